From an optimization exercise on the open Yosys and OpenROAD flow, aimed at a short achievable clock period and few clock cycles; shortcuts taken in it are not production practice. RTL that was checked went through simulation tests only; none was proved equivalent to the original. The runs stand in the order in which they began. Some may have run side by side, so a run need not build on the results above it, and the first need not be the original design. The series may have gaps, and a smaller design here may also do less where the tests do not look. The RTL of run 3 was laid out without a check of its function.

$ cat design/flow/run.sh
#!/bin/bash
# synth_recipe.tcl (not shown) runs the flow's synth.tcl, then flattens the netlist and writes it again
# the make line also repeats each setting of config.mk as NAME=value (left out here)
make -C /OpenROAD-flow-scripts/flow DESIGN_CONFIG=/design/flow/config.mk WORK_HOME=/design/flow/orfs CLKGATE_MAP_FILE= SYNTH_SCRIPT=/design/flow/synth_recipe.tcl finish
$ cat design/flow/config.mk
export PLATFORM = sky130hd
export DESIGN_NAME = CHIP
export DESIGN_NICKNAME = CHIP
export VERILOG_FILES = /design/flow/design.v
export SDC_FILE = /design/flow/constraint.sdc
export NUM_CORES = 4
export LEC_CHECK = 0
export CAP_MARGIN = 20
export CORE_MARGIN = 2
export CORE_UTILIZATION = 30
export PLACE_DENSITY = 0.5
export SETUP_SLACK_MARGIN = 0.6
export SLEW_MARGIN = 20
$ cat design/flow/constraint.sdc
create_clock -name core_clock -period 10.0 [get_ports {clk}]
set_input_delay 2.0000 -clock core_clock [delete_from_list [all_inputs] [get_ports {clk}]]
set_output_delay 2.0000 -clock core_clock [all_outputs]
set_load 0.01 [all_outputs]
$ cat design/flow/design.v
module ALU(rst_n, alu_in_1, alu_in_2, alu_ctrl, alu_out, zero);
    input rst_n;
    input[31:0] alu_in_1;
    input[31:0] alu_in_2;
    output [31:0] alu_out;
    reg [31:0] alu_out_r;
    input[3:0] alu_ctrl;
    output reg zero;
    wire value_zero;
    assign alu_out = alu_out_r;
    assign value_zero = (alu_out_r == 32'b0);
    always @(*) begin
        if (!rst_n) begin
            zero = 0;
            alu_out_r = 0;
        end
        else begin 
            zero = alu_ctrl[2] & value_zero;   
            case(alu_ctrl)
                4'b0000: alu_out_r = alu_in_1 & alu_in_2;
                4'b0001: alu_out_r = alu_in_1 | alu_in_2;
                4'b0010: alu_out_r = alu_in_1 + alu_in_2;
                4'b0110: alu_out_r = alu_in_1 - alu_in_2;
                4'b1000: begin 
                    if ($signed(alu_in_1) < $signed(alu_in_2)) begin 
                        alu_out_r = 1;
                    end
                    else begin 
                        alu_out_r = 0;
                    end
                end
                4'b1001: alu_out_r = alu_in_1 << alu_in_2[4:0];
                4'b1010: alu_out_r = $signed(alu_in_1) >>> alu_in_2[4:0];
                default: alu_out_r = 0;
            endcase
        end
    end    
endmodule
module ALU_Control(rst_n, I_in, ALUOp, alu_ctrl_out);
    input rst_n;
    input [31:0] I_in;
    input [1:0] ALUOp;
    output reg [3:0] alu_ctrl_out;
    always @(*) begin
        if (!rst_n) begin
            alu_ctrl_out = 0;
        end
        else begin 
            case(ALUOp)
                2'b00: alu_ctrl_out = 4'b0010;
                2'b01: alu_ctrl_out = 4'b0110;
                2'b10: begin 
                    case(I_in[14:12])
                        3'b000: alu_ctrl_out = (I_in[30] & I_in[5]) ? 4'b0110 : 4'b0010;
                        3'b111: alu_ctrl_out = 4'b0000;
                        3'b110: alu_ctrl_out = 4'b0001;
                        3'b010: alu_ctrl_out = 4'b1000;  
                        3'b001: alu_ctrl_out = 4'b1001;  
                        3'b101: alu_ctrl_out = 4'b1010;  
                        default: alu_ctrl_out = 0;
                    endcase
                end                   
                2'b11: alu_ctrl_out = 4'b0010;
                default: alu_ctrl_out = 0;
            endcase
        end
    end
endmodule
module Control(rst_n, Con_in, Branch, MemRead, ALUOp, MemWrite, ALUSrc, RegWrite, RegWrite_src, Jal, Jalr, Auipc, Mul);
	input rst_n;
	input [7:0] Con_in;
	output reg Branch;
	output reg MemRead;
	output reg MemWrite;
	output reg ALUSrc;
	output reg RegWrite;
	output reg Jal;
	output reg Jalr;
	output reg [1:0] ALUOp;
	output reg [1:0] RegWrite_src;
	output reg Auipc;
	output reg Mul;
	always @(*) begin
		if (!rst_n) begin
            Branch = 0;
			MemRead = 0;
			RegWrite_src = 0;
			MemWrite = 0;
			ALUSrc = 0;
			RegWrite = 0;
			ALUOp = 0;
			Jal = 0;
			Jalr = 0;
			Auipc = 0;
			Mul = 0;
        end
        else begin 
	    	ALUSrc = (~Con_in[6] & (~Con_in[4] | ~Con_in[5])) | Con_in[2];
			RegWrite_src[0] = ~Con_in[5] & ~Con_in[4] ;   
			RegWrite_src[1] = Con_in[2] & Con_in[5];     
			RegWrite = Con_in[4] | ~Con_in[5] | Con_in[2];
			MemRead = ~Con_in[5] ;
			MemWrite = Con_in[5] & ~Con_in[4] & ~Con_in[6];
			Branch = Con_in[6] & ~Con_in[2];
			ALUOp[1] =  (Con_in[4] & ~Con_in[2]) | (Con_in[2] & Con_in[5]);
			ALUOp[0] = Con_in[6];
			Jal = Con_in[2] & Con_in[3];
			Jalr = ~Con_in[4] & ~Con_in[3] & Con_in[2];
			Auipc = Con_in[2] & ~Con_in[5];
			Mul = ~Con_in[6] & Con_in[5] & Con_in[4] & ~Con_in[3] & ~Con_in[2] & Con_in[1] & Con_in[0] & Con_in[7];
		end 
    end
endmodule
module Imm_Gen(rst_n, I_in, imm_out);
	input rst_n;
	input [31:0] I_in;
	output reg [31:0] imm_out;
	always @(*) begin
		if (!rst_n) begin
            imm_out = 0;
        end
		else begin 
			case (I_in[6:5])
				2'b00: begin
					imm_out = I_in[2] ? (I_in & {{20{1'b1}}, 12'b0}) : { {20{I_in[31]}}, I_in[31:20]};   
				end
				2'b01: imm_out = { {20{I_in[31]}}, I_in[31:25], I_in[11:7]};
				2'b10: imm_out = { {20{I_in[31]}}, I_in[31], I_in[7], I_in[30:25], I_in[11:8]};
				2'b11: begin
					case (I_in[3:2]) 
						2'b00: imm_out = { {20{I_in[31]}}, I_in[31], I_in[7], I_in[30:25], I_in[11:8]};  	 
						2'b01: imm_out = { {20{I_in[31]}}, I_in[31:20]};  									 
						2'b11: imm_out = { {12{I_in[31]}}, I_in[31], I_in[19:12], I_in[20], I_in[30:21]};	 
						default: imm_out = 0;
					endcase
				end 
				default : imm_out = 0;
			endcase
		end
	end
endmodule
module PC_CAL(rst_n, pc_in, pc_out, mul, mul_ready, jump_signal, jump_addr, read_data);
	input rst_n;
    input mul;
    input mul_ready;
    input  [1:0]  jump_signal;
    input  [31:0] jump_addr;
    input  [31:0] pc_in;
    input  [31:0] read_data;
    output reg [31:0] pc_out;
    always @(*) begin
    	if (!rst_n) begin
            pc_out = 0;
        end
        else begin
            if (mul) begin 
                if (mul_ready) begin 
                    pc_out = pc_in+4;
                end
                else begin 
                    pc_out = pc_in;
                end
            end
            else begin 
                case (jump_signal) 
                    2'b00: pc_out = pc_in+4;
                    2'b01: pc_out = pc_in+jump_addr;
                    2'b10: pc_out = read_data;
                    default: pc_out = 0;
                endcase  
            end
        end 
    end
endmodule
module RegWrite_Mux(rst_n, ctrl, pc, read_data, alu_result, regW_data, mul_ready, mul_out);
	input rst_n;
    input  [1:0]  ctrl;
    input  [31:0] pc;
    input  [31:0] read_data;
    input  [31:0] alu_result;
    input mul_ready;
    input [31:0] mul_out;
    output reg [31:0] regW_data;
    always @(*) begin
    	if (!rst_n) begin
            regW_data = 0;
        end
        else begin
            if (mul_ready) begin 
                regW_data = mul_out;
            end
            else begin 
                case (ctrl) 
                    2'b00: regW_data = alu_result;
                    2'b01: regW_data = read_data;
                    2'b10: regW_data = pc +4;
                    default: regW_data = 0;
                endcase  
            end
        end 
    end
endmodule
module multDiv(
    clk,
    rst_n,
    valid,
    ready,
    mode,
    in_A,
    in_B,
    out
);
    input         clk, rst_n;
    input         valid, mode;  
    input  [31:0] in_A, in_B;
    output [63:0] out;
    output ready;
    parameter IDLE = 2'b00;
    parameter MULT = 2'b01;
    parameter DIV  = 2'b10;
    parameter OUT  = 2'b11;
    reg  [ 1:0] state, state_nxt;
    reg  [ 4:0] counter, counter_nxt;
    reg  [63:0] shreg, shreg_nxt;
    reg  [31:0] alu_in, alu_in_nxt;
    reg  [32:0] alu_out;
    reg ready_c, ready_nxt;
    assign out = shreg;
    assign ready = ready_c;
    always @(*) begin
        case(state)
            IDLE: begin
                if (valid == 0)
                    state_nxt = IDLE;
                else 
                    if (mode == 0)
                        state_nxt = MULT;
                    else
                        state_nxt = DIV;
            end
            MULT: begin 
                if (counter == 5'd31)
                    state_nxt = OUT;
                else 
                    state_nxt = MULT;
            end
            DIV : begin 
                if (counter == 5'd31)
                    state_nxt = OUT;
                else 
                    state_nxt = DIV;
            end
            OUT : state_nxt = IDLE;
        endcase
    end
    always @(*) begin
        case(state)
            MULT: begin 
                if (counter == 5'd31)
                    ready_nxt = 1;
                else 
                    ready_nxt = 0;
            end
            DIV : begin 
                if (counter == 5'd31)
                    ready_nxt = 1;
                else 
                    ready_nxt = 0;
            end
            default : ready_nxt = 0;
        endcase
    end
    always @(*) begin
        if (state == MULT || state == DIV)
            counter_nxt = counter + 1;
        else
            counter_nxt = 0;
    end
    always @(*) begin
        case(state)
            IDLE: begin
                if (valid) alu_in_nxt = in_B;
                else       alu_in_nxt = 0;
            end
            OUT : alu_in_nxt = 0;
            default: alu_in_nxt = alu_in;
        endcase
    end
    always @(*) begin
        case(state)
            MULT: begin
                if (shreg[0] == 1)
                    alu_out = alu_in + shreg[63:32];
                else 
                    alu_out = shreg[63:32];
            end
            DIV: begin
                if (shreg[62:31] < alu_in)  
                    alu_out = {shreg[62:31], 1'b0};
                else
                    alu_out = {shreg[62:31] - alu_in, 1'b1};
            end
            default: alu_out = 33'b0;
        endcase
    end
    always @(*) begin
        case(state)
            IDLE: begin
                if (valid) shreg_nxt = {33'b0, in_A};
                else       shreg_nxt = 0;
            end
            MULT: begin
                shreg_nxt[63:31] = alu_out;
                shreg_nxt[30:0] = shreg[31:1];
            end
            DIV: begin
                shreg_nxt[63:32] = alu_out[32:1];
                shreg_nxt[31:1] = shreg[30:0];
                shreg_nxt[0] = alu_out[0];
            end
            default: shreg_nxt = shreg;
        endcase
    end
    always @(posedge clk or negedge rst_n) begin
        if (!rst_n) begin
            state   <= IDLE;
            counter <= 0;
            shreg   <= 0;
            alu_in  <= 0;
            ready_c <= 0;
        end
        else begin
            state   <= state_nxt;
            counter <= counter_nxt;
            shreg   <= shreg_nxt;
            alu_in  <= alu_in_nxt;
            ready_c <= ready_nxt;
        end
    end
endmodule
module CHIP(clk,
            rst_n,
            mem_wen_D,
            mem_addr_D,
            mem_wdata_D,
            mem_rdata_D,
            mem_addr_I,
            mem_rdata_I);
    input         clk, rst_n ;
    output        mem_wen_D  ;
    output [31:0] mem_addr_D ;
    output [31:0] mem_wdata_D;
    input  [31:0] mem_rdata_D;
    output [31:0] mem_addr_I ;
    input  [31:0] mem_rdata_I;
    reg    [31:0] PC          ;              
    wire   [31:0] PC_nxt      ;              
    wire          regWrite    ;              
    wire   [ 4:0] rs1, rs2, rd;              
    wire   [31:0] rs1_data    ;              
    wire   [31:0] rs2_data    ;              
    wire   [31:0] rd_data     ;              
    wire branch, memRead, memWrite, aluSrc2_imm;   
    wire [1:0] aluOp;  
    wire [1:0] regWrite_src;
    wire jal;   
    wire jalr;   
    wire jump;   
    wire auipc;
    wire [31:0] jump_addr;
    wire [31:0] imm_addr;  
    wire alu_equal;   
    wire [31:0] alu_in_1; 
    wire [31:0] alu_in_2;  
    wire [31:0] alu_out;
    wire [3:0] alu_ctrl_out;  
    wire mul;
    wire mul_ready;
    wire [31:0] mul_out;
    reg_file reg0(                           
        .clk(clk),                           
        .rst_n(rst_n),                       
        .wen(regWrite),                      
        .a1(rs1),                            
        .a2(rs2),                            
        .aw(rd),                             
        .d(rd_data),                         
        .q1(rs1_data),                       
        .q2(rs2_data));                      
    assign rs1 = mem_rdata_I[19:15];
    assign rs2 = mem_rdata_I[24:20];
    assign rd = mem_rdata_I[11:7];
    assign jump = (alu_equal & branch) | jal;
    assign jump_addr = imm_addr << 1;
    assign alu_in_1 = auipc ? PC : rs1_data;   
    assign alu_in_2 = aluSrc2_imm ? imm_addr : rs2_data;
    assign mem_wen_D = memWrite;
    assign mem_addr_I = PC;
    assign mem_addr_D = alu_out;
    assign mem_wdata_D = rs2_data;
    PC_CAL pc_cal(
        .rst_n(rst_n),
        .pc_in(PC), 
        .pc_out(PC_nxt), 
        .mul(mul),
        .mul_ready(mul_ready),
        .jump_signal({jalr, jump}), 
        .jump_addr(jump_addr),
        .read_data(alu_out)
    );
    Control control(
        .rst_n(rst_n),
        .Con_in({mem_rdata_I[25] ,mem_rdata_I[6:0]}), 
        .Branch(branch), 
        .MemRead(memRead), 
        .RegWrite_src(regWrite_src), 
        .ALUOp(aluOp), 
        .MemWrite(memWrite), 
        .ALUSrc(aluSrc2_imm), 
        .RegWrite(regWrite),
        .Jal(jal),
        .Jalr(jalr),
        .Auipc(auipc),
        .Mul(mul)
    );
    Imm_Gen imm_gen(
        .rst_n(rst_n),
        .I_in(mem_rdata_I), 
        .imm_out(imm_addr)
    );
    ALU_Control alu_ctrl(
        .rst_n(rst_n),
        .I_in(mem_rdata_I), 
        .ALUOp(aluOp), 
        .alu_ctrl_out(alu_ctrl_out)
    );
    ALU alu(
        .rst_n(rst_n),
        .alu_in_1(alu_in_1), 
        .alu_in_2(alu_in_2),
        .alu_ctrl(alu_ctrl_out),
        .alu_out(alu_out), 
        .zero(alu_equal)
    );
    RegWrite_Mux reg_mux(
        .rst_n(rst_n), 
        .ctrl(regWrite_src), 
        .pc(PC),
        .read_data(mem_rdata_D), 
        .alu_result(alu_out), 
        .regW_data(rd_data),
        .mul_ready(mul_ready),
        .mul_out(mul_out)
    );
    multDiv multdiv(
        .clk(clk),
        .rst_n(rst_n),
        .valid(mul),
        .ready(mul_ready),
        .mode(1'b0),
        .in_A(rs1_data),
        .in_B(rs2_data),
        .out(mul_out)
    );
    always @(posedge clk or negedge rst_n) begin
        if (!rst_n) begin
            PC <= 32'h00010000;  
        end
        else begin
            PC <= PC_nxt;
        end
    end
endmodule
module reg_file(clk, rst_n, wen, a1, a2, aw, d, q1, q2);
    parameter BITS = 32;
    parameter word_depth = 32;
    parameter addr_width = 5;  
    input clk, rst_n, wen;  
    input [BITS-1:0] d;
    input [addr_width-1:0] a1, a2, aw;
    output [BITS-1:0] q1, q2;
    reg [BITS-1:0] mem [0:word_depth-1];
    reg [BITS-1:0] mem_nxt [0:word_depth-1];
    integer i;
    assign q1 = mem[a1];
    assign q2 = mem[a2];
    always @(*) begin
        for (i=0; i<word_depth; i=i+1)
            mem_nxt[i] = (wen && (aw == i)) ? d : mem[i];
    end
    always @(posedge clk or negedge rst_n) begin
        if (!rst_n) begin
            mem[0] <= 0;
            for (i=1; i<word_depth; i=i+1) begin
                case(i)
                    32'd2: mem[i] <= 32'hbffffff0;
                    32'd3: mem[i] <= 32'h10008000;
                    default: mem[i] <= 32'h0;
                endcase
            end
        end
        else begin
            mem[0] <= 0;
            for (i=1; i<word_depth; i=i+1)
                mem[i] <= mem_nxt[i];
        end       
    end
endmodule
==> reports/metrics.cfg, run 1 <==
[logic_synthesis]
synth_top_family_by_area = compound AO/OA/AOI/OAI gates
synthTopCellsByCount = nand2_1 (1862), dfrtp_1 (1098), o21ai_0 (719), clkbuf_1 (644), and3_1 (632)
synth_area_per_cell_um2 = 8.363
post-synth-top-count-cell = nand2_1
synth_edf_count = 0
yosys.area.top_type = dfrtp_1
yosysTopAreaCellShare = 0.3735
synth-main-ff-cell = dfrtp_1
ys_seq_area_frac = 0.3843
synth_area_leaders = dfrtp_1 (37%), nand2_1 (9.5%), and3_1 (5.4%)
synth_mux_area_frac = 0.05183
ys_ff_latch = 1128
synth_cell_types = 104
synth_xor_area_frac = 0.01560
synth_cells = 8795
synth-compound-area-share = 0.2335
synth_area_um2 = 73560
yosys.area_share.adder = 0.03538
synthSimpleGateAreaFrac = 0.2293
async_flop_share = 1.000
yosysWarnings = 12

[timing]
rsz0062_at_grt = true
period_share = 0.9695
fin_setup_tns_ns = 0
worst_pin_slew_ns = 1.244
hold_viol = 0
maxSlewHeadroom = 0.1706
fin_worst_skew_ns = 0.07147
slew_violations = 0
hold_slack_ns = 0.4700
setup_ws_ns = 0.3045
finalSetupViolCount = 0
fmax_mhz = 103.1
fin_crit_ns = 9.695

[floorplanning]
io_pins = 163
die-area_um2 = 249200
num_rows = 181
die_width_um = 499.2
start_util = 0.3021
die_h_um = 499.2
fp.coreArea_um2 = 243500

[routing]
wl_um = 504500
ant_nets = 0
drtPass1Iterations = 9
vias = 84635
drt-initial-drc-count = 13715
drc_errors = 0
via_per_inst = 6.385
routedWlPerCell_um = 38.06

[finish]
n_fill_cell = 24366
fin_nets = 10190
drive_gt1_frac = 0.2607
final_cells = 13256
area_delta_synth_final_pct = 34.04

[clock_network]
numCtsBuffers = 141
ctsLongestPathBuffers = 3
clk_latency_ns = 0.84
cts.sinks = 1128
cts_root_buffer = clkbuf_16
cts_htree_levels = 4
cts_tree = done
path_clk_slew_ns = 0.05
ctsHoldBuffers = 0

[grt]
overflow = 0
antenna_found_initial = 37
grt_pass1_wl_um = 681200
grt_max_degree = 130
first_global_vias = 79239
track_usage = 0.3902

[outcome]
status = timing/DRC/antenna clean

[placed_design]
placed_cells = 12807
dp_slack_ns = -1.666
gp_congestion = 1.037
hpwlAfterDp_um = 357900
io_buffers = 162

[worst_setup_path]
cp.arrival_ns = 7.70
cp-start-kind = input port
crit_family = buffers and inverters
worstSetupPathType = input port to output port
path_max_fanout = 8
path_common_cell = buf_4
ff2ff_setup_slack_ns = 2.76
cpPeakStageDelay_ns = 0.52
slowest_stage = or4_4
path_buf_inv = 11
cp.required_ns = 8.00
crit_path_end_kind = output port

[run]
drv_cap = 0

[min_path]
hp-class = flip-flop to flip-flop

## layout by cell type (no fill, tap or decap), drive strengths merged, types with 28 or more instances in the layout
cell type	netlist	layout
xor2	56	56
o31ai	75	75
nand3	139	139
nor2	434	434
mux2i	136	136
a21o	45	45
or3	64	64
dfrtp	1098	1098
a21oi	258	258
a22o	158	158
nand2b	36	36
and2	31	32
a222oi	29	29
o21bai	28	28
and3	633	633
clkinv	7	46
nor2b	28	28
a2111oi	157	157
a22oi	329	329
buf	104	1585
nand2	1862	1862
o21ai	726	726
a2111o	35	35
dfstp	30	30
a211oi	38	38
o211ai	65	65
xnor2	75	75
mux2	213	213
clkbuf	646	206
nor4	32	32
clkdlybuf4s50	0	120
ha	200	200
nand4	126	126
nand3b	34	34
a221oi	196	196
a31oi	37	37
inv	173	181
nor3	97	97
## state kept, by name (all words and copies together), names as in the netlist, named ones only
register	flops
reg0.mem	992
multdiv.shreg	64
multdiv.ready_c	1
multdiv.alu_in	32
multdiv.counter	5
multdiv.state	1
PC	32
## final timing paths
| check | startpoint | to | cells after the start |
|---|---|---|---|
| worst min register to register | multdiv.counter[0] | multdiv.counter[0] | 1 |
| min in group asynchronous | rst_n | multdiv.shreg[7] | 2 |
| worst max-delay path | mem_rdata_I[20] | mem_addr_D[10] | 29 |
| max in group asynchronous | rst_n | reg0.mem[27][14] | 5 |
| worst min-delay path | multdiv.counter[0] | multdiv.counter[0] | 1 |
| worst max register to register | reg0.mem[11][7] | PC[27] | 31 |
## timing repair
action | CTS | global route
pin swaps | 154 | 134
gates cloned | 8 | 2
setup endpoints to repair | 112 | 31
setup buffers | 124 | 35
resized for setup | 526 | 240
## final cells by class
type,instances,area (um^2),area share
Clock buffer,193,4066,0.04124
Sequential cell,1128,28270,0.2867
Timing Repair Buffer,1728,15870,0.1609
Inverter,180,686.9,0.006967
Clock inverter,66,900.9,0.009137
Antenna cell,19,47.55,0.0004822
Multi-Input combinational cell,6740,44750,0.4539
Tap cell,3202,4006,0.04063
## cells by family (layout without fill, tap and decap cells)
family,after synthesis,after routing
flip-flops,1128,1128
AO/OA/AOI/OAI,2433,2433
XOR/XNOR,131,131
adder cells (fa/ha/maj),205,205
other,0,19
buffers and inverters,930,2167
multiplexers,351,351
AND/OR/NAND/NOR,3617,3620
## worst register-to-register path: cells and delay by family (launching register included)
family / cells / cell delay, ns
adder cells (fa/ha/maj): 1 / 0.29
flip-flops: 1 / 0.42
AO/OA/AOI/OAI: 10 / 2.36
buffers and inverters: 8 / 1.57
AND/OR/NAND/NOR: 11 / 2.18
multiplexers: 1 / 0.26
## metal layers
| metal | vias to the layer above | global-route usage | wire length [um] |
|---|---|---|---|
| met3 | 1663 | 0.1280 | 62020 |
| met5 | - | 0 | 107 |
| met4 | 18 | 0.2183 | 35700 |
| met1 | 42092 | 0.5130 | 201100 |
| li1 | 34448 | - | - |
| met2 | 6414 | 0.5597 | 205600 |
## through the flow
stage	cell area [um^2]	utilization
floorplan	73570	-
global placement	89240	0.3666
detailed placement	89250	0.3666
finish	98590	0.4050
CTS	97260	0.3995
global route	98560	0.4048
Testbench counts, summed over its fixed seeds: cycles 38,625.
Power of run 1 is not shown: the default activity estimate is doubtful for this run.
## Run 2: large edit since run 1, in outline
design/flow/design.v: 508 -> 1804 lines; modules unchanged: 0
  mul_stA: new, 1409 lines, shown in part
  mul_stB: new, 233 lines
  CHIP: edited, 133 -> 162 lines
  removed: ALU, ALU_Control, Control, Imm_Gen, PC_CAL, RegWrite_Mux, multDiv, reg_file
==> module mul_stA as of run 2, first 60 of 1409 lines <==
module mul_stA(input [31:0] a, input [31:0] b, output [176:0] q);
  wire pp0_0 = a[0] & b[0];
  wire pp0_1 = a[1] & b[0];
  wire pp0_2 = a[2] & b[0];
  wire pp0_3 = a[3] & b[0];
  wire pp0_4 = a[4] & b[0];
  wire pp0_5 = a[5] & b[0];
  wire pp0_6 = a[6] & b[0];
  wire pp0_7 = a[7] & b[0];
  wire pp0_8 = a[8] & b[0];
  wire pp0_9 = a[9] & b[0];
  wire pp0_10 = a[10] & b[0];
  wire pp0_11 = a[11] & b[0];
  wire pp0_12 = a[12] & b[0];
  wire pp0_13 = a[13] & b[0];
  wire pp0_14 = a[14] & b[0];
  wire pp0_15 = a[15] & b[0];
  wire pp0_16 = a[16] & b[0];
  wire pp0_17 = a[17] & b[0];
  wire pp0_18 = a[18] & b[0];
  wire pp0_19 = a[19] & b[0];
  wire pp0_20 = a[20] & b[0];
  wire pp0_21 = a[21] & b[0];
  wire pp0_22 = a[22] & b[0];
  wire pp0_23 = a[23] & b[0];
  wire pp0_24 = a[24] & b[0];
  wire pp0_25 = a[25] & b[0];
  wire pp0_26 = a[26] & b[0];
  wire pp0_27 = a[27] & b[0];
  wire pp0_28 = a[28] & b[0];
  wire pp0_29 = a[29] & b[0];
  wire pp0_30 = a[30] & b[0];
  wire pp0_31 = a[31] & b[0];
  wire pp1_1 = a[0] & b[1];
  wire pp1_2 = a[1] & b[1];
  wire pp1_3 = a[2] & b[1];
  wire pp1_4 = a[3] & b[1];
  wire pp1_5 = a[4] & b[1];
  wire pp1_6 = a[5] & b[1];
  wire pp1_7 = a[6] & b[1];
  wire pp1_8 = a[7] & b[1];
  wire pp1_9 = a[8] & b[1];
  wire pp1_10 = a[9] & b[1];
  wire pp1_11 = a[10] & b[1];
  wire pp1_12 = a[11] & b[1];
  wire pp1_13 = a[12] & b[1];
  wire pp1_14 = a[13] & b[1];
  wire pp1_15 = a[14] & b[1];
  wire pp1_16 = a[15] & b[1];
  wire pp1_17 = a[16] & b[1];
  wire pp1_18 = a[17] & b[1];
  wire pp1_19 = a[18] & b[1];
  wire pp1_20 = a[19] & b[1];
  wire pp1_21 = a[20] & b[1];
  wire pp1_22 = a[21] & b[1];
  wire pp1_23 = a[22] & b[1];
  wire pp1_24 = a[23] & b[1];
  wire pp1_25 = a[24] & b[1];
  wire pp1_26 = a[25] & b[1];
  wire pp1_27 = a[26] & b[1];
==> module mul_stB as of run 2 <==
module mul_stB(input [176:0] q, output [31:0] p);
  wire bs703 = q[10] ^ q[11];
  wire bc704 = q[10] & q[11];
  wire bs705 = q[15] ^ q[16] ^ q[17];
  wire bc706 = (q[15] & q[16]) | (q[15] & q[17]) | (q[16] & q[17]);
  wire bs707 = q[18] ^ q[19];
  wire bc708 = q[18] & q[19];
  wire bs709 = q[21] ^ q[22] ^ q[23];
  wire bc710 = (q[21] & q[22]) | (q[21] & q[23]) | (q[22] & q[23]);
  wire bs711 = q[24] ^ q[25] ^ q[26];
  wire bc712 = (q[24] & q[25]) | (q[24] & q[26]) | (q[25] & q[26]);
  wire bs713 = q[27] ^ q[28] ^ q[29];
  wire bc714 = (q[27] & q[28]) | (q[27] & q[29]) | (q[28] & q[29]);
  wire bs715 = q[30] ^ q[31] ^ q[32];
  wire bc716 = (q[30] & q[31]) | (q[30] & q[32]) | (q[31] & q[32]);
  wire bs717 = q[33] ^ q[34] ^ q[35];
  wire bc718 = (q[33] & q[34]) | (q[33] & q[35]) | (q[34] & q[35]);
  wire bs719 = q[36] ^ q[37] ^ q[38];
  wire bc720 = (q[36] & q[37]) | (q[36] & q[38]) | (q[37] & q[38]);
  wire bs721 = q[39] ^ q[40] ^ q[41];
  wire bc722 = (q[39] & q[40]) | (q[39] & q[41]) | (q[40] & q[41]);
  wire bs723 = q[42] ^ q[43] ^ q[44];
  wire bc724 = (q[42] & q[43]) | (q[42] & q[44]) | (q[43] & q[44]);
  wire bs725 = q[45] ^ q[46] ^ q[47];
  wire bc726 = (q[45] & q[46]) | (q[45] & q[47]) | (q[46] & q[47]);
  wire bs727 = q[48] ^ q[49] ^ q[50];
  wire bc728 = (q[48] & q[49]) | (q[48] & q[50]) | (q[49] & q[50]);
  wire bs729 = q[51] ^ q[52] ^ q[53];
  wire bc730 = (q[51] & q[52]) | (q[51] & q[53]) | (q[52] & q[53]);
  wire bs731 = q[54] ^ q[55] ^ q[56];
  wire bc732 = (q[54] & q[55]) | (q[54] & q[56]) | (q[55] & q[56]);
  wire bs733 = q[57] ^ q[58] ^ q[59];
  wire bc734 = (q[57] & q[58]) | (q[57] & q[59]) | (q[58] & q[59]);
  wire bs735 = q[60] ^ q[61] ^ q[62];
  wire bc736 = (q[60] & q[61]) | (q[60] & q[62]) | (q[61] & q[62]);
  wire bs737 = q[63] ^ q[64] ^ q[65];
  wire bc738 = (q[63] & q[64]) | (q[63] & q[65]) | (q[64] & q[65]);
  wire bs739 = q[66] ^ q[67] ^ q[68];
  wire bc740 = (q[66] & q[67]) | (q[66] & q[68]) | (q[67] & q[68]);
  wire bs741 = q[69] ^ q[70] ^ q[71];
  wire bc742 = (q[69] & q[70]) | (q[69] & q[71]) | (q[70] & q[71]);
  wire bs743 = q[72] ^ q[73] ^ q[74];
  wire bc744 = (q[72] & q[73]) | (q[72] & q[74]) | (q[73] & q[74]);
  wire bs745 = q[75] ^ q[76] ^ q[77];
  wire bc746 = (q[75] & q[76]) | (q[75] & q[77]) | (q[76] & q[77]);
  wire bs747 = q[78] ^ q[79] ^ q[80];
  wire bc748 = (q[78] & q[79]) | (q[78] & q[80]) | (q[79] & q[80]);
  wire bs749 = q[81] ^ q[82] ^ q[83];
  wire bc750 = (q[81] & q[82]) | (q[81] & q[83]) | (q[82] & q[83]);
  wire bs751 = q[84] ^ q[85] ^ q[86];
  wire bc752 = (q[84] & q[85]) | (q[84] & q[86]) | (q[85] & q[86]);
  wire bs753 = q[87] ^ q[88] ^ q[89];
  wire bc754 = (q[87] & q[88]) | (q[87] & q[89]) | (q[88] & q[89]);
  wire bs755 = q[90] ^ q[91] ^ q[92];
  wire bc756 = (q[90] & q[91]) | (q[90] & q[92]) | (q[91] & q[92]);
  wire bs757 = q[93] ^ q[94] ^ q[95];
  wire bc758 = (q[93] & q[94]) | (q[93] & q[95]) | (q[94] & q[95]);
  wire bs759 = q[96] ^ q[97] ^ q[98];
  wire bc760 = (q[96] & q[97]) | (q[96] & q[98]) | (q[97] & q[98]);
  wire bs761 = q[99] ^ q[100] ^ q[101];
  wire bc762 = (q[99] & q[100]) | (q[99] & q[101]) | (q[100] & q[101]);
  wire bs763 = q[102] ^ q[103] ^ q[104];
  wire bc764 = (q[102] & q[103]) | (q[102] & q[104]) | (q[103] & q[104]);
  wire bs765 = q[105] ^ q[106] ^ q[107];
  wire bc766 = (q[105] & q[106]) | (q[105] & q[107]) | (q[106] & q[107]);
  wire bs767 = q[108] ^ q[109] ^ q[110];
  wire bc768 = (q[108] & q[109]) | (q[108] & q[110]) | (q[109] & q[110]);
  wire bs769 = q[111] ^ q[112] ^ q[113];
  wire bc770 = (q[111] & q[112]) | (q[111] & q[113]) | (q[112] & q[113]);
  wire bs771 = q[114] ^ q[115] ^ q[116];
  wire bc772 = (q[114] & q[115]) | (q[114] & q[116]) | (q[115] & q[116]);
  wire bs773 = q[117] ^ q[118] ^ q[119];
  wire bc774 = (q[117] & q[118]) | (q[117] & q[119]) | (q[118] & q[119]);
  wire bs775 = q[120] ^ q[121] ^ q[122];
  wire bc776 = (q[120] & q[121]) | (q[120] & q[122]) | (q[121] & q[122]);
  wire bs777 = q[123] ^ q[124] ^ q[125];
  wire bc778 = (q[123] & q[124]) | (q[123] & q[125]) | (q[124] & q[125]);
  wire bs779 = q[126] ^ q[127] ^ q[128];
  wire bc780 = (q[126] & q[127]) | (q[126] & q[128]) | (q[127] & q[128]);
  wire bs781 = q[129] ^ q[130] ^ q[131];
  wire bc782 = (q[129] & q[130]) | (q[129] & q[131]) | (q[130] & q[131]);
  wire bs783 = q[132] ^ q[133] ^ q[134];
  wire bc784 = (q[132] & q[133]) | (q[132] & q[134]) | (q[133] & q[134]);
  wire bs785 = q[135] ^ q[136] ^ q[137];
  wire bc786 = (q[135] & q[136]) | (q[135] & q[137]) | (q[136] & q[137]);
  wire bs787 = q[138] ^ q[139] ^ q[140];
  wire bc788 = (q[138] & q[139]) | (q[138] & q[140]) | (q[139] & q[140]);
  wire bs789 = q[141] ^ q[142] ^ q[143];
  wire bc790 = (q[141] & q[142]) | (q[141] & q[143]) | (q[142] & q[143]);
  wire bs791 = q[144] ^ q[145] ^ q[146];
  wire bc792 = (q[144] & q[145]) | (q[144] & q[146]) | (q[145] & q[146]);
  wire bs793 = q[147] ^ q[148] ^ q[149];
  wire bc794 = (q[147] & q[148]) | (q[147] & q[149]) | (q[148] & q[149]);
  wire bs795 = q[150] ^ q[151] ^ q[152];
  wire bc796 = (q[150] & q[151]) | (q[150] & q[152]) | (q[151] & q[152]);
  wire bs797 = q[153] ^ q[154] ^ q[155];
  wire bc798 = (q[153] & q[154]) | (q[153] & q[155]) | (q[154] & q[155]);
  wire bs799 = q[156] ^ q[157] ^ q[158];
  wire bc800 = (q[156] & q[157]) | (q[156] & q[158]) | (q[157] & q[158]);
  wire bs801 = q[159] ^ q[160] ^ q[161];
  wire bc802 = (q[159] & q[160]) | (q[159] & q[161]) | (q[160] & q[161]);
  wire bs803 = q[162] ^ q[163] ^ q[164];
  wire bc804 = (q[162] & q[163]) | (q[162] & q[164]) | (q[163] & q[164]);
  wire bs805 = q[165] ^ q[166] ^ q[167];
  wire bc806 = (q[165] & q[166]) | (q[165] & q[167]) | (q[166] & q[167]);
  wire bs807 = q[168] ^ q[169] ^ q[170];
  wire bc808 = (q[168] & q[169]) | (q[168] & q[170]) | (q[169] & q[170]);
  wire bs809 = q[171] ^ q[172] ^ q[173];
  wire bc810 = (q[171] & q[172]) | (q[171] & q[173]) | (q[172] & q[173]);
  wire bs811 = q[174] ^ q[175] ^ q[176];
  wire bc812 = (q[174] & q[175]) | (q[174] & q[176]) | (q[175] & q[176]);
  wire bs813 = q[6] ^ q[7];
  wire bc814 = q[6] & q[7];
  wire bs815 = q[12] ^ q[13] ^ q[14];
  wire bc816 = (q[12] & q[13]) | (q[12] & q[14]) | (q[13] & q[14]);
  wire bs817 = q[20] ^ bs705 ^ bs707;
  wire bc818 = (q[20] & bs705) | (q[20] & bs707) | (bs705 & bs707);
  wire bs819 = bs709 ^ bs711 ^ bc706;
  wire bc820 = (bs709 & bs711) | (bs709 & bc706) | (bs711 & bc706);
  wire bs821 = bs713 ^ bs715 ^ bc710;
  wire bc822 = (bs713 & bs715) | (bs713 & bc710) | (bs715 & bc710);
  wire bs823 = bs717 ^ bs719 ^ bc714;
  wire bc824 = (bs717 & bs719) | (bs717 & bc714) | (bs719 & bc714);
  wire bs825 = bs721 ^ bs723 ^ bc718;
  wire bc826 = (bs721 & bs723) | (bs721 & bc718) | (bs723 & bc718);
  wire bs827 = bs725 ^ bs727 ^ bc722;
  wire bc828 = (bs725 & bs727) | (bs725 & bc722) | (bs727 & bc722);
  wire bs829 = bs729 ^ bs731 ^ bc726;
  wire bc830 = (bs729 & bs731) | (bs729 & bc726) | (bs731 & bc726);
  wire bs831 = bs733 ^ bs735 ^ bc730;
  wire bc832 = (bs733 & bs735) | (bs733 & bc730) | (bs735 & bc730);
  wire bs833 = bs737 ^ bs739 ^ bc734;
  wire bc834 = (bs737 & bs739) | (bs737 & bc734) | (bs739 & bc734);
  wire bs835 = bs741 ^ bs743 ^ bc738;
  wire bc836 = (bs741 & bs743) | (bs741 & bc738) | (bs743 & bc738);
  wire bs837 = bs745 ^ bs747 ^ bc742;
  wire bc838 = (bs745 & bs747) | (bs745 & bc742) | (bs747 & bc742);
  wire bs839 = bs749 ^ bs751 ^ bc746;
  wire bc840 = (bs749 & bs751) | (bs749 & bc746) | (bs751 & bc746);
  wire bs841 = bs753 ^ bs755 ^ bc750;
  wire bc842 = (bs753 & bs755) | (bs753 & bc750) | (bs755 & bc750);
  wire bs843 = bs757 ^ bs759 ^ bc754;
  wire bc844 = (bs757 & bs759) | (bs757 & bc754) | (bs759 & bc754);
  wire bs845 = bs761 ^ bs763 ^ bc758;
  wire bc846 = (bs761 & bs763) | (bs761 & bc758) | (bs763 & bc758);
  wire bs847 = bs765 ^ bs767 ^ bc762;
  wire bc848 = (bs765 & bs767) | (bs765 & bc762) | (bs767 & bc762);
  wire bs849 = bs769 ^ bs771 ^ bc766;
  wire bc850 = (bs769 & bs771) | (bs769 & bc766) | (bs771 & bc766);
  wire bs851 = bs773 ^ bs775 ^ bc770;
  wire bc852 = (bs773 & bs775) | (bs773 & bc770) | (bs775 & bc770);
  wire bs853 = bs777 ^ bs779 ^ bc774;
  wire bc854 = (bs777 & bs779) | (bs777 & bc774) | (bs779 & bc774);
  wire bs855 = bs781 ^ bs783 ^ bc778;
  wire bc856 = (bs781 & bs783) | (bs781 & bc778) | (bs783 & bc778);
  wire bs857 = bs785 ^ bs787 ^ bc782;
  wire bc858 = (bs785 & bs787) | (bs785 & bc782) | (bs787 & bc782);
  wire bs859 = bs789 ^ bs791 ^ bc786;
  wire bc860 = (bs789 & bs791) | (bs789 & bc786) | (bs791 & bc786);
  wire bs861 = bs793 ^ bs795 ^ bc790;
  wire bc862 = (bs793 & bs795) | (bs793 & bc790) | (bs795 & bc790);
  wire bs863 = bs797 ^ bs799 ^ bc794;
  wire bc864 = (bs797 & bs799) | (bs797 & bc794) | (bs799 & bc794);
  wire bs865 = bs801 ^ bs803 ^ bc798;
  wire bc866 = (bs801 & bs803) | (bs801 & bc798) | (bs803 & bc798);
  wire bs867 = bs805 ^ bs807 ^ bc802;
  wire bc868 = (bs805 & bs807) | (bs805 & bc802) | (bs807 & bc802);
  wire bs869 = bs809 ^ bs811 ^ bc806;
  wire bc870 = (bs809 & bs811) | (bs809 & bc806) | (bs811 & bc806);
  wire bs871 = q[3] ^ q[4];
  wire bc872 = q[3] & q[4];
  wire bs873 = q[8] ^ q[9] ^ bs813;
  wire bc874 = (q[8] & q[9]) | (q[8] & bs813) | (q[9] & bs813);
  wire bs875 = bs703 ^ bs815 ^ bc814;
  wire bc876 = (bs703 & bs815) | (bs703 & bc814) | (bs815 & bc814);
  wire bs877 = bc704 ^ bs817 ^ bc816;
  wire bc878 = (bc704 & bs817) | (bc704 & bc816) | (bs817 & bc816);
  wire bs879 = bc708 ^ bs819 ^ bc818;
  wire bc880 = (bc708 & bs819) | (bc708 & bc818) | (bs819 & bc818);
  wire bs881 = bc712 ^ bs821 ^ bc820;
  wire bc882 = (bc712 & bs821) | (bc712 & bc820) | (bs821 & bc820);
  wire bs883 = bc716 ^ bs823 ^ bc822;
  wire bc884 = (bc716 & bs823) | (bc716 & bc822) | (bs823 & bc822);
  wire bs885 = bc720 ^ bs825 ^ bc824;
  wire bc886 = (bc720 & bs825) | (bc720 & bc824) | (bs825 & bc824);
  wire bs887 = bc724 ^ bs827 ^ bc826;
  wire bc888 = (bc724 & bs827) | (bc724 & bc826) | (bs827 & bc826);
  wire bs889 = bc728 ^ bs829 ^ bc828;
  wire bc890 = (bc728 & bs829) | (bc728 & bc828) | (bs829 & bc828);
  wire bs891 = bc732 ^ bs831 ^ bc830;
  wire bc892 = (bc732 & bs831) | (bc732 & bc830) | (bs831 & bc830);
  wire bs893 = bc736 ^ bs833 ^ bc832;
  wire bc894 = (bc736 & bs833) | (bc736 & bc832) | (bs833 & bc832);
  wire bs895 = bc740 ^ bs835 ^ bc834;
  wire bc896 = (bc740 & bs835) | (bc740 & bc834) | (bs835 & bc834);
  wire bs897 = bc744 ^ bs837 ^ bc836;
  wire bc898 = (bc744 & bs837) | (bc744 & bc836) | (bs837 & bc836);
  wire bs899 = bc748 ^ bs839 ^ bc838;
  wire bc900 = (bc748 & bs839) | (bc748 & bc838) | (bs839 & bc838);
  wire bs901 = bc752 ^ bs841 ^ bc840;
  wire bc902 = (bc752 & bs841) | (bc752 & bc840) | (bs841 & bc840);
  wire bs903 = bc756 ^ bs843 ^ bc842;
  wire bc904 = (bc756 & bs843) | (bc756 & bc842) | (bs843 & bc842);
  wire bs905 = bc760 ^ bs845 ^ bc844;
  wire bc906 = (bc760 & bs845) | (bc760 & bc844) | (bs845 & bc844);
  wire bs907 = bc764 ^ bs847 ^ bc846;
  wire bc908 = (bc764 & bs847) | (bc764 & bc846) | (bs847 & bc846);
  wire bs909 = bc768 ^ bs849 ^ bc848;
  wire bc910 = (bc768 & bs849) | (bc768 & bc848) | (bs849 & bc848);
  wire bs911 = bc772 ^ bs851 ^ bc850;
  wire bc912 = (bc772 & bs851) | (bc772 & bc850) | (bs851 & bc850);
  wire bs913 = bc776 ^ bs853 ^ bc852;
  wire bc914 = (bc776 & bs853) | (bc776 & bc852) | (bs853 & bc852);
  wire bs915 = bc780 ^ bs855 ^ bc854;
  wire bc916 = (bc780 & bs855) | (bc780 & bc854) | (bs855 & bc854);
  wire bs917 = bc784 ^ bs857 ^ bc856;
  wire bc918 = (bc784 & bs857) | (bc784 & bc856) | (bs857 & bc856);
  wire bs919 = bc788 ^ bs859 ^ bc858;
  wire bc920 = (bc788 & bs859) | (bc788 & bc858) | (bs859 & bc858);
  wire bs921 = bc792 ^ bs861 ^ bc860;
  wire bc922 = (bc792 & bs861) | (bc792 & bc860) | (bs861 & bc860);
  wire bs923 = bc796 ^ bs863 ^ bc862;
  wire bc924 = (bc796 & bs863) | (bc796 & bc862) | (bs863 & bc862);
  wire bs925 = bc800 ^ bs865 ^ bc864;
  wire bc926 = (bc800 & bs865) | (bc800 & bc864) | (bs865 & bc864);
  wire bs927 = bc804 ^ bs867 ^ bc866;
  wire bc928 = (bc804 & bs867) | (bc804 & bc866) | (bs867 & bc866);
  wire bs929 = bc808 ^ bs869 ^ bc868;
  wire bc930 = (bc808 & bs869) | (bc808 & bc868) | (bs869 & bc868);
  wire [31:0] r0 = {bs929, bs927, bs925, bs923, bs921, bs919, bs917, bs915, bs913, bs911, bs909, bs907, bs905, bs903, bs901, bs899, bs897, bs895, bs893, bs891, bs889, bs887, bs885, bs883, bs881, bs879, bs877, bs875, bs873, q[5], q[1], q[0]};
  wire [31:0] r1 = {bc928, bc926, bc924, bc922, bc920, bc918, bc916, bc914, bc912, bc910, bc908, bc906, bc904, bc902, bc900, bc898, bc896, bc894, bc892, bc890, bc888, bc886, bc884, bc882, bc880, bc878, bc876, bc874, bc872, bs871, q[2], 1'b0};
  assign p = r0 + r1;
endmodule
==> module CHIP as of run 2 <==
module CHIP(clk,
            rst_n,
            mem_wen_D,
            mem_addr_D,
            mem_wdata_D,
            mem_rdata_D,
            mem_addr_I,
            mem_rdata_I);
    input         clk, rst_n ;
    output        mem_wen_D  ;
    output [31:0] mem_addr_D ;
    output [31:0] mem_wdata_D;
    input  [31:0] mem_rdata_D;
    output [31:0] mem_addr_I ;
    input  [31:0] mem_rdata_I;
    reg  [31:0] PC;
    reg         e_valid;
    reg  [31:0] e_a, e_b, e_r2, e_imm, e_pc, e_link;
    reg  [1:0]  e_selA, e_selB, e_selS;     
    reg  [4:0]  e_rd;
    reg         e_wr, e_load, e_store, e_beq, e_jal, e_jalr, e_mul;
    reg         e_add, e_sub, e_and, e_or, e_slt, e_sll, e_sra;
    reg  [1:0]  mul_ph;
    reg  [31:0] mA, mB;
    reg  [176:0] mQ;
    reg         m_wr, m_load;
    reg  [4:0]  m_rd;
    reg  [31:0] m_res;
    reg         m_wen;
    reg  [31:0] m_addr, m_wdata;
    reg  [31:0] l_val;
    reg  [31:0] rf [1:31];
    wire [31:0] ins = mem_rdata_I;
    wire [4:0]  opc = ins[6:2];
    wire [2:0]  f3  = ins[14:12];
    wire [4:0]  rs1 = ins[19:15];
    wire [4:0]  rs2 = ins[24:20];
    wire [4:0]  rd  = ins[11:7];
    wire d_R     = (opc == 5'b01100);
    wire d_I     = (opc == 5'b00100);
    wire d_load  = (opc == 5'b00000);
    wire d_store = (opc == 5'b01000);
    wire d_beq   = (opc == 5'b11000);
    wire d_jal   = (opc == 5'b11011);
    wire d_jalr  = (opc == 5'b11001);
    wire d_auipc = (opc == 5'b00101);
    wire d_mul   = d_R & ins[25];
    wire d_use1  = ~(d_jal | d_auipc);
    wire d_use2  = d_R | d_store | d_beq;
    wire d_wr    = (d_R | d_I | d_load | d_jal | d_jalr | d_auipc) & (rd != 5'd0);
    wire d_useimm = ~(d_R | d_beq);
    reg [31:0] d_imm;
    always @(*) begin
        if (d_store)      d_imm = {{20{ins[31]}}, ins[31:25], ins[11:7]};
        else if (d_beq)   d_imm = {{20{ins[31]}}, ins[7], ins[30:25], ins[11:8], 1'b0};
        else if (d_jal)   d_imm = {{12{ins[31]}}, ins[19:12], ins[20], ins[30:21], 1'b0};
        else if (d_auipc) d_imm = {ins[31:12], 12'b0};
        else              d_imm = {{20{ins[31]}}, ins[31:20]};
    end
    wire [31:0] rv1 = (rs1 == 5'd0) ? 32'd0 : rf[rs1];
    wire [31:0] rv2 = (rs2 == 5'd0) ? 32'd0 : rf[rs2];
    wire hE1 = e_valid & e_wr & (e_rd == rs1);
    wire hE2 = e_valid & e_wr & (e_rd == rs2);
    wire hM1 = m_wr & (m_rd == rs1);
    wire hM2 = m_wr & (m_rd == rs2);
    wire load_use = e_valid & e_load & ((hE1 & d_use1) | (hE2 & d_use2));
    wire [31:0] a  = e_selA[1] ? m_res : e_selA[0] ? l_val : e_a;
    wire [31:0] b  = e_selB[1] ? m_res : e_selB[0] ? l_val : e_b;
    wire [31:0] r2 = e_selS[1] ? m_res : e_selS[0] ? l_val : e_r2;
    wire [31:0] sum  = e_sub ? (a - b) : (a + b);
    wire        lt   = $signed(a) < $signed(b);
    wire [31:0] shl  = a << b[4:0];
    wire [31:0] shr  = $signed(a) >>> b[4:0];
    wire [31:0] alu  = ({32{e_add | e_sub}} & sum) |
                       ({32{e_and}} & (a & b)) |
                       ({32{e_or}}  & (a | b)) |
                       ({32{e_slt}} & {31'd0, lt}) |
                       ({32{e_sll}} & shl) |
                       ({32{e_sra}} & shr) |
                       ({32{e_jal | e_jalr}} & e_link);
    wire        eq   = (a == b);
    wire [31:0] btgt = e_pc + e_imm;
    wire        taken = e_valid & (e_jal | e_jalr | (e_beq & eq));
    wire [31:0] tgt  = e_jalr ? sum : btgt;
    wire [31:0] mul_p;
    wire [176:0] mul_q;
    mul_stA mulA(.a(mA), .b(mB), .q(mul_q));
    mul_stB mulB(.q(mQ), .p(mul_p));
    wire e_busy = e_valid & e_mul & (mul_ph != 2'd2);
    wire stall = load_use | e_busy;
    wire [31:0] wb = m_load ? mem_rdata_D : m_res;
    assign mem_addr_I  = PC;
    assign mem_wen_D   = m_wen;
    assign mem_addr_D  = m_addr;
    assign mem_wdata_D = m_wdata;
    always @(posedge clk or negedge rst_n) begin
        if (!rst_n) begin
            PC      <= 32'h00010000;
            e_valid <= 1'b0;
            mul_ph  <= 2'd0;
            m_wr    <= 1'b0;
            m_wen   <= 1'b0;
        end else begin
            if (taken)       PC <= tgt;
            else if (!stall) PC <= PC + 32'd4;
            if (!e_busy) e_valid <= ~taken & ~load_use;
            if (e_valid & e_mul) mul_ph <= e_busy ? mul_ph + 2'd1 : 2'd0;
            m_wr  <= e_valid & e_wr & ~e_busy;
            m_wen <= e_valid & e_store;
        end
    end
    always @(posedge clk) begin
        if (!e_busy) begin
            e_a    <= d_auipc ? PC : rv1;
            e_b    <= d_useimm ? d_imm : rv2;
            e_r2   <= rv2;
            e_imm  <= d_imm;
            e_pc   <= PC;
            e_link <= PC + 32'd4;
            e_selA <= d_auipc ? 2'b00 : {hE1, ~hE1 & hM1};
            e_selB <= d_useimm ? 2'b00 : {hE2, ~hE2 & hM2};
            e_selS <= {hE2, ~hE2 & hM2};
            e_rd   <= rd;
            e_wr   <= d_wr;
            e_load <= d_load;
            e_store <= d_store;
            e_beq  <= d_beq;
            e_jal  <= d_jal;
            e_jalr <= d_jalr;
            e_mul  <= d_mul;
            e_add  <= ~d_mul & ((d_R & f3 == 3'b000 & ~ins[30]) | (d_I & f3 == 3'b000) | d_auipc);
            e_sub  <= ~d_mul & d_R & f3 == 3'b000 & ins[30];
            e_and  <= ~d_mul & (d_R | d_I) & f3 == 3'b111;
            e_or   <= ~d_mul & (d_R | d_I) & f3 == 3'b110;
            e_slt  <= ~d_mul & (d_R | d_I) & f3 == 3'b010;
            e_sll  <= ~d_mul & (d_R | d_I) & f3 == 3'b001;
            e_sra  <= ~d_mul & (d_R | d_I) & f3 == 3'b101;
        end
        if (e_valid & e_mul & mul_ph == 2'd0) begin
            mA <= a;
            mB <= b;
        end
        mQ <= mul_q;
        m_rd    <= e_rd;
        m_load  <= e_load;
        m_res   <= (e_mul) ? mul_p : alu;
        m_addr  <= sum;
        m_wdata <= r2;
        l_val   <= wb;
    end
    genvar gi;
    generate
        for (gi = 1; gi < 32; gi = gi + 1) begin : g_rf
            always @(posedge clk or negedge rst_n) begin
                if (!rst_n)
                    rf[gi] <= (gi == 2) ? 32'hbffffff0 : (gi == 3) ? 32'h10008000 : 32'h0;
                else if (m_wr && m_rd == gi)
                    rf[gi] <= wb;
            end
        end
    endgenerate
endmodule
--- a/design/flow/config.mk
+++ b/design/flow/config.mk
@@ -6,8 +6,9 @@
 export NUM_CORES = 4
 export LEC_CHECK = 0
+export ABC_CLOCK_PERIOD_IN_PS = 2500
 export CAP_MARGIN = 20
 export CORE_MARGIN = 2
 export CORE_UTILIZATION = 30
 export PLACE_DENSITY = 0.5
-export SETUP_SLACK_MARGIN = 0.6
+export SETUP_SLACK_MARGIN = 5
 export SLEW_MARGIN = 20
==> run 2 against run 1 <==
Net effect:
- synthesized cell count is 12% higher
- setup slack better by 4.6 ns
- worst hold slack worse by 0.036 ns
- die area is 25% higher
- register-to-register slack better by 2.2 ns
- synthesized area is 26% higher
- flip-flop and latch count is 491 higher
- first-iteration DRC count is 0.11% higher
- still clean
- global-route usage is 10 points lower
==> reports/metrics.cfg, run 2 <==
[finish]
fin_nets = 10472
n_fill_cell = 31272
largestRegisters = rf: 992 flops, mQ: 177 flops
regMostFlops = rf
area_delta_synth_final_pct = 16.10
final_cell_mix = dfrtp_1 (999), nand2_1 (990), a21oi_1 (943), nor2_1 (845), inv_1 (661)
mostFrequentLayoutCell = dfrtp_1
drive_gt1_frac = 0.09679
largest_reg_flops = 992

[timing]
slew_violations = 0
hold_viol = 0
fin_setup_tns_ns = 0
finalSetupViolCount = 0
fin_crit_ns = 5.125
fmax_mhz = 195.1
period_share = 0.5125
worst_pin_slew_ns = 1.255
fin_worst_skew_ns = 0.1082
rsz0062_at_grt = false
maxSlewHeadroom = 0.1631

[logic_synthesis]
ys_ff_latch = 1619
yosys.area.top_type = dfrtp_1
async_flop_share = 0.6356
synth_area_um2 = 92450
synth_area_per_cell_um2 = 9.361
yosysWarnings = 34
synth-main-ff-cell = dfrtp_1
synthTopCellsByCount = nand2_1 (1002), dfrtp_1 (999), a21oi_1 (948), nor2_1 (919), clkbuf_1 (679)
synth_area_leaders = dfrtp_1 (27%), edfxtp_1 (9.1%), fa_1 (8.9%)
synth_cells = 9877
synth_cell_types = 95
ys_seq_area_frac = 0.4369
synth_edf_count = 279
post-synth-top-count-cell = nand2_1
yosysTopAreaCellShare = 0.2704

[outcome]
status = timing/DRC/antenna clean

[worst_setup_path]
worstSetupPathType = input port to flip-flop
cpPeakStageDelay_ns = 0.83
ff2ff_setup_slack_ns = 4.98
crit_start = mem_rdata_I[19]
path_max_fanout = 25
cp.required_ns = 10.59
r2r_end = m_res[27]
crit_path_end_kind = flip-flop
cp-start-kind = input port
ff2ff_path_depth = 14
slowest_stage = nor3_1
reg2reg_from = e_selA[1]
critical_path.cell_chain = clkdlybuf4s50_1, nand2_1, nor2_4, buf_4, a222oi_1, nand4_1, nor3_1, o31ai_1
cp.arrival_ns = 5.72
cp-endpoint = e_a[3]

[routing]
drt-initial-drc-count = 13730
via_per_inst = 5.949
drtPass1Iterations = 13
vias = 83813
drc_errors = 0
ant_nets = 0
routedWlPerCell_um = 33.17
wl_um = 467300

[floorplanning]
die-area_um2 = 312600
io_pins = 163
fp.coreArea_um2 = 306300
die_width_um = 559.1
die_h_um = 559.1
start_util = 0.3018
num_rows = 203

[grt]
grt_pass1_wl_um = 644100
track_usage = 0.2887
overflow = 0
first_global_vias = 80393
antenna_found_initial = 36
grt_max_degree = 173

[clock_network]
cts_tree = done
ctsHoldBuffers = 0
cts_root_buffer = clkbuf_16
cts.sinks = 1619
numCtsBuffers = 193
cts_htree_levels = 4
ctsLongestPathBuffers = 4
path_clk_slew_ns = 0.06
clk_latency_ns = 0.94

[run]
drv_cap = 0

[placed_design]
io_buffers = 160
hpwlAfterDp_um = 302200
gp_congestion = 0.9893

[min_path]
min_path_cells = 0
hp-class = flip-flop to flip-flop

==> run 2: through the flow <==
step	hold slack, ns	area [um^2]	worst slack, ns	instances	utilization
after global placement	0.4144	99440	3.542	13647	0.3246
after floorplan	0.3715	92460	5.317	9877	-
final	0.4344	107300	4.875	14089	0.3504
after CTS	0.4364	106500	5.002	14026	0.3478
after global routing	0.4515	107300	4.956	14072	0.3503
after detailed placement	0.4218	99550	3.460	13651	0.3250
==> run 2: area by class of cell <==
type | instances | area (um^2) | share of cell area
Inverter | 672 | 2534 | 0.02360
Multi-Input combinational cell | 6819 | 48090 | 0.4480
Clock buffer | 274 | 5590 | 0.05208
Antenna cell | 19 | 47.55 | 0.0004429
Sequential cell | 1619 | 40400 | 0.3763
Timing Repair Buffer | 501 | 4572 | 0.04259
Clock inverter | 85 | 978.4 | 0.009115
Tap cell | 4100 | 5130 | 0.04779
==> run 2: critical path, delay by kind of cell <==
family | cells | cell delay (ns)
AOI/OAI and AO/OA | 2 | 0.50
buffers and inverters | 2 | 1.15
and+or+nand+nor | 4 | 2.00
==> run 2: worst min path at each step <==
stage               startpoint       to  slack (ns)
finish                 e_rd[3]  m_rd[3]        0.43
global route           e_rd[3]  m_rd[3]        0.45
CTS                    e_rd[3]  m_rd[3]        0.44
detailed placement     e_rd[3]  m_rd[3]        0.42
global placement        e_load   m_load        0.41
floorplan               e_load   m_load        0.37
==> run 2: cell families after synthesis <==
kind of cell,Yosys count,synth area share
fa+ha+maj,600,0.1145
simple gates,2897,0.1419
flops,1619,0.4369
buf+inv,1439,0.05909
mux,230,0.02523
xor+xnor,216,0.02046
compound gates,2876,0.2019
==> run 2: routing by layer <==
layer | wire [um] | up-vias | global-route usage
met4 | 31410 | 24 | 0.1566
met3 | 53560 | 1645 | 0.08233
li1 | - | 34371 | -
met5 | 448 | - | 0.003049
met1 | 181100 | 41781 | 0.3722
met2 | 200800 | 5992 | 0.4352
==> run 2: repair_timing <==
item,4_1_cts,5_1_grt
pin swaps,14,16
cloned,0,1
endpoints found under the setup margin,137,87
gates resized for setup,65,51
setup buffers,16,33
Testbench counts for the RTL of run 2, summed over its fixed seeds: cycles 25,491.
Power of run 2 is not shown: the default activity estimate is doubtful for this run.
==> inputs of run 3 (changes only) <==
--- a/design/flow/design.v
+++ b/design/flow/design.v
@@ -1,3 +1,3 @@
-module mul_stA(input [31:0] a, input [31:0] b, output [176:0] q);
+module mul_stA(input [31:0] a, input [31:0] b, output [251:0] q);
   wire pp0_0 = a[0] & b[0];
   wire pp0_1 = a[1] & b[0];
@@ -1080,154 +1080,4 @@
   wire as551 = ac362 ^ ac364 ^ ac366;
   wire ac552 = (ac362 & ac364) | (ac362 & ac366) | (ac364 & ac366);
-  wire as553 = pp0_6 ^ pp1_6;
-  wire ac554 = pp0_6 & pp1_6;
-  wire as555 = pp0_7 ^ pp1_7 ^ pp2_7;
-  wire ac556 = (pp0_7 & pp1_7) | (pp0_7 & pp2_7) | (pp1_7 & pp2_7);
-  wire as557 = pp3_7 ^ pp4_7;
-  wire ac558 = pp3_7 & pp4_7;
-  wire as559 = pp0_8 ^ pp1_8 ^ pp2_8;
-  wire ac560 = (pp0_8 & pp1_8) | (pp0_8 & pp2_8) | (pp1_8 & pp2_8);
-  wire as561 = pp3_8 ^ pp4_8 ^ pp5_8;
-  wire ac562 = (pp3_8 & pp4_8) | (pp3_8 & pp5_8) | (pp4_8 & pp5_8);
-  wire as563 = pp6_8 ^ pp7_8;
-  wire ac564 = pp6_8 & pp7_8;
-  wire as565 = pp2_9 ^ pp3_9 ^ pp4_9;
-  wire ac566 = (pp2_9 & pp3_9) | (pp2_9 & pp4_9) | (pp3_9 & pp4_9);
-  wire as567 = pp5_9 ^ pp6_9 ^ pp7_9;
-  wire ac568 = (pp5_9 & pp6_9) | (pp5_9 & pp7_9) | (pp6_9 & pp7_9);
-  wire as569 = pp8_9 ^ pp9_9 ^ as381;
-  wire ac570 = (pp8_9 & pp9_9) | (pp8_9 & as381) | (pp9_9 & as381);
-  wire as571 = pp5_10 ^ pp6_10 ^ pp7_10;
-  wire ac572 = (pp5_10 & pp6_10) | (pp5_10 & pp7_10) | (pp6_10 & pp7_10);
-  wire as573 = pp8_10 ^ pp9_10 ^ pp10_10;
-  wire ac574 = (pp8_10 & pp9_10) | (pp8_10 & pp10_10) | (pp9_10 & pp10_10);
-  wire as575 = as383 ^ as385 ^ ac382;
-  wire ac576 = (as383 & as385) | (as383 & ac382) | (as385 & ac382);
-  wire as577 = pp8_11 ^ pp9_11 ^ pp10_11;
-  wire ac578 = (pp8_11 & pp9_11) | (pp8_11 & pp10_11) | (pp9_11 & pp10_11);
-  wire as579 = pp11_11 ^ as387 ^ as389;
-  wire ac580 = (pp11_11 & as387) | (pp11_11 & as389) | (as387 & as389);
-  wire as581 = as391 ^ ac384 ^ ac386;
-  wire ac582 = (as391 & ac384) | (as391 & ac386) | (ac384 & ac386);
-  wire as583 = pp11_12 ^ pp12_12 ^ as393;
-  wire ac584 = (pp11_12 & pp12_12) | (pp11_12 & as393) | (pp12_12 & as393);
-  wire as585 = as395 ^ as397 ^ as399;
-  wire ac586 = (as395 & as397) | (as395 & as399) | (as397 & as399);
-  wire as587 = ac388 ^ ac390 ^ ac392;
-  wire ac588 = (ac388 & ac390) | (ac388 & ac392) | (ac390 & ac392);
-  wire as589 = as183 ^ as401 ^ as403;
-  wire ac590 = (as183 & as401) | (as183 & as403) | (as401 & as403);
-  wire as591 = as405 ^ as407 ^ ac394;
-  wire ac592 = (as405 & as407) | (as405 & ac394) | (as407 & ac394);
-  wire as593 = ac396 ^ ac398 ^ ac400;
-  wire ac594 = (ac396 & ac398) | (ac396 & ac400) | (ac398 & ac400);
-  wire as595 = ac184 ^ as409 ^ as411;
-  wire ac596 = (ac184 & as409) | (ac184 & as411) | (as409 & as411);
-  wire as597 = as413 ^ as415 ^ ac402;
-  wire ac598 = (as413 & as415) | (as413 & ac402) | (as415 & ac402);
-  wire as599 = ac404 ^ ac406 ^ ac408;
-  wire ac600 = (ac404 & ac406) | (ac404 & ac408) | (ac406 & ac408);
-  wire as601 = ac188 ^ as417 ^ as419;
-  wire ac602 = (ac188 & as417) | (ac188 & as419) | (as417 & as419);
-  wire as603 = as421 ^ as423 ^ ac410;
-  wire ac604 = (as421 & as423) | (as421 & ac410) | (as423 & ac410);
-  wire as605 = ac412 ^ ac414 ^ ac416;
-  wire ac606 = (ac412 & ac414) | (ac412 & ac416) | (ac414 & ac416);
-  wire as607 = ac194 ^ as425 ^ as427;
-  wire ac608 = (ac194 & as425) | (ac194 & as427) | (as425 & as427);
-  wire as609 = as429 ^ as431 ^ ac418;
-  wire ac610 = (as429 & as431) | (as429 & ac418) | (as431 & ac418);
-  wire as611 = ac420 ^ ac422 ^ ac424;
-  wire ac612 = (ac420 & ac422) | (ac420 & ac424) | (ac422 & ac424);
-  wire as613 = ac202 ^ as433 ^ as435;
-  wire ac614 = (ac202 & as433) | (ac202 & as435) | (as433 & as435);
-  wire as615 = as437 ^ as439 ^ ac426;
-  wire ac616 = (as437 & as439) | (as437 & ac426) | (as439 & ac426);
-  wire as617 = ac428 ^ ac430 ^ ac432;
-  wire ac618 = (ac428 & ac430) | (ac428 & ac432) | (ac430 & ac432);
-  wire as619 = ac212 ^ as441 ^ as443;
-  wire ac620 = (ac212 & as441) | (ac212 & as443) | (as441 & as443);
-  wire as621 = as445 ^ as447 ^ ac434;
-  wire ac622 = (as445 & as447) | (as445 & ac434) | (as447 & ac434);
-  wire as623 = ac436 ^ ac438 ^ ac440;
-  wire ac624 = (ac436 & ac438) | (ac436 & ac440) | (ac438 & ac440);
-  wire as625 = ac224 ^ as449 ^ as451;
-  wire ac626 = (ac224 & as449) | (ac224 & as451) | (as449 & as451);
-  wire as627 = as453 ^ as455 ^ ac442;
-  wire ac628 = (as453 & as455) | (as453 & ac442) | (as455 & ac442);
-  wire as629 = ac444 ^ ac446 ^ ac448;
-  wire ac630 = (ac444 & ac446) | (ac444 & ac448) | (ac446 & ac448);
-  wire as631 = ac236 ^ as457 ^ as459;
-  wire ac632 = (ac236 & as457) | (ac236 & as459) | (as457 & as459);
-  wire as633 = as461 ^ as463 ^ ac450;
-  wire ac634 = (as461 & as463) | (as461 & ac450) | (as463 & ac450);
-  wire as635 = ac452 ^ ac454 ^ ac456;
-  wire ac636 = (ac452 & ac454) | (ac452 & ac456) | (ac454 & ac456);
-  wire as637 = ac248 ^ as465 ^ as467;
-  wire ac638 = (ac248 & as465) | (ac248 & as467) | (as465 & as467);
-  wire as639 = as469 ^ as471 ^ ac458;
-  wire ac640 = (as469 & as471) | (as469 & ac458) | (as471 & ac458);
-  wire as641 = ac460 ^ ac462 ^ ac464;
-  wire ac642 = (ac460 & ac462) | (ac460 & ac464) | (ac462 & ac464);
-  wire as643 = ac260 ^ as473 ^ as475;
-  wire ac644 = (ac260 & as473) | (ac260 & as475) | (as473 & as475);
-  wire as645 = as477 ^ as479 ^ ac466;
-  wire ac646 = (as477 & as479) | (as477 & ac466) | (as479 & ac466);
-  wire as647 = ac468 ^ ac470 ^ ac472;
-  wire ac648 = (ac468 & ac470) | (ac468 & ac472) | (ac470 & ac472);
-  wire as649 = ac272 ^ as481 ^ as483;
-  wire ac650 = (ac272 & as481) | (ac272 & as483) | (as481 & as483);
-  wire as651 = as485 ^ as487 ^ ac474;
-  wire ac652 = (as485 & as487) | (as485 & ac474) | (as487 & ac474);
-  wire as653 = ac476 ^ ac478 ^ ac480;
-  wire ac654 = (ac476 & ac478) | (ac476 & ac480) | (ac478 & ac480);
-  wire as655 = ac284 ^ as489 ^ as491;
-  wire ac656 = (ac284 & as489) | (ac284 & as491) | (as489 & as491);
-  wire as657 = as493 ^ as495 ^ ac482;
-  wire ac658 = (as493 & as495) | (as493 & ac482) | (as495 & ac482);
-  wire as659 = ac484 ^ ac486 ^ ac488;
-  wire ac660 = (ac484 & ac486) | (ac484 & ac488) | (ac486 & ac488);
-  wire as661 = ac296 ^ as497 ^ as499;
-  wire ac662 = (ac296 & as497) | (ac296 & as499) | (as497 & as499);
-  wire as663 = as501 ^ as503 ^ ac490;
-  wire ac664 = (as501 & as503) | (as501 & ac490) | (as503 & ac490);
-  wire as665 = ac492 ^ ac494 ^ ac496;
-  wire ac666 = (ac492 & ac494) | (ac492 & ac496) | (ac494 & ac496);
-  wire as667 = ac308 ^ as505 ^ as507;
-  wire ac668 = (ac308 & as505) | (ac308 & as507) | (as505 & as507);
-  wire as669 = as509 ^ as511 ^ ac498;
-  wire ac670 = (as509 & as511) | (as509 & ac498) | (as511 & ac498);
-  wire as671 = ac500 ^ ac502 ^ ac504;
-  wire ac672 = (ac500 & ac502) | (ac500 & ac504) | (ac502 & ac504);
-  wire as673 = ac320 ^ as513 ^ as515;
-  wire ac674 = (ac320 & as513) | (ac320 & as515) | (as513 & as515);
-  wire as675 = as517 ^ as519 ^ ac506;
-  wire ac676 = (as517 & as519) | (as517 & ac506) | (as519 & ac506);
-  wire as677 = ac508 ^ ac510 ^ ac512;
-  wire ac678 = (ac508 & ac510) | (ac508 & ac512) | (ac510 & ac512);
-  wire as679 = ac332 ^ as521 ^ as523;
-  wire ac680 = (ac332 & as521) | (ac332 & as523) | (as521 & as523);
-  wire as681 = as525 ^ as527 ^ ac514;
-  wire ac682 = (as525 & as527) | (as525 & ac514) | (as527 & ac514);
-  wire as683 = ac516 ^ ac518 ^ ac520;
-  wire ac684 = (ac516 & ac518) | (ac516 & ac520) | (ac518 & ac520);
-  wire as685 = ac344 ^ as529 ^ as531;
-  wire ac686 = (ac344 & as529) | (ac344 & as531) | (as529 & as531);
-  wire as687 = as533 ^ as535 ^ ac522;
-  wire ac688 = (as533 & as535) | (as533 & ac522) | (as535 & ac522);
-  wire as689 = ac524 ^ ac526 ^ ac528;
-  wire ac690 = (ac524 & ac526) | (ac524 & ac528) | (ac526 & ac528);
-  wire as691 = ac356 ^ as537 ^ as539;
-  wire ac692 = (ac356 & as537) | (ac356 & as539) | (as537 & as539);
-  wire as693 = as541 ^ as543 ^ ac530;
-  wire ac694 = (as541 & as543) | (as541 & ac530) | (as543 & ac530);
-  wire as695 = ac532 ^ ac534 ^ ac536;
-  wire ac696 = (ac532 & ac534) | (ac532 & ac536) | (ac534 & ac536);
-  wire as697 = ac368 ^ as545 ^ as547;
-  wire ac698 = (ac368 & as545) | (ac368 & as547) | (as545 & as547);
-  wire as699 = as549 ^ as551 ^ ac538;
-  wire ac700 = (as549 & as551) | (as549 & ac538) | (as551 & ac538);
-  wire as701 = ac540 ^ ac542 ^ ac544;
-  wire ac702 = (ac540 & ac542) | (ac540 & ac544) | (ac542 & ac544);
   assign q[0] = pp0_0;
   assign q[1] = pp0_1;
@@ -1251,162 +1101,387 @@
   assign q[19] = pp4_5;
   assign q[20] = pp5_5;
-  assign q[21] = pp2_6;
-  assign q[22] = pp3_6;
-  assign q[23] = pp4_6;
-  assign q[24] = pp5_6;
-  assign q[25] = pp6_6;
-  assign q[26] = as553;
-  assign q[27] = pp5_7;
-  assign q[28] = pp6_7;
-  assign q[29] = pp7_7;
-  assign q[30] = as555;
-  assign q[31] = as557;
-  assign q[32] = ac554;
-  assign q[33] = pp8_8;
-  assign q[34] = as559;
-  assign q[35] = as561;
-  assign q[36] = as563;
-  assign q[37] = ac556;
-  assign q[38] = ac558;
-  assign q[39] = as565;
-  assign q[40] = as567;
-  assign q[41] = as569;
-  assign q[42] = ac560;
-  assign q[43] = ac562;
-  assign q[44] = ac564;
-  assign q[45] = as571;
-  assign q[46] = as573;
-  assign q[47] = as575;
-  assign q[48] = ac566;
-  assign q[49] = ac568;
-  assign q[50] = ac570;
-  assign q[51] = as577;
-  assign q[52] = as579;
-  assign q[53] = as581;
-  assign q[54] = ac572;
-  assign q[55] = ac574;
-  assign q[56] = ac576;
-  assign q[57] = as583;
-  assign q[58] = as585;
-  assign q[59] = as587;
-  assign q[60] = ac578;
-  assign q[61] = ac580;
-  assign q[62] = ac582;
-  assign q[63] = as589;
-  assign q[64] = as591;
-  assign q[65] = as593;
-  assign q[66] = ac584;
-  assign q[67] = ac586;
-  assign q[68] = ac588;
-  assign q[69] = as595;
-  assign q[70] = as597;
-  assign q[71] = as599;
-  assign q[72] = ac590;
-  assign q[73] = ac592;
-  assign q[74] = ac594;
-  assign q[75] = as601;
-  assign q[76] = as603;
-  assign q[77] = as605;
-  assign q[78] = ac596;
-  assign q[79] = ac598;
-  assign q[80] = ac600;
-  assign q[81] = as607;
-  assign q[82] = as609;
-  assign q[83] = as611;
-  assign q[84] = ac602;
-  assign q[85] = ac604;
-  assign q[86] = ac606;
-  assign q[87] = as613;
-  assign q[88] = as615;
-  assign q[89] = as617;
-  assign q[90] = ac608;
-  assign q[91] = ac610;
-  assign q[92] = ac612;
-  assign q[93] = as619;
-  assign q[94] = as621;
-  assign q[95] = as623;
-  assign q[96] = ac614;
-  assign q[97] = ac616;
-  assign q[98] = ac618;
-  assign q[99] = as625;
-  assign q[100] = as627;
-  assign q[101] = as629;
-  assign q[102] = ac620;
-  assign q[103] = ac622;
-  assign q[104] = ac624;
-  assign q[105] = as631;
-  assign q[106] = as633;
-  assign q[107] = as635;
-  assign q[108] = ac626;
-  assign q[109] = ac628;
-  assign q[110] = ac630;
-  assign q[111] = as637;
-  assign q[112] = as639;
-  assign q[113] = as641;
-  assign q[114] = ac632;
-  assign q[115] = ac634;
-  assign q[116] = ac636;
-  assign q[117] = as643;
-  assign q[118] = as645;
-  assign q[119] = as647;
-  assign q[120] = ac638;
-  assign q[121] = ac640;
-  assign q[122] = ac642;
-  assign q[123] = as649;
-  assign q[124] = as651;
-  assign q[125] = as653;
-  assign q[126] = ac644;
-  assign q[127] = ac646;
-  assign q[128] = ac648;
-  assign q[129] = as655;
-  assign q[130] = as657;
-  assign q[131] = as659;
-  assign q[132] = ac650;
-  assign q[133] = ac652;
-  assign q[134] = ac654;
-  assign q[135] = as661;
-  assign q[136] = as663;
-  assign q[137] = as665;
-  assign q[138] = ac656;
-  assign q[139] = ac658;
-  assign q[140] = ac660;
-  assign q[141] = as667;
-  assign q[142] = as669;
-  assign q[143] = as671;
-  assign q[144] = ac662;
-  assign q[145] = ac664;
-  assign q[146] = ac666;
-  assign q[147] = as673;
-  assign q[148] = as675;
-  assign q[149] = as677;
-  assign q[150] = ac668;
-  assign q[151] = ac670;
-  assign q[152] = ac672;
-  assign q[153] = as679;
-  assign q[154] = as681;
-  assign q[155] = as683;
-  assign q[156] = ac674;
-  assign q[157] = ac676;
-  assign q[158] = ac678;
-  assign q[159] = as685;
-  assign q[160] = as687;
-  assign q[161] = as689;
-  assign q[162] = ac680;
-  assign q[163] = ac682;
-  assign q[164] = ac684;
-  assign q[165] = as691;
-  assign q[166] = as693;
-  assign q[167] = as695;
-  assign q[168] = ac686;
-  assign q[169] = ac688;
-  assign q[170] = ac690;
-  assign q[171] = as697;
-  assign q[172] = as699;
-  assign q[173] = as701;
-  assign q[174] = ac692;
-  assign q[175] = ac694;
-  assign q[176] = ac696;
+  assign q[21] = pp0_6;
+  assign q[22] = pp1_6;
+  assign q[23] = pp2_6;
+  assign q[24] = pp3_6;
+  assign q[25] = pp4_6;
+  assign q[26] = pp5_6;
+  assign q[27] = pp6_6;
+  assign q[28] = pp0_7;
+  assign q[29] = pp1_7;
+  assign q[30] = pp2_7;
+  assign q[31] = pp3_7;
+  assign q[32] = pp4_7;
+  assign q[33] = pp5_7;
+  assign q[34] = pp6_7;
+  assign q[35] = pp7_7;
+  assign q[36] = pp0_8;
+  assign q[37] = pp1_8;
+  assign q[38] = pp2_8;
+  assign q[39] = pp3_8;
+  assign q[40] = pp4_8;
+  assign q[41] = pp5_8;
+  assign q[42] = pp6_8;
+  assign q[43] = pp7_8;
+  assign q[44] = pp8_8;
+  assign q[45] = pp2_9;
+  assign q[46] = pp3_9;
+  assign q[47] = pp4_9;
+  assign q[48] = pp5_9;
+  assign q[49] = pp6_9;
+  assign q[50] = pp7_9;
+  assign q[51] = pp8_9;
+  assign q[52] = pp9_9;
+  assign q[53] = as381;
+  assign q[54] = pp5_10;
+  assign q[55] = pp6_10;
+  assign q[56] = pp7_10;
+  assign q[57] = pp8_10;
+  assign q[58] = pp9_10;
+  assign q[59] = pp10_10;
+  assign q[60] = as383;
+  assign q[61] = as385;
+  assign q[62] = ac382;
+  assign q[63] = pp8_11;
+  assign q[64] = pp9_11;
+  assign q[65] = pp10_11;
+  assign q[66] = pp11_11;
+  assign q[67] = as387;
+  assign q[68] = as389;
+  assign q[69] = as391;
+  assign q[70] = ac384;
+  assign q[71] = ac386;
+  assign q[72] = pp11_12;
+  assign q[73] = pp12_12;
+  assign q[74] = as393;
+  assign q[75] = as395;
+  assign q[76] = as397;
+  assign q[77] = as399;
+  assign q[78] = ac388;
+  assign q[79] = ac390;
+  assign q[80] = ac392;
+  assign q[81] = as183;
+  assign q[82] = as401;
+  assign q[83] = as403;
+  assign q[84] = as405;
+  assign q[85] = as407;
+  assign q[86] = ac394;
+  assign q[87] = ac396;
+  assign q[88] = ac398;
+  assign q[89] = ac400;
+  assign q[90] = ac184;
+  assign q[91] = as409;
+  assign q[92] = as411;
+  assign q[93] = as413;
+  assign q[94] = as415;
+  assign q[95] = ac402;
+  assign q[96] = ac404;
+  assign q[97] = ac406;
+  assign q[98] = ac408;
+  assign q[99] = ac188;
+  assign q[100] = as417;
+  assign q[101] = as419;
+  assign q[102] = as421;
+  assign q[103] = as423;
+  assign q[104] = ac410;
+  assign q[105] = ac412;
+  assign q[106] = ac414;
+  assign q[107] = ac416;
+  assign q[108] = ac194;
+  assign q[109] = as425;
+  assign q[110] = as427;
+  assign q[111] = as429;
+  assign q[112] = as431;
+  assign q[113] = ac418;
+  assign q[114] = ac420;
+  assign q[115] = ac422;
+  assign q[116] = ac424;
+  assign q[117] = ac202;
+  assign q[118] = as433;
+  assign q[119] = as435;
+  assign q[120] = as437;
+  assign q[121] = as439;
+  assign q[122] = ac426;
+  assign q[123] = ac428;
+  assign q[124] = ac430;
+  assign q[125] = ac432;
+  assign q[126] = ac212;
+  assign q[127] = as441;
+  assign q[128] = as443;
+  assign q[129] = as445;
+  assign q[130] = as447;
+  assign q[131] = ac434;
+  assign q[132] = ac436;
+  assign q[133] = ac438;
+  assign q[134] = ac440;
+  assign q[135] = ac224;
+  assign q[136] = as449;
+  assign q[137] = as451;
+  assign q[138] = as453;
+  assign q[139] = as455;
+  assign q[140] = ac442;
+  assign q[141] = ac444;
+  assign q[142] = ac446;
+  assign q[143] = ac448;
+  assign q[144] = ac236;
+  assign q[145] = as457;
+  assign q[146] = as459;
+  assign q[147] = as461;
+  assign q[148] = as463;
+  assign q[149] = ac450;
+  assign q[150] = ac452;
+  assign q[151] = ac454;
+  assign q[152] = ac456;
+  assign q[153] = ac248;
+  assign q[154] = as465;
+  assign q[155] = as467;
+  assign q[156] = as469;
+  assign q[157] = as471;
+  assign q[158] = ac458;
+  assign q[159] = ac460;
+  assign q[160] = ac462;
+  assign q[161] = ac464;
+  assign q[162] = ac260;
+  assign q[163] = as473;
+  assign q[164] = as475;
+  assign q[165] = as477;
+  assign q[166] = as479;
+  assign q[167] = ac466;
+  assign q[168] = ac468;
+  assign q[169] = ac470;
+  assign q[170] = ac472;
+  assign q[171] = ac272;
+  assign q[172] = as481;
+  assign q[173] = as483;
+  assign q[174] = as485;
+  assign q[175] = as487;
+  assign q[176] = ac474;
+  assign q[177] = ac476;
+  assign q[178] = ac478;
+  assign q[179] = ac480;
+  assign q[180] = ac284;
+  assign q[181] = as489;
+  assign q[182] = as491;
+  assign q[183] = as493;
+  assign q[184] = as495;
+  assign q[185] = ac482;
+  assign q[186] = ac484;
+  assign q[187] = ac486;
+  assign q[188] = ac488;
+  assign q[189] = ac296;
+  assign q[190] = as497;
+  assign q[191] = as499;
+  assign q[192] = as501;
+  assign q[193] = as503;
+  assign q[194] = ac490;
+  assign q[195] = ac492;
+  assign q[196] = ac494;
+  assign q[197] = ac496;
+  assign q[198] = ac308;
+  assign q[199] = as505;
+  assign q[200] = as507;
+  assign q[201] = as509;
+  assign q[202] = as511;
+  assign q[203] = ac498;
+  assign q[204] = ac500;
+  assign q[205] = ac502;
+  assign q[206] = ac504;
+  assign q[207] = ac320;
+  assign q[208] = as513;
+  assign q[209] = as515;
+  assign q[210] = as517;
+  assign q[211] = as519;
+  assign q[212] = ac506;
+  assign q[213] = ac508;
+  assign q[214] = ac510;
+  assign q[215] = ac512;
+  assign q[216] = ac332;
+  assign q[217] = as521;
+  assign q[218] = as523;
+  assign q[219] = as525;
+  assign q[220] = as527;
+  assign q[221] = ac514;
+  assign q[222] = ac516;
+  assign q[223] = ac518;
+  assign q[224] = ac520;
+  assign q[225] = ac344;
+  assign q[226] = as529;
+  assign q[227] = as531;
+  assign q[228] = as533;
+  assign q[229] = as535;
+  assign q[230] = ac522;
+  assign q[231] = ac524;
+  assign q[232] = ac526;
+  assign q[233] = ac528;
+  assign q[234] = ac356;
+  assign q[235] = as537;
+  assign q[236] = as539;
+  assign q[237] = as541;
+  assign q[238] = as543;
+  assign q[239] = ac530;
+  assign q[240] = ac532;
+  assign q[241] = ac534;
+  assign q[242] = ac536;
+  assign q[243] = ac368;
+  assign q[244] = as545;
+  assign q[245] = as547;
+  assign q[246] = as549;
+  assign q[247] = as551;
+  assign q[248] = ac538;
+  assign q[249] = ac540;
+  assign q[250] = ac542;
+  assign q[251] = ac544;
 endmodule
-module mul_stB(input [176:0] q, output [31:0] p);
+module mul_stB(input [251:0] q, output [63:0] p);
+  wire bs553 = q[21] ^ q[22];
+  wire bc554 = q[21] & q[22];
+  wire bs555 = q[28] ^ q[29] ^ q[30];
+  wire bc556 = (q[28] & q[29]) | (q[28] & q[30]) | (q[29] & q[30]);
+  wire bs557 = q[31] ^ q[32];
+  wire bc558 = q[31] & q[32];
+  wire bs559 = q[36] ^ q[37] ^ q[38];
+  wire bc560 = (q[36] & q[37]) | (q[36] & q[38]) | (q[37] & q[38]);
+  wire bs561 = q[39] ^ q[40] ^ q[41];
+  wire bc562 = (q[39] & q[40]) | (q[39] & q[41]) | (q[40] & q[41]);
+  wire bs563 = q[42] ^ q[43];
+  wire bc564 = q[42] & q[43];
+  wire bs565 = q[45] ^ q[46] ^ q[47];
+  wire bc566 = (q[45] & q[46]) | (q[45] & q[47]) | (q[46] & q[47]);
+  wire bs567 = q[48] ^ q[49] ^ q[50];
+  wire bc568 = (q[48] & q[49]) | (q[48] & q[50]) | (q[49] & q[50]);
+  wire bs569 = q[51] ^ q[52] ^ q[53];
+  wire bc570 = (q[51] & q[52]) | (q[51] & q[53]) | (q[52] & q[53]);
+  wire bs571 = q[54] ^ q[55] ^ q[56];
+  wire bc572 = (q[54] & q[55]) | (q[54] & q[56]) | (q[55] & q[56]);
+  wire bs573 = q[57] ^ q[58] ^ q[59];
+  wire bc574 = (q[57] & q[58]) | (q[57] & q[59]) | (q[58] & q[59]);
+  wire bs575 = q[60] ^ q[61] ^ q[62];
+  wire bc576 = (q[60] & q[61]) | (q[60] & q[62]) | (q[61] & q[62]);
+  wire bs577 = q[63] ^ q[64] ^ q[65];
+  wire bc578 = (q[63] & q[64]) | (q[63] & q[65]) | (q[64] & q[65]);
+  wire bs579 = q[66] ^ q[67] ^ q[68];
+  wire bc580 = (q[66] & q[67]) | (q[66] & q[68]) | (q[67] & q[68]);
+  wire bs581 = q[69] ^ q[70] ^ q[71];
+  wire bc582 = (q[69] & q[70]) | (q[69] & q[71]) | (q[70] & q[71]);
+  wire bs583 = q[72] ^ q[73] ^ q[74];
+  wire bc584 = (q[72] & q[73]) | (q[72] & q[74]) | (q[73] & q[74]);
+  wire bs585 = q[75] ^ q[76] ^ q[77];
+  wire bc586 = (q[75] & q[76]) | (q[75] & q[77]) | (q[76] & q[77]);
+  wire bs587 = q[78] ^ q[79] ^ q[80];
+  wire bc588 = (q[78] & q[79]) | (q[78] & q[80]) | (q[79] & q[80]);
+  wire bs589 = q[81] ^ q[82] ^ q[83];
+  wire bc590 = (q[81] & q[82]) | (q[81] & q[83]) | (q[82] & q[83]);
+  wire bs591 = q[84] ^ q[85] ^ q[86];
+  wire bc592 = (q[84] & q[85]) | (q[84] & q[86]) | (q[85] & q[86]);
+  wire bs593 = q[87] ^ q[88] ^ q[89];
+  wire bc594 = (q[87] & q[88]) | (q[87] & q[89]) | (q[88] & q[89]);
+  wire bs595 = q[90] ^ q[91] ^ q[92];
+  wire bc596 = (q[90] & q[91]) | (q[90] & q[92]) | (q[91] & q[92]);
+  wire bs597 = q[93] ^ q[94] ^ q[95];
+  wire bc598 = (q[93] & q[94]) | (q[93] & q[95]) | (q[94] & q[95]);
+  wire bs599 = q[96] ^ q[97] ^ q[98];
+  wire bc600 = (q[96] & q[97]) | (q[96] & q[98]) | (q[97] & q[98]);
+  wire bs601 = q[99] ^ q[100] ^ q[101];
+  wire bc602 = (q[99] & q[100]) | (q[99] & q[101]) | (q[100] & q[101]);
+  wire bs603 = q[102] ^ q[103] ^ q[104];
+  wire bc604 = (q[102] & q[103]) | (q[102] & q[104]) | (q[103] & q[104]);
+  wire bs605 = q[105] ^ q[106] ^ q[107];
+  wire bc606 = (q[105] & q[106]) | (q[105] & q[107]) | (q[106] & q[107]);
+  wire bs607 = q[108] ^ q[109] ^ q[110];
+  wire bc608 = (q[108] & q[109]) | (q[108] & q[110]) | (q[109] & q[110]);
+  wire bs609 = q[111] ^ q[112] ^ q[113];
+  wire bc610 = (q[111] & q[112]) | (q[111] & q[113]) | (q[112] & q[113]);
+  wire bs611 = q[114] ^ q[115] ^ q[116];
+  wire bc612 = (q[114] & q[115]) | (q[114] & q[116]) | (q[115] & q[116]);
+  wire bs613 = q[117] ^ q[118] ^ q[119];
+  wire bc614 = (q[117] & q[118]) | (q[117] & q[119]) | (q[118] & q[119]);
+  wire bs615 = q[120] ^ q[121] ^ q[122];
+  wire bc616 = (q[120] & q[121]) | (q[120] & q[122]) | (q[121] & q[122]);
+  wire bs617 = q[123] ^ q[124] ^ q[125];
+  wire bc618 = (q[123] & q[124]) | (q[123] & q[125]) | (q[124] & q[125]);
+  wire bs619 = q[126] ^ q[127] ^ q[128];
+  wire bc620 = (q[126] & q[127]) | (q[126] & q[128]) | (q[127] & q[128]);
+  wire bs621 = q[129] ^ q[130] ^ q[131];
+  wire bc622 = (q[129] & q[130]) | (q[129] & q[131]) | (q[130] & q[131]);
+  wire bs623 = q[132] ^ q[133] ^ q[134];
+  wire bc624 = (q[132] & q[133]) | (q[132] & q[134]) | (q[133] & q[134]);
+  wire bs625 = q[135] ^ q[136] ^ q[137];
+  wire bc626 = (q[135] & q[136]) | (q[135] & q[137]) | (q[136] & q[137]);
+  wire bs627 = q[138] ^ q[139] ^ q[140];
+  wire bc628 = (q[138] & q[139]) | (q[138] & q[140]) | (q[139] & q[140]);
+  wire bs629 = q[141] ^ q[142] ^ q[143];
+  wire bc630 = (q[141] & q[142]) | (q[141] & q[143]) | (q[142] & q[143]);
+  wire bs631 = q[144] ^ q[145] ^ q[146];
+  wire bc632 = (q[144] & q[145]) | (q[144] & q[146]) | (q[145] & q[146]);
+  wire bs633 = q[147] ^ q[148] ^ q[149];
+  wire bc634 = (q[147] & q[148]) | (q[147] & q[149]) | (q[148] & q[149]);
+  wire bs635 = q[150] ^ q[151] ^ q[152];
+  wire bc636 = (q[150] & q[151]) | (q[150] & q[152]) | (q[151] & q[152]);
+  wire bs637 = q[153] ^ q[154] ^ q[155];
+  wire bc638 = (q[153] & q[154]) | (q[153] & q[155]) | (q[154] & q[155]);
+  wire bs639 = q[156] ^ q[157] ^ q[158];
+  wire bc640 = (q[156] & q[157]) | (q[156] & q[158]) | (q[157] & q[158]);
+  wire bs641 = q[159] ^ q[160] ^ q[161];
+  wire bc642 = (q[159] & q[160]) | (q[159] & q[161]) | (q[160] & q[161]);
+  wire bs643 = q[162] ^ q[163] ^ q[164];
+  wire bc644 = (q[162] & q[163]) | (q[162] & q[164]) | (q[163] & q[164]);
+  wire bs645 = q[165] ^ q[166] ^ q[167];
+  wire bc646 = (q[165] & q[166]) | (q[165] & q[167]) | (q[166] & q[167]);
+  wire bs647 = q[168] ^ q[169] ^ q[170];
+  wire bc648 = (q[168] & q[169]) | (q[168] & q[170]) | (q[169] & q[170]);
+  wire bs649 = q[171] ^ q[172] ^ q[173];
+  wire bc650 = (q[171] & q[172]) | (q[171] & q[173]) | (q[172] & q[173]);
+  wire bs651 = q[174] ^ q[175] ^ q[176];
+  wire bc652 = (q[174] & q[175]) | (q[174] & q[176]) | (q[175] & q[176]);
+  wire bs653 = q[177] ^ q[178] ^ q[179];
+  wire bc654 = (q[177] & q[178]) | (q[177] & q[179]) | (q[178] & q[179]);
+  wire bs655 = q[180] ^ q[181] ^ q[182];
+  wire bc656 = (q[180] & q[181]) | (q[180] & q[182]) | (q[181] & q[182]);
+  wire bs657 = q[183] ^ q[184] ^ q[185];
+  wire bc658 = (q[183] & q[184]) | (q[183] & q[185]) | (q[184] & q[185]);
+  wire bs659 = q[186] ^ q[187] ^ q[188];
+  wire bc660 = (q[186] & q[187]) | (q[186] & q[188]) | (q[187] & q[188]);
+  wire bs661 = q[189] ^ q[190] ^ q[191];
+  wire bc662 = (q[189] & q[190]) | (q[189] & q[191]) | (q[190] & q[191]);
+  wire bs663 = q[192] ^ q[193] ^ q[194];
+  wire bc664 = (q[192] & q[193]) | (q[192] & q[194]) | (q[193] & q[194]);
+  wire bs665 = q[195] ^ q[196] ^ q[197];
+  wire bc666 = (q[195] & q[196]) | (q[195] & q[197]) | (q[196] & q[197]);
+  wire bs667 = q[198] ^ q[199] ^ q[200];
+  wire bc668 = (q[198] & q[199]) | (q[198] & q[200]) | (q[199] & q[200]);
+  wire bs669 = q[201] ^ q[202] ^ q[203];
+  wire bc670 = (q[201] & q[202]) | (q[201] & q[203]) | (q[202] & q[203]);
+  wire bs671 = q[204] ^ q[205] ^ q[206];
+  wire bc672 = (q[204] & q[205]) | (q[204] & q[206]) | (q[205] & q[206]);
+  wire bs673 = q[207] ^ q[208] ^ q[209];
+  wire bc674 = (q[207] & q[208]) | (q[207] & q[209]) | (q[208] & q[209]);
+  wire bs675 = q[210] ^ q[211] ^ q[212];
+  wire bc676 = (q[210] & q[211]) | (q[210] & q[212]) | (q[211] & q[212]);
+  wire bs677 = q[213] ^ q[214] ^ q[215];
+  wire bc678 = (q[213] & q[214]) | (q[213] & q[215]) | (q[214] & q[215]);
+  wire bs679 = q[216] ^ q[217] ^ q[218];
+  wire bc680 = (q[216] & q[217]) | (q[216] & q[218]) | (q[217] & q[218]);
+  wire bs681 = q[219] ^ q[220] ^ q[221];
+  wire bc682 = (q[219] & q[220]) | (q[219] & q[221]) | (q[220] & q[221]);
+  wire bs683 = q[222] ^ q[223] ^ q[224];
+  wire bc684 = (q[222] & q[223]) | (q[222] & q[224]) | (q[223] & q[224]);
+  wire bs685 = q[225] ^ q[226] ^ q[227];
+  wire bc686 = (q[225] & q[226]) | (q[225] & q[227]) | (q[226] & q[227]);
+  wire bs687 = q[228] ^ q[229] ^ q[230];
+  wire bc688 = (q[228] & q[229]) | (q[228] & q[230]) | (q[229] & q[230]);
+  wire bs689 = q[231] ^ q[232] ^ q[233];
+  wire bc690 = (q[231] & q[232]) | (q[231] & q[233]) | (q[232] & q[233]);
+  wire bs691 = q[234] ^ q[235] ^ q[236];
+  wire bc692 = (q[234] & q[235]) | (q[234] & q[236]) | (q[235] & q[236]);
+  wire bs693 = q[237] ^ q[238] ^ q[239];
+  wire bc694 = (q[237] & q[238]) | (q[237] & q[239]) | (q[238] & q[239]);
+  wire bs695 = q[240] ^ q[241] ^ q[242];
+  wire bc696 = (q[240] & q[241]) | (q[240] & q[242]) | (q[241] & q[242]);
+  wire bs697 = q[243] ^ q[244] ^ q[245];
+  wire bc698 = (q[243] & q[244]) | (q[243] & q[245]) | (q[244] & q[245]);
+  wire bs699 = q[246] ^ q[247] ^ q[248];
+  wire bc700 = (q[246] & q[247]) | (q[246] & q[248]) | (q[247] & q[248]);
+  wire bs701 = q[249] ^ q[250] ^ q[251];
+  wire bc702 = (q[249] & q[250]) | (q[249] & q[251]) | (q[250] & q[251]);
   wire bs703 = q[10] ^ q[11];
   wire bc704 = q[10] & q[11];
@@ -1415,108 +1490,108 @@
   wire bs707 = q[18] ^ q[19];
   wire bc708 = q[18] & q[19];
-  wire bs709 = q[21] ^ q[22] ^ q[23];
-  wire bc710 = (q[21] & q[22]) | (q[21] & q[23]) | (q[22] & q[23]);
-  wire bs711 = q[24] ^ q[25] ^ q[26];
-  wire bc712 = (q[24] & q[25]) | (q[24] & q[26]) | (q[25] & q[26]);
-  wire bs713 = q[27] ^ q[28] ^ q[29];
-  wire bc714 = (q[27] & q[28]) | (q[27] & q[29]) | (q[28] & q[29]);
-  wire bs715 = q[30] ^ q[31] ^ q[32];
-  wire bc716 = (q[30] & q[31]) | (q[30] & q[32]) | (q[31] & q[32]);
-  wire bs717 = q[33] ^ q[34] ^ q[35];
-  wire bc718 = (q[33] & q[34]) | (q[33] & q[35]) | (q[34] & q[35]);
-  wire bs719 = q[36] ^ q[37] ^ q[38];
-  wire bc720 = (q[36] & q[37]) | (q[36] & q[38]) | (q[37] & q[38]);
-  wire bs721 = q[39] ^ q[40] ^ q[41];
-  wire bc722 = (q[39] & q[40]) | (q[39] & q[41]) | (q[40] & q[41]);
-  wire bs723 = q[42] ^ q[43] ^ q[44];
-  wire bc724 = (q[42] & q[43]) | (q[42] & q[44]) | (q[43] & q[44]);
-  wire bs725 = q[45] ^ q[46] ^ q[47];
-  wire bc726 = (q[45] & q[46]) | (q[45] & q[47]) | (q[46] & q[47]);
-  wire bs727 = q[48] ^ q[49] ^ q[50];
-  wire bc728 = (q[48] & q[49]) | (q[48] & q[50]) | (q[49] & q[50]);
-  wire bs729 = q[51] ^ q[52] ^ q[53];
-  wire bc730 = (q[51] & q[52]) | (q[51] & q[53]) | (q[52] & q[53]);
-  wire bs731 = q[54] ^ q[55] ^ q[56];
-  wire bc732 = (q[54] & q[55]) | (q[54] & q[56]) | (q[55] & q[56]);
-  wire bs733 = q[57] ^ q[58] ^ q[59];
-  wire bc734 = (q[57] & q[58]) | (q[57] & q[59]) | (q[58] & q[59]);
-  wire bs735 = q[60] ^ q[61] ^ q[62];
-  wire bc736 = (q[60] & q[61]) | (q[60] & q[62]) | (q[61] & q[62]);
-  wire bs737 = q[63] ^ q[64] ^ q[65];
-  wire bc738 = (q[63] & q[64]) | (q[63] & q[65]) | (q[64] & q[65]);
-  wire bs739 = q[66] ^ q[67] ^ q[68];
-  wire bc740 = (q[66] & q[67]) | (q[66] & q[68]) | (q[67] & q[68]);
-  wire bs741 = q[69] ^ q[70] ^ q[71];
-  wire bc742 = (q[69] & q[70]) | (q[69] & q[71]) | (q[70] & q[71]);
-  wire bs743 = q[72] ^ q[73] ^ q[74];
-  wire bc744 = (q[72] & q[73]) | (q[72] & q[74]) | (q[73] & q[74]);
-  wire bs745 = q[75] ^ q[76] ^ q[77];
-  wire bc746 = (q[75] & q[76]) | (q[75] & q[77]) | (q[76] & q[77]);
-  wire bs747 = q[78] ^ q[79] ^ q[80];
-  wire bc748 = (q[78] & q[79]) | (q[78] & q[80]) | (q[79] & q[80]);
-  wire bs749 = q[81] ^ q[82] ^ q[83];
-  wire bc750 = (q[81] & q[82]) | (q[81] & q[83]) | (q[82] & q[83]);
-  wire bs751 = q[84] ^ q[85] ^ q[86];
-  wire bc752 = (q[84] & q[85]) | (q[84] & q[86]) | (q[85] & q[86]);
-  wire bs753 = q[87] ^ q[88] ^ q[89];
-  wire bc754 = (q[87] & q[88]) | (q[87] & q[89]) | (q[88] & q[89]);
-  wire bs755 = q[90] ^ q[91] ^ q[92];
-  wire bc756 = (q[90] & q[91]) | (q[90] & q[92]) | (q[91] & q[92]);
-  wire bs757 = q[93] ^ q[94] ^ q[95];
-  wire bc758 = (q[93] & q[94]) | (q[93] & q[95]) | (q[94] & q[95]);
-  wire bs759 = q[96] ^ q[97] ^ q[98];
-  wire bc760 = (q[96] & q[97]) | (q[96] & q[98]) | (q[97] & q[98]);
-  wire bs761 = q[99] ^ q[100] ^ q[101];
-  wire bc762 = (q[99] & q[100]) | (q[99] & q[101]) | (q[100] & q[101]);
-  wire bs763 = q[102] ^ q[103] ^ q[104];
-  wire bc764 = (q[102] & q[103]) | (q[102] & q[104]) | (q[103] & q[104]);
-  wire bs765 = q[105] ^ q[106] ^ q[107];
-  wire bc766 = (q[105] & q[106]) | (q[105] & q[107]) | (q[106] & q[107]);
-  wire bs767 = q[108] ^ q[109] ^ q[110];
-  wire bc768 = (q[108] & q[109]) | (q[108] & q[110]) | (q[109] & q[110]);
-  wire bs769 = q[111] ^ q[112] ^ q[113];
-  wire bc770 = (q[111] & q[112]) | (q[111] & q[113]) | (q[112] & q[113]);
-  wire bs771 = q[114] ^ q[115] ^ q[116];
-  wire bc772 = (q[114] & q[115]) | (q[114] & q[116]) | (q[115] & q[116]);
-  wire bs773 = q[117] ^ q[118] ^ q[119];
-  wire bc774 = (q[117] & q[118]) | (q[117] & q[119]) | (q[118] & q[119]);
-  wire bs775 = q[120] ^ q[121] ^ q[122];
-  wire bc776 = (q[120] & q[121]) | (q[120] & q[122]) | (q[121] & q[122]);
-  wire bs777 = q[123] ^ q[124] ^ q[125];
-  wire bc778 = (q[123] & q[124]) | (q[123] & q[125]) | (q[124] & q[125]);
-  wire bs779 = q[126] ^ q[127] ^ q[128];
-  wire bc780 = (q[126] & q[127]) | (q[126] & q[128]) | (q[127] & q[128]);
-  wire bs781 = q[129] ^ q[130] ^ q[131];
-  wire bc782 = (q[129] & q[130]) | (q[129] & q[131]) | (q[130] & q[131]);
-  wire bs783 = q[132] ^ q[133] ^ q[134];
-  wire bc784 = (q[132] & q[133]) | (q[132] & q[134]) | (q[133] & q[134]);
-  wire bs785 = q[135] ^ q[136] ^ q[137];
-  wire bc786 = (q[135] & q[136]) | (q[135] & q[137]) | (q[136] & q[137]);
-  wire bs787 = q[138] ^ q[139] ^ q[140];
-  wire bc788 = (q[138] & q[139]) | (q[138] & q[140]) | (q[139] & q[140]);
-  wire bs789 = q[141] ^ q[142] ^ q[143];
-  wire bc790 = (q[141] & q[142]) | (q[141] & q[143]) | (q[142] & q[143]);
-  wire bs791 = q[144] ^ q[145] ^ q[146];
-  wire bc792 = (q[144] & q[145]) | (q[144] & q[146]) | (q[145] & q[146]);
-  wire bs793 = q[147] ^ q[148] ^ q[149];
-  wire bc794 = (q[147] & q[148]) | (q[147] & q[149]) | (q[148] & q[149]);
-  wire bs795 = q[150] ^ q[151] ^ q[152];
-  wire bc796 = (q[150] & q[151]) | (q[150] & q[152]) | (q[151] & q[152]);
-  wire bs797 = q[153] ^ q[154] ^ q[155];
-  wire bc798 = (q[153] & q[154]) | (q[153] & q[155]) | (q[154] & q[155]);
-  wire bs799 = q[156] ^ q[157] ^ q[158];
-  wire bc800 = (q[156] & q[157]) | (q[156] & q[158]) | (q[157] & q[158]);
-  wire bs801 = q[159] ^ q[160] ^ q[161];
-  wire bc802 = (q[159] & q[160]) | (q[159] & q[161]) | (q[160] & q[161]);
-  wire bs803 = q[162] ^ q[163] ^ q[164];
-  wire bc804 = (q[162] & q[163]) | (q[162] & q[164]) | (q[163] & q[164]);
-  wire bs805 = q[165] ^ q[166] ^ q[167];
-  wire bc806 = (q[165] & q[166]) | (q[165] & q[167]) | (q[166] & q[167]);
-  wire bs807 = q[168] ^ q[169] ^ q[170];
-  wire bc808 = (q[168] & q[169]) | (q[168] & q[170]) | (q[169] & q[170]);
-  wire bs809 = q[171] ^ q[172] ^ q[173];
-  wire bc810 = (q[171] & q[172]) | (q[171] & q[173]) | (q[172] & q[173]);
-  wire bs811 = q[174] ^ q[175] ^ q[176];
-  wire bc812 = (q[174] & q[175]) | (q[174] & q[176]) | (q[175] & q[176]);
+  wire bs709 = q[23] ^ q[24] ^ q[25];
+  wire bc710 = (q[23] & q[24]) | (q[23] & q[25]) | (q[24] & q[25]);
+  wire bs711 = q[26] ^ q[27] ^ bs553;
+  wire bc712 = (q[26] & q[27]) | (q[26] & bs553) | (q[27] & bs553);
+  wire bs713 = q[33] ^ q[34] ^ q[35];
+  wire bc714 = (q[33] & q[34]) | (q[33] & q[35]) | (q[34] & q[35]);
+  wire bs715 = bs555 ^ bs557 ^ bc554;
+  wire bc716 = (bs555 & bs557) | (bs555 & bc554) | (bs557 & bc554);
+  wire bs717 = q[44] ^ bs559 ^ bs561;
+  wire bc718 = (q[44] & bs559) | (q[44] & bs561) | (bs559 & bs561);
+  wire bs719 = bs563 ^ bc556 ^ bc558;
+  wire bc720 = (bs563 & bc556) | (bs563 & bc558) | (bc556 & bc558);
+  wire bs721 = bs565 ^ bs567 ^ bs569;
+  wire bc722 = (bs565 & bs567) | (bs565 & bs569) | (bs567 & bs569);
+  wire bs723 = bc560 ^ bc562 ^ bc564;
+  wire bc724 = (bc560 & bc562) | (bc560 & bc564) | (bc562 & bc564);
+  wire bs725 = bs571 ^ bs573 ^ bs575;
+  wire bc726 = (bs571 & bs573) | (bs571 & bs575) | (bs573 & bs575);
+  wire bs727 = bc566 ^ bc568 ^ bc570;
+  wire bc728 = (bc566 & bc568) | (bc566 & bc570) | (bc568 & bc570);
+  wire bs729 = bs577 ^ bs579 ^ bs581;
+  wire bc730 = (bs577 & bs579) | (bs577 & bs581) | (bs579 & bs581);
+  wire bs731 = bc572 ^ bc574 ^ bc576;
+  wire bc732 = (bc572 & bc574) | (bc572 & bc576) | (bc574 & bc576);
+  wire bs733 = bs583 ^ bs585 ^ bs587;
+  wire bc734 = (bs583 & bs585) | (bs583 & bs587) | (bs585 & bs587);
+  wire bs735 = bc578 ^ bc580 ^ bc582;
+  wire bc736 = (bc578 & bc580) | (bc578 & bc582) | (bc580 & bc582);
+  wire bs737 = bs589 ^ bs591 ^ bs593;
+  wire bc738 = (bs589 & bs591) | (bs589 & bs593) | (bs591 & bs593);
+  wire bs739 = bc584 ^ bc586 ^ bc588;
+  wire bc740 = (bc584 & bc586) | (bc584 & bc588) | (bc586 & bc588);
+  wire bs741 = bs595 ^ bs597 ^ bs599;
+  wire bc742 = (bs595 & bs597) | (bs595 & bs599) | (bs597 & bs599);
+  wire bs743 = bc590 ^ bc592 ^ bc594;
+  wire bc744 = (bc590 & bc592) | (bc590 & bc594) | (bc592 & bc594);
+  wire bs745 = bs601 ^ bs603 ^ bs605;
+  wire bc746 = (bs601 & bs603) | (bs601 & bs605) | (bs603 & bs605);
+  wire bs747 = bc596 ^ bc598 ^ bc600;
+  wire bc748 = (bc596 & bc598) | (bc596 & bc600) | (bc598 & bc600);
+  wire bs749 = bs607 ^ bs609 ^ bs611;
+  wire bc750 = (bs607 & bs609) | (bs607 & bs611) | (bs609 & bs611);
+  wire bs751 = bc602 ^ bc604 ^ bc606;
+  wire bc752 = (bc602 & bc604) | (bc602 & bc606) | (bc604 & bc606);
+  wire bs753 = bs613 ^ bs615 ^ bs617;
+  wire bc754 = (bs613 & bs615) | (bs613 & bs617) | (bs615 & bs617);
+  wire bs755 = bc608 ^ bc610 ^ bc612;
+  wire bc756 = (bc608 & bc610) | (bc608 & bc612) | (bc610 & bc612);
+  wire bs757 = bs619 ^ bs621 ^ bs623;
+  wire bc758 = (bs619 & bs621) | (bs619 & bs623) | (bs621 & bs623);
+  wire bs759 = bc614 ^ bc616 ^ bc618;
+  wire bc760 = (bc614 & bc616) | (bc614 & bc618) | (bc616 & bc618);
+  wire bs761 = bs625 ^ bs627 ^ bs629;
+  wire bc762 = (bs625 & bs627) | (bs625 & bs629) | (bs627 & bs629);
+  wire bs763 = bc620 ^ bc622 ^ bc624;
+  wire bc764 = (bc620 & bc622) | (bc620 & bc624) | (bc622 & bc624);
+  wire bs765 = bs631 ^ bs633 ^ bs635;
+  wire bc766 = (bs631 & bs633) | (bs631 & bs635) | (bs633 & bs635);
+  wire bs767 = bc626 ^ bc628 ^ bc630;
+  wire bc768 = (bc626 & bc628) | (bc626 & bc630) | (bc628 & bc630);
+  wire bs769 = bs637 ^ bs639 ^ bs641;
+  wire bc770 = (bs637 & bs639) | (bs637 & bs641) | (bs639 & bs641);
+  wire bs771 = bc632 ^ bc634 ^ bc636;
+  wire bc772 = (bc632 & bc634) | (bc632 & bc636) | (bc634 & bc636);
+  wire bs773 = bs643 ^ bs645 ^ bs647;
+  wire bc774 = (bs643 & bs645) | (bs643 & bs647) | (bs645 & bs647);
+  wire bs775 = bc638 ^ bc640 ^ bc642;
+  wire bc776 = (bc638 & bc640) | (bc638 & bc642) | (bc640 & bc642);
+  wire bs777 = bs649 ^ bs651 ^ bs653;
+  wire bc778 = (bs649 & bs651) | (bs649 & bs653) | (bs651 & bs653);
+  wire bs779 = bc644 ^ bc646 ^ bc648;
+  wire bc780 = (bc644 & bc646) | (bc644 & bc648) | (bc646 & bc648);
+  wire bs781 = bs655 ^ bs657 ^ bs659;
+  wire bc782 = (bs655 & bs657) | (bs655 & bs659) | (bs657 & bs659);
+  wire bs783 = bc650 ^ bc652 ^ bc654;
+  wire bc784 = (bc650 & bc652) | (bc650 & bc654) | (bc652 & bc654);
+  wire bs785 = bs661 ^ bs663 ^ bs665;
+  wire bc786 = (bs661 & bs663) | (bs661 & bs665) | (bs663 & bs665);
+  wire bs787 = bc656 ^ bc658 ^ bc660;
+  wire bc788 = (bc656 & bc658) | (bc656 & bc660) | (bc658 & bc660);
+  wire bs789 = bs667 ^ bs669 ^ bs671;
+  wire bc790 = (bs667 & bs669) | (bs667 & bs671) | (bs669 & bs671);
+  wire bs791 = bc662 ^ bc664 ^ bc666;
+  wire bc792 = (bc662 & bc664) | (bc662 & bc666) | (bc664 & bc666);
+  wire bs793 = bs673 ^ bs675 ^ bs677;
+  wire bc794 = (bs673 & bs675) | (bs673 & bs677) | (bs675 & bs677);
+  wire bs795 = bc668 ^ bc670 ^ bc672;
+  wire bc796 = (bc668 & bc670) | (bc668 & bc672) | (bc670 & bc672);
+  wire bs797 = bs679 ^ bs681 ^ bs683;
+  wire bc798 = (bs679 & bs681) | (bs679 & bs683) | (bs681 & bs683);
+  wire bs799 = bc674 ^ bc676 ^ bc678;
+  wire bc800 = (bc674 & bc676) | (bc674 & bc678) | (bc676 & bc678);
+  wire bs801 = bs685 ^ bs687 ^ bs689;
+  wire bc802 = (bs685 & bs687) | (bs685 & bs689) | (bs687 & bs689);
+  wire bs803 = bc680 ^ bc682 ^ bc684;
+  wire bc804 = (bc680 & bc682) | (bc680 & bc684) | (bc682 & bc684);
+  wire bs805 = bs691 ^ bs693 ^ bs695;
+  wire bc806 = (bs691 & bs693) | (bs691 & bs695) | (bs693 & bs695);
+  wire bs807 = bc686 ^ bc688 ^ bc690;
+  wire bc808 = (bc686 & bc688) | (bc686 & bc690) | (bc688 & bc690);
+  wire bs809 = bs697 ^ bs699 ^ bs701;
+  wire bc810 = (bs697 & bs699) | (bs697 & bs701) | (bs699 & bs701);
+  wire bs811 = bc692 ^ bc694 ^ bc696;
+  wire bc812 = (bc692 & bc694) | (bc692 & bc696) | (bc694 & bc696);
   wire bs813 = q[6] ^ q[7];
   wire bc814 = q[6] & q[7];
@@ -1639,5 +1714,5 @@
   wire [31:0] r0 = {bs929, bs927, bs925, bs923, bs921, bs919, bs917, bs915, bs913, bs911, bs909, bs907, bs905, bs903, bs901, bs899, bs897, bs895, bs893, bs891, bs889, bs887, bs885, bs883, bs881, bs879, bs877, bs875, bs873, q[5], q[1], q[0]};
   wire [31:0] r1 = {bc928, bc926, bc924, bc922, bc920, bc918, bc916, bc914, bc912, bc910, bc908, bc906, bc904, bc902, bc900, bc898, bc896, bc894, bc892, bc890, bc888, bc886, bc884, bc882, bc880, bc878, bc876, bc874, bc872, bs871, q[2], 1'b0};
-  assign p = r0 + r1;
+  assign p = {r1, r0};
 endmodule
 module CHIP(clk,
@@ -1657,14 +1732,17 @@
     input  [31:0] mem_rdata_I;
     reg  [31:0] PC;
+    reg  [31:0] PC_o;                       
     reg         e_valid;
-    reg  [31:0] e_a, e_b, e_r2, e_imm, e_pc, e_link;
-    reg  [1:0]  e_selA, e_selB, e_selS;     
+    reg  [31:0] e_a, e_b, e_imm, e_pc, e_link;
+    reg  [3:0]  e_selA;                     
+    reg  [3:0]  e_selB;                     
+    reg  [1:0]  e_selS;                     
     reg  [4:0]  e_rd;
     reg         e_wr, e_load, e_store, e_beq, e_jal, e_jalr, e_mul;
     reg         e_add, e_sub, e_and, e_or, e_slt, e_sll, e_sra;
-    reg  [1:0]  mul_ph;
-    reg  [31:0] mA, mB;
-    reg  [176:0] mQ;
-    reg         m_wr, m_load;
+    localparam MQW = 252;                   
+    reg  [MQW-1:0] mQ;
+    reg  [63:0] mQ2;
+    reg         m_wr, m_load, m_mul, m_ph;
     reg  [4:0]  m_rd;
     reg  [31:0] m_res;
@@ -1696,41 +1774,53 @@
         if (d_store)      d_imm = {{20{ins[31]}}, ins[31:25], ins[11:7]};
         else if (d_beq)   d_imm = {{20{ins[31]}}, ins[7], ins[30:25], ins[11:8], 1'b0};
-        else if (d_jal)   d_imm = {{12{ins[31]}}, ins[19:12], ins[20], ins[30:21], 1'b0};
         else if (d_auipc) d_imm = {ins[31:12], 12'b0};
         else              d_imm = {{20{ins[31]}}, ins[31:20]};
     end
-    wire [31:0] rv1 = (rs1 == 5'd0) ? 32'd0 : rf[rs1];
-    wire [31:0] rv2 = (rs2 == 5'd0) ? 32'd0 : rf[rs2];
+    wire [991:0] rf_flat;
+    genvar gi;
+    generate
+        for (gi = 1; gi < 32; gi = gi + 1) begin : g_flat
+            assign rf_flat[32*gi-1 -: 32] = rf[gi];
+        end
+    endgenerate
+    wire [31:0] rv1, rv2;
+    rf_read rd1(.regs(rf_flat), .sel(rs1), .q(rv1));
+    rf_read rd2(.regs(rf_flat), .sel(rs2), .q(rv2));
     wire hE1 = e_valid & e_wr & (e_rd == rs1);
     wire hE2 = e_valid & e_wr & (e_rd == rs2);
     wire hM1 = m_wr & (m_rd == rs1);
     wire hM2 = m_wr & (m_rd == rs2);
-    wire load_use = e_valid & e_load & ((hE1 & d_use1) | (hE2 & d_use2));
-    wire [31:0] a  = e_selA[1] ? m_res : e_selA[0] ? l_val : e_a;
-    wire [31:0] b  = e_selB[1] ? m_res : e_selB[0] ? l_val : e_b;
-    wire [31:0] r2 = e_selS[1] ? m_res : e_selS[0] ? l_val : e_r2;
-    wire [31:0] sum  = e_sub ? (a - b) : (a + b);
-    wire        lt   = $signed(a) < $signed(b);
-    wire [31:0] shl  = a << b[4:0];
-    wire [31:0] shr  = $signed(a) >>> b[4:0];
-    wire [31:0] alu  = ({32{e_add | e_sub}} & sum) |
-                       ({32{e_and}} & (a & b)) |
-                       ({32{e_or}}  & (a | b)) |
-                       ({32{e_slt}} & {31'd0, lt}) |
-                       ({32{e_sll}} & shl) |
-                       ({32{e_sra}} & shr) |
-                       ({32{e_jal | e_jalr}} & e_link);
-    wire        eq   = (a == b);
-    wire [31:0] btgt = e_pc + e_imm;
-    wire        taken = e_valid & (e_jal | e_jalr | (e_beq & eq));
-    wire [31:0] tgt  = e_jalr ? sum : btgt;
+    wire load_use = e_valid & (e_load | e_mul) & ((hE1 & d_use1) | (hE2 & d_use2));
+    wire [31:0] jal_tgt;
+    jal_add jadd(.pc(PC), .ins(ins), .tgt(jal_tgt));
+    wire [31:0] a, b, r2, alu, sum, tgt;
+    wire        eq;
+    ex_stage ex(
+        .e_a(e_a), .e_b(e_b), .e_imm(e_imm), .e_pc(e_pc), .e_link(e_link),
+        .m_res(m_res), .l_val(l_val),
+        .selA(e_selA), .selB(e_selB), .selS(e_selS),
+        .op_add(e_add), .op_sub(e_sub), .op_and(e_and), .op_or(e_or), .op_slt(e_slt),
+        .op_sll(e_sll), .op_sra(e_sra), .op_link(e_jal | e_jalr), .jalr(e_jalr),
+        .a(a), .b(b), .r2(r2), .alu(alu), .sum(sum), .eq(eq), .tgt(tgt));
+    wire        m_busy = m_mul & ~m_ph;      
+    wire        taken = e_valid & ~m_busy & (e_jalr | (e_beq & eq));
     wire [31:0] mul_p;
-    wire [176:0] mul_q;
-    mul_stA mulA(.a(mA), .b(mB), .q(mul_q));
-    mul_stB mulB(.q(mQ), .p(mul_p));
-    wire e_busy = e_valid & e_mul & (mul_ph != 2'd2);
-    wire stall = load_use | e_busy;
-    wire [31:0] wb = m_load ? mem_rdata_D : m_res;
-    assign mem_addr_I  = PC;
+    wire [63:0] mul_r;
+    wire [MQW-1:0] mul_q;
+    mul_stA mulA(.a(a), .b(b), .q(mul_q));
+    mul_stB mulB(.q(mQ), .p(mul_r));
+    mul_add mulC(.r(mQ2), .p(mul_p));
+    wire stall = load_use | m_busy;
+    wire [31:0] pc_inc = PC + 32'd4;
+    wire        s_t = taken;
+    wire        s_h = ~taken & stall;
+    wire        s_j = ~taken & ~stall & d_jal;
+    wire        s_i = ~taken & ~stall & ~d_jal;
+    wire [31:0] pc_nxt = ({32{s_t}} & tgt) | ({32{s_h}} & PC) |
+                         ({32{s_j}} & jal_tgt) | ({32{s_i}} & pc_inc);
+    wire [31:0] pco_nxt = ({32{s_t}} & tgt) | ({32{s_h}} & PC_o) |
+                          ({32{s_j}} & jal_tgt) | ({32{s_i}} & (PC_o + 32'd4));
+    wire [31:0] wb = m_load ? mem_rdata_D : m_mul ? mul_p : m_res;
+    assign mem_addr_I  = PC_o;
     assign mem_wen_D   = m_wen;
     assign mem_addr_D  = m_addr;
@@ -1739,57 +1829,57 @@
         if (!rst_n) begin
             PC      <= 32'h00010000;
+            PC_o    <= 32'h00010000;
             e_valid <= 1'b0;
-            mul_ph  <= 2'd0;
             m_wr    <= 1'b0;
             m_wen   <= 1'b0;
+            m_mul   <= 1'b0;
+            m_ph    <= 1'b0;
         end else begin
-            if (taken)       PC <= tgt;
-            else if (!stall) PC <= PC + 32'd4;
-            if (!e_busy) e_valid <= ~taken & ~load_use;
-            if (e_valid & e_mul) mul_ph <= e_busy ? mul_ph + 2'd1 : 2'd0;
-            m_wr  <= e_valid & e_wr & ~e_busy;
-            m_wen <= e_valid & e_store;
+            PC      <= pc_nxt;
+            PC_o    <= pco_nxt;
+            m_ph    <= m_busy;
+            if (!m_busy) begin
+                e_valid <= ~taken & ~load_use;
+                m_wr    <= e_valid & e_wr;
+                m_wen   <= e_valid & e_store;
+                m_mul   <= e_valid & e_wr & e_mul;
+            end
         end
     end
     always @(posedge clk) begin
-        if (!e_busy) begin
-            e_a    <= d_auipc ? PC : rv1;
-            e_b    <= d_useimm ? d_imm : rv2;
-            e_r2   <= rv2;
-            e_imm  <= d_imm;
-            e_pc   <= PC;
-            e_link <= PC + 32'd4;
-            e_selA <= d_auipc ? 2'b00 : {hE1, ~hE1 & hM1};
-            e_selB <= d_useimm ? 2'b00 : {hE2, ~hE2 & hM2};
-            e_selS <= {hE2, ~hE2 & hM2};
-            e_rd   <= rd;
-            e_wr   <= d_wr;
-            e_load <= d_load;
-            e_store <= d_store;
-            e_beq  <= d_beq;
-            e_jal  <= d_jal;
-            e_jalr <= d_jalr;
-            e_mul  <= d_mul;
-            e_add  <= ~d_mul & ((d_R & f3 == 3'b000 & ~ins[30]) | (d_I & f3 == 3'b000) | d_auipc);
-            e_sub  <= ~d_mul & d_R & f3 == 3'b000 & ins[30];
-            e_and  <= ~d_mul & (d_R | d_I) & f3 == 3'b111;
-            e_or   <= ~d_mul & (d_R | d_I) & f3 == 3'b110;
-            e_slt  <= ~d_mul & (d_R | d_I) & f3 == 3'b010;
-            e_sll  <= ~d_mul & (d_R | d_I) & f3 == 3'b001;
-            e_sra  <= ~d_mul & (d_R | d_I) & f3 == 3'b101;
-        end
-        if (e_valid & e_mul & mul_ph == 2'd0) begin
-            mA <= a;
-            mB <= b;
-        end
-        mQ <= mul_q;
+        if (!m_busy) begin
+        e_a    <= rv1;
+        e_b    <= rv2;
+        e_imm  <= d_imm;
+        e_pc   <= PC;
+        e_link <= pc_inc;
+        e_selA <= d_auipc  ? 4'b0001 : {hE1, ~hE1 & hM1, ~hE1 & ~hM1, 1'b0};
+        e_selB <= d_useimm ? 4'b0001 : {hE2, ~hE2 & hM2, ~hE2 & ~hM2, 1'b0};
+        e_selS <= {hE2, ~hE2 & hM2};
+        e_rd   <= rd;
+        e_wr   <= d_wr;
+        e_load <= d_load;
+        e_store <= d_store;
+        e_beq  <= d_beq;
+        e_jal  <= d_jal;
+        e_jalr <= d_jalr;
+        e_mul  <= d_mul;
+        e_add  <= ~d_mul & ((d_R & f3 == 3'b000 & ~ins[30]) | (d_I & f3 == 3'b000) | d_auipc);
+        e_sub  <= ~d_mul & d_R & f3 == 3'b000 & ins[30];
+        e_and  <= ~d_mul & (d_R | d_I) & f3 == 3'b111;
+        e_or   <= ~d_mul & (d_R | d_I) & f3 == 3'b110;
+        e_slt  <= ~d_mul & (d_R | d_I) & f3 == 3'b010;
+        e_sll  <= ~d_mul & (d_R | d_I) & f3 == 3'b001;
+        e_sra  <= ~d_mul & (d_R | d_I) & f3 == 3'b101;
         m_rd    <= e_rd;
         m_load  <= e_load;
-        m_res   <= (e_mul) ? mul_p : alu;
+        l_val   <= wb;
+        end
+        m_res   <= alu;
         m_addr  <= sum;
         m_wdata <= r2;
-        l_val   <= wb;
+        mQ  <= mul_q;
+        mQ2 <= mul_r;
     end
-    genvar gi;
     generate
         for (gi = 1; gi < 32; gi = gi + 1) begin : g_rf
@@ -1797,5 +1887,5 @@
                 if (!rst_n)
                     rf[gi] <= (gi == 2) ? 32'hbffffff0 : (gi == 3) ? 32'h10008000 : 32'h0;
-                else if (m_wr && m_rd == gi)
+                else if (m_wr && !m_busy && m_rd == gi)
                     rf[gi] <= wb;
             end
@@ -1803,2 +1893,49 @@
     endgenerate
 endmodule
+module rf_read(regs, sel, q);
+    input  [991:0] regs;
+    input  [4:0]   sel;
+    output [31:0]  q;
+    wire   [1023:0] all = {regs, 32'd0};
+    assign q = all[32*sel +: 32];
+endmodule
+module jal_add(pc, ins, tgt);
+    input  [31:0] pc, ins;
+    output [31:0] tgt;
+    assign tgt = pc + {{12{ins[31]}}, ins[19:12], ins[20], ins[30:21], 1'b0};
+endmodule
+module mul_add(r, p);
+    input  [63:0] r;
+    output [31:0] p;
+    assign p = r[31:0] + r[63:32];
+endmodule
+module ex_stage(e_a, e_b, e_imm, e_pc, e_link, m_res, l_val, selA, selB, selS,
+                op_add, op_sub, op_and, op_or, op_slt, op_sll, op_sra, op_link, jalr,
+                a, b, r2, alu, sum, eq, tgt);
+    input  [31:0] e_a, e_b, e_imm, e_pc, e_link, m_res, l_val;
+    input  [3:0]  selA, selB;
+    input  [1:0]  selS;
+    input         op_add, op_sub, op_and, op_or, op_slt, op_sll, op_sra, op_link, jalr;
+    output [31:0] a, b, r2, alu, sum, tgt;
+    output        eq;
+    assign a  = ({32{selA[3]}} & m_res) | ({32{selA[2]}} & l_val) |
+                ({32{selA[1]}} & e_a)   | ({32{selA[0]}} & e_pc);
+    assign b  = ({32{selB[3]}} & m_res) | ({32{selB[2]}} & l_val) |
+                ({32{selB[1]}} & e_b)   | ({32{selB[0]}} & e_imm);
+    assign r2 = ({32{selS[1]}} & m_res) | ({32{selS[0]}} & l_val) |
+                ({32{~(selS[1] | selS[0])}} & e_b);
+    assign sum = op_sub ? (a - b) : (a + b);
+    wire        lt  = $signed(a) < $signed(b);
+    wire [31:0] shl = a << b[4:0];
+    wire [31:0] shr = $signed(a) >>> b[4:0];
+    assign alu = ({32{op_add | op_sub}} & sum) |
+                 ({32{op_and}} & (a & b)) |
+                 ({32{op_or}}  & (a | b)) |
+                 ({32{op_slt}} & {31'd0, lt}) |
+                 ({32{op_sll}} & shl) |
+                 ({32{op_sra}} & shr) |
+                 ({32{op_link}} & e_link);
+    assign eq  = (a == b);
+    wire [31:0] btgt = e_pc + e_imm;
+    assign tgt = ({32{jalr}} & sum) | ({32{~jalr}} & btgt);
+endmodule
==> design/flow/flow/run.sh (new file) <==
#!/bin/bash
set -euo pipefail
MARGIN=7
sed -E "s/\"\\\$\\{@:-finish\\}\"/SETUP_SLACK_MARGIN=$MARGIN \"\${@:-finish}\"/" standard.sh > my_standard.sh
grep -q "SETUP_SLACK_MARGIN=$MARGIN" my_standard.sh
sed -E "s/\"\\\$\\{@:-finish\\}\"/ADDER_MAP_FILE= \"\${@:-finish}\"/" standard.sh > synth_standard.sh
grep -q "ADDER_MAP_FILE= " synth_standard.sh
bash synth_standard.sh synth > log_synth.txt 2>&1
for t in floorplan place cts route finish; do
  bash my_standard.sh $t > log_$t.txt 2>&1
done
==> design/flow/standard.sh (new file) <==
#!/bin/bash
# synth_recipe.tcl (not shown) runs the flow's synth.tcl, then flattens the netlist and writes it again
# the make line also repeats each setting of config.mk as NAME=value (left out here)
make -C /OpenROAD-flow-scripts/flow DESIGN_CONFIG=/design/flow/config.mk WORK_HOME=/design/flow/orfs CLKGATE_MAP_FILE= SYNTH_SCRIPT=/design/flow/synth_recipe.tcl "${@:-finish}"
==> design/flow/config.mk (replaced) <==
export PLATFORM = sky130hd
export DESIGN_NAME = CHIP
export DESIGN_NICKNAME = CHIP
export VERILOG_FILES = /design/flow/design.v
export SDC_FILE = /design/flow/constraint.sdc
export NUM_CORES = 4
export LEC_CHECK = 0
export CAP_MARGIN = 20
export CORE_MARGIN = 2
export CORE_UTILIZATION = 30
export PLACE_DENSITY = 0.45
export SLEW_MARGIN = 20
export SYNTH_HIERARCHICAL = 1
export TNS_END_PERCENT = 10
removed: design/flow/run.sh
==> run 3 against run 2 <==
Net effect:
- now fails the layout checks on max-capacitance violations
- critical path type is now flip-flop to flip-flop
- routed wire length is 4.3% higher
- synthesized cell count increased by 12%
- final area is 21% higher
- synthesized area increased by 15%
- via count rose by 7.3%
- highest routed layer unchanged
- flip-flop and latch count is 79 higher
- register-to-register slack better by 0.08 ns
- global-route usage decreased by 3.1 points
==> reports/metrics.cfg, run 3 <==
[logic_synthesis]
async_flop_share = 0.6249
synth_area_per_cell_um2 = 9.610
yosysTopAreaCellShare = 0.2423
synth_edf_count = 225
yosys.area.top_type = dfrtp_1
synth_cells = 11068
synthTopCellsByCount = nand2_1 (1922), o21ai_0 (1230), dfrtp_1 (1030), xnor2_1 (665), clkbuf_1 (578)
synth_area_leaders = dfrtp_1 (24%), mux4_2 (8.1%), dfxtp_1 (7.8%)
synth_area_um2 = 106400
synth_cell_types = 116
ys_ff_latch = 1698
yosysWarnings = 8
post-synth-top-count-cell = nand2_1
ys_seq_area_frac = 0.3910
synth-main-ff-cell = dfrtp_1

[worst_setup_path]
worstSetupPathType = flip-flop to flip-flop
crit_path_end_kind = flip-flop
slowest_stage = nor3_4
cp_num_cells = 24
cp.required_ns = 10.75
crit_family = simple AND/OR/NAND/NOR gates
cpPeakStageDelay_ns = 0.50
cp.arrival_ns = 5.69
cp-start-kind = flip-flop
ff2ff_path_depth = 24
path_common_cell = buf_6
critical_path.cell_chain = buf_6, buf_12, a22o_4, a221oi_4, inv_4, buf_6, buf_6, buf_6, buf_6, xnor2_4, or3_4, nor3_4, nand3_2, nor3_4, a21o_1, buf_6, and3_4, buf_12, a41o_4, nor3_4, buf_6, buf_12, a222oi_1, o21ai_1
path_buf_inv = 11
path_max_fanout = 6

[finish]
mostFrequentLayoutCell = nand2_1
area_delta_synth_final_pct = 22.09
final_cell_mix = nand2_1 (1869), o21ai_0 (1085), dfrtp_1 (1024), xnor2_1 (627), dfxtp_1 (405)
drive_gt1_frac = 0.2156
n_fill_cell = 34868
regMostFlops = rf
largestRegisters = rf: 992 flops, mQ: 252 flops, mQ2: 64 flops
fin_nets = 11053
largest_reg_flops = 992

[grt]
met2_usage = 0.4132
met1_usage = 0.3290
track_usage = 0.2579
antenna_found_initial = 41
first_global_vias = 86730
grt_max_degree = 187
overflow = 0
grt_pass1_wl_um = 664500
busiest_layer = met2
grt_use_met3 = 0.03984

[clock_network]
cts_root_buffer = clkbuf_16
cts_tree = done
numCtsBuffers = 210
clk_latency_ns = 0.95
ctsHoldBuffers = 0
cts.sinks = 1698
path_clk_slew_ns = 0.06
cts_htree_levels = 4
ctsLongestPathBuffers = 4

[floorplanning]
die-area_um2 = 359300
start_util = 0.3016
die_width_um = 599.4
num_rows = 218
fp.coreArea_um2 = 352700
io_pins = 163
die_h_um = 599.4

[routing]
via_per_inst = 5.649
drc_errors = 0
wl_um = 487500
drtPass1Iterations = 6
drt-initial-drc-count = 9216
routedWlPerCell_um = 30.64
ant_nets = 0
vias = 89892

[run]
drv_cap = 1

[timing]
finalSetupViolCount = 0
period_share = 0.4944
fmax_mhz = 202.3
fin_crit_ns = 4.944
maxSlewHeadroom = 0.04215
fin_worst_skew_ns = 0.1042
hold_viol = 0
worst_pin_slew_ns = 1.437
fin_setup_tns_ns = 0
rsz0062_at_grt = true
slew_violations = 0

[min_path]
hp-class = flip-flop to flip-flop
min_path_cells = 0

[placed_design]
io_buffers = 160
hpwlAfterDp_um = 285800
gp_congestion = 0.9425

[outcome]
so.violations = max-capacitance violations
status = complete, but fails checks

[run 3: cell types whose count changed in the layout (fill, tap and decap cells not counted), moves of 515 or more]
cell     change
xnor2_1    +515
o21ai_0    +517
nor2_1     -561
inv_1      -532
a21oi_1    -732
nand2_1    +879
[run 3: per-layer routing]
metal  vias up  routed length [um]
met2      3882              220900
met3      1110               35700
met5         -                 146
li1      39298                   -
met4        22               34160
met1     45580              196600
[run 3: cell type report]
type / instances / area (um^2) / share of cell area
Inverter: 176 / 797.0 / 0.006137
Timing Repair inverter: 1 / 8.758 / 0.00006744
Clock buffer: 319 / 6376 / 0.04910
Clock inverter: 70 / 805.8 / 0.006205
Sequential cell: 1698 / 41620 / 0.3205
Multi-Input combinational cell: 8026 / 62830 / 0.4839
Tap cell: 4730 / 5918 / 0.04557
Timing Repair Buffer: 874 / 11450 / 0.08816
Antenna cell: 20 / 50.05 / 0.0003854
[run 3: worst register-to-register path, delay by kind of cell, from the launching register on]
kind	cells	cell delay, ns
simple gates	6	1.51
compound gates	6	1.35
buf+inv	11	1.28
flops	1	0.44
xor+xnor	1	0.14
[run 3: through the flow]
step	cell area, um^2	std cells	util	hold slack [ns]	setup slack, ns
after detailed placement	110500	14984	0.3132	0.3150	3.343
after global placement	110400	14981	0.3130	0.3099	2.989
after global routing	129800	15900	0.3681	0.3297	4.928
after floorplan	107300	11068	-	0.3997	5.725
after CTS	126900	15747	0.3597	0.3289	5.079
final	129900	15914	0.3682	0.3272	5.056
[run 3: path summary, 6_finish.rpt]
path | from | end | slack (ns)
max in group asynchronous | rst_n | rf[11][29] | 6.63
hold / removal | mQ[0] | mQ2[0] | 0.33
setup reg to reg | e_selB[0] | PC[10] | 5.06
min in group asynchronous | rst_n | rf[20][3] | 1.07
hold reg to reg | mQ[0] | mQ2[0] | 0.33
setup / recovery | e_selB[0] | PC[10] | 5.06
[run 3: Yosys stat by module, one instance, submodules excluded]
| module | cell area [um^2] | cells |
|---|---|---|
| CHIP | 55770 | 4735 |
| ex_stage | 10920 | 1805 |
| mul_add | 1755 | 269 |
| rf_read | 8127 | 688 |
| jal_add | 1572 | 239 |
| mul_stA | 12230 | 1802 |
| mul_stB | 7865 | 842 |
[run 3: kinds of logic after synthesis]
| family | share of synthesized area |
|---|---|
| flops | 0.3910 |
| xor+xnor | 0.1030 |
| fa+ha+maj | 0.03683 |
| simple gates | 0.1217 |
| buf+inv | 0.06538 |
| other cells | 0.00003526 |
| compound gates | 0.1634 |
| mux | 0.1186 |
[run 3: what timing repair did]
action	4_1_cts	5_1_grt
resized for setup	989	413
gates cloned	96	27
endpoints found under the setup margin	2007	1929
buffers inserted	278	115
pin swaps	202	215
Power of run 3 is not shown: the default activity estimate is doubtful for this run.
==> inputs of run 4 (changes only) <==
--- a/design/flow/design.v
+++ b/design/flow/design.v
@@ -1734,8 +1734,6 @@
     reg  [31:0] PC_o;                       
     reg         e_valid;
-    reg  [31:0] e_a, e_b, e_imm, e_pc, e_link;
-    reg  [3:0]  e_selA;                     
-    reg  [3:0]  e_selB;                     
-    reg  [1:0]  e_selS;                     
+    reg  [31:0] e_a, e_b, e_r2, e_imm, e_pc, e_link;
+    reg         e_selA, e_selB, e_selS;     
     reg  [4:0]  e_rd;
     reg         e_wr, e_load, e_store, e_beq, e_jal, e_jalr, e_mul;
@@ -1749,6 +1747,7 @@
     reg         m_wen;
     reg  [31:0] m_addr, m_wdata;
-    reg  [31:0] l_val;
     reg  [31:0] rf [1:31];
+    wire [31:0] mul_p;
+    wire [31:0] wb = m_load ? mem_rdata_D : m_mul ? mul_p : m_res;
     wire [31:0] ins = mem_rdata_I;
     wire [4:0]  opc = ins[6:2];
@@ -1792,4 +1791,6 @@
     wire hM2 = m_wr & (m_rd == rs2);
     wire load_use = e_valid & (e_load | e_mul) & ((hE1 & d_use1) | (hE2 & d_use2));
+    wire [31:0] op1 = hM1 ? wb : rv1;
+    wire [31:0] op2 = hM2 ? wb : rv2;
     wire [31:0] jal_tgt;
     jal_add jadd(.pc(PC), .ins(ins), .tgt(jal_tgt));
@@ -1798,5 +1799,5 @@
     ex_stage ex(
         .e_a(e_a), .e_b(e_b), .e_imm(e_imm), .e_pc(e_pc), .e_link(e_link),
-        .m_res(m_res), .l_val(l_val),
+        .e_r2(e_r2), .m_res(m_res),
         .selA(e_selA), .selB(e_selB), .selS(e_selS),
         .op_add(e_add), .op_sub(e_sub), .op_and(e_and), .op_or(e_or), .op_slt(e_slt),
@@ -1805,5 +1806,4 @@
     wire        m_busy = m_mul & ~m_ph;      
     wire        taken = e_valid & ~m_busy & (e_jalr | (e_beq & eq));
-    wire [31:0] mul_p;
     wire [63:0] mul_r;
     wire [MQW-1:0] mul_q;
@@ -1821,5 +1821,4 @@
     wire [31:0] pco_nxt = ({32{s_t}} & tgt) | ({32{s_h}} & PC_o) |
                           ({32{s_j}} & jal_tgt) | ({32{s_i}} & (PC_o + 32'd4));
-    wire [31:0] wb = m_load ? mem_rdata_D : m_mul ? mul_p : m_res;
     assign mem_addr_I  = PC_o;
     assign mem_wen_D   = m_wen;
@@ -1849,12 +1848,13 @@
     always @(posedge clk) begin
         if (!m_busy) begin
-        e_a    <= rv1;
-        e_b    <= rv2;
+        e_a    <= d_auipc ? PC : op1;
+        e_b    <= d_useimm ? d_imm : op2;
+        e_r2   <= op2;
         e_imm  <= d_imm;
         e_pc   <= PC;
         e_link <= pc_inc;
-        e_selA <= d_auipc  ? 4'b0001 : {hE1, ~hE1 & hM1, ~hE1 & ~hM1, 1'b0};
-        e_selB <= d_useimm ? 4'b0001 : {hE2, ~hE2 & hM2, ~hE2 & ~hM2, 1'b0};
-        e_selS <= {hE2, ~hE2 & hM2};
+        e_selA <= ~d_auipc & hE1;
+        e_selB <= ~d_useimm & hE2;
+        e_selS <= hE2;
         e_rd   <= rd;
         e_wr   <= d_wr;
@@ -1874,5 +1874,4 @@
         m_rd    <= e_rd;
         m_load  <= e_load;
-        l_val   <= wb;
         end
         m_res   <= alu;
@@ -1910,19 +1909,15 @@
     assign p = r[31:0] + r[63:32];
 endmodule
-module ex_stage(e_a, e_b, e_imm, e_pc, e_link, m_res, l_val, selA, selB, selS,
+module ex_stage(e_a, e_b, e_r2, e_imm, e_pc, e_link, m_res, selA, selB, selS,
                 op_add, op_sub, op_and, op_or, op_slt, op_sll, op_sra, op_link, jalr,
                 a, b, r2, alu, sum, eq, tgt);
-    input  [31:0] e_a, e_b, e_imm, e_pc, e_link, m_res, l_val;
-    input  [3:0]  selA, selB;
-    input  [1:0]  selS;
+    input  [31:0] e_a, e_b, e_r2, e_imm, e_pc, e_link, m_res;
+    input         selA, selB, selS;
     input         op_add, op_sub, op_and, op_or, op_slt, op_sll, op_sra, op_link, jalr;
     output [31:0] a, b, r2, alu, sum, tgt;
     output        eq;
-    assign a  = ({32{selA[3]}} & m_res) | ({32{selA[2]}} & l_val) |
-                ({32{selA[1]}} & e_a)   | ({32{selA[0]}} & e_pc);
-    assign b  = ({32{selB[3]}} & m_res) | ({32{selB[2]}} & l_val) |
-                ({32{selB[1]}} & e_b)   | ({32{selB[0]}} & e_imm);
-    assign r2 = ({32{selS[1]}} & m_res) | ({32{selS[0]}} & l_val) |
-                ({32{~(selS[1] | selS[0])}} & e_b);
+    assign a  = selA ? m_res : e_a;
+    assign b  = selB ? m_res : e_b;
+    assign r2 = selS ? m_res : e_r2;
     assign sum = op_sub ? (a - b) : (a + b);
     wire        lt  = $signed(a) < $signed(b);
==> run 4 against run 3 <==
Net effect:
- the run now finishes clean
- flip-flop and latch count down 7
- final cell count increased by 1.1%
- sequential share of layout area shrank 0.43 points
- utilization is 0.23 points lower
- critical path depth is the same
- synthesized cell count is 0.81% higher
- critical endpoint is now PC[3]
- non-clock buffer count fell by 10
- setup slack improved by 0.42 ns
==> reports/metrics.cfg, run 4 <==
[grt]
first_global_vias = 87629
overflow = 0
antenna_found_initial = 40
grt_pass1_wl_um = 657900
track_usage = 0.2504
grt_max_degree = 179

[floorplanning]
die-area_um2 = 364000
start_util = 0.3007
num_rows = 220
io_pins = 163
fp.coreArea_um2 = 358400
die_h_um = 603.3
die_width_um = 603.3

[placed_design]
io_buffers = 160
hpwlAfterDp_um = 282400
gp_congestion = 0.9412

[worst_setup_path]
cp.arrival_ns = 5.34
reg2reg_from = e_selB
worstSetupPathType = flip-flop to flip-flop
path_max_fanout = 8
cp-start-kind = flip-flop
crit_start = e_selB
cp.required_ns = 10.81
crit_path_end_kind = flip-flop

[logic_synthesis]
synth_cells = 11158
async_flop_share = 0.6274
synth_cell_types = 134
synthTopCellsByCount = nand2_1 (1886), o21ai_0 (1239), dfrtp_1 (1030), xnor2_1 (672), clkbuf_1 (563)
synth_area_um2 = 107800
yosysWarnings = 8
synth_area_leaders = dfrtp_1 (24%), mux4_2 (8.0%), dfxtp_1 (7.7%)
synth_edf_count = 218
synth-main-ff-cell = dfrtp_1
yosys.area.top_type = dfrtp_1
ys_ff_latch = 1691
post-synth-top-count-cell = nand2_1
ys_seq_area_frac = 0.3841
yosysTopAreaCellShare = 0.2392
synth_area_per_cell_um2 = 9.657

[finish]
n_fill_cell = 35642
mostFrequentLayoutCell = nand2_1
largest_reg_flops = 992
area_delta_synth_final_pct = 21.69
fin_nets = 11158
final_cell_mix = nand2_1 (1843), o21ai_0 (1162), dfrtp_1 (1029), xnor2_1 (630), buf_4 (410)
regMostFlops = rf
drive_gt1_frac = 0.2199
largestRegisters = rf: 992 flops, mQ: 252 flops, mQ2: 64 flops

[run]
drv_cap = 0

[clock_network]
ctsLongestPathBuffers = 4
ctsHoldBuffers = 0
path_clk_slew_ns = 0.07
numCtsBuffers = 211
cts_root_buffer = clkbuf_16
cts_tree = done
clk_latency_ns = 0.96
cts_htree_levels = 4
cts.sinks = 1691

[routing]
drt-initial-drc-count = 9320
routedWlPerCell_um = 29.64
drc_errors = 0
ant_nets = 0
highest_layer = met5
wl_um = 477000
vias = 90188
drtPass1Iterations = 9
via_per_inst = 5.604
wl_met3_um = 37710
dr_wl_met2_um = 212800
wl_met1_um = 192200

[timing]
fin_crit_ns = 4.525
rsz0062_at_grt = true
finalSetupViolCount = 0
maxSlewHeadroom = 0.1179
period_share = 0.4525
worst_pin_slew_ns = 1.323
fmax_mhz = 221.0
slew_violations = 0
fin_worst_skew_ns = 0.07546
hold_viol = 0
hold_slack_ns = 0.3246
fin_setup_tns_ns = 0

[outcome]
status = timing/DRC/antenna clean

[min_path]
worstHoldStart = mQ[0]
hp-class = flip-flop to flip-flop

[run 4: per-layer routing]
layer,vias up,global-route usage
li1,39630,-
met3,1189,0.04699
met1,45362,0.3219
met5,-,0
met4,14,0.1503
met2,3993,0.3909
[run 4: kinds of logic after synthesis]
kind of cell	count (synthesis)	share of synthesized area
adder cells (fa/ha/maj)	382	0.03566
AND/OR/NAND/NOR	2913	0.1188
other	1	0.00003480
multiplexers	908	0.1311
XOR/XNOR	1117	0.1038
buffers and inverters	1370	0.06484
flip-flops	1691	0.3841
AO/OA/AOI/OAI	2776	0.1617
[run 4: per-stage QoR]
step	cells	util	instance area, um^2	worst slack [ns]
floorplan	11158	-	108400	5.733
global placement	15112	0.3114	111600	3.097
detailed placement	15112	0.3115	111600	3.385
CTS	15861	0.3544	127000	5.636
global route	16083	0.3658	131100	5.434
finish	16093	0.3659	131100	5.475
[run 4: Yosys stat by module (local to each module, per instance)]
module    flip-flops and latches  area, um^2  copies in the design  cells inside
ex_stage                       0       10780                     1          1723
mul_stB                        0        7865                     1           842
jal_add                        0        1572                     1           239
mul_add                        0        1822                     1           243
CHIP                        1691       57230                     1          4933
mul_stA                        0       12230                     1          1802
rf_read                        0        8127                     2           688
[run 4: final timing paths]
path / to / slack (ns) / cells past startpoint
setup / recovery: PC[3] / 5.47 / 24
hold / removal: mQ2[0] / 0.32 / 0
hold reg to reg: mQ2[0] / 0.32 / 0
setup reg to reg: PC[3] / 5.47 / 24
max in group asynchronous: PC[28] / 6.74 / 3
min in group asynchronous: rf[21][4] / 1.12 / 1
[run 4: critical path: stages (launching register included)]
cell	delay (ns)
edfxtp_1	0.39
buf_6	0.17
buf_12	0.15
buf_12	0.13
buf_6	0.09
nand2b_4	0.15
buf_12	0.13
buf_6	0.10
buf_6	0.09
o22ai_4	0.07
nor4_4	0.33
nand2_2	0.12
nor3_4	0.36
inv_2	0.11
nor4_4	0.47
a21o_1	0.23
a21o_1	0.16
buf_6	0.10
buf_6	0.09
buf_6	0.09
nor2_4	0.07
buf_12	0.16
buf_16	0.15
a22o_4	0.23
a221o_1	0.26
[run 4: area by class of cell]
type / instances / area [um^2] / area share
inverters: 196 / 939.7 / 0.007166
multi-input cells: 8123 / 64810 / 0.4942
well taps: 4773 / 5972 / 0.04554
clock buffers: 300 / 6190 / 0.04720
flip-flops and latches: 1691 / 41460 / 0.3162
repair inverters: 5 / 36.28 / 0.0002767
clock inverters: 84 / 1064 / 0.008111
repair buffers: 864 / 10510 / 0.08015
diodes: 57 / 142.6 / 0.001088
[run 4: timing repair]
item                        CTS  global route
gates cloned                 74            30
setup endpoints to repair  1673          1672
pin swaps                   134           188
setup buffers               291           143
gates resized for setup     839           477
Testbench counts for the RTL of run 4, summed over its fixed seeds: cycles 23,807.
Power of run 4 is not shown: the default activity estimate is doubtful for this run.
==> inputs of run 5 (changes only) <==
--- a/design/flow/design.v
+++ b/design/flow/design.v
@@ -1736,4 +1736,5 @@
     reg  [31:0] e_a, e_b, e_r2, e_imm, e_pc, e_link;
     reg         e_selA, e_selB, e_selS;     
+    reg         e_eq;                       
     reg  [4:0]  e_rd;
     reg         e_wr, e_load, e_store, e_beq, e_jal, e_jalr, e_mul;
@@ -1742,5 +1743,7 @@
     reg  [MQW-1:0] mQ;
     reg  [63:0] mQ2;
-    reg         m_wr, m_load, m_mul, m_ph;
+    reg  [31:0] mres;
+    reg         m_wr, m_load, m_mul;
+    reg  [1:0]  m_ph;
     reg  [4:0]  m_rd;
     reg  [31:0] m_res;
@@ -1749,5 +1752,5 @@
     reg  [31:0] rf [1:31];
     wire [31:0] mul_p;
-    wire [31:0] wb = m_load ? mem_rdata_D : m_mul ? mul_p : m_res;
+    wire [31:0] wb = m_load ? mem_rdata_D : m_mul ? mres : m_res;
     wire [31:0] ins = mem_rdata_I;
     wire [4:0]  opc = ins[6:2];
@@ -1795,14 +1798,14 @@
     wire [31:0] jal_tgt;
     jal_add jadd(.pc(PC), .ins(ins), .tgt(jal_tgt));
-    wire [31:0] a, b, r2, alu, sum, tgt;
+    wire [31:0] a, b, r2, alu, addr, tgt;
     wire        eq;
     ex_stage ex(
         .e_a(e_a), .e_b(e_b), .e_imm(e_imm), .e_pc(e_pc), .e_link(e_link),
-        .e_r2(e_r2), .m_res(m_res),
+        .e_r2(e_r2), .e_eq(e_eq), .m_res(m_res),
         .selA(e_selA), .selB(e_selB), .selS(e_selS),
         .op_add(e_add), .op_sub(e_sub), .op_and(e_and), .op_or(e_or), .op_slt(e_slt),
         .op_sll(e_sll), .op_sra(e_sra), .op_link(e_jal | e_jalr), .jalr(e_jalr),
-        .a(a), .b(b), .r2(r2), .alu(alu), .sum(sum), .eq(eq), .tgt(tgt));
-    wire        m_busy = m_mul & ~m_ph;      
+        .a(a), .b(b), .r2(r2), .alu(alu), .addr(addr), .eq(eq), .tgt(tgt));
+    wire        m_busy = m_mul & ~m_ph[1];   
     wire        taken = e_valid & ~m_busy & (e_jalr | (e_beq & eq));
     wire [63:0] mul_r;
@@ -1833,9 +1836,9 @@
             m_wen   <= 1'b0;
             m_mul   <= 1'b0;
-            m_ph    <= 1'b0;
+            m_ph    <= 2'd0;
         end else begin
             PC      <= pc_nxt;
             PC_o    <= pco_nxt;
-            m_ph    <= m_busy;
+            m_ph    <= m_busy ? m_ph + 2'd1 : 2'd0;
             if (!m_busy) begin
                 e_valid <= ~taken & ~load_use;
@@ -1851,4 +1854,5 @@
         e_b    <= d_useimm ? d_imm : op2;
         e_r2   <= op2;
+        e_eq   <= (op1 == op2);
         e_imm  <= d_imm;
         e_pc   <= PC;
@@ -1876,8 +1880,9 @@
         end
         m_res   <= alu;
-        m_addr  <= sum;
+        m_addr  <= addr;
         m_wdata <= r2;
         mQ  <= mul_q;
         mQ2 <= mul_r;
+        mres <= mul_p;
     end
     generate
@@ -1909,16 +1914,19 @@
     assign p = r[31:0] + r[63:32];
 endmodule
-module ex_stage(e_a, e_b, e_r2, e_imm, e_pc, e_link, m_res, selA, selB, selS,
+module ex_stage(e_a, e_b, e_r2, e_eq, e_imm, e_pc, e_link, m_res, selA, selB, selS,
                 op_add, op_sub, op_and, op_or, op_slt, op_sll, op_sra, op_link, jalr,
-                a, b, r2, alu, sum, eq, tgt);
+                a, b, r2, alu, addr, eq, tgt);
     input  [31:0] e_a, e_b, e_r2, e_imm, e_pc, e_link, m_res;
-    input         selA, selB, selS;
+    input         selA, selB, selS, e_eq;
     input         op_add, op_sub, op_and, op_or, op_slt, op_sll, op_sra, op_link, jalr;
-    output [31:0] a, b, r2, alu, sum, tgt;
+    output [31:0] a, b, r2, alu, addr, tgt;
     output        eq;
     assign a  = selA ? m_res : e_a;
     assign b  = selB ? m_res : e_b;
     assign r2 = selS ? m_res : e_r2;
-    assign sum = op_sub ? (a - b) : (a + b);
+    wire [31:0] sum = op_sub ? (a - b) : (a + b);
+    wire [31:0] addr_m = m_res + e_imm;
+    wire [31:0] addr_e = e_a + e_imm;
+    assign addr = selA ? addr_m : addr_e;
     wire        lt  = $signed(a) < $signed(b);
     wire [31:0] shl = a << b[4:0];
@@ -1931,6 +1939,8 @@
                  ({32{op_sra}} & shr) |
                  ({32{op_link}} & e_link);
-    assign eq  = (a == b);
+    wire eq_a = (m_res == e_r2);            
+    wire eq_b = (e_a == m_res);             
+    assign eq = selA ? (selS | eq_a) : selS ? eq_b : e_eq;
     wire [31:0] btgt = e_pc + e_imm;
-    assign tgt = ({32{jalr}} & sum) | ({32{~jalr}} & btgt);
+    assign tgt = ({32{jalr}} & addr) | ({32{~jalr}} & btgt);
 endmodule
==> design/flow/flow/run.sh (replaced) <==
#!/bin/bash
# The standard ORFS layout (standard.sh) with these changes:
#  - synthesis leaves adders to ABC instead of mapping full/half-adder cells first
#    (ADDER_MAP_FILE empty); registers, names and the synthesis script are unchanged;
#  - port buffers are plain buffers (buf_4) rather than the delay cell buffer_ports picks.
# The SDC and every other step are the standard ones. Each make target logs to its own file.
set -euo pipefail
EXTRA='SETUP_SLACK_MARGIN=7 MATCH_CELL_FOOTPRINT=0 "BUFFER_PORTS_ARGS=-buffer_cell sky130_fd_sc_hd__buf_4"'
sed -E "s/\"\\\$\\{@:-finish\\}\"/$EXTRA \"\${@:-finish}\"/" standard.sh > my_standard.sh
grep -q "SETUP_SLACK_MARGIN=7 MATCH_CELL_FOOTPRINT=0" my_standard.sh
sed -E "s/\"\\\$\\{@:-finish\\}\"/ADDER_MAP_FILE= \"\${@:-finish}\"/" standard.sh > synth_standard.sh
grep -q "ADDER_MAP_FILE= " synth_standard.sh
bash synth_standard.sh synth > log_synth.txt 2>&1
for t in floorplan place cts route finish; do
  bash my_standard.sh $t > log_$t.txt 2>&1
done
--- a/design/flow/config.mk
+++ b/design/flow/config.mk
@@ -6,5 +6,5 @@
 export NUM_CORES = 4
 export LEC_CHECK = 0
-export CAP_MARGIN = 20
+export CAP_MARGIN = 30
 export CORE_MARGIN = 2
 export CORE_UTILIZATION = 30
==> run 5 against run 4 <==
Net effect:
- still clean on timing, DRC and antenna
- flip-flop and latch count up 34
- routed wire length up 7.2%
- register-to-register slack better by 0.07 ns
- synthesized area up 3.5%
- die area up 3.5%
- critical path depth down 11
- final cell count up 5.1%
- global-route usage up 1.2 points
- final area up 5.7%
==> reports/metrics.cfg, run 5 <==
[worst_setup_path]
cp.arrival_ns = 5.22
crit_path_end_kind = flip-flop
worstSetupPathType = input port to flip-flop
reg2reg_from = e_selA
crit_start = mem_rdata_I[15]
path_max_fanout = 13
cp-start-kind = input port
cp.required_ns = 10.72

[timing]
worst_pin_slew_ns = 1.252
slew_violations = 0
maxSlewHeadroom = 0.1653
setup_ws_ns = 5.502
period_share = 0.4498
finalSetupViolCount = 0
hold_slack_ns = 0.3271
fmax_mhz = 222.3
hold_viol = 0
rsz0062_at_grt = true
fin_worst_skew_ns = 0.06442
fin_crit_ns = 4.498
fin_setup_tns_ns = 0

[grt]
antenna_found_initial = 37
grt_use_met3 = 0.04676
track_usage = 0.2620
grt_pass1_wl_um = 706200
met2_usage = 0.4174
first_global_vias = 91943
met1_usage = 0.3277
overflow = 0
busiest_layer = met2
grt_max_degree = 164

[finish]
n_fill_cell = 36421
regMostFlops = rf
fin_nets = 11836
final_cell_mix = nand2_1 (1863), o21ai_0 (1126), dfrtp_1 (1024), buf_4 (695), xnor2_1 (667)
final_cells = 16907
area_delta_synth_final_pct = 24.18
largest_reg_flops = 992
drive_gt1_frac = 0.2611
largestRegisters = rf: 992 flops, mQ: 252 flops, mQ2: 64 flops
mostFrequentLayoutCell = nand2_1

[floorplanning]
io_pins = 163
num_rows = 223
die_width_um = 613.8
die-area_um2 = 376800
die_h_um = 613.8
fp.coreArea_um2 = 369700
start_util = 0.3018

[min_path]
hp-class = flip-flop to flip-flop
worstHoldStart = mQ[0]

[logic_synthesis]
synth_area_per_cell_um2 = 9.597
ys_seq_area_frac = 0.3772
synthTopCellsByCount = nand2_1 (1926), o21ai_0 (1320), dfrtp_1 (1031), xnor2_1 (754), clkbuf_1 (629)
yosysTopAreaCellShare = 0.2312
post-synth-top-count-cell = nand2_1
ys_ff_latch = 1725
synth_area_um2 = 111600
yosys.area.top_type = dfrtp_1
synth-main-ff-cell = dfrtp_1
synth_edf_count = 219
synth_area_leaders = dfrtp_1 (23%), dfxtp_1 (8.0%), mux4_2 (7.8%)
synth_cell_types = 144
synth_cells = 11625
async_flop_share = 0.6157
yosysWarnings = 8

[placed_design]
placed_cells = 15766
gp_congestion = 0.9760
dp_slack_ns = 3.440
hpwlAfterDp_um = 316500
io_buffers = 160

[clock_network]
ctsHoldBuffers = 0
cts.sinks = 1725
numCtsBuffers = 206
cts_htree_levels = 4
path_clk_slew_ns = 0.06
clk_latency_ns = 0.93
cts_tree = done
cts_root_buffer = clkbuf_16
ctsLongestPathBuffers = 4

[routing]
via_per_inst = 5.624
drtPass1Iterations = 6
vias = 95090
ant_nets = 0
drc_errors = 0
drt-initial-drc-count = 9797
routedWlPerCell_um = 30.24
wl_um = 511300

[outcome]
status = timing/DRC/antenna clean

[run]
drv_cap = 0

-- run 5: cell count changes after synthesis, sizes merged, moves of 38 or more --
cell and delta:
nor2 +55, xor2 +38, clkbuf +67, inv -59, nor3 +40, o21ai +54, xnor2 +84, mux2i -50
-- run 5: worst paths after layout --
| path | to | slack [ns] | cells after the start |
|---|---|---|---|
| max reg2reg | m_res[31] | 5.54 | 23 |
| max | e_eq | 5.50 | 13 |
| min | mQ2[0] | 0.33 | 0 |
| min reg2reg | mQ2[0] | 0.33 | 0 |
| max in group asynchronous | rf[14][2] | 6.97 | 3 |
| min in group asynchronous | rf[18][1] | 1.19 | 1 |
-- run 5: metrics by stage --
stage | area (um^2) | util
after floorplan | 111800 | -
after detailed placement | 115800 | 0.3132
after CTS | 134000 | 0.3624
after global routing | 138500 | 0.3747
final | 138500 | 0.3748
after global placement | 115100 | 0.3115
-- run 5: Yosys stat by module, one instance, submodules excluded, excerpt --
module	flip-flops and latches	cell area, um^2	copies in the design	cells inside
rf_read	0	8127	2	688
CHIP	1725	58730	1	5065
mul_add	0	1822	1	243
mul_stB	0	7865	1	842
jal_add	0	1572	1	239
ex_stage	0	13100	1	2058
-- run 5: what timing repair did --
action,in CTS,in global routing
endpoints found under the setup margin,2031,1663
cloned,103,15
pin swaps,282,247
gates resized for setup,1300,520
buffers inserted,424,194
-- run 5: worst max-delay path, stage by stage --
cell	delay (ns)
buf_16	0.13
buf_12	0.11
buf_16	0.16
buf_12	0.14
mux4_2	0.49
a22o_1	0.28
o21ai_2	0.35
o31ai_2	0.21
o21ai_0	0.21
a211o_2	0.22
nand4b_4	0.11
or4_4	0.48
nor4_2	0.25
-- run 5: cell type report --
class	instances	area, um^2	area share
diodes	20	50.05	0.0003612
multi-input cells	8545	68750	0.4962
inverters	142	865.8	0.006249
well taps	4950	6193	0.04470
flip-flops and latches	1725	42100	0.3039
repair buffers	1148	13760	0.09931
clock inverters	68	759.5	0.005482
repair inverters	2	16.27	0.0001174
clock buffers	307	6055	0.04370
-- run 5: kinds of logic (layout without fill, tap and decap cells) --
family                     Yosys count  in the layout  share of synthesized area
DFF                               1725           1725                     0.3772
buffers and inverters             1360           1667                    0.06224
other                                1             21                 0.00003361
and+or+nand+nor                   3117           3122                     0.1240
adders and majority gates          393            393                    0.03549
muxes                              875            875                     0.1255
xor gates and xnor gates          1239           1239                     0.1100
AOI/OAI and AO/OA                 2915           2915                     0.1656
-- run 5: per-layer routing --
metal | vias up | wire length [um] | share of wire
li1 | 41722 | - | -
met1 | 47830 | 202600 | 0.40
met2 | 4276 | 231400 | 0.45
met3 | 1254 | 38760 | 0.076
met4 | 8 | 38500 | 0.075
met5 | - | 68 | 0.00013
Testbench counts for the RTL of run 5, summed over its fixed seeds: cycles 24,307.
Power of run 5 is not shown: the default activity estimate is doubtful for this run.
==> inputs of run 6 (changes only) <==
--- a/design/flow/design.v
+++ b/design/flow/design.v
@@ -1823,5 +1823,5 @@
                          ({32{s_j}} & jal_tgt) | ({32{s_i}} & pc_inc);
     wire [31:0] pco_nxt = ({32{s_t}} & tgt) | ({32{s_h}} & PC_o) |
-                          ({32{s_j}} & jal_tgt) | ({32{s_i}} & (PC_o + 32'd4));
+                          ({32{s_j}} & jal_tgt) | ({32{s_i}} & pc_inc);
     assign mem_addr_I  = PC_o;
     assign mem_wen_D   = m_wen;
@@ -1925,5 +1925,11 @@
     assign b  = selB ? m_res : e_b;
     assign r2 = selS ? m_res : e_r2;
-    wire [31:0] sum = op_sub ? (a - b) : (a + b);
+    wire [31:0] bx_e = op_sub ? ~e_b : e_b;
+    wire [31:0] bx_m = op_sub ? ~m_res : m_res;
+    wire [31:0] s_ee = e_a + bx_e + {31'd0, op_sub};
+    wire [31:0] s_me = m_res + bx_e + {31'd0, op_sub};
+    wire [31:0] s_em = e_a + bx_m + {31'd0, op_sub};
+    wire [31:0] s_mm = m_res + bx_m + {31'd0, op_sub};
+    wire [31:0] sum = selA ? (selB ? s_mm : s_me) : (selB ? s_em : s_ee);
     wire [31:0] addr_m = m_res + e_imm;
     wire [31:0] addr_e = e_a + e_imm;
==> run 6 against run 5 <==
Net effect:
- routed wire length is 5.1% higher
- clock skew grew 0.063 ns
- critical path type unchanged
- via count grew 6.5%
- flip-flop and latch count unchanged
- worst hold slack lost 0.0073 ns
- critical path depth fell by 1
- maximum frequency up 2.5%
- count of clock-buffer cells in the layout up 8
- largest cell class unchanged
- final cell count up 8.0%
- highest routed layer unchanged
- still clean
- final area is 3.9% higher
- die area up 6.3%
==> reports/metrics.cfg, run 6 <==
[outcome]
status = timing/DRC/antenna clean

[worst_setup_path]
path_buf_inv = 3
crit_path_end_kind = flip-flop
ff2ff_path_depth = 17
critical_path.cell_chain = clkbuf_16, buf_4, buf_16, mux4_2, mux2i_1, and2_1, o31ai_2, o21ai_0, o211a_1, or4b_4, nor4_4, and4_1
cpPeakStageDelay_ns = 0.51
r2r_end = PC_o[21]
ff2ff_setup_slack_ns = 5.74
crit_family = simple AND/OR/NAND/NOR gates
worstSetupPathType = input port to flip-flop
cp.arrival_ns = 5.26
reg2reg_from = e_selA
cp-start-kind = input port
crit_start = mem_rdata_I[15]
cp.required_ns = 10.87
path_max_fanout = 14
slowest_stage = or4b_4

[floorplanning]
die-area_um2 = 400400
fp.coreArea_um2 = 393100
num_rows = 230
die_width_um = 632.8
io_pins = 163
start_util = 0.3017
die_h_um = 632.8

[finish]
area_delta_synth_final_pct = 21.32
regMostFlops = rf
largest_reg_flops = 992
fin_nets = 12858
final_cells = 18267
final_cell_mix = nand2_1 (1964), o21ai_0 (1304), dfrtp_1 (1031), xnor2_1 (800), buf_4 (720)
utilization = 0.3661
largestRegisters = rf: 992 flops, mQ: 252 flops, mQ2: 64 flops
mostFrequentLayoutCell = nand2_1
drive_gt1_frac = 0.2244

[logic_synthesis]
yosys.area.top_type = dfrtp_1
synth_area_per_cell_um2 = 9.214
ys_seq_area_frac = 0.3548
yosysWarnings = 8
yosys.area_share.adder = 0.03230
synth-main-ff-cell = dfrtp_1
synth_area_um2 = 118600
async_flop_share = 0.6157
yosysTopAreaCellShare = 0.2175
synth_area_leaders = dfrtp_1 (22%), dfxtp_1 (7.5%), mux4_2 (7.3%)
ys_ff_latch = 1725
synth_cell_types = 131
synth-compound-area-share = 0.1798
synth_top_family_by_area = compound AO/OA/AOI/OAI gates
synthSimpleGateAreaFrac = 0.1327
synth_mux_area_frac = 0.1192
synth_edf_count = 219
post-synth-top-count-cell = nand2_1
synth_cells = 12873
synthTopCellsByCount = nand2_1 (2003), o21ai_0 (1392), dfrtp_1 (1031), xnor2_1 (841), clkbuf_1 (732)
synth_xor_area_frac = 0.1172

[timing]
rsz0062_at_grt = true
period_share = 0.4390
fin_setup_tns_ns = 0
worst_pin_slew_ns = 1.206
hold_viol = 0
maxSlewHeadroom = 0.1928
setup_ws_ns = 5.610
fin_crit_ns = 4.390
finalSetupViolCount = 0
fin_worst_skew_ns = 0.1272
fmax_mhz = 227.8
slew_violations = 0

[routing]
wl_um = 537500
via_per_inst = 5.543
routedWlPerCell_um = 29.42
vias = 101247
drc_errors = 0
drtPass1Iterations = 7
ant_nets = 0
drt-initial-drc-count = 10273

[grt]
track_usage = 0.2591
grt_max_degree = 152
overflow = 0
first_global_vias = 95847
antenna_found_initial = 48
grt_pass1_wl_um = 745600

[clock_network]
cts.sinks = 1725
ctsHoldBuffers = 0
cts_tree = done
ctsLongestPathBuffers = 4
numCtsBuffers = 218
path_clk_slew_ns = 0.07
clk_latency_ns = 1.00
cts_root_buffer = clkbuf_16
cts_htree_levels = 4

[placed_design]
placed_cells = 17188
dp_slack_ns = 3.307
hpwlAfterDp_um = 333700
io_buffers = 160
gp_congestion = 0.9801

[min_path]
worstHoldStart = mQ[1]
hold_end = mQ2[1]
min_path_cells = 0
hp-class = flip-flop to flip-flop

[run]
drv_cap = 0

run 6: changes by cell type after synthesis, sizes merged, moves of 28 or more:
| cell | previous run | this run |
|---|---|---|
| xnor2 | 761 | 847 |
| buf | 588 | 653 |
| nand2b | 12 | 59 |
| o21ai | 1432 | 1501 |
| nor2b | 25 | 72 |
| a211oi | 126 | 169 |
| nand3 | 86 | 130 |
| clkbuf | 630 | 732 |
| nand2 | 1929 | 2006 |
| nor2 | 398 | 534 |
| o22ai | 95 | 123 |
| a21oi | 259 | 397 |
| xor2 | 387 | 486 |
run 6: worst max-delay path by stage:
stage	end	slack, ns	cells after the start
after CTS	e_eq	5.73	12
after floorplan	e_eq	5.33	12
final	e_eq	5.61	12
after detailed placement	e_eq	3.31	12
after global placement	e_eq	3.07	11
after global routing	e_eq	5.66	12
run 6: kinds of logic (layout without fill, tap and decap cells):
family / Yosys count / after routing
simple gates: 3532 / 3542
compound gates: 3371 / 3371
flops: 1725 / 1725
buf+inv: 1532 / 1613
xor+xnor: 1425 / 1425
mux: 907 / 909
fa+ha+maj: 380 / 380
other cells: 1 / 82
run 6: cell type report:
type,instances,area (um^2)
diodes,81,202.7
clock buffers,315,6492
clock inverters,79,1025
fillers,39761,249200
inverters,147,691.9
multi-input cells,9628,74710
flip-flops and latches,1725,42080
well taps,5220,6531
repair buffers,1072,12170
run 6: per-module statistics from Yosys, one instance, submodules excluded:
module,times used,cells,flip-flops and latches
ex_stage,1,3402,0
rf_read,2,688,0
mul_stB,1,842,0
CHIP,1,4969,1725
jal_add,1,239,0
mul_stA,1,1802,0
mul_add,1,243,0
run 6: repair_timing:
action / 4_1_cts / 5_1_grt
buffers inserted: 383 / 121
gates cloned: 86 / 10
resized for setup: 1185 / 288
pin swaps: 292 / 187
endpoints found under the setup margin: 1890 / 2130
endpoints found under the hold margin: 0 / 0
run 6: metal layers:
metal  up-vias  global-route usage  part of all wire
met2      3998              0.4046              0.45
met4        14              0.1649             0.074
met3      1123             0.04761             0.075
li1      45724                   -                 -
met1     50388              0.3297              0.41
met5         -                   0           0.00019
run 6: per-stage QoR:
step	hold slack (ns)	area (um^2)
6_report	0.3199	143900
5_1_grt	0.3279	143900
4_1_cts	0.3218	140900
3_5_place_dp	0.3121	122900
3_3_place_gp	0.3115	122600
2_1_floorplan	0.3949	118800
Testbench counts for the RTL of run 6, summed over its fixed seeds: cycles 24,307.
Power of run 6 is not shown: the default activity estimate is doubtful for this run.
==> inputs of run 7 (changes only) <==
--- a/design/flow/design.v
+++ b/design/flow/design.v
@@ -1736,5 +1736,4 @@
     reg  [31:0] e_a, e_b, e_r2, e_imm, e_pc, e_link;
     reg         e_selA, e_selB, e_selS;     
-    reg         e_eq;                       
     reg  [4:0]  e_rd;
     reg         e_wr, e_load, e_store, e_beq, e_jal, e_jalr, e_mul;
@@ -1802,5 +1801,5 @@
     ex_stage ex(
         .e_a(e_a), .e_b(e_b), .e_imm(e_imm), .e_pc(e_pc), .e_link(e_link),
-        .e_r2(e_r2), .e_eq(e_eq), .m_res(m_res),
+        .e_r2(e_r2), .m_res(m_res),
         .selA(e_selA), .selB(e_selB), .selS(e_selS),
         .op_add(e_add), .op_sub(e_sub), .op_and(e_and), .op_or(e_or), .op_slt(e_slt),
@@ -1854,5 +1853,4 @@
         e_b    <= d_useimm ? d_imm : op2;
         e_r2   <= op2;
-        e_eq   <= (op1 == op2);
         e_imm  <= d_imm;
         e_pc   <= PC;
@@ -1914,9 +1912,9 @@
     assign p = r[31:0] + r[63:32];
 endmodule
-module ex_stage(e_a, e_b, e_r2, e_eq, e_imm, e_pc, e_link, m_res, selA, selB, selS,
+module ex_stage(e_a, e_b, e_r2, e_imm, e_pc, e_link, m_res, selA, selB, selS,
                 op_add, op_sub, op_and, op_or, op_slt, op_sll, op_sra, op_link, jalr,
                 a, b, r2, alu, addr, eq, tgt);
     input  [31:0] e_a, e_b, e_r2, e_imm, e_pc, e_link, m_res;
-    input         selA, selB, selS, e_eq;
+    input         selA, selB, selS;
     input         op_add, op_sub, op_and, op_or, op_slt, op_sll, op_sra, op_link, jalr;
     output [31:0] a, b, r2, alu, addr, tgt;
@@ -1931,8 +1929,9 @@
     wire [31:0] s_em = e_a + bx_m + {31'd0, op_sub};
     wire [31:0] s_mm = m_res + bx_m + {31'd0, op_sub};
-    wire [31:0] sum = selA ? (selB ? s_mm : s_me) : (selB ? s_em : s_ee);
+    wire [31:0] sum = ({32{ selA &  selB}} & s_mm) | ({32{ selA & ~selB}} & s_me) |
+                      ({32{~selA &  selB}} & s_em) | ({32{~selA & ~selB}} & s_ee);
     wire [31:0] addr_m = m_res + e_imm;
     wire [31:0] addr_e = e_a + e_imm;
-    assign addr = selA ? addr_m : addr_e;
+    assign addr = ({32{selA}} & addr_m) | ({32{~selA}} & addr_e);
     wire        lt  = $signed(a) < $signed(b);
     wire [31:0] shl = a << b[4:0];
@@ -1947,5 +1946,6 @@
     wire eq_a = (m_res == e_r2);            
     wire eq_b = (e_a == m_res);             
-    assign eq = selA ? (selS | eq_a) : selS ? eq_b : e_eq;
+    wire eq_e = (e_a == e_r2);              
+    assign eq = (selA & (selS | eq_a)) | (~selA & selS & eq_b) | (~selA & ~selS & eq_e);
     wire [31:0] btgt = e_pc + e_imm;
     assign tgt = ({32{jalr}} & addr) | ({32{~jalr}} & btgt);
--- a/design/flow/flow/run.sh
+++ b/design/flow/flow/run.sh
@@ -6,7 +6,7 @@
 # The SDC and every other step are the standard ones. Each make target logs to its own file.
 set -euo pipefail
-EXTRA='SETUP_SLACK_MARGIN=7 MATCH_CELL_FOOTPRINT=0 "BUFFER_PORTS_ARGS=-buffer_cell sky130_fd_sc_hd__buf_4"'
+EXTRA='SETUP_SLACK_MARGIN=6.4 MATCH_CELL_FOOTPRINT=0 "BUFFER_PORTS_ARGS=-buffer_cell sky130_fd_sc_hd__buf_4"'
 sed -E "s/\"\\\$\\{@:-finish\\}\"/$EXTRA \"\${@:-finish}\"/" standard.sh > my_standard.sh
-grep -q "SETUP_SLACK_MARGIN=7 MATCH_CELL_FOOTPRINT=0" my_standard.sh
+grep -q "SETUP_SLACK_MARGIN=6.4 MATCH_CELL_FOOTPRINT=0" my_standard.sh
 sed -E "s/\"\\\$\\{@:-finish\\}\"/ADDER_MAP_FILE= \"\${@:-finish}\"/" standard.sh > synth_standard.sh
 grep -q "ADDER_MAP_FILE= " synth_standard.sh
--- a/design/flow/config.mk
+++ b/design/flow/config.mk
@@ -12,3 +12,2 @@
 export SLEW_MARGIN = 20
 export SYNTH_HIERARCHICAL = 1
-export TNS_END_PERCENT = 10
==> run 7 against run 6 <==
Net effect:
- still clean
- critical path depth grew 4
- utilization shrank 0.064 points
- clock skew rose by 0.058 ns
- via count shrank 0.80%
- worst hold slack better by 0.0086 ns
- register-to-register slack got worse by 0.06 ns
==> reports/metrics.cfg, run 7 <==
[floorplanning]
io_pins = 163
die_h_um = 633.9
fp.coreArea_um2 = 395400
die-area_um2 = 401900
die_width_um = 633.9
num_rows = 231
start_util = 0.3011

[logic_synthesis]
synth-compound-area-share = 0.1706
synth_area_leaders = dfrtp_1 (22%), dfxtp_1 (7.5%), mux4_2 (7.3%)
ys_ff_latch = 1724
synth_cell_types = 131
synthSimpleGateAreaFrac = 0.1308
synth_cells = 12954
async_flop_share = 0.6160
post-synth-top-count-cell = nand2_1
synth_area_per_cell_um2 = 9.190
yosysTopAreaCellShare = 0.2167
synth_xor_area_frac = 0.1274
yosys.area_share.adder = 0.03315
synth_edf_count = 218
synth_area_um2 = 119000
yosysWarnings = 8
synth_top_family_by_area = compound AO/OA/AOI/OAI gates
synthTopCellsByCount = nand2_1 (2113), o21ai_0 (1360), dfrtp_1 (1031), xnor2_1 (936), clkbuf_1 (704)
synth-main-ff-cell = dfrtp_1
yosys.area.top_type = dfrtp_1
ys_seq_area_frac = 0.3532
synth_mux_area_frac = 0.1186

[grt]
grt_pass1_wl_um = 713700
overflow = 0
first_global_vias = 95945
antenna_found_initial = 25
grt_max_degree = 164
track_usage = 0.2438

[finish]
fin_nets = 12947
final_cell_mix = nand2_1 (2041), o21ai_0 (1099), dfrtp_1 (1025), xnor2_1 (886), buf_4 (727)
regMostFlops = rf
mostFrequentLayoutCell = nand2_1
seqCellArea_um2 = 42060
drive_gt1_frac = 0.2276
largestRegisters = rf: 992 flops, mQ: 252 flops, mQ2: 64 flops
largest_reg_flops = 992
area_delta_synth_final_pct = 21.37
n_fill_cell = 39990
multi_input_area_um2 = 75190

[worst_setup_path]
worstSetupPathType = flip-flop to flip-flop
path_max_fanout = 5
crit_path_end_kind = flip-flop
cp.required_ns = 10.81
cp-start-kind = flip-flop
cp.arrival_ns = 5.13
ff2ff_path_depth = 16

[timing]
slew_violations = 0
worst_pin_slew_ns = 1.132
period_share = 0.4318
fin_worst_skew_ns = 0.1853
hold_viol = 0
fin_crit_ns = 4.318
fmax_mhz = 231.6
fin_setup_tns_ns = 0
finalSetupViolCount = 0
rsz0062_at_grt = true
maxSlewHeadroom = 0.2426

[run]
drv_cap = 0

[clock_network]
ctsHoldBuffers = 0
numCtsBuffers = 212
cts_root_buffer = clkbuf_16
cts_htree_levels = 4
cts.sinks = 1724
cts_tree = done
path_clk_slew_ns = 0.07
ctsLongestPathBuffers = 4
clk_latency_ns = 1.02

[outcome]
status = timing/DRC/antenna clean

[routing]
wl_um = 512200
vias = 100442
drtPass1Iterations = 6
via_per_inst = 5.487
drt-initial-drc-count = 10024
drc_errors = 0
ant_nets = 0
routedWlPerCell_um = 27.98

[placed_design]
io_buffers = 160
hpwlAfterDp_um = 314400
gp_congestion = 0.9458

[min_path]
hp-class = flip-flop to flip-flop
min_path_cells = 0

[run 7: cell count changes after synthesis, moves of 34 or more]
cell	before	now
nor2_1	533	466
a211oi_1	167	119
buf_1	73	119
or2_2	61	27
inv_1	131	194
a21boi_0	100	66
xnor2_1	841	936
nand2_1	2003	2113
mux2i_1	328	372
xor2_1	484	536
[run 7: metal layers]
layer	part of all wire	global-route usage	up-vias
li1	-	-	45679
met1	0.42	0.3178	50131
met2	0.45	0.3920	3703
met3	0.069	0.03758	921
met4	0.057	0.1220	8
met5	0.00010	0	-
[run 7: critical path: stages (launching register included)]
cell and delay (ns):
edfxtp_1 0.49, a31oi_2 0.25, o22ai_1 0.12, a211o_1 0.36
a211oi_2 0.25, o211ai_1 0.26, o21bai_1 0.26, inv_1 0.07
maj3_2 0.31, maj3_2 0.31, maj3_2 0.30, xor2_1 0.14
mux2i_1 0.22, xnor2_2 0.14, a22o_1 0.28, a21o_1 0.16
a311o_1 0.27
[run 7: per-module statistics from Yosys (local to each module, per instance)]
module    cells  times used  flops+latches  cell area, um^2
jal_add     239           1              0             1572
ex_stage   3621           1              0            22180
mul_add     243           1              0             1822
rf_read     688           2              0             8127
mul_stA    1802           1              0            12230
CHIP       4831           1           1724            57120
mul_stB     842           1              0             7865
[run 7: area by class of cell]
cell class,instances,share of cell area
tap,5242,0.04539
inverter,206,0.006244
multi-input combinational,9620,0.5204
sequential,1724,0.2911
clock buffer,295,0.04256
timing repair buffer,1116,0.08716
timing repair inverter,1,0.00005196
clock inverter,88,0.006841
antenna,15,0.0002598
[run 7: repair_timing]
item / CTS / global route
endpoints found under the hold margin: 0 / 0
gates resized for setup: 947 / 550
cloned: 72 / 31
buffers inserted: 369 / 211
pin swaps: 214 / 288
endpoints found under the setup margin: 534 / 366
[run 7: cell families after synthesis]
family,after synthesis
XOR/XNOR,1571
other,1
buffers and inverters,1615
flip-flops,1724
adder cells (fa/ha/maj),392
multiplexers,911
AND/OR/NAND/NOR,3520
AO/OA/AOI/OAI,3220
[run 7: worst paths after layout]
path | end | slack [ns] | start
worst max-delay path | PC[24] | 5.68 | e_pc[8]
worst min-delay path | mQ2[2] | 0.33 | mQ[5]
worst max register to register | PC[24] | 5.68 | e_pc[8]
worst min register to register | mQ2[2] | 0.33 | mQ[5]
max in group asynchronous | PC_o[20] | 6.83 | rst_n
min in group asynchronous | rf[18][25] | 0.97 | rst_n
[run 7: per-stage QoR]
step                hold WS, ns  utilization  cell area, um^2  instances  worst slack, ns
floorplan                0.3949            -           120300      12954            4.853
global placement         0.3121       0.3104           122700      17198            3.901
detailed placement       0.3121       0.3111           123000      17217            3.925
CTS                      0.3289       0.3516           139000      18041            5.698
global route             0.3362       0.3654           144500      18297            5.539
finish                   0.3285       0.3654           144500      18307            5.682
Testbench counts for the RTL of run 7, summed over its fixed seeds: cycles 24,307.
Power of run 7 is not shown: the default activity estimate is doubtful for this run.
==> inputs of run 8 (changes only) <==
--- a/design/flow/design.v
+++ b/design/flow/design.v
@@ -1810,5 +1810,5 @@
     wire [63:0] mul_r;
     wire [MQW-1:0] mul_q;
-    mul_stA mulA(.a(a), .b(b), .q(mul_q));
+    mul_ops mulO(.m_res(m_res), .e_a(e_a), .e_b(e_b), .selA(e_selA), .selB(e_selB), .q(mul_q));
     mul_stB mulB(.q(mQ), .p(mul_r));
     mul_add mulC(.r(mQ2), .p(mul_p));
@@ -1907,4 +1907,12 @@
     assign tgt = pc + {{12{ins[31]}}, ins[19:12], ins[20], ins[30:21], 1'b0};
 endmodule
+module mul_ops(m_res, e_a, e_b, selA, selB, q);
+    input  [31:0] m_res, e_a, e_b;
+    input         selA, selB;
+    output [251:0] q;
+    wire   [31:0] a = selA ? m_res : e_a;
+    wire   [31:0] b = selB ? m_res : e_b;
+    mul_stA st(.a(a), .b(b), .q(q));
+endmodule
 module mul_add(r, p);
     input  [63:0] r;
==> run 8 against run 7 <==
Net effect:
- still clean on timing, DRC and antenna
- via count rose by 0.95%
- utilization fell by 0.88 points
- global-route usage rose by 0.71 points
- non-clock buffer count fell by 176
- critical path depth did not move
- final cell count fell by 0.60%
==> reports/metrics.cfg, run 8 <==
[timing]
fin_setup_tns_ns = 0
worst_pin_slew_ns = 1.091
hold_viol = 0
maxSlewHeadroom = 0.2696
rsz0062_at_grt = true
finalSetupViolCount = 0
period_share = 0.4348
slew_violations = 0
fin_worst_skew_ns = 0.07820
fmax_mhz = 230.0
fin_crit_ns = 4.348

[clock_network]
cts_tree = done
ctsLongestPathBuffers = 4
cts_root_buffer = clkbuf_16
cts_htree_levels = 4
cts.sinks = 1724
clk_latency_ns = 0.92
ctsHoldBuffers = 0
numCtsBuffers = 203
path_clk_slew_ns = 0.06

[grt]
grt_max_degree = 159
grt_use_met3 = 0.03939
first_global_vias = 96439
overflow = 0
track_usage = 0.2509
busiest_layer = met2
antenna_found_initial = 38
met2_usage = 0.3961
grt_pass1_wl_um = 738400
met1_usage = 0.3306

[logic_synthesis]
synth_area_per_cell_um2 = 9.224
synth_area_um2 = 120100
synth_cells = 13022
yosysWarnings = 8

[worst_setup_path]
worstSetupPathType = flip-flop to flip-flop
cp.required_ns = 10.74
crit_start = e_link[1]
reg2reg_from = e_link[1]
crit_path_end_kind = flip-flop
path_max_fanout = 4
cp.arrival_ns = 5.08
cp-start-kind = flip-flop

[run]
drv_cap = 0

[routing]
wl_um = 528300
via_per_inst = 5.572
routedWlPerCell_um = 29.03
drt-initial-drc-count = 10679
vias = 101392
drc_errors = 0
ant_nets = 0
drtPass1Iterations = 6

[finish]
largestRegisters = rf: 992 flops, mQ: 252 flops, mQ2: 64 flops
fin_nets = 12817
final_cell_mix = nand2_1 (2073), o21ai_0 (1110), dfrtp_1 (1029), xnor2_1 (890), buf_4 (592)
largest_reg_flops = 992
n_fill_cell = 40518
regMostFlops = rf
area_delta_synth_final_pct = 18.42
mostFrequentLayoutCell = nand2_1
drive_gt1_frac = 0.2093

[floorplanning]
die-area_um2 = 405500
die_width_um = 636.8
die_h_um = 636.8
fp.coreArea_um2 = 398800
num_rows = 232
io_pins = 163
start_util = 0.3012

[placed_design]
hpwlAfterDp_um = 330800
io_buffers = 160
gp_congestion = 0.9488

[min_path]
worstHoldStart = mQ[5]
hp-class = flip-flop to flip-flop

[outcome]
status = timing/DRC/antenna clean

==> run 8: repair_timing <==
action	CTS	global route
setup endpoints to repair	285	207
resized for setup	887	350
pin swaps	207	181
setup buffers	310	94
cloned	75	10
==> run 8: critical path: stages, from the launching register on <==
cell and delay [ns]:
edfxtp_1 0.54, a21oi_1 0.27, o221ai_2 0.15, a211o_1 0.31, a211oi_2 0.23, o211ai_1 0.21, o21bai_1 0.28, inv_1 0.07
maj3_2 0.31, maj3_2 0.32, maj3_2 0.32, xor2_1 0.14, mux2i_1 0.21, xnor2_2 0.17, a22o_1 0.25, a21o_1 0.15
a311o_1 0.27
==> run 8: path summary, 6_finish.rpt <==
check	to	slack (ns)	cells past startpoint
setup / recovery	PC[24]	5.65	16
hold / removal	mQ2[2]	0.32	0
setup reg to reg	PC[24]	5.65	16
hold reg to reg	mQ2[2]	0.32	0
max in group asynchronous	rf[31][12]	7.05	3
min in group asynchronous	rf[24][21]	1.05	1
==> run 8: per-layer routing <==
metal  wire [um]  up-vias
met2      238600     4192
met4       30790        8
met5         171        -
met3       37590     1060
li1            -    45528
met1      221100    50604
==> run 8: through the flow <==
step / hold slack, ns / instance area, um^2 / worst slack [ns] / cells / utilization
6_report: 0.3228 / 142200 / 5.652 / 18197 / 0.3566
5_1_grt: 0.3316 / 142200 / 5.526 / 18192 / 0.3566
4_1_cts: 0.3251 / 139200 / 5.663 / 18065 / 0.3491
3_5_place_dp: 0.3121 / 124100 / 3.899 / 17310 / 0.3110
3_3_place_gp: 0.3096 / 123600 / 3.873 / 17290 / 0.3100
2_1_floorplan: 0.3949 / 121300 / 4.853 / 13022 / -
==> run 8: final cells by class <==
class	instances	area, um^2	area share
clock buffer	288	5937	0.04174
antenna	16	40.04	0.0002815
inverter	202	808.3	0.005682
sequential	1724	42070	0.2957
tap	5265	6588	0.04631
multi-input combinational	9680	74740	0.5254
timing repair buffer	940	11100	0.07806
clock inverter	82	965.9	0.006791
Testbench counts for the RTL of run 8, summed over its fixed seeds: cycles 24,307.
Power of run 8 is not shown: the default activity estimate is doubtful for this run.
==> inputs of run 9 (changes only) <==
--- a/design/flow/design.v
+++ b/design/flow/design.v
@@ -1807,5 +1807,5 @@
         .a(a), .b(b), .r2(r2), .alu(alu), .addr(addr), .eq(eq), .tgt(tgt));
     wire        m_busy = m_mul & ~m_ph[1];   
-    wire        taken = e_valid & ~m_busy & (e_jalr | (e_beq & eq));
+    wire        taken = e_valid & (e_jalr | (e_beq & eq));
     wire [63:0] mul_r;
     wire [MQW-1:0] mul_q;
@@ -1813,5 +1813,7 @@
     mul_stB mulB(.q(mQ), .p(mul_r));
     mul_add mulC(.r(mQ2), .p(mul_p));
-    wire stall = load_use | m_busy;
+    wire mul_wait = (e_valid & e_mul) | (m_mul & (m_ph == 2'd0)) |
+                    (m_mul & (m_ph == 2'd1) & ((hM1 & d_use1) | (hM2 & d_use2)));
+    wire stall = load_use | mul_wait;
     wire [31:0] pc_inc = PC + 32'd4;
     wire        s_t = taken;
@@ -1819,8 +1821,9 @@
     wire        s_j = ~taken & ~stall & d_jal;
     wire        s_i = ~taken & ~stall & ~d_jal;
-    wire [31:0] pc_nxt = ({32{s_t}} & tgt) | ({32{s_h}} & PC) |
-                         ({32{s_j}} & jal_tgt) | ({32{s_i}} & pc_inc);
-    wire [31:0] pco_nxt = ({32{s_t}} & tgt) | ({32{s_h}} & PC_o) |
-                          ({32{s_j}} & jal_tgt) | ({32{s_i}} & pc_inc);
+    wire [31:0] pc_oth  = ({32{s_t}} & tgt) | ({32{s_h}} & PC) | ({32{s_i}} & pc_inc);
+    wire [31:0] pco_oth = ({32{s_t}} & tgt) | ({32{s_h}} & PC_o) | ({32{s_i}} & pc_inc);
+    wire [31:0] pc_nxt, pco_nxt;
+    pc_pick pick1(.s(s_j), .x(jal_tgt), .y(pc_oth), .q(pc_nxt));
+    pc_pick pick2(.s(s_j), .x(jal_tgt), .y(pco_oth), .q(pco_nxt));
     assign mem_addr_I  = PC_o;
     assign mem_wen_D   = m_wen;
@@ -1840,6 +1843,6 @@
             PC_o    <= pco_nxt;
             m_ph    <= m_busy ? m_ph + 2'd1 : 2'd0;
+            e_valid <= ~taken & ~stall;
             if (!m_busy) begin
-                e_valid <= ~taken & ~load_use;
                 m_wr    <= e_valid & e_wr;
                 m_wen   <= e_valid & e_store;
@@ -1849,7 +1852,8 @@
     end
     always @(posedge clk) begin
-        if (!m_busy) begin
-        e_a    <= d_auipc ? PC : op1;
-        e_b    <= d_useimm ? d_imm : op2;
+        e_a    <= ({32{d_auipc}} & PC) | ({32{~d_auipc & hM1}} & wb) |
+                  ({32{~d_auipc & ~hM1}} & rv1);
+        e_b    <= ({32{d_useimm}} & d_imm) | ({32{~d_useimm & hM2}} & wb) |
+                  ({32{~d_useimm & ~hM2}} & rv2);
         e_r2   <= op2;
         e_imm  <= d_imm;
@@ -1874,6 +1878,7 @@
         e_sll  <= ~d_mul & (d_R | d_I) & f3 == 3'b001;
         e_sra  <= ~d_mul & (d_R | d_I) & f3 == 3'b101;
-        m_rd    <= e_rd;
-        m_load  <= e_load;
+        if (!m_busy) begin
+            m_rd    <= e_rd;
+            m_load  <= e_load;
         end
         m_res   <= alu;
@@ -1905,5 +1910,18 @@
     input  [31:0] pc, ins;
     output [31:0] tgt;
-    assign tgt = pc + {{12{ins[31]}}, ins[19:12], ins[20], ins[30:21], 1'b0};
+    wire [20:0] imm = {ins[31], ins[19:12], ins[20], ins[30:21], 1'b0};
+    wire [21:0] lo  = {1'b0, pc[20:0]} + {1'b0, imm};
+    wire [10:0] hi_p = pc[31:21] + 11'd1;
+    wire [10:0] hi_m = pc[31:21] - 11'd1;
+    wire        sp  = lo[21] & ~ins[31];
+    wire        sm  = ~lo[21] & ins[31];
+    wire [10:0] hi  = ({11{sp}} & hi_p) | ({11{sm}} & hi_m) | ({11{~(sp | sm)}} & pc[31:21]);
+    assign tgt = {hi, lo[20:0]};
+endmodule
+module pc_pick(s, x, y, q);
+    input         s;
+    input  [31:0] x, y;
+    output [31:0] q;
+    assign q = s ? x : y;
 endmodule
 module mul_ops(m_res, e_a, e_b, selA, selB, q);
@@ -1920,4 +1938,16 @@
     assign p = r[31:0] + r[63:32];
 endmodule
+module add32(x, y, c, s);
+    input  [31:0] x, y;
+    input         c;
+    output [31:0] s;
+    assign s = x + y + {31'd0, c};
+endmodule
+module addsub32(x, y, sub, s);
+    input  [31:0] x, y;
+    input         sub;
+    output [31:0] s;
+    assign s = x + (sub ? ~y : y) + {31'd0, sub};
+endmodule
 module ex_stage(e_a, e_b, e_r2, e_imm, e_pc, e_link, m_res, selA, selB, selS,
                 op_add, op_sub, op_and, op_or, op_slt, op_sll, op_sra, op_link, jalr,
@@ -1931,14 +1961,14 @@
     assign b  = selB ? m_res : e_b;
     assign r2 = selS ? m_res : e_r2;
-    wire [31:0] bx_e = op_sub ? ~e_b : e_b;
-    wire [31:0] bx_m = op_sub ? ~m_res : m_res;
-    wire [31:0] s_ee = e_a + bx_e + {31'd0, op_sub};
-    wire [31:0] s_me = m_res + bx_e + {31'd0, op_sub};
-    wire [31:0] s_em = e_a + bx_m + {31'd0, op_sub};
-    wire [31:0] s_mm = m_res + bx_m + {31'd0, op_sub};
+    wire [31:0] s_ee, s_me, s_em, s_mm;
+    addsub32 add_ee(.x(e_a),   .y(e_b),   .sub(op_sub), .s(s_ee));
+    addsub32 add_me(.x(m_res), .y(e_b),   .sub(op_sub), .s(s_me));
+    addsub32 add_em(.x(e_a),   .y(m_res), .sub(op_sub), .s(s_em));
+    addsub32 add_mm(.x(m_res), .y(m_res), .sub(op_sub), .s(s_mm));
     wire [31:0] sum = ({32{ selA &  selB}} & s_mm) | ({32{ selA & ~selB}} & s_me) |
                       ({32{~selA &  selB}} & s_em) | ({32{~selA & ~selB}} & s_ee);
-    wire [31:0] addr_m = m_res + e_imm;
-    wire [31:0] addr_e = e_a + e_imm;
+    wire [31:0] addr_m, addr_e;
+    add32 add_am(.x(m_res), .y(e_imm), .c(1'b0), .s(addr_m));
+    add32 add_ae(.x(e_a),   .y(e_imm), .c(1'b0), .s(addr_e));
     assign addr = ({32{selA}} & addr_m) | ({32{~selA}} & addr_e);
     wire        lt  = $signed(a) < $signed(b);
@@ -1956,5 +1986,6 @@
     wire eq_e = (e_a == e_r2);              
     assign eq = (selA & (selS | eq_a)) | (~selA & selS & eq_b) | (~selA & ~selS & eq_e);
-    wire [31:0] btgt = e_pc + e_imm;
+    wire [31:0] btgt;
+    add32 add_bt(.x(e_pc), .y(e_imm), .c(1'b0), .s(btgt));
     assign tgt = ({32{jalr}} & addr) | ({32{~jalr}} & btgt);
 endmodule
==> run 9 against run 8 <==
Net effect:
- largest cell class unchanged
- sequential share of layout area is 2.8 points lower
- maximum frequency is 2.1% lower
- critical path type unchanged
- final area is 5.2% higher
- count of clock-buffer cells in the layout is 17 higher
- worst hold slack worse by 0.032 ns
- die area is 8.0% higher
- final cell count is 8.7% higher
==> reports/metrics.cfg, run 9 <==
[run]
drv_cap = 0

[min_path]
hp-class = flip-flop to flip-flop
min_path_cells = 0
worstHoldStart = mQ[5]
hold_end = mQ2[2]

[routing]
via_per_inst = 5.627
ant_nets = 0
vias = 111301
drtPass1Iterations = 8
wl_um = 588900
drt-initial-drc-count = 11064
routedWlPerCell_um = 29.77
drc_errors = 0

[floorplanning]
die-area_um2 = 437800
num_rows = 241
die_h_um = 661.7
start_util = 0.3011
io_pins = 163
fp.coreArea_um2 = 430900
die_width_um = 661.7

[timing]
fmax_mhz = 225.2
maxSlewHeadroom = 0.1311
fin_setup_tns_ns = 0
finalSetupViolCount = 0
fin_worst_skew_ns = 0.1165
slew_violations = 0
worst_pin_slew_ns = 1.303
fin_crit_ns = 4.440
rsz0062_at_grt = true
period_share = 0.4440
hold_viol = 0

[grt]
first_global_vias = 104677
antenna_found_initial = 66
grt_max_degree = 128
overflow = 0
track_usage = 0.2586
grt_pass1_wl_um = 815100

[finish]
final_cells = 19781
largestRegisters = rf: 992 flops, mQ: 252 flops, mQ2: 64 flops
n_fill_cell = 43948
area_delta_synth_final_pct = 15.30
utilization = 0.3472
mostFrequentLayoutCell = nand2_1
largest_reg_flops = 992
regMostFlops = rf
fin_nets = 13919
drive_gt1_frac = 0.1977
final_cell_mix = nand2_1 (2049), o21ai_0 (1267), xnor2_1 (1053), dfrtp_1 (998), dfxtp_1 (597)

[logic_synthesis]
synth_area_um2 = 129800
synth_cells = 14309
yosysWarnings = 8
synth_area_per_cell_um2 = 9.068

[clock_network]
numCtsBuffers = 210
cts_root_buffer = clkbuf_16
ctsLongestPathBuffers = 4
ctsHoldBuffers = 0
cts_htree_levels = 4
path_clk_slew_ns = 0.07
cts_tree = done
cts.sinks = 1724
clk_latency_ns = 1.01

[worst_setup_path]
r2r_end = m_res[24]
cp.required_ns = 10.82
cp-start-kind = flip-flop
path_max_fanout = 5
reg2reg_from = m_res[12]
slowest_stage = mux4_2
cpPeakStageDelay_ns = 0.57
cp.arrival_ns = 5.26
ff2ff_path_depth = 16
worstSetupPathType = flip-flop to flip-flop
crit_path_end_kind = flip-flop
critical_path.cell_chain = buf_16, nand2b_4, maj3_2, a21o_1, o311a_1, o221a_1, buf_6, o21ai_4, a21oi_4, o41a_1, mux2i_2, xnor2_2, mux4_2, nand2_2, nand4_1, a311o_1
ff2ff_setup_slack_ns = 5.56

[placed_design]
hpwlAfterDp_um = 374300
gp_congestion = 0.9481
io_buffers = 160
placed_cells = 19013

[outcome]
status = timing/DRC/antenna clean

==> run 9: layer usage <==
metal | wire, um | vias up | global-route usage | part of all wire
li1 | - | 50160 | - | -
met1 | 242300 | 55140 | 0.3317 | 0.41
met2 | 257300 | 4648 | 0.4020 | 0.44
met3 | 45980 | 1327 | 0.05176 | 0.078
met4 | 43120 | 26 | 0.1533 | 0.073
met5 | 154 | - | 0 | 0.00026
==> run 9: per-stage QoR <==
stage	setup WS, ns	hold WS (ns)	area [um^2]
6_report	5.560	0.2913	149600
5_1_grt	5.550	0.2927	149500
4_1_cts	5.686	0.2888	147200
3_5_place_dp	4.131	0.3121	133700
3_3_place_gp	4.099	0.3119	133300
2_1_floorplan	6.014	0.3607	130400
==> run 9: critical path, delay by kind of cell, from the launching register on <==
kind	cells	cell delay, ns
AOI/OAI and AO/OA	7	1.74
muxes	2	0.78
and+or+nand+nor	3	0.47
DFF	1	0.41
adders and majority gates	1	0.39
buffers and inverters	2	0.30
xor gates and xnor gates	1	0.14
==> run 9: what timing repair did <==
action | CTS | global route
pin swaps | 135 | 83
endpoints found under the setup margin | 307 | 315
resized for setup | 801 | 212
cloned | 58 | 22
setup buffers | 174 | 78
==> run 9: worst max path at each step <==
stage	start	to	slack, ns	depth (start not counted)
global placement	mem_rdata_I[17]	e_a[2]	4.10	10
detailed placement	mem_rdata_I[18]	PC_o[29]	4.13	11
global route	e_sub	m_res[30]	5.55	17
floorplan	mem_rdata_I[29]	PC[14]	6.01	9
finish	m_res[12]	m_res[24]	5.56	16
CTS	m_res[12]	m_res[30]	5.69	15
==> run 9: final cells by class <==
cell class,instances,area [um^2],area share
Multi-Input combinational cell,10842,84250,0.5631
Sequential cell,1724,40120,0.2682
Timing Repair Buffer,794,9731,0.06504
Tap cell,5710,7144,0.04775
Clock buffer,305,6161,0.04118
Inverter,281,1080,0.007217
Clock inverter,79,1013,0.006774
Antenna cell,46,115.1,0.0007694
Testbench counts for the RTL of run 9, summed over its fixed seeds: cycles 24,322.
Power of run 9 is not shown: the default activity estimate is doubtful for this run.
==> inputs of run 10 (changes only) <==
--- a/design/flow/design.v
+++ b/design/flow/design.v
@@ -1738,5 +1738,6 @@
     reg  [4:0]  e_rd;
     reg         e_wr, e_load, e_store, e_beq, e_jal, e_jalr, e_mul;
-    reg         e_add, e_sub, e_and, e_or, e_slt, e_sll, e_sra;
+    reg         e_sub, e_and, e_or, e_slt, e_sll, e_sra;
+    reg  [3:0]  e_rsum;                     
     localparam MQW = 252;                   
     reg  [MQW-1:0] mQ;
@@ -1793,4 +1794,7 @@
     wire hM2 = m_wr & (m_rd == rs2);
     wire load_use = e_valid & (e_load | e_mul) & ((hE1 & d_use1) | (hE2 & d_use2));
+    wire d_addsub = ~d_mul & ((d_R & f3 == 3'b000) | (d_I & f3 == 3'b000) | d_auipc);
+    wire fA = ~d_auipc & hE1;
+    wire fB = ~d_useimm & hE2;
     wire [31:0] op1 = hM1 ? wb : rv1;
     wire [31:0] op2 = hM2 ? wb : rv2;
@@ -1803,5 +1807,5 @@
         .e_r2(e_r2), .m_res(m_res),
         .selA(e_selA), .selB(e_selB), .selS(e_selS),
-        .op_add(e_add), .op_sub(e_sub), .op_and(e_and), .op_or(e_or), .op_slt(e_slt),
+        .rsum(e_rsum), .op_sub(e_sub), .op_and(e_and), .op_or(e_or), .op_slt(e_slt),
         .op_sll(e_sll), .op_sra(e_sra), .op_link(e_jal | e_jalr), .jalr(e_jalr),
         .a(a), .b(b), .r2(r2), .alu(alu), .addr(addr), .eq(eq), .tgt(tgt));
@@ -1860,6 +1864,6 @@
         e_pc   <= PC;
         e_link <= pc_inc;
-        e_selA <= ~d_auipc & hE1;
-        e_selB <= ~d_useimm & hE2;
+        e_selA <= fA;
+        e_selB <= fB;
         e_selS <= hE2;
         e_rd   <= rd;
@@ -1871,6 +1875,6 @@
         e_jalr <= d_jalr;
         e_mul  <= d_mul;
-        e_add  <= ~d_mul & ((d_R & f3 == 3'b000 & ~ins[30]) | (d_I & f3 == 3'b000) | d_auipc);
         e_sub  <= ~d_mul & d_R & f3 == 3'b000 & ins[30];
+        e_rsum <= {4{d_addsub}} & {fA & fB, fA & ~fB, ~fA & fB, ~fA & ~fB};
         e_and  <= ~d_mul & (d_R | d_I) & f3 == 3'b111;
         e_or   <= ~d_mul & (d_R | d_I) & f3 == 3'b110;
@@ -1951,9 +1955,10 @@
 endmodule
 module ex_stage(e_a, e_b, e_r2, e_imm, e_pc, e_link, m_res, selA, selB, selS,
-                op_add, op_sub, op_and, op_or, op_slt, op_sll, op_sra, op_link, jalr,
+                rsum, op_sub, op_and, op_or, op_slt, op_sll, op_sra, op_link, jalr,
                 a, b, r2, alu, addr, eq, tgt);
     input  [31:0] e_a, e_b, e_r2, e_imm, e_pc, e_link, m_res;
     input         selA, selB, selS;
-    input         op_add, op_sub, op_and, op_or, op_slt, op_sll, op_sra, op_link, jalr;
+    input  [3:0]  rsum;
+    input         op_sub, op_and, op_or, op_slt, op_sll, op_sra, op_link, jalr;
     output [31:0] a, b, r2, alu, addr, tgt;
     output        eq;
@@ -1966,6 +1971,4 @@
     addsub32 add_em(.x(e_a),   .y(m_res), .sub(op_sub), .s(s_em));
     addsub32 add_mm(.x(m_res), .y(m_res), .sub(op_sub), .s(s_mm));
-    wire [31:0] sum = ({32{ selA &  selB}} & s_mm) | ({32{ selA & ~selB}} & s_me) |
-                      ({32{~selA &  selB}} & s_em) | ({32{~selA & ~selB}} & s_ee);
     wire [31:0] addr_m, addr_e;
     add32 add_am(.x(m_res), .y(e_imm), .c(1'b0), .s(addr_m));
@@ -1975,5 +1978,6 @@
     wire [31:0] shl = a << b[4:0];
     wire [31:0] shr = $signed(a) >>> b[4:0];
-    assign alu = ({32{op_add | op_sub}} & sum) |
+    assign alu = ({32{rsum[3]}} & s_mm) | ({32{rsum[2]}} & s_me) |
+                 ({32{rsum[1]}} & s_em) | ({32{rsum[0]}} & s_ee) |
                  ({32{op_and}} & (a & b)) |
                  ({32{op_or}}  & (a | b)) |
==> run 10 against run 9 <==
Net effect:
- worst hold slack better by 0.035 ns
- first-iteration DRC count fell by 0.67%
- synthesized area grew 0.48%
- still clean
- via count shrank 1.5%
- die area rose by 0.47%
- global-route usage shrank 1.1 points
- non-clock buffer count is 14 lower
- critical endpoint is now m_res[25]
- count of clock-buffer cells in the layout decreased by 26
- setup slack improved by 0.026 ns
- highest routed layer unchanged
- final area rose by 0.49%
- flip-flop and latch count up 3
- clock skew grew 0.030 ns
==> reports/metrics.cfg, run 10 <==
[run]
drv_cap = 0

[worst_setup_path]
critical_path.cell_chain = buf_16, buf_12, clkbuf_16, a31o_1, a21oi_2, a21oi_2, a311oi_2, o21ai_4, a211o_4, buf_4, a41o_4, a21oi_4, o21ai_1, xnor2_1, a222oi_1, nand2_1, a311oi_2, o211ai_1
r2r_end = m_res[25]
worstSetupPathType = flip-flop to flip-flop
ff2ff_setup_slack_ns = 5.59
reg2reg_from = e_sub
cp.arrival_ns = 5.20
cp-start-kind = flip-flop
crit_path_end_kind = flip-flop
slowest_stage = a222oi_1
path_max_fanout = 7
cp.required_ns = 10.79
ff2ff_path_depth = 18
cpPeakStageDelay_ns = 0.45

[placed_design]
place_area_um2 = 133700
dp_slack_ns = 4.041
hpwlAfterDp_um = 362800
placed_cells = 18927
gp_congestion = 0.9360
io_buffers = 160

[timing]
maxSlewHeadroom = 0.3202
finalSetupViolCount = 0
fmax_mhz = 226.5
period_share = 0.4414
setup_ws_ns = 5.586
worst_pin_slew_ns = 0.9913
rsz0062_at_grt = true
hold_viol = 0
slew_violations = 0
fin_crit_ns = 4.414
fin_worst_skew_ns = 0.1467
fin_setup_tns_ns = 0

[grt]
grt_pass1_wl_um = 796500
track_usage = 0.2475
antenna_found_initial = 52
first_global_vias = 103810
overflow = 0
grt_max_degree = 155

[routing]
vias = 109604
routedWlPerCell_um = 28.71
drc_errors = 0
drt-initial-drc-count = 10990
drtPass1Iterations = 8
wl_um = 566900
ant_nets = 0
via_per_inst = 5.551

[outcome]
status = timing/DRC/antenna clean

[finish]
area_delta_synth_final_pct = 15.32
fin_nets = 13809
largestRegisters = rf: 992 flops, mQ: 252 flops, mQ2: 64 flops
drive_gt1_frac = 0.2005
finalInstanceArea_um2 = 150400
final_cells = 19746
regMostFlops = rf
mostFrequentLayoutCell = nand2_1
final_cell_mix = nand2_1 (1953), o21ai_0 (1133), xnor2_1 (1066), dfrtp_1 (1030), dfxtp_1 (587)
largest_reg_flops = 992

[floorplanning]
die_h_um = 663.2
die-area_um2 = 439900
num_rows = 242
start_util = 0.3007
die_width_um = 663.2
fp.coreArea_um2 = 433600
io_pins = 163

[clock_network]
cts_htree_levels = 4
ctsHoldBuffers = 0
numCtsBuffers = 207
ctsLongestPathBuffers = 4
cts.sinks = 1727
clk_latency_ns = 0.99
cts_root_buffer = clkbuf_16
path_clk_slew_ns = 0.07
cts_tree = done

[min_path]
hp-class = flip-flop to flip-flop
hold_end = mQ2[33]
min_path_cells = 0
worstHoldStart = mQ[2]

[logic_synthesis]
synth_area_per_cell_um2 = 9.175
synth_cells = 14209
yosysWarnings = 8
synth_area_um2 = 130400

## run 10: changes by cell type in the layout (fill, tap and decap cells not counted), moves of 33 or more
cell	previous run	this run
nand3_1	299	219
a21o_1	81	116
nor2_1	417	384
nand2_1	2049	1953
o21ai_1	141	232
o21ai_0	1267	1133
diode_2	46	91
## run 10: worst max-delay path by stage
stage | startpoint | end | slack, ns | cells past startpoint
floorplan | mem_rdata_I[29] | PC[14] | 6.01 | 9
global placement | mem_rdata_I[20] | e_b[15] | 4.04 | 9
detailed placement | mem_rdata_I[20] | e_b[15] | 4.04 | 9
CTS | e_sub | m_res[23] | 5.79 | 17
global route | e_sub | m_res[23] | 5.55 | 17
finish | e_sub | m_res[25] | 5.59 | 18
## run 10: routing by layer
| layer | track usage | up-vias | routed length [um] |
|---|---|---|---|
| met5 | 0 | - | 96 |
| met4 | 0.1454 | 16 | 38790 |
| met3 | 0.03628 | 1061 | 36550 |
| met2 | 0.3857 | 4023 | 251300 |
| met1 | 0.3257 | 54478 | 240200 |
| li1 | - | 50026 | - |
## run 10: critical path: cells and delay by family, from the launching register on
family	cells	cell delay, ns
simple gates	1	0.21
buf+inv	4	0.64
flops	1	0.42
compound gates	12	2.80
xor+xnor	1	0.18
## run 10: repair_timing
item	CTS	global route
gates resized for setup	837	197
buffers inserted	202	51
pin swaps	162	98
setup endpoints to repair	274	171
gates cloned	64	17
## run 10: layout make-up
class / instances / area [um^2]
timing repair buffer: 780 / 9773
tap: 5734 / 7174
multi-input combinational: 10745 / 84560
sequential: 1727 / 40150
antenna: 91 / 227.7
inverter: 282 / 1089
fill: 44354 / 283200
clock inverter: 108 / 1400
clock buffer: 279 / 5979
## run 10: stage by stage
stage	hold WS [ns]	util
2_1_floorplan	0.3639	-
3_3_place_gp	0.3119	0.3077
3_5_place_dp	0.3121	0.3084
4_1_cts	0.3253	0.3418
5_1_grt	0.3333	0.3467
6_report	0.3259	0.3468
Testbench counts for the RTL of run 10, summed over its fixed seeds: cycles 24,322.
Power of run 10 is not shown: the default activity estimate is doubtful for this run.
==> inputs of run 11 (changes only) <==
--- a/design/flow/config.mk
+++ b/design/flow/config.mk
@@ -8,6 +8,6 @@
 export CAP_MARGIN = 30
 export CORE_MARGIN = 2
-export CORE_UTILIZATION = 30
-export PLACE_DENSITY = 0.45
+export CORE_UTILIZATION = 45
+export PLACE_DENSITY = 0.6
 export SLEW_MARGIN = 20
 export SYNTH_HIERARCHICAL = 1
==> run 11 against run 10 <==
Net effect:
- still clean on timing, DRC and antenna
- setup slack lost 0.048 ns
- clock skew decreased by 0.023 ns
- count of clock-buffer cells in the layout is 7 lower
- final area fell by 0.84%
- synthesized area did not move
- die area down 33%
- global-route usage is 9.7 points higher
- routed wire length fell by 6.5%
- register-to-register slack got worse by 0.05 ns
- critical path depth shrank 1
- synthesized cell count stayed put
- worst hold slack lost 0.024 ns
- critical path type unchanged
==> reports/metrics.cfg, run 11 <==
[routing]
vias = 113435
drtPass1Iterations = 10
wl_um = 530200
routedWlPerCell_um = 29.73
via_per_inst = 6.361
drc_errors = 0
ant_nets = 0
drt-initial-drc-count = 13705

[finish]
utilization = 0.5174
final_cells = 17832
largest_reg_flops = 992
largestRegisters = rf: 992 flops, mQ: 252 flops, mQ2: 64 flops
area_delta_synth_final_pct = 14.36
final_cell_mix = nand2_1 (1952), o21ai_0 (1127), xnor2_1 (1045), dfrtp_1 (1030), dfxtp_1 (596)
mostFrequentLayoutCell = nand2_1
regMostFlops = rf
drive_gt1_frac = 0.2079
fin_nets = 13926

[timing]
worst_pin_slew_ns = 1.104
fin_setup_tns_ns = 0
rsz0062_at_grt = true
fin_worst_skew_ns = 0.1237
fmax_mhz = 224.1
fin_crit_ns = 4.463
slew_violations = 0
maxSlewHeadroom = 0.2640
period_share = 0.4463
hold_slack_ns = 0.3021
finalSetupViolCount = 0
hold_viol = 0

[grt]
grt_max_degree = 173
first_global_vias = 104258
track_usage = 0.3443
grt_pass1_wl_um = 745000
overflow = 0
antenna_found_initial = 39

[worst_setup_path]
cp.arrival_ns = 5.24
crit_start = e_sub
cp.required_ns = 10.78
cp-endpoint = m_res[31]
crit_path_end_kind = flip-flop
r2r_end = m_res[31]
cp-start-kind = flip-flop
slowest_stage = a222oi_1
crit_family = compound AO/OA/AOI/OAI gates
reg2reg_from = e_sub
path_buf_inv = 4
cp_num_cells = 17
ff2ff_path_depth = 17
critical_path.cell_chain = buf_12, buf_16, buf_16, a31oi_1, o21ai_1, o21ai_2, a21oi_1, o32a_1, a211o_1, buf_4, a211o_1, nor2_4, nand3_2, and3_4, a222oi_1, o2111ai_1, a31o_2
ff2ff_setup_slack_ns = 5.54
cpPeakStageDelay_ns = 0.84
worstSetupPathType = flip-flop to flip-flop
path_max_fanout = 7

[logic_synthesis]
synth_area_um2 = 130400
synth_cells = 14209
yosysWarnings = 8
synth_area_per_cell_um2 = 9.175

[clock_network]
numCtsBuffers = 199
cts_tree = done
cts_root_buffer = clkbuf_16
clk_latency_ns = 0.93
ctsLongestPathBuffers = 4
cts_htree_levels = 4
path_clk_slew_ns = 0.07
ctsHoldBuffers = 0
cts.sinks = 1727

[floorplanning]
num_rows = 197
io_pins = 163
die-area_um2 = 294000
die_width_um = 542.3
start_util = 0.4525
die_h_um = 542.3
fp.coreArea_um2 = 288100

[run]
drv_cap = 0

[placed_design]
hpwlAfterDp_um = 321600
io_buffers = 160
gp_congestion = 1.036
placed_cells = 16970

[outcome]
status = timing/DRC/antenna clean

[min_path]
min_path_cells = 0
hp-class = flip-flop to flip-flop

==> run 11: timing repair <==
action,CTS,global route
gates resized for setup,868,334
pin swaps,163,195
setup buffers,219,123
setup endpoints to repair,335,167
cloned,87,32
==> run 11: worst min path at each step <==
stage               startpoint       end  slack, ns
finish                   mQ[1]    mQ2[1]       0.30
floorplan               PC[11]  e_pc[11]       0.36
detailed placement       mQ[1]    mQ2[1]       0.31
global placement         mQ[2]   mQ2[33]       0.31
global route             mQ[1]    mQ2[1]       0.32
CTS                      mQ[1]    mQ2[1]       0.31
==> run 11: area by class of cell <==
cell class / instances / area [um^2]
clock buffers: 272 / 5619
well taps: 3781 / 4731
multi-input cells: 10753 / 85270
repair buffers: 897 / 11200
clock inverters: 82 / 917.1
fillers: 26205 / 139000
flip-flops and latches: 1727 / 40180
diodes: 38 / 95.09
inverters: 282 / 1085
==> run 11: metal layers <==
layer  wire length (um)  part of all wire  GRT usage  vias up
li1                   -                 -          -    50156
met1             205200              0.39     0.4396    55236
met2             222300              0.42     0.5045     6331
met3              58830              0.11    0.09493     1690
met4              43560             0.082     0.2356       22
met5                331           0.00062   0.004603        -
==> run 11: stage by stage <==
step,instance area (um^2),setup WS [ns]
floorplan,131000,6.014
global placement,130700,3.606
detailed placement,131300,3.575
CTS,145600,5.775
global route,149000,5.620
finish,149100,5.537
Power of run 11 is not shown: the default activity estimate is doubtful for this run.
==> inputs of run 12 (changes only) <==
--- a/design/flow/design.v
+++ b/design/flow/design.v
@@ -1738,5 +1738,6 @@
     reg  [4:0]  e_rd;
     reg         e_wr, e_load, e_store, e_beq, e_jal, e_jalr, e_mul;
-    reg         e_sub, e_and, e_or, e_slt, e_sll, e_sra;
+    reg         e_and, e_or, e_slt, e_sll, e_sra;
+    reg  [3:0]  e_subs;                     
     reg  [3:0]  e_rsum;                     
     localparam MQW = 252;                   
@@ -1795,4 +1796,5 @@
     wire load_use = e_valid & (e_load | e_mul) & ((hE1 & d_use1) | (hE2 & d_use2));
     wire d_addsub = ~d_mul & ((d_R & f3 == 3'b000) | (d_I & f3 == 3'b000) | d_auipc);
+    wire d_sub    = ~d_mul & d_R & f3 == 3'b000 & ins[30];
     wire fA = ~d_auipc & hE1;
     wire fB = ~d_useimm & hE2;
@@ -1807,5 +1809,5 @@
         .e_r2(e_r2), .m_res(m_res),
         .selA(e_selA), .selB(e_selB), .selS(e_selS),
-        .rsum(e_rsum), .op_sub(e_sub), .op_and(e_and), .op_or(e_or), .op_slt(e_slt),
+        .rsum(e_rsum), .subs(e_subs), .op_and(e_and), .op_or(e_or), .op_slt(e_slt),
         .op_sll(e_sll), .op_sra(e_sra), .op_link(e_jal | e_jalr), .jalr(e_jalr),
         .a(a), .b(b), .r2(r2), .alu(alu), .addr(addr), .eq(eq), .tgt(tgt));
@@ -1875,6 +1877,6 @@
         e_jalr <= d_jalr;
         e_mul  <= d_mul;
-        e_sub  <= ~d_mul & d_R & f3 == 3'b000 & ins[30];
         e_rsum <= {4{d_addsub}} & {fA & fB, fA & ~fB, ~fA & fB, ~fA & ~fB};
+        e_subs <= {4{d_sub}} & {fA & fB, fA & ~fB, ~fA & fB, ~fA & ~fB};
         e_and  <= ~d_mul & (d_R | d_I) & f3 == 3'b111;
         e_or   <= ~d_mul & (d_R | d_I) & f3 == 3'b110;
@@ -1955,10 +1957,10 @@
 endmodule
 module ex_stage(e_a, e_b, e_r2, e_imm, e_pc, e_link, m_res, selA, selB, selS,
-                rsum, op_sub, op_and, op_or, op_slt, op_sll, op_sra, op_link, jalr,
+                rsum, subs, op_and, op_or, op_slt, op_sll, op_sra, op_link, jalr,
                 a, b, r2, alu, addr, eq, tgt);
     input  [31:0] e_a, e_b, e_r2, e_imm, e_pc, e_link, m_res;
     input         selA, selB, selS;
-    input  [3:0]  rsum;
-    input         op_sub, op_and, op_or, op_slt, op_sll, op_sra, op_link, jalr;
+    input  [3:0]  rsum, subs;
+    input         op_and, op_or, op_slt, op_sll, op_sra, op_link, jalr;
     output [31:0] a, b, r2, alu, addr, tgt;
     output        eq;
@@ -1967,8 +1969,8 @@
     assign r2 = selS ? m_res : e_r2;
     wire [31:0] s_ee, s_me, s_em, s_mm;
-    addsub32 add_ee(.x(e_a),   .y(e_b),   .sub(op_sub), .s(s_ee));
-    addsub32 add_me(.x(m_res), .y(e_b),   .sub(op_sub), .s(s_me));
-    addsub32 add_em(.x(e_a),   .y(m_res), .sub(op_sub), .s(s_em));
-    addsub32 add_mm(.x(m_res), .y(m_res), .sub(op_sub), .s(s_mm));
+    addsub32 add_ee(.x(e_a),   .y(e_b),   .sub(subs[0]), .s(s_ee));
+    addsub32 add_me(.x(m_res), .y(e_b),   .sub(subs[2]), .s(s_me));
+    addsub32 add_em(.x(e_a),   .y(m_res), .sub(subs[1]), .s(s_em));
+    addsub32 add_mm(.x(m_res), .y(m_res), .sub(subs[3]), .s(s_mm));
     wire [31:0] addr_m, addr_e;
     add32 add_am(.x(m_res), .y(e_imm), .c(1'b0), .s(addr_m));
--- a/design/flow/config.mk
+++ b/design/flow/config.mk
@@ -8,6 +8,6 @@
 export CAP_MARGIN = 30
 export CORE_MARGIN = 2
-export CORE_UTILIZATION = 45
-export PLACE_DENSITY = 0.6
+export CORE_UTILIZATION = 30
+export PLACE_DENSITY = 0.45
 export SLEW_MARGIN = 20
 export SYNTH_HIERARCHICAL = 1
==> run 12 against run 11 <==
Net effect:
- still clean on timing, DRC and antenna
- flip-flop and latch count grew 3
- synthesized area down 0.19%
- routed wire length is 6.1% higher
- clock skew is 0.0042 ns higher
- worst hold slack improved by 0.024 ns
- via count is 2.9% lower
- final area rose by 0.65%
- critical path depth shrank 3
- critical path type unchanged
- critical endpoint unchanged
- highest routed layer unchanged
==> reports/metrics.cfg, run 12 <==
[routing]
drt-initial-drc-count = 10157
ant_nets = 0
drc_errors = 0
vias = 110132
via_per_inst = 5.582
drtPass1Iterations = 7
wl_um = 562300
routedWlPerCell_um = 28.50

[grt]
overflow = 0
grt_max_degree = 145
track_usage = 0.2427
antenna_found_initial = 48
grt_pass1_wl_um = 784200
first_global_vias = 103427

[floorplanning]
io_pins = 163
die-area_um2 = 439000
die_h_um = 662.6
start_util = 0.3016
fp.coreArea_um2 = 431500
die_width_um = 662.6
num_rows = 241

[clock_network]
path_clk_slew_ns = 0.06
ctsLongestPathBuffers = 4
cts_root_buffer = clkbuf_16
numCtsBuffers = 206
cts_htree_levels = 4
ctsHoldBuffers = 0
cts_tree = done
clk_latency_ns = 0.98
cts.sinks = 1730

[worst_setup_path]
cp.arrival_ns = 5.15
cp-start-kind = flip-flop
path_max_fanout = 6
cp.required_ns = 10.79
crit_path_end_kind = flip-flop
critical_path.cell_chain = buf_8, nor2b_1, a2bb2oi_2, o21ai_0, a311oi_2, o21ai_4, a211o_4, a211o_1, nor2_4, nand3_1, and3_4, a222oi_1, o2111ai_1, a31o_2
path_buf_inv = 1
slowest_stage = a222oi_1
worstSetupPathType = flip-flop to flip-flop
crit_family = compound AO/OA/AOI/OAI gates
cpPeakStageDelay_ns = 0.93

[finish]
area_delta_synth_final_pct = 15.33
fin_nets = 13831
final_cell_mix = nand2_1 (2008), o21ai_0 (1259), xnor2_1 (1050), dfrtp_1 (1027), dfxtp_1 (594)
largestRegisters = rf: 992 flops, mQ: 252 flops, mQ2: 64 flops
regMostFlops = rf
mostFrequentLayoutCell = nand2_1
drive_gt1_frac = 0.2025
largest_reg_flops = 992

[timing]
maxSlewHeadroom = 0.2759
setup_ws_ns = 5.637
hold_viol = 0
fin_worst_skew_ns = 0.1279
fin_crit_ns = 4.363
rsz0062_at_grt = true
slew_violations = 0
fmax_mhz = 229.2
period_share = 0.4363
finalSetupViolCount = 0
fin_setup_tns_ns = 0
worst_pin_slew_ns = 1.086
hold_slack_ns = 0.3263

[placed_design]
hpwlAfterDp_um = 353500
gp_congestion = 0.9638
dp_slack_ns = 4.367
io_buffers = 160

[run]
drv_cap = 0

[outcome]
status = timing/DRC/antenna clean

[logic_synthesis]
yosysWarnings = 8
synth_cells = 14251
synth_area_um2 = 130100
synth_area_per_cell_um2 = 9.131

[min_path]
hp-class = flip-flop to flip-flop

-- run 12: metrics by stage --
step | utilization | std cells | cell area (um^2)
3_5_place_dp | 0.3091 | 18923 | 133400
4_1_cts | 0.3390 | 19517 | 146300
3_3_place_gp | 0.3084 | 18905 | 133100
6_report | 0.3478 | 19729 | 150100
5_1_grt | 0.3477 | 19712 | 150000
2_1_floorplan | - | 14256 | 130700
-- run 12: per-layer routing --
layer  vias to the layer above  track usage  part of all wire
met5                         -            0           0.00028
met4                        26       0.1375             0.066
met3                      1150      0.04299             0.071
met2                      4139       0.3752              0.44
met1                     54785       0.3191              0.42
li1                      50032            -                 -
-- run 12: layout make-up --
type / count / area [um^2]
diodes: 80 / 200.2
inverters: 319 / 1224
repair buffers: 763 / 9385
well taps: 5710 / 7144
clock buffers: 291 / 6066
clock inverters: 91 / 1011
multi-input cells: 10745 / 84800
fillers: 44127 / 281400
flip-flops and latches: 1730 / 40240
-- run 12: timing repair --
item,in CTS,in global routing
gates cloned,53,33
buffers inserted,159,97
resized for setup,724,373
pin swaps,131,127
endpoints found under the setup margin,319,390
-- run 12: worst register-to-register path, cell delays in order, from the launching register on --
cell       delay [ns]
dfxtp_4          0.39
buf_8            0.15
nor2b_1          0.14
a2bb2oi_2        0.21
o21ai_0          0.12
a311oi_2         0.35
o21ai_4          0.16
a211o_4          0.40
a211o_1          0.30
nor2_4           0.23
nand3_1          0.11
and3_4           0.18
a222oi_1         0.93
o2111ai_1        0.25
a31o_2           0.29
-- run 12: worst paths after layout --
| path | startpoint | to | slack, ns | depth (start not counted) |
|---|---|---|---|---|
| min reg2reg | mQ[5] | mQ2[2] | 0.33 | 0 |
| min in group asynchronous | rst_n | rf[28][16] | 1.14 | 1 |
| max reg2reg | e_subs[2] | m_res[31] | 5.64 | 14 |
| min | mQ[5] | mQ2[2] | 0.33 | 0 |
| max | e_subs[2] | m_res[31] | 5.64 | 14 |
| max in group asynchronous | rst_n | PC_o[6] | 6.77 | 3 |
Testbench counts for the RTL of run 12, summed over its fixed seeds: cycles 24,322.
Power of run 12 is not shown: the default activity estimate is doubtful for this run.
==> inputs of run 13 (changes only) <==
--- a/design/flow/design.v
+++ b/design/flow/design.v
@@ -1950,4 +1950,11 @@
     assign s = x + y + {31'd0, c};
 endmodule
+module res_pick(s_mm, s_me, s_em, s_ee, rsum, other, q);
+    input  [31:0] s_mm, s_me, s_em, s_ee, other;
+    input  [3:0]  rsum;
+    output [31:0] q;
+    assign q = ({32{rsum[3]}} & s_mm) | ({32{rsum[2]}} & s_me) |
+               ({32{rsum[1]}} & s_em) | ({32{rsum[0]}} & s_ee) | other;
+endmodule
 module addsub32(x, y, sub, s);
     input  [31:0] x, y;
@@ -1980,7 +1987,5 @@
     wire [31:0] shl = a << b[4:0];
     wire [31:0] shr = $signed(a) >>> b[4:0];
-    assign alu = ({32{rsum[3]}} & s_mm) | ({32{rsum[2]}} & s_me) |
-                 ({32{rsum[1]}} & s_em) | ({32{rsum[0]}} & s_ee) |
-                 ({32{op_and}} & (a & b)) |
+    wire [31:0] other = ({32{op_and}} & (a & b)) |
                  ({32{op_or}}  & (a | b)) |
                  ({32{op_slt}} & {31'd0, lt}) |
@@ -1988,4 +1993,6 @@
                  ({32{op_sra}} & shr) |
                  ({32{op_link}} & e_link);
+    res_pick pick(.s_mm(s_mm), .s_me(s_me), .s_em(s_em), .s_ee(s_ee), .rsum(rsum),
+                  .other(other), .q(alu));
     wire eq_a = (m_res == e_r2);            
     wire eq_b = (e_a == m_res);             
==> run 13 against run 12 <==
Net effect:
- first-iteration DRC count is 7.1% lower
- global-route usage is 0.87 points lower
- count of clock-buffer cells in the layout is 21 higher
- critical path depth is 4 lower
- clock skew is 0.010 ns higher
- final area is 1.8% lower
- flip-flop and latch count stayed put
- register-to-register slack better by 0.68 ns
- critical endpoint is now PC_o[25]
==> reports/metrics.cfg, run 13 <==
[worst_setup_path]
cp.required_ns = 10.82
cp-start-kind = input port
reg2reg_from = e_a[21]
crit_family = simple AND/OR/NAND/NOR gates
slowest_stage = nor4_2
cp.arrival_ns = 4.58
path_buf_inv = 1
critical_path.cell_chain = buf_16, xnor2_2, nor4_2, a22oi_1, o2bb2ai_2, a31oi_4, nor2_4, a32oi_1, xnor2_1, mux2_4
cpPeakStageDelay_ns = 0.55
r2r_end = PC_o[17]
crit_path_end_kind = flip-flop
ff2ff_setup_slack_ns = 6.32
worstSetupPathType = input port to flip-flop
ff2ff_path_depth = 14
path_max_fanout = 18

[timing]
rsz0062_at_grt = true
slew_violations = 0
maxSlewHeadroom = 0.2710
worst_pin_slew_ns = 1.063
period_share = 0.3758
fin_setup_tns_ns = 0
hold_viol = 0
fin_worst_skew_ns = 0.1382
fmax_mhz = 266.1
finalSetupViolCount = 0
fin_crit_ns = 3.758

[routing]
routedWlPerCell_um = 27.66
drtPass1Iterations = 8
ant_nets = 0
wl_um = 545100
via_per_inst = 5.497
drt-initial-drc-count = 9437
vias = 108347
drc_errors = 0

[finish]
largestRegisters = rf: 992 flops, mQ: 252 flops, mQ2: 64 flops
seqCellArea_um2 = 40240
multi_input_area_um2 = 83290
regMostFlops = rf
mostFrequentLayoutCell = nand2_1
largest_reg_flops = 992
n_fill_cell = 44341
drive_gt1_frac = 0.1828
utilization = 0.3415
fin_nets = 13764
area_delta_synth_final_pct = 13.17
final_cell_mix = nand2_1 (2039), o21ai_0 (1261), xnor2_1 (1064), dfrtp_1 (1025), dfxtp_1 (595)
final_cells = 19709

[placed_design]
placed_cells = 18993
gp_congestion = 0.9503
io_buffers = 160
hpwlAfterDp_um = 346700

[min_path]
min_path_cells = 0
worstHoldStart = mQ[2]
hold_end = mQ2[33]
hp-class = flip-flop to flip-flop

[clock_network]
cts_htree_levels = 4
numCtsBuffers = 207
ctsLongestPathBuffers = 4
path_clk_slew_ns = 0.06
cts_root_buffer = clkbuf_16
cts_tree = done
ctsHoldBuffers = 0
cts.sinks = 1730
clk_latency_ns = 1.00

[floorplanning]
fp.coreArea_um2 = 431500
die_h_um = 662.8
die-area_um2 = 439400
io_pins = 163
die_width_um = 662.8
num_rows = 241
start_util = 0.3018

[grt]
first_global_vias = 102230
track_usage = 0.2340
overflow = 0
grt_pass1_wl_um = 760900
antenna_found_initial = 45
grt_max_degree = 161

[outcome]
status = timing/DRC/antenna clean

[run]
drv_cap = 0

[logic_synthesis]
synth_area_um2 = 130200
yosysWarnings = 8
synth_cells = 14311
synth_area_per_cell_um2 = 9.099

==> run 13: what timing repair did <==
item                                    4_1_cts  5_1_grt
resized for setup                           504      304
buffers inserted                             43       90
pin swaps                                    32       75
endpoints found under the setup margin      228      234
cloned                                       36       34
==> run 13: layer usage <==
| metal | wire [um] | global-route usage | part of all wire | vias up |
|---|---|---|---|---|
| li1 | - | - | - | 50020 |
| met1 | 232200 | 0.3075 | 0.43 | 53577 |
| met2 | 245500 | 0.3734 | 0.45 | 3750 |
| met3 | 35180 | 0.03609 | 0.065 | 984 |
| met4 | 32110 | 0.1164 | 0.059 | 16 |
| met5 | 92 | 0 | 0.00017 | - |
==> run 13: area by class of cell <==
| class | count | share of cell area |
|---|---|---|
| Sequential cell | 1730 | 0.2730 |
| Tap cell | 5710 | 0.04848 |
| Antenna cell | 129 | 0.002190 |
| Multi-Input combinational cell | 10797 | 0.5652 |
| Clock inverter | 69 | 0.006274 |
| Inverter | 320 | 0.008295 |
| Timing Repair Buffer | 642 | 0.05435 |
| Clock buffer | 312 | 0.04223 |
==> run 13: how the worst max path moves through the flow <==
stage | cells after the start | endpoint | slack [ns] | start
2_1_floorplan | 9 | PC[14] | 6.01 | mem_rdata_I[29]
3_3_place_gp | 8 | e_b[8] | 4.31 | mem_rdata_I[20]
3_5_place_dp | 8 | e_b[25] | 4.33 | mem_rdata_I[20]
4_1_cts | 1 | mem_addr_I[2] | 6.33 | PC_o[2]
5_1_grt | 10 | PC_o[28] | 6.19 | mem_rdata_I[15]
6_report | 10 | PC_o[25] | 6.24 | mem_rdata_I[15]
==> run 13: through the flow <==
| step | area (um^2) | hold WS (ns) | worst slack, ns |
|---|---|---|---|
| detailed placement | 133600 | 0.3132 | 4.331 |
| floorplan | 130800 | 0.3575 | 6.013 |
| global route | 147300 | 0.3288 | 6.191 |
| global placement | 133200 | 0.3101 | 4.315 |
| CTS | 144100 | 0.3233 | 6.330 |
| finish | 147400 | 0.3258 | 6.242 |
Testbench counts for the RTL of run 13, summed over its fixed seeds: cycles 24,322.
Power of run 13 is not shown: the default activity estimate is doubtful for this run.
==> inputs of run 14 (changes only) <==
--- a/design/flow/flow/run.sh
+++ b/design/flow/flow/run.sh
@@ -6,7 +6,7 @@
 # The SDC and every other step are the standard ones. Each make target logs to its own file.
 set -euo pipefail
-EXTRA='SETUP_SLACK_MARGIN=6.4 MATCH_CELL_FOOTPRINT=0 "BUFFER_PORTS_ARGS=-buffer_cell sky130_fd_sc_hd__buf_4"'
+EXTRA='SETUP_SLACK_MARGIN=7 MATCH_CELL_FOOTPRINT=0 "BUFFER_PORTS_ARGS=-buffer_cell sky130_fd_sc_hd__buf_4"'
 sed -E "s/\"\\\$\\{@:-finish\\}\"/$EXTRA \"\${@:-finish}\"/" standard.sh > my_standard.sh
-grep -q "SETUP_SLACK_MARGIN=6.4 MATCH_CELL_FOOTPRINT=0" my_standard.sh
+grep -q "SETUP_SLACK_MARGIN=7 MATCH_CELL_FOOTPRINT=0" my_standard.sh
 sed -E "s/\"\\\$\\{@:-finish\\}\"/ADDER_MAP_FILE= \"\${@:-finish}\"/" standard.sh > synth_standard.sh
 grep -q "ADDER_MAP_FILE= " synth_standard.sh
==> run 14 against run 13 <==
Net effect:
- synthesized area is the same
- clock skew shrank 0.029 ns
- global-route usage grew 2.4 points
- synthesized cell count is the same
- non-clock buffer count grew 474
- routed wire length grew 9.9%
- worst hold slack is essentially flat
- sequential share of layout area shrank 1.8 points
- critical path type is now flip-flop to flip-flop
- highest routed layer unchanged
==> reports/metrics.cfg, run 14 <==
[worst_setup_path]
path_max_fanout = 23
slowest_stage = a222oi_1
critical_path.cell_chain = buf_6, nand2b_1, a21oi_1, o21ai_1, a21oi_1, o32a_1, a211o_1, buf_4, a211o_1, nor2_4, o21ai_2, xnor2_1, a222oi_1, nand2_1
cp-start-kind = flip-flop
cp.arrival_ns = 4.46
cpPeakStageDelay_ns = 0.48
reg2reg_from = e_b[7]
ff2ff_path_depth = 14
r2r_end = m_res[27]
crit_path_end_kind = flip-flop
worstSetupPathType = flip-flop to flip-flop
ff2ff_setup_slack_ns = 6.35
cp.required_ns = 10.81

[finish]
final_cells = 20147
area_delta_synth_final_pct = 21.63
drive_gt1_frac = 0.2431
regMostFlops = rf
fin_nets = 14264
mostFrequentLayoutCell = nand2_1
largestRegisters = rf: 992 flops, mQ: 252 flops, mQ2: 64 flops
final_cell_mix = nand2_1 (2038), o21ai_0 (1221), xnor2_1 (1030), dfrtp_1 (1023), dfxtp_1 (509)
largest_reg_flops = 992

[floorplanning]
die-area_um2 = 439400
num_rows = 241
start_util = 0.3018
die_h_um = 662.8
fp.coreArea_um2 = 431500
io_pins = 163
die_width_um = 662.8

[routing]
drt-initial-drc-count = 11820
via_per_inst = 5.662
wl_um = 599200
drtPass1Iterations = 9
vias = 114068
routedWlPerCell_um = 29.74
ant_nets = 0
drc_errors = 0

[min_path]
min_path_cells = 0
worstHoldStart = mQ[2]
hold_end = mQ2[33]
hp-class = flip-flop to flip-flop

[timing]
rsz0062_at_grt = true
maxSlewHeadroom = 0.2838
fin_worst_skew_ns = 0.1094
finalSetupViolCount = 0
period_share = 0.3652
fin_setup_tns_ns = 0
worst_pin_slew_ns = 1.074
fin_crit_ns = 3.652
slew_violations = 0
fmax_mhz = 273.9
hold_viol = 0

[grt]
antenna_found_initial = 49
grt_max_degree = 158
track_usage = 0.2579
first_global_vias = 107207
grt_pass1_wl_um = 827400
overflow = 0

[logic_synthesis]
synth_area_per_cell_um2 = 9.099
synth_cells = 14311
synth_area_um2 = 130200
yosysWarnings = 8

[clock_network]
numCtsBuffers = 207
cts_htree_levels = 4
cts.sinks = 1730
clk_latency_ns = 0.96
ctsHoldBuffers = 0
cts_tree = done
path_clk_slew_ns = 0.06
ctsLongestPathBuffers = 4
cts_root_buffer = clkbuf_16

[placed_design]
placed_cells = 18996
hpwlAfterDp_um = 349200
io_buffers = 160
gp_congestion = 0.9373

[run]
drv_cap = 0

[outcome]
status = timing/DRC/antenna clean

==> run 14: cell count changes in the layout (fill, tap and decap cells not counted), sizes merged <==
cell	change
buf	+406
diode	-60
clkbuf	+54
mux2	+20
bufinv	+5
clkinvlp	+5
nand3	+5
and2	+1
clkinv	+1
inv	+1
==> run 14: how the worst max path moves through the flow <==
stage,start,to,slack (ns),depth (start not counted)
2_1_floorplan,mem_rdata_I[29],PC[14],6.01,9
3_3_place_gp,mem_rdata_I[20],e_b[25],4.21,9
3_5_place_dp,mem_rdata_I[20],e_b[25],4.20,9
4_1_cts,PC_o[16],mem_addr_I[16],6.30,1
5_1_grt,e_b[7],m_res[25],6.30,13
6_report,e_b[7],m_res[27],6.35,14
==> run 14: layer usage <==
metal  track usage  vias to the layer above  share of wire
li1              -                    51006              -
met1        0.3285                    56497           0.41
met2        0.4036                     5075           0.44
met3       0.04675                     1480          0.076
met4        0.1618                       10          0.075
met5             0                        -        0.00013
==> run 14: layout make-up <==
| cell class | instances | area, um^2 |
|---|---|---|
| fillers | 43249 | 273100 |
| multi-input cells | 10823 | 87340 |
| well taps | 5710 | 7144 |
| clock buffers | 298 | 6035 |
| flip-flops and latches | 1730 | 40390 |
| diodes | 69 | 172.7 |
| inverters | 320 | 1246 |
| clock inverters | 81 | 1114 |
| repair buffers | 1116 | 14950 |
==> run 14: repair_timing <==
item / CTS / global route
resized for setup: 1478 / 475
buffers inserted: 348 / 162
setup endpoints to repair: 1534 / 859
gates cloned: 159 / 29
pin swaps: 219 / 229
==> run 14: worst max-delay path: cells and delay by family, from the launching register on <==
kind,cells,cell delay (ns)
and+or+nand+nor,3,0.45
buffers and inverters,2,0.48
AOI/OAI and AO/OA,8,2.05
xor gates and xnor gates,1,0.14
DFF,1,0.32
==> run 14: through the flow <==
stage	setup WS (ns)	hold slack, ns	util	instance area (um^2)
6_report	6.348	0.3260	0.3671	158400
5_1_grt	6.295	0.3335	0.3669	158300
4_1_cts	6.304	0.3257	0.3567	153900
3_5_place_dp	4.199	0.3121	0.3097	133600
3_3_place_gp	4.214	0.3109	0.3088	133200
2_1_floorplan	6.013	0.3575	-	131000
Power of run 14 is not shown: the default activity estimate is doubtful for this run.

[afterwards: timing with drivers on the ports]
The flow's constraints put no driver on any port. The routed layouts listed below were extracted and timed again, unchanged, in two steps. Step 1 (the two cells are an assumption about what drives the block):
set clk [get_ports {clk}]
set_driving_cell -lib_cell sky130_fd_sc_hd__clkbuf_16 $clk
set_driving_cell -lib_cell sky130_fd_sc_hd__buf_2 [delete_from_list [all_inputs] $clk]
Step 2, shift: input delay + t, output delay - t, t = (earliest + latest rising clock arrival at the registers) / 2. This alone moves slack from input paths to output paths. Slacks: no drivers / after step 1 / after step 2; pairs: no drivers / after step 1.
run | t (ns) | setup slack, ns | worst register clock-pin slew, ns | pins driven straight from the clock port
run 1 | 0.904 | 0.305 / 0.266 / 0.266 | 0.07 / 0.07 | 1
run 2 | 0.985 | 4.875 / 4.953 / 3.968 | 0.08 / 0.08 | 1
run 3 | 1.011 | 5.056 / 5.056 / 4.353 | 0.07 / 0.07 | 1
run 4 | 1.018 | 5.475 / 5.475 / 4.568 | 0.07 / 0.07 | 1
run 5 | 1.006 | 5.502 / 5.199 / 4.193 | 0.08 / 0.08 | 1
run 6 | 1.060 | 5.610 / 5.166 / 4.106 | 0.08 / 0.08 | 1
run 7 | 1.032 | 5.682 / 5.638 / 4.606 | 0.07 / 0.07 | 1
run 8 | 0.992 | 5.652 / 5.652 / 4.669 | 0.07 / 0.07 | 1
run 9 | 1.086 | 5.560 / 5.560 / 4.746 | 0.08 / 0.08 | 1
run 10 | 1.040 | 5.586 / 5.586 / 5.047 | 0.08 / 0.08 | 1
run 11 | 0.965 | 5.537 / 5.537 / 5.085 | 0.07 / 0.07 | 1
run 12 | 1.016 | 5.637 / 5.637 / 5.057 | 0.07 / 0.07 | 1
run 13 | 1.043 | 6.242 / 6.041 / 4.998 | 0.07 / 0.07 | 1
run 14 | 1.042 | 6.348 / 5.983 / 4.940 | 0.08 / 0.08 | 1
For run 6, which loses most, drivers alone change the setup slack by -0.444 ns; drivers and shift together by -1.504 ns.
